From an optimization exercise on the open Yosys and OpenROAD flow, aimed at small area; shortcuts taken in it are not production practice.
Only simulation tests tie the RTL to the original design; equivalence was not proved.
Runs are listed by start time; runs that overlapped did not see each other's results, and the first one shown may already differ from the original design.
Some runs may be left out. An edit can pass the tests and still lose a function that they never use.
In runs 10 and 11 the design's own scripts or RTL, not TritonCTS, make the clock network.
The flow treats the clock pin as an ideal source. Dropping or thinning the clock tree relies on that and would not hold on a real chip.

===== flow/config.mk =====
export PLATFORM = sky130hd
export DESIGN_NAME = temp_display
export DESIGN_NICKNAME = temp_display
export VERILOG_FILES = /design/flow/design.v
export SDC_FILE = /design/flow/constraint.sdc
export NUM_CORES = 4
export LEC_CHECK = 0
export CAP_MARGIN = 20
export CORE_MARGIN = 2
export CORE_UTILIZATION = 40
export SLEW_MARGIN = 20

===== flow/design.v =====
`timescale 1ns / 1ps
module i2cMaster(go, done, ready, rw, N_Byte, dev_add, dwr, R_Pointer,
drd,ack_e, reset,clk ,scl,sda,scl_int,sda_int);
input go,rw;
input clk;
input [5:0] N_Byte;
input [6:0] dev_add;
input [7:0] dwr;
input [7:0] R_Pointer;
input reset;
output reg [7:0] drd;
output reg ack_e;
output ready;
output reg done;
input scl;   
input sda;   
reg [3:0] state;
reg [7:0] RTX;
reg [7:0] RRX;
reg [7:0] R;
reg [5:0] NB;
reg [9:0] count;
reg stretch;
reg Q3;
reg [3:0] bc;
reg R_W;
output reg scl_int, sda_int;  
wire rbit;
wire ne;
wire pe;
wire wbit;
wire idle;
assign ne = (count ==0);
assign wbit = (count ==10'b0100000000);
assign pe = (count ==  10'b1000000000);
assign rbit = (count ==10'b1100000000);
assign ready = ((state==5 & !R_W) | (state==10 & NB>0) | (state==13) ) & wbit; 
assign idle=(scl & sda);  
always @ (posedge clk)
begin
		if (reset == 1'b1)
			begin
			count <= 0;
			end
		else
		begin
			if (state == 0)
				count <= 0;
			else
				begin
				if (stretch == 1'b0)
					count <= count + 1;
				end
		end
end
always @ (posedge clk)
begin
	if (reset)
	begin
		stretch <= 0;
		Q3 <= 0;
	end
	else if (pe)
		Q3 <= 1'b1;
		else if (rbit)
			Q3 <= 1'b0;
			else if (Q3)
				begin
				if (scl == 1'b0)  
					stretch <= 1'b1;
				else
					stretch <= 1'b0;
				end
end
always @(posedge clk)
begin
if( reset)begin
	scl_int<=1'b1; sda_int<=1'b1; drd<=0; done<=1'b1; ack_e<=1'b0; state<=0;  
end
else 
		case(state)
		0:begin 
					if(go&&idle)begin 
						RTX<=R_Pointer; NB<=N_Byte; R_W<=rw; ack_e<=1'b0; done<=1'b0; R<={dev_add,1'b0}; state<=1; end  
					else begin  scl_int<=1'b1; sda_int<=1'b1; state<=0; end  
				end  
		1:begin  if(rbit)begin sda_int<=1'b0; state<=1;end  
				else begin 
					if(ne && !sda_int)begin scl_int<=1'b0; bc<=8; state<=2; end
				end  
			end  
		2:begin if(wbit)begin
						if(bc>0)begin
							sda_int<=R[bc-1]; bc<=bc-1; state<=2;
							end
						else state<=2;	
				   end  
					else begin if(pe)begin scl_int<=1'b1; state<=2;end
							else begin if(ne)begin
											if(bc==0)begin
												scl_int<=1'b0; sda_int<=1'b1; state<=3; 
											end 
											else begin scl_int<=1'b0; state<=2;
											end
											end 
										  else state<=2;
										end
					end 
			end  
		3:begin  if(pe)begin
						scl_int<=1'b1; state<=3;
					end 
				  else begin
						if (rbit) begin
							if(sda!=1'b0)begin 
								ack_e<=1'b1; state<=3;
							end
							else begin
								ack_e<=1'b0; state<=3;
							end
						end
						else begin
							if(ne)begin
								scl_int<=1'b0; sda_int<=1'b1;bc<=8;state<=4;
							end
							else begin
								state<=3;
							end
						end
				  end  
		end  
		4:begin if(wbit)begin
						if(bc>0)begin
							sda_int<=RTX[bc-1]; bc<=bc-1; state<=4;
						end
						else state<=4;
					end  
				  else begin
						if(pe)begin
							scl_int<=1'b1; state<=4;
						end 
						else begin 
							if(ne)begin
								if(bc==0)begin
									scl_int<=1'b0; sda_int<=1'b1; state<=5;
								end 
								else begin
									scl_int<=1'b0; state<=4;
								end 
							end 
							else state<=4;
						end
						end
		end  
		5:begin if(pe)begin
						scl_int<=1; state<=5;
					end
				  else begin
						if(rbit)begin
							if(sda!=1'b0) begin ack_e<=1'b1; state<=5; end
							else begin ack_e<=1'b0; state<=5; end
						end
						else begin
							if (ne) begin 
								if(R_W) begin
									scl_int<=1'b0; sda_int<=1'b1; bc<=8; state<=6;
								end
								else begin 
									scl_int<=1'b0; sda_int<=1'b1; bc<=8; RTX<=dwr; state<=9;
								end
							end  
							else state<=5;
						end
				  end  
		end  
		6: begin if (wbit)begin
					scl_int<=1'b1; state<=6;
				end 
				else begin
					if (rbit)begin
						sda_int<=1'b0; state<=6;
					end  
					else begin
						if(ne&&sda==1'b0) begin
							scl_int<=1'b0; bc<=8; R<={dev_add,1'b1}; state<=7;
						end  
						else state<=6;
					end  
				end  
		end  
		7:begin if(wbit) begin
					if(bc>0) begin
					sda_int<=R[bc-1];bc<=bc-1;state<=7;
					end
					else state<=7;
					end
					else begin
						if(pe) begin
						scl_int<=1'b1; state<=7;
						end
						else begin
						if(ne)begin
							if(bc==0) begin
							scl_int<=1'b0;sda_int<=1'b1;state<=8;
							end
							else begin
									scl_int<=1'b0; state<=7;
								end
							end  
						else state<=7;
						end
					end
		end  
		8: begin if (pe) begin
						scl_int<=1'b1; state<=8;
					end 
					else begin
						if(rbit) begin
							if(sda!=1'b0)begin
								ack_e<=1'b1; state<=8;
							end
							else begin ack_e<=1'b0; state<=8;end
						end 
						else begin
							if(ne)begin
								scl_int<=1'b0; sda_int<=1'b1; bc<=8; state<=12;  
							end
							else state<=8;
						end  
					end 
		end  
		9:begin if (wbit)begin
						if(bc>0)begin
							sda_int<=RTX[bc-1]; bc<=bc-1; state<=9;
						end 
						else state<=9;
					end  
					else begin
						if(pe) begin
							scl_int<=1'b1; state<=9;
						end  
						else begin
							if(ne)begin
								if(bc==0)begin
									scl_int<=1'b0; sda_int<=1'b1; NB<=NB-1; state<=10;  
								end  
								else begin
									scl_int<=1'b0; state<=9;
								end
							end  
							else begin
								state<=9;
							end  
						end 
					end
		end  
		10:begin if(pe)begin 
					scl_int<=1'b1; state<=10;
				end  
				else begin
					if (rbit)begin
						if(sda!=1'b0)begin
							ack_e<=1'b1; state<=10;
						end  
						else begin
							ack_e<=1'b0; state<=10;
						end  
					end  
					else begin
						if (ne)begin
							if(NB>0)begin
								scl_int<=1'b0; sda_int<=1'b1; bc<=8; RTX<=dwr; state<=9;  
							end  
							else begin
								scl_int<=1'b0; sda_int<=1'b0; state<=11;  
							end  
						end  
						else state<=10;  
					end 
				end  
		 end  
		 11:begin if (pe)begin
		 			scl_int<=1'b1; state<=11;  
		 		end  
		 		else begin
		 			if (rbit)begin
		 				sda_int<=1'b1; state<=11;  
		 			end  
		 			else begin
		 				if(ne)begin
		 					scl_int<=1'b1; sda_int<=1'b1; drd<=0; ack_e<=1'b0; done<=1; state<=0;  
		 				end
		 				else state<=11;  
		 			end  
		 		end 
		 	end  
		 12:begin if (pe)begin
		 			scl_int<=1'b1; state<=12;
		 		end  
		 		else begin
		 			if(rbit)begin
		 				if(bc>0)begin
		 					RRX[bc-1]<=sda; bc<=bc-1; state<=12;  
		 				end 
		 				else state<=12;  
		 			end  
		 			else begin
		 				if(ne)begin
		 					if(bc==0)begin
		 						scl_int<=1'b0; drd<=RRX; NB<=NB-1; RRX<=1'b0; state<=13;  
		 					end  
		 					else begin	
		 						scl_int<=1'b0; state<=12;  
		 					end  
		 				end  
		 				else state<=12;  
		 			end  
		 		end  
		 end  
		 13:begin if (wbit)begin
		 			if(NB>0)begin
		 				sda_int<=1'b0; state<=13;  
		 			end  
		 			else begin
		 				sda_int<=1'b1; state<=13;  
		 			end  
		 		end  
		 		else begin
		 			if (pe) begin
		 				scl_int<=1'b1; state<=13;  
		 			end  
		 			else begin
		 				if(ne)begin
		 					if(NB>0)begin
		 						scl_int<=1'b0; bc<=8; sda_int<=1'b1; state<=12;  
		 					end  
		 					else begin
		 						scl_int<=1'b0; bc<=8; sda_int<=1'b0; state<=11;  
		 					end  
		 				end  
		 				else state<=13;
		 			end  
		 		end  
		 end  
		endcase
end  
endmodule
`timescale 1ns / 1ps
module controller(clk,reset,done,ready,drd,ack_e,go, rw, N_Byte, dev_add, dwr, R_Pointer,W,WADD,DIN);
input ready, done,ack_e;
input clk;
input reset;
input [7:0] drd;
output go;
output reg W;
output reg [4:0] WADD;
output reg [7:0]DIN;
output reg rw;
output reg [5:0] N_Byte;
output reg [6:0] dev_add;
output reg [7:0] dwr;
output reg [7:0] R_Pointer;
localparam [7:0] conifg_second_byte=0,conifg_first_byte=0, Temp_R_add=8'h05;  
reg [7:0] T;
localparam [7:0] Conf_R_add=8'b00000001;
reg [3:0] D1t,D2t;
reg [15:0]data;
reg [4:0] state;
	reg [3:0] hundreds;
   reg [3:0] tens;
   reg [3:0] ones;
   reg [19:0] shift;
   integer i; 
wire go;
assign go = (state == 1 || state==7 );  
always @(posedge clk)
if( reset)begin
state<=0; W<=0;
end 
else
	case(state)
	0: begin 
				if(done)begin
				rw<=0; N_Byte<=2; R_Pointer<=Conf_R_add; dev_add<=7'b0011_000; state<=1;  
			end
			else state<=0;
	end  
	1: begin  state<=2; end  
	2: begin if(ready)begin
				dwr<=conifg_first_byte; state<=3;  
			end
			else state<=2;
	end  
	3: begin  state<=4; end   
	4: begin  if(ready)begin
				dwr<=conifg_second_byte; state<=6;  
			end
			else state<=4;  
	end  
	5: begin 
			if(done)begin
				state<=6;  
			end
			else state<=5;  
	end  
	6: begin  
			if(done)begin
				rw<=1; N_Byte<=2; R_Pointer<=Temp_R_add; dev_add<=7'b0011_000; state<=7;  
			end
			else state<=6;  
	end  
	7: begin  state<=8; end   
	8: begin  
			if(ready)begin
				data[15:8]<=drd; state<=9;  
			end
			else state<=8;  
	end  
	9: begin 
			if(ready)begin
				data[7:0]<=drd; state<=10;  
			end
			else state<=9;  
	end  
	10: begin  
			if(data[12])begin
				T<=256-data[11:4]; state<=11;  
			end
			else begin
				T<=data[11:4]; state<=11;  
			end  
	end  
	11: begin  
			if(done)begin
				state<=12;
			end  
			else begin
				state<=11;
			end  
	end  
	12:begin
		D1t<=0; D2t<=0; state<=13;
	end  
	13: begin
		if(T>99)begin D2t<=D2t+1; T<=T-100; state<=13; end
		else state<=14;
	end  
	14: begin
		if(T>9)begin D1t<=D1t+1; T<=T-10; state<=14; end
		else state<=15;
	end  
	15: begin W<=1; DIN<=8'b01001001; WADD<=5'b10000; state<=16; end
	16: begin W<=1; DIN<={4'b0011,D2t}; WADD<=5'b000000; state<=17; end
	17: begin W<=1; DIN<={4'b0011,D1t}; WADD<=5'b000001; state<=18; end
	18: begin W<=1; DIN<={4'b0011,T[3:0]}; WADD<=5'b000010; state<=19;end
	19: begin W<=0; state<=5;end
	endcase
endmodule
`timescale 1ns / 1ps
module LCDI(clk, reset, DIN,W,WADD, dataout, control);
         input clk;
         input reset;
         input [7:0] DIN;
         output [3:0] dataout;
         output [2:0] control;
	 input [4:0] WADD;
	 input W;
	 reg [2:0] sel;
	 reg [25:0] delay;  
	 reg [5:0] state;
	 reg [3:0] dataout;
	 reg [2:0] control;  
	 reg [7:0] DR;
	 reg [4:0] add;
	 reg [7:0] datain;
	 reg R;
	 reg [7:0]LCDRAM[0:31];
	integer i;
	always@(posedge clk)
		if(reset)
			for (i = 0; i < 32; i = i+1)
				LCDRAM[i]<= 8'hFE;
		else if(W)LCDRAM[WADD]<= DIN;
	always@(*)
		if(R)datain=LCDRAM[add];
		else datain=0;
	 always @ (posedge clk)
	 if(reset)begin state<=0; control<=0; dataout<=0; end
	 else
	 begin
	 case(state)
	 0:begin delay <= 750_000; state<= 1;control[2:1] <= 0; control[0] <= 0;   end  
	 1:begin 
	   if(delay==0)begin state <= 2; delay<=12; dataout<= 4'h3; control<=3'h4; end
		else delay <= delay -1; 
		end
	 2:begin if(delay==0)begin delay <= 205_000; state<= 3;control <= 0; end
	   else delay <= delay -1 ; 
		end
	 3:begin 
	   if(delay==0)begin state <= 4; delay<=12; dataout<= 4'h3; control<=3'h4; end
		else delay <= delay -1; 
		end
	 4:begin if(delay==0)begin delay <= 5_000; state<= 5;control <= 0; end
	   else delay <= delay -1 ; 
		end
	 5:begin 
	   if(delay==0)begin state <= 6; delay<=12; dataout<= 4'h3; control<=3'h4; end
		else delay <= delay -1; 
		end
	 6:begin if(delay==0)begin delay <= 2_000; state<= 7;control <= 0; end
	   else delay <= delay -1 ; 
		end
	 7:begin 
	   if(delay==0)begin state <= 8; delay<=12; dataout<= 4'h2; control<=3'h4; end
		else delay <= delay -1; 
		end
	 8:begin if(delay==0)begin delay <= 2_000; state<= 9;control <= 0; end   
	   else delay <= delay -1 ; 
		end
	 9:begin 
	   if(delay==0)begin state <= 10;sel <= 4; end
		else delay <= delay -1; 
		end
	10:begin  
	   case(sel)
			 0: begin state <= 20; delay <= 82_000; end
			 1: begin state <= 11; DR <= 8'h01; end
			 2: begin state <= 11; DR <= 8'h0C; end
			 3: begin state <= 11; DR <= 8'h06; end
			 4: begin state <= 11; DR <= 8'h28; end 		 
	 default: state <= 0 ;
		endcase end
	11:begin state <= 12; control <= 0; dataout <= DR[7:4]; delay <= 2; sel <= sel -1; end
	12:begin if(delay==0)begin delay <= 12; state<= 13; control<=3'h4; end
	         else delay <= delay -1 ;end
	13:begin if(delay==0)begin delay <= 2; state<= 14; control<=0; end
	         else delay <= delay -1 ; end
	14:begin if(delay==0)begin delay <= 50 ; state<= 15; end
	         else delay <= delay -1 ; end
	15:begin if(delay==0)begin state <= 16; control <= 0; dataout <=DR[3:0]; delay <= 2;end
	         else delay <= delay -1 ; end
	16:begin if(delay==0)begin delay <= 12; state<= 17; control<=3'h4; end
	         else delay <= delay -1 ; end
	17:begin if(delay==0)begin delay <= 2; state<= 18; control<=0; end
	         else delay <= delay -1 ; end
	18:begin if(delay==0)begin delay <= 2_000 ; state<= 19; end
	         else delay <= delay -1 ; end
	19:begin if(delay==0)begin state<= 10; end
	         else delay <= delay -1 ; end
	20:begin if(delay==0)begin state<= 21; end
	   else delay <= delay -1 ; 
		end
	21:begin state <= 22;add <= 0;R <=1; end
	22:begin state <= 23; if(add==0)DR <=8'h80;else DR<=8'hC0;  end 
	23:begin state <= 24; control <= 0; dataout <= DR[7:4]; delay <= 2;end
	24:begin if(delay==0)begin delay <= 12; state<= 25; control<=3'h4; end
	         else delay <= delay -1 ;end
	25:begin if(delay==0)begin delay <= 2; state<= 26; control<=0; end
	         else delay <= delay -1 ; end
	26:begin if(delay==0)begin delay <= 50 ; state<= 27; end
	         else delay <= delay -1 ; end
	27:begin if(delay==0)begin state <= 28; control <= 0; dataout <=DR[3:0]; delay <= 2;end
	         else delay <= delay -1 ; end
	28:begin if(delay==0)begin delay <= 12; state<= 29; control<=3'h4; end
	         else delay <= delay -1 ; end
	29:begin if(delay==0)begin delay <= 2; state<= 30; control<=0; end
	         else delay <= delay -1 ; end
	30:begin if(delay==0)begin delay <= 2_000 ; state<= 31; end
	         else delay <= delay -1 ; end
	31:begin if(delay==0)begin state<= 32; end
	         else delay <= delay -1 ; end
	32:begin state <= 33; DR <= datain; if(add==31)add<=0;else add<= add+1;  end
	33:begin state <= 34; control <= 3'b010; dataout <= DR[7:4]; delay <= 2; end
	34:begin if(delay==0)begin delay <= 12; state<= 35; control<=3'b110; end
	         else delay <= delay -1 ;end
	35:begin if(delay==0)begin delay <= 2; state<= 36; control<=3'b010; end
	         else delay <= delay -1 ; end
	36:begin if(delay==0)begin delay <= 50 ; state<= 37;control<=0; end
	         else delay <= delay -1 ; end
	37:begin if(delay==0)begin state <= 38; control <= 3'b010; dataout <=DR[3:0]; delay <= 2;end
	         else delay <= delay -1 ; end
	38:begin if(delay==0)begin delay <= 12; state<= 39; control<=3'b110; end
	         else delay <= delay -1 ; end
	39:begin if(delay==0)begin delay <= 2; state<= 40; control<=3'b010; end
	         else delay <= delay -1 ; end
	40:begin if(delay==0)begin delay <= 2_000 ; state<= 41;control<=0; end
	         else delay <= delay -1 ; end
	41:begin if(delay==0)begin if(add==0 | add==16)state<= 42;else state<= 32;  end
	         else delay <= delay -1 ; end
	42:begin if(add==0)begin state <= 43; delay <= 1_000_000;end else state<=22; end
        43:begin if(delay==0)begin state<= 22; end
	         else delay <= delay -1 ; end	
	default: state <= 0;
	endcase
	 end
endmodule
`timescale 1ns / 1ps
module temp_display(clk, reset, dataout, control, scl_in, sda_in, scl_out, sda_out);
input clk,reset;
input scl_in, sda_in;    
output scl_out, sda_out;  
output [3:0] dataout;
output [2:0] control;
wire go,done, ready, rw, ack_e, W;
wire [5:0] N_Byte;
wire [6:0] dev_add;
wire [7:0] dwr,R_Pointer,drd,DIN;
wire [4:0] WADD;
i2cMaster I2c(go, done, ready, rw, N_Byte, dev_add, dwr, R_Pointer,drd,ack_e, reset,clk ,scl_in,sda_in,scl_out,sda_out );
controller Control(clk,reset,done,ready,drd,ack_e,go, rw, N_Byte, dev_add, dwr, R_Pointer,W,WADD,DIN ); 
LCDI display (clk, reset, DIN,W,WADD, dataout, control);
endmodule

===== flow/constraint.sdc =====
create_clock -name core_clock -period 10.0 [get_ports {clk}]
set_input_delay 2.0000 -clock core_clock [delete_from_list [all_inputs] [get_ports {clk}]]
set_output_delay 2.0000 -clock core_clock [all_outputs]
set_load 0.01 [all_outputs]

===== flow/run.sh =====
#!/bin/bash
# synth_recipe.tcl (not shown) runs the flow's synth.tcl, then flattens the netlist and writes it again
# the make line also repeats each setting of config.mk as NAME=value (left out here)
make -C /OpenROAD-flow-scripts/flow DESIGN_CONFIG=/design/flow/config.mk WORK_HOME=/design/flow/orfs CLKGATE_MAP_FILE= SYNTH_SCRIPT=/design/flow/synth_recipe.tcl finish

==> qor.csv, run 1 <==
stage;metric;value;unit
outcome;status;no timing/DRC/antenna violations;
critical_path;cp_slowest_cell;or4bb_1;
clock_tree;cts-root-buf;clkbuf_16;
timing;rsz0062_at_grt;no;
floorplan;io_pins;13;
placed_design;hpwl;21.6;mm
timing;max_clock_freq;244;MHz
clock_tree;cts_sinks;204;
logic_synthesis;yosys.area.top_type_share;0.363;
clock_tree;clock_latency;0.52;ns
logic_synthesis;syn_area;12700;um2
clock_tree;post_cts_resized;0;
clock_tree;ctsHoldBuffers;0;
final_layout;final_cell_mix;154 x edfxtp_1, 151 x nor2_1, 93 x nand2_1;
logic_synthesis;yosysWarnings;3;
logic_synthesis;ys.flop_type;edfxtp_1;
final_layout;finalNetCount;1348;
final_layout;antenna_cells;0;
floorplan;initial_core_util;0.405;
global_route;grt_max_degree;48;
logic_synthesis;yosys.cell_types.count;87;
critical_path;crit_buf_inv;2;
critical_path;max_stage_delay;0.50;ns
timing;slew_violations;0;
detailed_routing;ant_nets;0;
final_layout;fillers;3013;
detailed_routing;routedWlPerCell;18.0;um
logic_synthesis;synth_edf_count;154;
logic_synthesis;synth-seq-cells;204;
critical_path;start_kind;flip-flop;
timing;setup_viol;0;
clock_tree;post_cts_buffers;0;
timing;slew_headroom;0.276;
logic_synthesis;synth_area_per_cell;9.47;um2
logic_synthesis;synth_top_area_cell;edfxtp_1;
logic_synthesis;synthTopCellsByArea;edfxtp_1 36%, dfxtp_1 7.9%, nor2_1 4.4%, ha_1 2.9%, a21oi_1 2.9%;
critical_path;worstSetupEndpointType;flip-flop;
detailed_routing;vias;10168;
global_route;grtUsageTotal;0.187;
floorplan;core_region_area;31500;um2
timing;finalWorstSetupSlack;5.91;ns
placed_design;post-place-ws;5.54;ns
global_route;antenna_found_initial;0;
floorplan;die_width;182;um
detailed_routing;via_per_inst;5.86;
logic_synthesis;async_reset_ff_frac;0;
final_layout;final_common_cell;edfxtp_1;
final_layout;areaGrowthSynthToFinish;9.02;%
floorplan;die_y;182;um
floorplan;fp-row-count;65;
timing;finalCritPeriodShare;0.409;
detailed_routing;drc;0;
placed_design;place_congestion;0.906;
critical_path;crit_type;reg -> reg;
timing;fin_crit;4.09;ns
detailed_routing;wl;31.2;mm
global_route;grt-ovfl-total;0;
timing;tightest_slew;1.08;ns
critical_path;path_cells;inv_1 > ha_1 > or3b_1 > clkinv_2 > ha_1 > or4bb_1 > nor3_1 > o211ai_1 > nor4_1 > mux2i_1 > nor2_1;
global_route;grt_pass1_wl;51.2;mm
logic_synthesis;synthCells;1345;
clock_tree;htree_levels;1;
timing;clock_skew;0.0106;ns
clock_tree;clock_path_buffers;3;
critical_path;crit_path_frequent_cell;ha_1;
critical_path;required;10.26;ns
critical_path;crit_arrival;4.35;ns
timing;tns;0;ns
clock_tree;numCtsBuffers;24;
detailed_routing;drt-pass1-iter-count;5;
critical_path;path_max_fanout;11;
global_route;grt_pass1_vias;9695;
worst_hold_path;hold_path_class;reg -> reg;
logic_synthesis;synth-seq-area-share;0.442;
detailed_routing;drt_iter0_markers;1004;
timing;hold_violations;0;
floorplan;die_area;33300;um2
critical_path;crit_family;simple AND/OR/NAND/NOR gates;
clock_tree;tritoncts;built;
clock_tree;clkTransAtPathRegs;0.06;ns
final_layout;drive_above_1_share;0.0871;
job;cap_violations;0;
placed_design;port_buffers;11;
==> flip-flops by register name, summed over array words and instances, names as in the netlist, 8 cells and up, named ones only <==
| register | cells |
|---|---|
| Control.T | 8 |
| Control.data | 9 |
| I2c.RRX | 8 |
| I2c.count | 10 |
| I2c.drd | 8 |
| display.DR | 8 |
| display.LCDRAM | 56 |
| display.delay | 26 |
==> kinds of logic (layout without fill, tap and decap cells) <==
family,after synthesis,in the layout,synth area share
xor+xnor,61,61,0.0419
compound gates,305,305,0.162
other cells,2,5,0.000590
simple gates,568,568,0.235
buf+inv,135,119,0.0441
flops,204,204,0.442
mux,40,40,0.0456
fa+ha+maj,30,30,0.0295
==> path summary, 6_finish.rpt <==
kind,slack [ns],end,start,depth (start not counted)
worst max-delay path,5.91,I2c.RRX[6],I2c.bc[0],11
worst min-delay path,0.43,Control.data[9],I2c.drd[1],0
worst max register to register,5.91,I2c.RRX[6],I2c.bc[0],11
worst min register to register,0.43,Control.data[9],I2c.drd[1],0
==> layout make-up <==
cell class              instances  area, um2  area share
multi-input cells            1009       6580       0.474
flip-flops and latches        204       5630       0.405
repair buffers                 28        233      0.0168
inverters                      47        178      0.0128
clock buffers                  34        658      0.0474
clock inverters                10        113     0.00811
well taps                     402        503      0.0362
==> cells in the mapped netlist (7+ instances only) <==
cell         n
nor2_1     151
edfxtp_1   154
nor2b_1     36
clkbuf_1    57
and3_1      15
a21oi_1     73
a211oi_1     9
o21ai_1     13
o31ai_1     14
o211ai_1    13
a31oi_1     11
a211o_1      7
nand2_1     93
buf_2       19
nand2b_1    27
o21ai_0     45
xor2_1      32
nand3_1     42
nor4_1      27
or2_2       32
buf_4        8
mux4_2      14
nor3b_1      7
a22oi_1     15
nand4_1     16
dfxtp_1     50
inv_1       45
nor3_1      38
or4_1       12
and2_1      10
xnor2_1     29
nand3b_1    10
or3_1       21
o22ai_1     16
mux2i_1     22
ha_1        30
a2111oi_0   12
==> through the flow <==
| stage | std cells | area [um2] | utilization | hold slack (ns) |
|---|---|---|---|---|
| 2_1_floorplan | 1348 | 12700 | - | 0.409 |
| 3_3_place_gp | 1690 | 13100 | 0.417 | 0.423 |
| 3_5_place_dp | 1690 | 13100 | 0.417 | 0.421 |
| 4_1_cts | 1734 | 13900 | 0.441 | 0.435 |
| 5_1_grt | 1734 | 13900 | 0.441 | 0.447 |
| 6_report | 1734 | 13900 | 0.441 | 0.434 |
==> layer usage <==
| metal | share of wire | up-vias | GRT usage |
|---|---|---|---|
| met5 | 0 | - | 0 |
| met4 | 0.030 | 0 | 0.0616 |
| met3 | 0.056 | 85 | 0.0257 |
| met2 | 0.45 | 313 | 0.299 |
| met1 | 0.47 | 4830 | 0.263 |
| li1 | - | 4940 | - |
Power of run 1 is not shown: the default activity estimate is doubtful for this run.
==> run 2: changes to the inputs <==
==> flow/design.v (replaced) <==
`timescale 1ns / 1ps
module i2cMaster(clk, reset, go, rd, scl, sda, scl_int, sda_int, done, ready, shift_en);
input clk, reset;
input go;        
input rd;        
input scl, sda;  
output reg scl_int, sda_int;  
output done;      
output ready;     
output shift_en;  
localparam CW = 10;  
reg [CW-1:0] count;
reg stretch;
reg [3:0] state;
reg [3:0] bc;
reg nb;  
wire z8   = (count[CW-3:0] == 0);
wire ne   = z8 & (count[CW-1:CW-2] == 2'd0);
wire wbit = z8 & (count[CW-1:CW-2] == 2'd1);
wire pe   = z8 & (count[CW-1:CW-2] == 2'd2);
wire rbit = z8 & (count[CW-1:CW-2] == 2'd3);
wire win  = count[CW-1] & ~count[CW-2] & ~z8;  
wire idle = scl & sda;
wire bcz  = (bc == 4'd0);
assign done  = (state == 4'd0);
assign ready = wbit & (((state == 4'd5) & ~rd) | ((state == 4'd10) & nb) | (state == 4'd13));
wire bc_hi = bc[3] | (bc[2] & (bc[1] | bc[0]));              
wire bc_lo = ~bcz & ~bc[3] & ~(bc[2] & bc[1]);              
assign shift_en = (state == 4'd12) & rbit & (nb ? bc_hi : bc_lo);
wire bytest = (state == 4'd2) | (state == 4'd4) | (state == 4'd7) | (state == 4'd9) | (state == 4'd12);
reg txbit;
always @(*)
	case (state)
	4'd2: txbit = (bc == 4'd6) | (bc == 4'd5);
	4'd7: txbit = (bc == 4'd6) | (bc == 4'd5) | (bc == 4'd1);
	4'd4: txbit = (bc == 4'd1) | ((bc == 4'd3) & rd);
	default: txbit = 1'b0;
	endcase
always @(posedge clk)
	if (reset)
		count <= 0;
	else if (state == 4'd0)
		count <= 0;
	else if (!stretch)
		count <= count + 1'b1;
always @(posedge clk)
	if (reset)
		stretch <= 1'b0;
	else if (win)
		stretch <= ~scl;
always @(posedge clk)
	if (ne & (bcz | ~bytest))
		bc <= 4'd8;
	else if (~bcz & (((state == 4'd12) & rbit) | ((state != 4'd12) & bytest & wbit)))
		bc <= bc - 1'b1;
always @(posedge clk)
if (reset) begin
	scl_int <= 1'b1; sda_int <= 1'b1; state <= 4'd0;
end else
	case (state)
	4'd0: if (go & idle) begin nb <= 1'b0; state <= 4'd1; end
	4'd1: if (rbit) sda_int <= 1'b0;
	      else if (ne & ~sda_int) begin scl_int <= 1'b0; state <= 4'd2; end
	4'd2, 4'd4, 4'd7, 4'd9: begin
		if (wbit) begin
			if (~bcz) sda_int <= txbit;
		end else if (pe) scl_int <= 1'b1;
		else if (ne) begin
			scl_int <= 1'b0;
			if (bcz) begin
				sda_int <= 1'b1;
				case (state)
				4'd2: state <= 4'd3;
				4'd4: state <= 4'd5;
				4'd7: state <= 4'd8;
				default: begin state <= 4'd10; nb <= ~nb; end
				endcase
			end
		end
	end
	4'd3, 4'd5, 4'd8:
		if (pe) scl_int <= 1'b1;
		else if (ne) begin
			scl_int <= 1'b0; sda_int <= 1'b1;
			case (state)
			4'd3: state <= 4'd4;
			4'd5: state <= rd ? 4'd6 : 4'd9;
			default: state <= 4'd12;
			endcase
		end
	4'd6: if (wbit) scl_int <= 1'b1;
	      else if (rbit) sda_int <= 1'b0;
	      else if (ne & ~sda) begin scl_int <= 1'b0; state <= 4'd7; end
	4'd10: if (pe) scl_int <= 1'b1;
	       else if (ne) begin
	       	scl_int <= 1'b0;
	       	if (nb) begin sda_int <= 1'b1; state <= 4'd9; end
	       	else begin sda_int <= 1'b0; state <= 4'd11; end
	       end
	4'd11: if (pe) scl_int <= 1'b1;
	       else if (rbit) sda_int <= 1'b1;
	       else if (ne) begin scl_int <= 1'b1; sda_int <= 1'b1; state <= 4'd0; end
	4'd12: if (pe) scl_int <= 1'b1;
	       else if (ne) begin
	       	scl_int <= 1'b0;
	       	if (bcz) begin nb <= ~nb; state <= 4'd13; end
	       end
	4'd13: if (wbit) sda_int <= ~nb;
	       else if (pe) scl_int <= 1'b1;
	       else if (ne) begin
	       	scl_int <= 1'b0;
	       	if (nb) begin sda_int <= 1'b1; state <= 4'd12; end
	       	else begin sda_int <= 1'b0; state <= 4'd11; end
	       end
	default: ;
	endcase
endmodule
`timescale 1ns / 1ps
module controller(clk, reset, done, ready, shift_en, sda, go, rd, dh, dt, dn, v16);
input clk, reset;
input done, ready;
input shift_en, sda;    
output go;
output rd;
output reg [1:0] dh;    
output reg [3:0] dt;    
output reg [3:0] dn;    
output reg v16;         
reg [4:0] state;
reg [8:0] S;     
reg [1:0] D2t;
reg [3:0] D1t;
assign go = (state == 5'd1) | (state == 5'd7);
assign rd = state[3];
always @(posedge clk)
if (reset) begin
	state <= 5'd0; dh <= 2'd3; dt <= 4'd14; dn <= 4'd14; v16 <= 1'b0;
end else begin
	if (shift_en) S <= {S[7:0], sda};
	case (state)
	5'd0: if (done) state <= 5'd1;
	5'd1: state <= 5'd2;
	5'd2: if (ready) state <= 5'd4;
	5'd4: if (ready) state <= 5'd6;
	5'd5: if (done) state <= 5'd6;
	5'd6: if (done) state <= 5'd7;
	5'd7: state <= 5'd8;
	5'd8: if (ready) state <= 5'd9;
	5'd9: if (ready) state <= 5'd10;
	5'd10: begin
		S[7:0] <= S[8] ? 8'd0 - S[7:0] : S[7:0];
		D1t <= 4'd0; D2t <= 2'd0; state <= 5'd11;
	end
	5'd11: if (done) state <= 5'd12;
	5'd12: state <= 5'd13;
	5'd13: if (S[7:0] > 8'd99) begin D2t <= D2t + 1'b1; S[7:0] <= S[7:0] - 8'd100; end
	       else state <= 5'd14;
	5'd14: if (S[6:0] > 7'd9) begin D1t <= D1t + 1'b1; S[6:0] <= S[6:0] - 7'd10; end
	       else state <= 5'd15;
	5'd15: state <= 5'd16;
	5'd16: begin v16 <= 1'b1; state <= 5'd17; end
	5'd17: begin dh <= D2t; state <= 5'd18; end
	5'd18: begin dt <= D1t; state <= 5'd19; end
	5'd19: begin dn <= S[3:0]; state <= 5'd5; end
	default: ;
	endcase
end
endmodule
`timescale 1ns / 1ps
module LCDI(clk, reset, dh, dt, dn, v16, dataout, control);
input clk, reset;
input [1:0] dh;   
input [3:0] dt;   
input [3:0] dn;   
input v16;        
output reg [3:0] dataout;
output [2:0] control;  
localparam M_INIT = 2'd0, M_CFG = 2'd1, M_LINE = 2'd2, M_CHAR = 2'd3;
reg [1:0] mode;
reg [3:0] ph;
reg [19:0] delay;
reg [4:0] idx;     
reg [3:0] DR;      
wire dz  = (delay == 20'd0);
wire m0  = (mode == M_INIT);
wire adv = dz | (m0 & (ph == 4'd0));
reg [3:0] clo;
always @(*)
	case (idx)
	5'd0:  clo = (dh == 2'd3) ? 4'hE : {2'b00, dh};
	5'd1:  clo = dt;
	5'd2:  clo = dn;
	5'd16: clo = v16 ? 4'h9 : 4'hE;
	default: clo = 4'hE;
	endcase
reg [3:0] cmdlo;
always @(*)
	case (idx[1:0])
	2'd0: cmdlo = 4'h8;
	2'd1: cmdlo = 4'h6;
	2'd2: cmdlo = 4'hC;
	default: cmdlo = 4'h1;
	endcase
reg [3:0] hi, lo;
always @(*) begin
	case (mode)
	M_CFG:  hi = {2'b00, idx[1:0] == 2'd0, 1'b0};
	M_LINE: hi = {1'b1, idx[4], 2'b00};
	default: hi = (DR == 4'hE) ? 4'hF : {1'b0, idx[4], ~idx[4], ~idx[4]};
	endcase
	case (mode)
	M_CFG:  lo = cmdlo;
	M_LINE: lo = 4'h0;
	default: lo = DR;
	endcase
end
reg [1:0] nmode;
reg [3:0] nph;
always @(*) begin
	nmode = mode; nph = ph + 1'b1;
	if (m0)
		case (ph)
		4'd9:  begin nmode = M_CFG; nph = 4'd0; end
		4'd11, 4'd13: begin nmode = M_LINE; nph = 4'd0; end
		4'd12: if (idx != 5'd0) begin nmode = M_LINE; nph = 4'd0; end
		default: ;
		endcase
	else if (ph == 4'd0) begin
		if (mode == M_CFG && idx == 5'd0) begin nmode = M_INIT; nph = 4'd10; end
	end else if (ph == 4'd9) begin
		nph = 4'd0;
		if (mode == M_LINE) nmode = M_CHAR;
		else if (mode == M_CHAR && (idx[3:0] == 4'd15)) begin nmode = M_INIT; nph = 4'd12; end
	end
end
reg [19:0] nd;
always @(*)
	if (nmode == M_INIT)
		case (nph)
		4'd1: nd = 20'd750_000;
		4'd3: nd = 20'd205_000;
		4'd5: nd = 20'd5_000;
		4'd7, 4'd9: nd = 20'd2_000;
		4'd10: nd = 20'd82_000;
		4'd13: nd = 20'd1_000_000;
		4'd2, 4'd4, 4'd6, 4'd8: nd = 20'd12;
		default: nd = 20'd0;
		endcase
	else
		case (nph)
		4'd2, 4'd4, 4'd6, 4'd8: nd = 20'd2;
		4'd3, 4'd7: nd = 20'd12;
		4'd5: nd = 20'd50;
		4'd9: nd = 20'd2_000;
		default: nd = 20'd0;
		endcase
assign control[2] = m0 ? (ph == 4'd2 | ph == 4'd4 | ph == 4'd6 | ph == 4'd8)
                       : (ph == 4'd3 | ph == 4'd7);
assign control[1] = (mode == M_CHAR) & (ph == 4'd2 | ph == 4'd3 | ph == 4'd4 |
                                        ph == 4'd6 | ph == 4'd7 | ph == 4'd8);
assign control[0] = 1'b0;
always @(posedge clk)
	delay <= adv ? nd : delay - 1'b1;
always @(posedge clk)
	if (adv & ~m0 & (ph == 4'd0)) DR <= clo;
always @(posedge clk)
	if (adv) begin
		if (m0 & (ph == 4'd9)) idx <= 5'd28;
		else if (~m0 & (ph == 4'd9) & (mode != M_LINE)) idx <= idx + 1'b1;
	end
always @(posedge clk)
if (reset) begin
	mode <= M_INIT; ph <= 4'd0; dataout <= 4'd0;
end else if (adv) begin
	mode <= nmode; ph <= nph;
	if (m0) begin
		if (ph == 4'd1 | ph == 4'd3 | ph == 4'd5) dataout <= 4'h3;
		else if (ph == 4'd7) dataout <= 4'h2;
	end else begin
		if (ph == 4'd1) dataout <= hi;
		else if (ph == 4'd5) dataout <= lo;
	end
end
endmodule
`timescale 1ns / 1ps
module temp_display(clk, reset, dataout, control, scl_in, sda_in, scl_out, sda_out);
input clk, reset;
input scl_in, sda_in;     
output scl_out, sda_out;  
output [3:0] dataout;
output [2:0] control;
wire go, rd, done, ready, shift_en;
wire [1:0] dh;
wire [3:0] dt, dn;
wire v16;
i2cMaster I2c(.clk(clk), .reset(reset), .go(go), .rd(rd), .scl(scl_in), .sda(sda_in),
              .scl_int(scl_out), .sda_int(sda_out), .done(done), .ready(ready), .shift_en(shift_en));
controller Control(.clk(clk), .reset(reset), .done(done), .ready(ready), .shift_en(shift_en),
                   .sda(sda_in), .go(go), .rd(rd), .dh(dh), .dt(dt), .dn(dn), .v16(v16));
LCDI display(.clk(clk), .reset(reset), .dh(dh), .dt(dt), .dn(dn), .v16(v16),
             .dataout(dataout), .control(control));
endmodule
==> qor.csv, run 2 <==
stage;metric;value;unit;change
clock_tree;clock_path_buffers;2;;-1
clock_tree;cts-root-buf;clkbuf_16;;
detailed_routing;drt-pass1-iter-count;5;;unchanged
global_route;grtUsageTotal;0.183;;-0.00410
placed_design;place_area;7030;um2;-46%
placed_design;place_congestion;0.897;;-1.0%
floorplan;initial_core_util;0.411;;+0.00657
final_layout;top_register;display.delay;;
detailed_routing;drt_iter0_markers;470;;-53%
floorplan;core_region_area;16700;um2;-47%
logic_synthesis;yosysWarnings;3;;unchanged
critical_path;r2r_cells;9;;-2
timing;setup_viol;0;;unchanged
final_layout;reg_top3;display.delay x20, I2c.count x10, Control.S x9;;
logic_synthesis;synth_commonest_cells;94 x nor2_1, 75 x nand2_1, 67 x dfxtp_1, 48 x o21ai_0, 46 x a21oi_1;;
clock_tree;post_cts_resized;0;;unchanged
timing;fin_crit;4.33;ns;+0.240 ns
timing;slew_violations;0;;unchanged
outcome;status;no timing/DRC/antenna violations;;
logic_synthesis;yosys.area.top_type_share;0.195;;-0.168
clock_tree;clkTransAtPathRegs;0.07;ns;about the same
critical_path;required;8.00;ns;-2.26 ns
critical_path;r2r-start;display.mode[0];;
final_layout;drive_above_1_share;0.0605;;-0.0266
critical_path;worstSetupEndpointType;primary output;;
final_layout;fillers;1706;;-43%
logic_synthesis;synth_area_per_cell;8.06;um2;-15%
worst_hold_path;whs_endpoint;display.dataout[3];;
logic_synthesis;synth_edf_count;25;;-84%
final_layout;final_cell_mix;94 x nor2_1, 75 x nand2_1, 67 x dfxtp_1;;
logic_synthesis;yosys.cell_types.count;89;;+2.3%
logic_synthesis;synth-seq-cells;92;;-55%
placed_design;port_buffers;11;;unchanged
global_route;grt-ovfl-total;0;;unchanged
critical_path;crit_type;reg -> out;;
worst_hold_path;hold_start;display.dataout[3];;
critical_path;path_max_fanout;16;;+5
critical_path;start_kind;flip-flop;;
logic_synthesis;ys.flop_type;dfxtp_1;;
detailed_routing;vias;5940;;-42%
logic_synthesis;synthCells;852;;-37%
final_layout;fin_area;7310;um2;-47%
logic_synthesis;async_reset_ff_frac;0;;unchanged
clock_tree;htree_levels;3;;+2
timing;finalWorstSetupSlack;5.67;ns;-0.240 ns
detailed_routing;routedWlPerCell;15.6;um;-13%
final_layout;areaGrowthSynthToFinish;6.48;%;
clock_tree;tritoncts;built;;
critical_path;r2r_slack;6.62;ns;+0.71 ns
timing;clock_skew;0.0100;ns;-0.000535 ns
logic_synthesis;syn_area;6870;um2;-46%
final_layout;antenna_cells;0;;unchanged
logic_synthesis;synth_top_area_cell;dfxtp_1;;
critical_path;r2r-end;display.delay[3];;
worst_hold_path;hold_path_class;reg -> reg;;
clock_tree;numCtsBuffers;9;;-63%
floorplan;io_pins;13;;unchanged
logic_synthesis;yosysMostFrequentCell;nor2_1;;
timing;tightest_slew;0.942;ns;-0.141 ns
job;cap_violations;0;;unchanged
clock_tree;post_cts_buffers;0;;unchanged
logic_synthesis;synth-seq-area-share;0.305;;-0.137
logic_synthesis;synthTopCellsByArea;dfxtp_1 20%, edfxtp_1 11%, ha_1 6.7%, nor2_1 5.1%, nand2_1 4.1%;;
final_layout;largest_reg_flops;20;;-64%
clock_tree;ctsHoldBuffers;0;;unchanged
final_layout;final_common_cell;nor2_1;;
floorplan;fp-row-count;47;;-28%
final_layout;utilization;0.438;;-0.00326
timing;rsz0062_at_grt;no;;
timing;finalCritPeriodShare;0.433;;+0.0240
floorplan;die_area;18200;um2;-45%
detailed_routing;via_per_inst;5.67;;-3.2%
clock_tree;cts_sinks;92;;-55%
detailed_routing;wl;16.3;mm;-48%
final_layout;finalNetCount;863;;-36%
timing;tns;0;ns;unchanged
timing;slew_headroom;0.372;;+0.0954
critical_path;crit_arrival;2.33;ns;-2.02 ns
global_route;grt_pass1_vias;5441;;-44%
floorplan;die_y;135;um;-26%
global_route;antenna_found_initial;0;;unchanged
worst_hold_path;worstHoldPathCells;2;;+2
timing;hold_violations;0;;unchanged
floorplan;die_width;135;um;-26%
placed_design;hpwl;11.5;mm;-47%
placed_design;post-place-ws;6.06;ns;+0.519 ns
global_route;grt_pass1_wl;27.2;mm;-47%
clock_tree;clock_latency;0.36;ns;-0.16 ns
detailed_routing;ant_nets;0;;unchanged
global_route;grt_max_degree;35;;-27%
detailed_routing;drc;0;;unchanged
timing;max_clock_freq;231;MHz;-5.5%
==> run 2: changes by cell type after synthesis, moves of 20 or more <==
cell,previous run,this run
nor2_1,151,94
nor4_1,27,7
a21oi_1,73,46
nor2b_1,36,13
or2_2,32,7
edfxtp_1,154,25
==> run 2: worst max path at each step <==
| stage | from | to | depth (start not counted) |
|---|---|---|---|
| after floorplan | display.ph[0] | control[1] | 6 |
| after global placement | display.mode[0] | control[2] | 6 |
| after detailed placement | display.mode[0] | control[2] | 6 |
| after CTS | display.mode[0] | control[2] | 6 |
| after global routing | display.mode[0] | control[2] | 6 |
| final | display.mode[0] | control[2] | 6 |
==> run 2: routing by layer <==
metal,share of wire,vias to the layer above,GRT usage
met3,0.032,9,0.0364
met4,0.0099,0,0.0446
li1,-,3038,-
met5,0,-,0
met2,0.47,99,0.299
met1,0.49,2794,0.250
==> run 2: cells by family (layout without fill, tap and decap cells) <==
family                   Yosys count  in the layout  share of synthesized area
adder cells (fa/ha/maj)           37             37                     0.0674
XOR/XNOR                          39             39                     0.0497
AO/OA/AOI/OAI                    226            226                      0.220
flip-flops                        92             92                      0.305
AND/OR/NAND/NOR                  335            335                      0.257
multiplexers                      29             29                     0.0428
buffers and inverters             93             68                     0.0579
other                              1              1                   0.000546
==> run 2: cell type report <==
class / count / area, um2 / share of cell area
Multi-Input combinational cell: 667 / 4380 / 0.599
Clock buffer: 10 / 239 / 0.0327
Sequential cell: 92 / 2090 / 0.286
Clock inverter: 6 / 46.3 / 0.00633
Inverter: 36 / 135 / 0.0185
Timing Repair Buffer: 16 / 148 / 0.0202
Tap cell: 220 / 275 / 0.0376
==> run 2: per-stage QoR <==
stage	hold slack, ns	std cells
3_5_place_dp	0.450	1031
2_1_floorplan	0.425	852
4_1_cts	0.457	1047
3_3_place_gp	0.444	1031
6_report	0.454	1047
5_1_grt	0.483	1047
==> run 2: critical path: stages (launching register included) <==
cell,delay [ns]
dfxtp_1,0.35
inv_1,0.14
ha_1,0.57
inv_1,0.23
nand2_1,0.11
o21ai_0,0.07
clkdlybuf4s50_1,0.50
Power of run 2 is not shown: the default activity estimate is doubtful for this run.
==> run 3: changes to the inputs <==
--- a/flow/design.v
+++ b/flow/design.v
@@ -1,4 +1,4 @@
 `timescale 1ns / 1ps
-module i2cMaster(clk, reset, go, rd, scl, sda, scl_int, sda_int, done, ready, shift_en);
+module i2cMaster(clk, reset, go, rd, scl, sda, scl_int, sda_int, done, ready, shift_en, sbit);
 input clk, reset;
 input go;        
@@ -9,4 +9,5 @@
 output ready;     
 output shift_en;  
+output sbit;      
 localparam CW = 10;  
 reg [CW-1:0] count;
@@ -27,4 +28,5 @@
 wire bc_hi = bc[3] | (bc[2] & (bc[1] | bc[0]));              
 wire bc_lo = ~bcz & ~bc[3] & ~(bc[2] & bc[1]);              
+assign sbit = ~nb & (bc == 4'd5);
 assign shift_en = (state == 4'd12) & rbit & (nb ? bc_hi : bc_lo);
 wire bytest = (state == 4'd2) | (state == 4'd4) | (state == 4'd7) | (state == 4'd9) | (state == 4'd12);
@@ -117,8 +119,8 @@
 endmodule
 `timescale 1ns / 1ps
-module controller(clk, reset, done, ready, shift_en, sda, go, rd, dh, dt, dn, v16);
+module controller(clk, reset, done, ready, shift_en, sbit, sda, go, rd, dh, dt, dn, v16);
 input clk, reset;
 input done, ready;
-input shift_en, sda;    
+input shift_en, sbit, sda;  
 output go;
 output rd;
@@ -127,40 +129,62 @@
 output reg [3:0] dn;    
 output reg v16;         
+localparam [4:0]
+	S_INIT = 5'd0,  S_GOW = 5'd1, S_RDY1 = 5'd2, S_RDY2 = 5'd3, S_WAIT = 5'd4,
+	S_GOR = 5'd5, S_RDY3 = 5'd6, S_RDY4 = 5'd7, S_NEG = 5'd8, S_DONE = 5'd9,
+	S_C12 = 5'd11, S_H0 = 5'd12, S_T0 = 5'd16, S_W15 = 5'd26, S_W16 = 5'd27,
+	S_W17 = 5'd28, S_W18 = 5'd29, S_W19 = 5'd30, S_W5 = 5'd31;
 reg [4:0] state;
-reg [8:0] S;     
-reg [1:0] D2t;
-reg [3:0] D1t;
-assign go = (state == 5'd1) | (state == 5'd7);
-assign rd = state[3];
+reg sign;
+reg [1:0] wh;
+reg [3:0] wt, wo;
+assign go = (state == S_GOW) | (state == S_GOR);
+assign rd = (state == S_RDY3);
+wire b = sda ^ sign;
+wire [3:0] oa = (wo > 4'd4) ? wo + 4'd3 : wo;
+wire [3:0] ta = (wt > 4'd4) ? wt + 4'd3 : wt;
 always @(posedge clk)
 if (reset) begin
-	state <= 5'd0; dh <= 2'd3; dt <= 4'd14; dn <= 4'd14; v16 <= 1'b0;
+	state <= S_INIT; dh <= 2'd3; dt <= 4'd14; dn <= 4'd14; v16 <= 1'b0;
 end else begin
-	if (shift_en) S <= {S[7:0], sda};
+	if (shift_en) begin
+		if (sbit) begin
+			sign <= sda; wh <= 2'd0; wt <= 4'd0; wo <= 4'd0;
+		end else begin
+			wh <= {wh[0], ta[3]}; wt <= {ta[2:0], oa[3]}; wo <= {oa[2:0], b};
+		end
+	end
 	case (state)
-	5'd0: if (done) state <= 5'd1;
-	5'd1: state <= 5'd2;
-	5'd2: if (ready) state <= 5'd4;
-	5'd4: if (ready) state <= 5'd6;
-	5'd5: if (done) state <= 5'd6;
-	5'd6: if (done) state <= 5'd7;
-	5'd7: state <= 5'd8;
-	5'd8: if (ready) state <= 5'd9;
-	5'd9: if (ready) state <= 5'd10;
-	5'd10: begin
-		S[7:0] <= S[8] ? 8'd0 - S[7:0] : S[7:0];
-		D1t <= 4'd0; D2t <= 2'd0; state <= 5'd11;
+	S_INIT: if (done) state <= S_GOW;
+	S_GOW: state <= S_RDY1;
+	S_RDY1: if (ready) state <= S_RDY2;
+	S_RDY2: if (ready) state <= S_WAIT;
+	S_WAIT: if (done) state <= S_GOR;
+	S_GOR: state <= S_RDY3;
+	S_RDY3: if (ready) state <= S_RDY4;
+	S_RDY4: if (ready) state <= S_NEG;
+	S_NEG: begin
+		if (sign) begin
+			if (wh == 2'd2 && wt == 4'd5 && wo == 4'd5) begin
+				wh <= 2'd0; wt <= 4'd0; wo <= 4'd0;
+			end else if (wo != 4'd9) wo <= wo + 1'b1;
+			else begin
+				wo <= 4'd0;
+				if (wt != 4'd9) wt <= wt + 1'b1;
+				else begin wt <= 4'd0; wh <= wh + 1'b1; end
+			end
+		end
+		state <= S_DONE;
 	end
-	5'd11: if (done) state <= 5'd12;
-	5'd12: state <= 5'd13;
-	5'd13: if (S[7:0] > 8'd99) begin D2t <= D2t + 1'b1; S[7:0] <= S[7:0] - 8'd100; end
-	       else state <= 5'd14;
-	5'd14: if (S[6:0] > 7'd9) begin D1t <= D1t + 1'b1; S[6:0] <= S[6:0] - 7'd10; end
-	       else state <= 5'd15;
-	5'd15: state <= 5'd16;
-	5'd16: begin v16 <= 1'b1; state <= 5'd17; end
-	5'd17: begin dh <= D2t; state <= 5'd18; end
-	5'd18: begin dt <= D1t; state <= 5'd19; end
-	5'd19: begin dn <= S[3:0]; state <= 5'd5; end
+	S_DONE: if (done) state <= S_C12;
+	S_C12: state <= S_H0;
+	5'd12, 5'd13, 5'd14: state <= (state[1:0] == wh) ? S_T0 : state + 1'b1;
+	5'd16, 5'd17, 5'd18, 5'd19, 5'd20, 5'd21, 5'd22, 5'd23, 5'd24, 5'd25:
+		state <= (state[3:0] == wt) ? S_W15 : state + 1'b1;
+	S_W15: state <= S_W16;
+	S_W16: begin v16 <= 1'b1; state <= S_W17; end
+	S_W17: begin dh <= wh; state <= S_W18; end
+	S_W18: begin dt <= wt; state <= S_W19; end
+	S_W19: begin dn <= wo; state <= S_W5; end
+	S_W5: state <= S_WAIT;
 	default: ;
 	endcase
@@ -182,5 +206,5 @@
 reg [4:0] idx;     
 reg [3:0] DR;      
-wire dz  = (delay == 20'd0);
+wire dz  = (delay == 20'hFFFFF);
 wire m0  = (mode == M_INIT);
 wire adv = dz | (m0 & (ph == 4'd0));
@@ -238,20 +262,20 @@
 	if (nmode == M_INIT)
 		case (nph)
-		4'd1: nd = 20'd750_000;
-		4'd3: nd = 20'd205_000;
-		4'd5: nd = 20'd5_000;
-		4'd7, 4'd9: nd = 20'd2_000;
-		4'd10: nd = 20'd82_000;
-		4'd13: nd = 20'd1_000_000;
-		4'd2, 4'd4, 4'd6, 4'd8: nd = 20'd12;
-		default: nd = 20'd0;
+		4'd1: nd = 20'hBCDDB;
+		4'd3: nd = 20'hF1D74;
+		4'd5: nd = 20'hD09DF;
+		4'd7, 4'd9: nd = 20'h11274;
+		4'd10: nd = 20'h806C3;
+		4'd13: nd = 20'hD4CD1;
+		4'd2, 4'd4, 4'd6, 4'd8: nd = 20'hE38FF;
+		default: nd = 20'hFFFFF;
 		endcase
 	else
 		case (nph)
-		4'd2, 4'd4, 4'd6, 4'd8: nd = 20'd2;
-		4'd3, 4'd7: nd = 20'd12;
-		4'd5: nd = 20'd50;
-		4'd9: nd = 20'd2_000;
-		default: nd = 20'd0;
+		4'd2, 4'd4, 4'd6, 4'd8: nd = 20'h3FFFF;
+		4'd3, 4'd7: nd = 20'hE38FF;
+		4'd5: nd = 20'hC52C4;
+		4'd9: nd = 20'h11274;
+		default: nd = 20'hFFFFF;
 		endcase
 assign control[2] = m0 ? (ph == 4'd2 | ph == 4'd4 | ph == 4'd6 | ph == 4'd8)
@@ -261,5 +285,5 @@
 assign control[0] = 1'b0;
 always @(posedge clk)
-	delay <= adv ? nd : delay - 1'b1;
+	delay <= adv ? nd : {delay[18:0], delay[19] ^ delay[16]};
 always @(posedge clk)
 	if (adv & ~m0 & (ph == 4'd0)) DR <= clo;
@@ -290,11 +314,11 @@
 output [3:0] dataout;
 output [2:0] control;
-wire go, rd, done, ready, shift_en;
+wire go, rd, done, ready, shift_en, sbit;
 wire [1:0] dh;
 wire [3:0] dt, dn;
 wire v16;
 i2cMaster I2c(.clk(clk), .reset(reset), .go(go), .rd(rd), .scl(scl_in), .sda(sda_in),
-              .scl_int(scl_out), .sda_int(sda_out), .done(done), .ready(ready), .shift_en(shift_en));
-controller Control(.clk(clk), .reset(reset), .done(done), .ready(ready), .shift_en(shift_en),
+              .scl_int(scl_out), .sda_int(sda_out), .done(done), .ready(ready), .shift_en(shift_en), .sbit(sbit));
+controller Control(.clk(clk), .reset(reset), .done(done), .ready(ready), .shift_en(shift_en), .sbit(sbit),
                    .sda(sda_in), .go(go), .rd(rd), .dh(dh), .dt(dt), .dn(dn), .v16(v16));
 LCDI display(.clk(clk), .reset(reset), .dh(dh), .dt(dt), .dn(dn), .v16(v16),
==> flow/flow/run.sh (new file) <==
#!/bin/bash
# Layout flow: the standard synthesis, then the combinational logic between
# the registers is re-mapped for area with ABC (registers, their names and cell
# types are kept), the re-mapped netlist is proven equivalent to the standard
# one, and the standard ORFS flow lays it out. Each tool's output goes to a log
# file of its own in the work folder.
set -euo pipefail
W=$(pwd)
R=$W/orfs/results/${FLOW_PLATFORM}/temp_display/base
LIB=${FLOW_HOME}/platforms/${FLOW_PLATFORM}/lib/sky130_fd_sc_hd__tt_025C_1v80.lib
YOSYS=yosys
command -v yosys >/dev/null 2>&1 || YOSYS=${FLOW_HOME}/../tools/install/yosys/bin/yosys

bash standard.sh synth > $W/synth.log 2>&1
cp $R/1_2_yosys.v $W/synth_standard.v

# cells the synthesis must not use, as the standard synthesis was told
DU=$(grep -o -- "-dont_use [^ ]*" $(ls $W/orfs/logs/${FLOW_PLATFORM}/temp_display/base/1_2_yosys.log) | sort -u | tr '\n' ' ')
# register and tie cells stay as they are
SEQ=$(grep -o "sky130_fd_sc_hd__[a-z0-9_]*" $W/synth_standard.v | sort -u | grep -E "__(df|edf|sdf|dl|conb)" | tr '\n' ' ')

remap() {  # remap SCRIPT OUT LOG
	cat > $W/remap_$1.ys <<EOY
read_liberty -ignore_miss_func $LIB
setattr -mod -set blackbox 1 $SEQ
read_verilog $W/synth_standard.v
hierarchy -top ${FLOW_TOP}
flatten
opt_clean
abc -liberty $LIB $DU -script $W/flow/$1.abc
opt_clean -purge
hilomap -singleton -hicell sky130_fd_sc_hd__conb_1 HI -locell sky130_fd_sc_hd__conb_1 LO
insbuf -buf sky130_fd_sc_hd__buf_4 A X
splitnets
opt_clean -purge
tee -q -o $W/remap_$1_stat.txt stat -liberty $LIB
write_verilog -noexpr -noattr -nohex -nodec $2
EOY
	$YOSYS -s $W/remap_$1.ys > $3 2>&1
}

prove() {  # prove NETLIST LOG: the netlist does what the standard one does
	cat > $W/prove.ys <<EOY
read_liberty -ignore_miss_func $LIB
setattr -mod -set blackbox 1 $SEQ
read_verilog $W/synth_standard.v
rename ${FLOW_TOP} gold
read_verilog $1
rename ${FLOW_TOP} gate
hierarchy -check
flatten gold gate
opt_clean
equiv_make gold gate equiv
hierarchy -top equiv
equiv_simple
equiv_status -assert
EOY
	$YOSYS -s $W/prove.ys > $2 2>&1
}

area() { grep "Chip area" $1 | awk '{print $NF}'; }

best=$W/synth_standard.v
$YOSYS -p "read_liberty -lib $LIB; read_verilog $W/synth_standard.v; hierarchy -top ${FLOW_TOP}; tee -q -o $W/standard_stat.txt stat -liberty $LIB" > $W/standard_stat.log 2>&1
best_area=$(area $W/standard_stat.txt)
echo "standard synthesis: $best_area" > $W/remap_summary.txt
for s in deep map; do
	if remap $s $W/remap_$s.v $W/remap_$s.log && prove $W/remap_$s.v $W/prove_$s.log; then
		a=$(area $W/remap_${s}_stat.txt)
		echo "$s: $a (proven)" >> $W/remap_summary.txt
		if awk "BEGIN{exit !($a < $best_area)}"; then best=$W/remap_$s.v; best_area=$a; fi
	else
		echo "$s: failed" >> $W/remap_summary.txt
	fi
done
echo "using $best" >> $W/remap_summary.txt
cp $best $R/1_2_yosys.v
rm -f $R/1_synth.odb $R/1_synth.sdc
bash standard.sh > $W/layout.log 2>&1
==> flow/flow/deep.abc (new file) <==
strash; &get -n; &deepsyn -T 60; &put; dch -f; map -a; topo
==> flow/flow/map.abc (new file) <==
strash; dch; map -a; topo
==> flow/standard.sh (new file) <==
#!/bin/bash
# synth_recipe.tcl (not shown) runs the flow's synth.tcl, then flattens the netlist and writes it again
# the make line also repeats each setting of config.mk as NAME=value (left out here)
make -C /OpenROAD-flow-scripts/flow DESIGN_CONFIG=/design/flow/config.mk WORK_HOME=/design/flow/orfs CLKGATE_MAP_FILE= SYNTH_SCRIPT=/design/flow/synth_recipe.tcl "${@:-finish}"
removed: flow/run.sh
==> qor.csv, run 3 <==
stage;metric;value;unit;change
outcome;status;no timing/DRC/antenna violations;;
clock_tree;post_cts_buffers;0;;unchanged
timing;rsz0062_at_grt;no;;
timing;setup_viol;0;;unchanged
global_route;antenna_found_initial;0;;unchanged
critical_path;r2r_slack;6.18;ns;-0.44 ns
timing;slew_violations;0;;unchanged
timing;slew_headroom;0.296;;-0.0763
timing;fin_crit;4.50;ns;+0.170 ns
clock_tree;numCtsBuffers;9;;unchanged
critical_path;path_max_fanout;9;;-7
floorplan;die_width;113;um;-16%
final_layout;fillers;1177;;-31%
final_layout;reg_top3;display.delay x20, I2c.count x10;;
floorplan;io_pins;13;;unchanged
final_layout;final_cell_mix;120 x clkinv_1, 118 x nor2_1, 67 x dfxtp_1;;
timing;hold_violations;0;;unchanged
critical_path;worstSetupEndpointType;primary output;;
clock_tree;htree_levels;3;;unchanged
floorplan;fp-row-count;39;;-17%
floorplan;die_area;12700;um2;-30%
placed_design;place_congestion;0.952;;+6.1%
worst_hold_path;hold_start;display.delay[11];;
global_route;met2_usage;0.352;;+0.0529
global_route;grt_pass1_vias;4450;;-18%
clock_tree;cts-root-buf;clkbuf_16;;
global_route;grtUsageTotal;0.206;;+0.0229
final_layout;final_common_cell;clkinv_1;;
critical_path;crit_type;reg -> out;;
detailed_routing;routedWlPerCell;15.3;um;-2.0%
clock_tree;tritoncts;built;;
placed_design;port_buffers;11;;unchanged
worst_hold_path;hold_path_class;reg -> reg;;
detailed_routing;wl;12.7;mm;-22%
critical_path;r2r_cells;14;;+5
clock_tree;clkTransAtPathRegs;0.07;ns;about the same
logic_synthesis;synth_area_per_cell;7.12;um2;-12%
worst_hold_path;whs_endpoint;display.delay[12];;
detailed_routing;drt-pass1-iter-count;6;;+1
global_route;gr-usage-met1;0.252;;+0.00242
placed_design;hpwl;9.57;mm;-17%
detailed_routing;drt_iter0_markers;400;;-15%
logic_synthesis;synthCells;665;;-22%
final_layout;largest_reg_flops;20;;unchanged
timing;clock_skew;0.0111;ns;+0.00102 ns
global_route;grt_use_met3;0.0311;;-0.00535
global_route;busiest_layer;met2;;
global_route;grt_max_degree;20;;-43%
clock_tree;clock_path_buffers;2;;unchanged
timing;max_clock_freq;222;MHz;-3.8%
global_route;grt-ovfl-total;0;;unchanged
clock_tree;cts_sinks;88;;-4.3%
timing;tightest_slew;1.05;ns;+0.105 ns
final_layout;drive_above_1_share;0.0406;;-0.0199
detailed_routing;vias;4653;;-22%
clock_tree;post_cts_resized;0;;unchanged
logic_synthesis;yosysWarnings;3;;unchanged
detailed_routing;ant_nets;0;;unchanged
final_layout;antenna_cells;0;;unchanged
critical_path;required;8.00;ns;about the same
global_route;grt_pass1_wl;21.4;mm;-21%
clock_tree;ctsHoldBuffers;0;;unchanged
detailed_routing;via_per_inst;5.59;;-1.5%
final_layout;top_register;display.delay;;
floorplan;core_region_area;11500;um2;-31%
critical_path;start_kind;flip-flop;;
clock_tree;clock_latency;0.36;ns;about the same
floorplan;initial_core_util;0.413;;+0.00147
timing;tns;0;ns;unchanged
critical_path;crit_arrival;2.50;ns;+0.17 ns
critical_path;r2r-end;Control.wt[1];;
critical_path;r2r-start;I2c.state[3];;
detailed_routing;drc;0;;unchanged
logic_synthesis;syn_area;4730;um2;-31%
final_layout;finalNetCount;689;;-20%
worst_hold_path;worstHoldPathCells;2;;unchanged
floorplan;die_y;113;um;-16%
final_layout;areaGrowthSynthToFinish;12.0;%;
job;cap_violations;0;;unchanged
timing;finalCritPeriodShare;0.450;;+0.0170
-- run 3: cell count changes in the layout (fill, tap and decap cells not counted), sizes merged, moves of 11 or more --
| cell | previous run | this run |
|---|---|---|
| and2 | 11 | 0 |
| clkinv | 3 | 123 |
| ha | 37 | 0 |
| inv | 39 | 3 |
| mux2i | 26 | 0 |
| nor2 | 95 | 118 |
| nor2b | 13 | 0 |
| nor3 | 29 | 42 |
| or3 | 12 | 0 |
| xnor2 | 25 | 0 |
-- run 3: cell type report --
cell class,count,area (um2),area share
clock inverter,6,45.0,0.00849
tap,143,179,0.0337
timing repair buffer,14,133,0.0250
clock buffer,10,250,0.0472
multi-input combinational,452,2270,0.429
sequential,88,1970,0.372
inverter,120,450,0.0849
-- run 3: per-layer routing --
metal,share of wire,vias to the layer above
met5,0,-
met4,0.030,0
met3,0.043,32
met2,0.49,147
met1,0.43,2145
li1,-,2329
-- run 3: critical path, stage by stage (launching register included) --
cell and delay [ns]:
dfxtp_1 0.42, clkinv_1 0.25, nand2_1 0.20, nor3_1 0.08, a21oi_1 0.25, clkinv_1 0.21
a21oi_1 0.19, clkdlybuf4s50_1 0.55
-- run 3: worst max-delay path by stage --
stage                        startpoint         end  depth (start not counted)
after global routing      display.ph[0]  control[2]                          7
after global placement    display.ph[0]  control[2]                          7
final                     display.ph[0]  control[2]                          7
after floorplan           display.ph[0]  control[2]                          6
after detailed placement  display.ph[0]  control[2]                          7
after CTS                 display.ph[0]  control[2]                          7
-- run 3: through the flow --
step / hold slack (ns) / utilization / std cells / setup WS [ns] / instance area, um2
2_1_floorplan: 0.403 / - / 665 / 6.61 / 4730
3_3_place_gp: 0.415 / 0.437 / 817 / 5.96 / 5010
3_5_place_dp: 0.421 / 0.437 / 817 / 5.93 / 5010
4_1_cts: 0.431 / 0.462 / 833 / 5.54 / 5300
5_1_grt: 0.462 / 0.462 / 833 / 5.27 / 5300
6_report: 0.425 / 0.462 / 833 / 5.50 / 5300
Power of run 3 is not shown: the default activity estimate is doubtful for this run.
==> run 4: changes to the inputs <==
--- a/flow/flow/run.sh
+++ b/flow/flow/run.sh
@@ -77,3 +77,4 @@
 cp $best $R/1_2_yosys.v
 rm -f $R/1_synth.odb $R/1_synth.sdc
-bash standard.sh > $W/layout.log 2>&1
+# port buffers: the smallest buffer cell
+bash standard.sh "BUFFER_PORTS_ARGS=-buffer_cell sky130_fd_sc_hd__buf_1" finish > $W/layout.log 2>&1
--- a/flow/config.mk
+++ b/flow/config.mk
@@ -9,3 +9,4 @@
 export CORE_MARGIN = 2
 export CORE_UTILIZATION = 40
+export CTS_BUF_LIST = sky130_fd_sc_hd__clkbuf_8
 export SLEW_MARGIN = 20
==> qor.csv, run 4 <==
stage;metric;value;unit;change
critical_path;r2r-end;Control.wt[1];;
worst_hold_path;hold_start;display.delay[11];;
critical_path;max_stage_delay;0.44;ns;-0.11 ns
final_layout;final_cell_mix;121 x clkinv_1, 118 x nor2_1, 67 x dfxtp_1;;
clock_tree;clkTransAtPathRegs;0.08;ns;about the same
floorplan;initial_core_util;0.413;;unchanged
critical_path;start_kind;flip-flop;;
detailed_routing;vias;4695;;+0.90%
clock_tree;htree_levels;3;;unchanged
global_route;antenna_found_initial;0;;unchanged
final_layout;multi_input_area;2270;um2;unchanged
global_route;gr-usage-met1;0.249;;-0.00328
placed_design;place_congestion;0.957;;+0.56%
final_layout;areaGrowthSynthToFinish;8.78;%;
job;cap_violations;0;;unchanged
detailed_routing;via_per_inst;5.64;;+0.90%
floorplan;die_width;113;um;unchanged
floorplan;io_pins;13;;unchanged
final_layout;fillers;1146;;-2.6%
timing;fin_crit;4.08;ns;-0.423 ns
critical_path;r2r-start;I2c.state[3];;
critical_path;crit_type;reg -> out;;
placed_design;hpwl;9.55;mm;-0.21%
floorplan;die_area;12700;um2;unchanged
worst_hold_path;whs_endpoint;display.delay[12];;
timing;rsz0062_at_grt;no;;
global_route;grt_pass1_vias;4468;;+0.40%
global_route;grtUsageTotal;0.207;;+0.00140
floorplan;core_region_area;11500;um2;unchanged
final_layout;finalNetCount;689;;unchanged
critical_path;worstSetupEndpointType;primary output;;
worst_hold_path;worstHoldPathCells;2;;unchanged
final_layout;regArea;1970;um2;unchanged
clock_tree;cts-root-buf;clkbuf_8;;
logic_synthesis;synth_area_per_cell;7.12;um2;unchanged
critical_path;path_cells;clkinv_1 > nand2_1 > nor3_1 > a21oi_1 > clkinv_1 > a21oi_1 > buf_1;;
critical_path;r2r_slack;6.35;ns;+0.17 ns
logic_synthesis;synthCells;665;;unchanged
clock_tree;clock_latency;0.38;ns;+0.02 ns
clock_tree;ctsHoldBuffers;0;;unchanged
timing;slew_violations;0;;unchanged
clock_tree;numCtsBuffers;9;;unchanged
clock_tree;clock_path_buffers;2;;unchanged
global_route;grt_pass1_wl;21.4;mm;about the same
global_route;grt_max_degree;20;;unchanged
final_layout;drive_above_1_share;0.0377;;-0.00290
timing;holdWs;0.433;ns;+0.00811 ns
final_layout;top_register;display.delay;;
clock_tree;post_cts_resized;0;;unchanged
critical_path;crit_arrival;2.08;ns;-0.42 ns
final_layout;largest_reg_flops;20;;unchanged
final_layout;antenna_cells;0;;unchanged
logic_synthesis;yosysWarnings;3;;unchanged
global_route;grt-ovfl-total;0;;unchanged
timing;finalCritPeriodShare;0.408;;-0.0423
timing;max_clock_freq;245;MHz;+10%
clock_tree;cts_sinks;88;;unchanged
final_layout;reg_top3;display.delay x20, I2c.count x10;;
detailed_routing;routedWlPerCell;15.3;um;about the same
critical_path;required;8.00;ns;about the same
placed_design;port_buffers;11;;unchanged
detailed_routing;drt-pass1-iter-count;6;;unchanged
critical_path;r2r_cells;14;;unchanged
timing;setup_viol;0;;unchanged
timing;clock_skew;0.0132;ns;+0.00217 ns
detailed_routing;ant_nets;0;;unchanged
clock_tree;tritoncts;built;;
floorplan;die_y;113;um;unchanged
global_route;busiest_layer;met2;;
global_route;met2_usage;0.351;;-0.000798
logic_synthesis;syn_area;4730;um2;unchanged
timing;tightest_slew;0.919;ns;-0.128 ns
detailed_routing;drt_iter0_markers;352;;-12%
floorplan;fp-row-count;39;;unchanged
detailed_routing;drc;0;;unchanged
worst_hold_path;hold_path_class;reg -> reg;;
critical_path;cp_slowest_cell;dfxtp_1;;
clock_tree;post_cts_buffers;0;;unchanged
final_layout;final_common_cell;clkinv_1;;
global_route;grt_use_met3;0.0332;;+0.00214
timing;tns;0;ns;unchanged
outcome;status;no timing/DRC/antenna violations;;
critical_path;path_max_fanout;9;;unchanged
timing;slew_headroom;0.381;;+0.0858
timing;hold_violations;0;;unchanged
detailed_routing;wl;12.7;mm;about the same
==> run 4: cell types whose count changed in the layout (fill, tap and decap cells not counted), sizes merged <==
| cell | previous run | this run |
|---|---|---|
| clkinvlp | 0 | 1 |
| inv | 3 | 2 |
| clkinv | 123 | 122 |
| buf | 3 | 14 |
| clkbuf | 10 | 9 |
| bufinv | 0 | 2 |
| clkdlybuf4s50 | 11 | 0 |
==> run 4: area by class of cell <==
type,instances,share of cell area
clock buffer,9,0.0241
clock inverter,7,0.0168
inverter,120,0.0875
multi-input combinational,452,0.442
sequential,88,0.383
tap,143,0.0348
timing repair buffer,14,0.0124
==> run 4: routing by layer <==
metal	part of all wire	up-vias	routed length (um)
li1	-	2345	-
met1	0.43	2128	5480
met2	0.48	177	6130
met3	0.047	45	600
met4	0.041	0	524
met5	0	-	0
==> run 4: critical path, delay by kind of cell (launching register included) <==
family / cells / cell delay [ns]
AND/OR/NAND/NOR: 2 / 0.26
flip-flops: 1 / 0.44
buffers and inverters: 3 / 0.60
AO/OA/AOI/OAI: 2 / 0.41
==> run 4: how the worst max path moves through the flow <==
stage	startpoint	end	slack, ns	cells after the start
2_1_floorplan	display.ph[0]	control[2]	6.61	6
3_3_place_gp	display.ph[0]	control[2]	6.38	7
3_5_place_dp	display.ph[0]	control[2]	6.34	7
4_1_cts	display.ph[0]	control[2]	5.93	7
5_1_grt	display.ph[0]	control[2]	5.72	7
6_report	display.ph[0]	control[2]	5.92	7
==> run 4: metrics by stage <==
stage           util  cells  instance area (um2)  worst slack (ns)
5_1_grt        0.449    833                 5150              5.72
3_5_place_dp   0.431    817                 4940              6.34
4_1_cts        0.449    833                 5150              5.93
6_report       0.449    833                 5150              5.92
2_1_floorplan      -    665                 4730              6.61
3_3_place_gp   0.431    817                 4940              6.38
Power of run 4 is not shown: the default activity estimate is doubtful for this run.
==> run 5: changes to the inputs <==
--- a/flow/design.v
+++ b/flow/design.v
@@ -1,4 +1,4 @@
 `timescale 1ns / 1ps
-module i2cMaster(clk, reset, go, rd, scl, sda, scl_int, sda_int, done, ready, shift_en, sbit);
+module i2cMaster(clk, reset, go, rd, scl, sda, scl_int, sda_int, done, shift_en, sbit);
 input clk, reset;
 input go;        
@@ -7,5 +7,4 @@
 output reg scl_int, sda_int;  
 output done;      
-output ready;     
 output shift_en;  
 output sbit;      
@@ -25,5 +24,4 @@
 wire bcz  = (bc == 4'd0);
 assign done  = (state == 4'd0);
-assign ready = wbit & (((state == 4'd5) & ~rd) | ((state == 4'd10) & nb) | (state == 4'd13));
 wire bc_hi = bc[3] | (bc[2] & (bc[1] | bc[0]));              
 wire bc_lo = ~bcz & ~bc[3] & ~(bc[2] & bc[1]);              
@@ -119,10 +117,10 @@
 endmodule
 `timescale 1ns / 1ps
-module controller(clk, reset, done, ready, shift_en, sbit, sda, go, rd, dh, dt, dn, v16);
+module controller(clk, reset, done, shift_en, sbit, sda, go, rd, dh, dt, dn, v16);
 input clk, reset;
-input done, ready;
+input done;             
 input shift_en, sbit, sda;  
 output go;
-output rd;
+output rd;              
 output reg [1:0] dh;    
 output reg [3:0] dt;    
@@ -130,6 +128,6 @@
 output reg v16;         
 localparam [4:0]
-	S_INIT = 5'd0,  S_GOW = 5'd1, S_RDY1 = 5'd2, S_RDY2 = 5'd3, S_WAIT = 5'd4,
-	S_GOR = 5'd5, S_RDY3 = 5'd6, S_RDY4 = 5'd7, S_NEG = 5'd8, S_DONE = 5'd9,
+	S_INIT = 5'd0, S_GOW = 5'd1, S_ACCW = 5'd2, S_WAIT = 5'd3,
+	S_GOR = 5'd5, S_ACCR = 5'd6, S_DONE = 5'd7,
 	S_C12 = 5'd11, S_H0 = 5'd12, S_T0 = 5'd16, S_W15 = 5'd26, S_W16 = 5'd27,
 	S_W17 = 5'd28, S_W18 = 5'd29, S_W19 = 5'd30, S_W5 = 5'd31;
@@ -139,12 +137,16 @@
 reg [3:0] wt, wo;
 assign go = (state == S_GOW) | (state == S_GOR);
-assign rd = (state == S_RDY3);
+assign rd = (state == S_DONE);
 wire b = sda ^ sign;
+wire o9 = (wo == 4'd9);
+wire t9 = (wt == 4'd9);
+wire w255 = wh[1] & (wt == 4'd5) & (wo == 4'd5);
+wire inc = sign & ~w255;
+wire [1:0] hT = w255 & sign ? 2'd0 : wh + (inc & o9 & t9);
+wire [3:0] tT = w255 & sign ? 4'd0 : (inc & o9) ? (t9 ? 4'd0 : wt + 1'b1) : wt;
+wire [3:0] oT = w255 & sign ? 4'd0 : inc ? (o9 ? 4'd0 : wo + 1'b1) : wo;
 wire [3:0] oa = (wo > 4'd4) ? wo + 4'd3 : wo;
 wire [3:0] ta = (wt > 4'd4) ? wt + 4'd3 : wt;
 always @(posedge clk)
-if (reset) begin
-	state <= S_INIT; dh <= 2'd3; dt <= 4'd14; dn <= 4'd14; v16 <= 1'b0;
-end else begin
 	if (shift_en) begin
 		if (sbit) begin
@@ -154,40 +156,28 @@
 		end
 	end
+always @(posedge clk)
+if (reset) begin
+	state <= S_INIT; dh <= 2'd3; dt <= 4'd14; dn <= 4'd14; v16 <= 1'b0;
+end else
 	case (state)
 	S_INIT: if (done) state <= S_GOW;
-	S_GOW: state <= S_RDY1;
-	S_RDY1: if (ready) state <= S_RDY2;
-	S_RDY2: if (ready) state <= S_WAIT;
+	S_GOW: state <= S_ACCW;
+	S_ACCW: if (~done) state <= S_WAIT;
 	S_WAIT: if (done) state <= S_GOR;
-	S_GOR: state <= S_RDY3;
-	S_RDY3: if (ready) state <= S_RDY4;
-	S_RDY4: if (ready) state <= S_NEG;
-	S_NEG: begin
-		if (sign) begin
-			if (wh == 2'd2 && wt == 4'd5 && wo == 4'd5) begin
-				wh <= 2'd0; wt <= 4'd0; wo <= 4'd0;
-			end else if (wo != 4'd9) wo <= wo + 1'b1;
-			else begin
-				wo <= 4'd0;
-				if (wt != 4'd9) wt <= wt + 1'b1;
-				else begin wt <= 4'd0; wh <= wh + 1'b1; end
-			end
-		end
-		state <= S_DONE;
-	end
+	S_GOR: state <= S_ACCR;
+	S_ACCR: if (~done) state <= S_DONE;
 	S_DONE: if (done) state <= S_C12;
 	S_C12: state <= S_H0;
-	5'd12, 5'd13, 5'd14: state <= (state[1:0] == wh) ? S_T0 : state + 1'b1;
+	5'd12, 5'd13, 5'd14: state <= (state[1:0] == hT) ? S_T0 : state + 1'b1;
 	5'd16, 5'd17, 5'd18, 5'd19, 5'd20, 5'd21, 5'd22, 5'd23, 5'd24, 5'd25:
-		state <= (state[3:0] == wt) ? S_W15 : state + 1'b1;
+		state <= (state[3:0] == tT) ? S_W15 : state + 1'b1;
 	S_W15: state <= S_W16;
 	S_W16: begin v16 <= 1'b1; state <= S_W17; end
-	S_W17: begin dh <= wh; state <= S_W18; end
-	S_W18: begin dt <= wt; state <= S_W19; end
-	S_W19: begin dn <= wo; state <= S_W5; end
+	S_W17: begin dh <= hT; state <= S_W18; end
+	S_W18: begin dt <= tT; state <= S_W19; end
+	S_W19: begin dn <= oT; state <= S_W5; end
 	S_W5: state <= S_WAIT;
 	default: ;
 	endcase
-end
 endmodule
 `timescale 1ns / 1ps
@@ -314,11 +304,11 @@
 output [3:0] dataout;
 output [2:0] control;
-wire go, rd, done, ready, shift_en, sbit;
+wire go, rd, done, shift_en, sbit;
 wire [1:0] dh;
 wire [3:0] dt, dn;
 wire v16;
 i2cMaster I2c(.clk(clk), .reset(reset), .go(go), .rd(rd), .scl(scl_in), .sda(sda_in),
-              .scl_int(scl_out), .sda_int(sda_out), .done(done), .ready(ready), .shift_en(shift_en), .sbit(sbit));
-controller Control(.clk(clk), .reset(reset), .done(done), .ready(ready), .shift_en(shift_en), .sbit(sbit),
+              .scl_int(scl_out), .sda_int(sda_out), .done(done), .shift_en(shift_en), .sbit(sbit));
+controller Control(.clk(clk), .reset(reset), .done(done), .shift_en(shift_en), .sbit(sbit),
                    .sda(sda_in), .go(go), .rd(rd), .dh(dh), .dt(dt), .dn(dn), .v16(v16));
 LCDI display(.clk(clk), .reset(reset), .dh(dh), .dt(dt), .dn(dn), .v16(v16),
--- a/flow/flow/run.sh
+++ b/flow/flow/run.sh
@@ -65,5 +65,5 @@
 best_area=$(area $W/standard_stat.txt)
 echo "standard synthesis: $best_area" > $W/remap_summary.txt
-for s in deep map; do
+for s in amap nf deep; do
 	if remap $s $W/remap_$s.v $W/remap_$s.log && prove $W/remap_$s.v $W/prove_$s.log; then
 		a=$(area $W/remap_${s}_stat.txt)
==> flow/flow/amap.abc (new file) <==
strash; &get -n; &deepsyn -T 30 -S 1; &put; dch -f; amap; topo
==> flow/flow/deep.abc (replaced) <==
strash; &get -n; &deepsyn -T 30 -S 1; &put; dch -f; map -a; topo
==> flow/flow/nf.abc (new file) <==
strash; &get -n; &deepsyn -T 30 -S 1; &dch -f; &nf -R 1000; &put; topo
removed: flow/flow/map.abc
==> qor.csv, run 5 <==
stage;metric;value;unit;change
logic_synthesis;syn_area;4540;um2;-4.1%
clock_tree;htree_levels;3;;unchanged
global_route;met2_usage;0.284;;-0.0675
floorplan;core_region_area;10900;um2;-4.6%
detailed_routing;wl;10.8;mm;-15%
critical_path;r2r_slack;6.53;ns;+0.18 ns
critical_path;crit_buf_inv;2;;-1
final_layout;fin_area;4940;um2;-4.0%
timing;slew_violations;0;;unchanged
logic_synthesis;synthCells;569;;-14%
critical_path;critPathLaunch;display.ph[3];;
clock_tree;clock_latency;0.37;ns;about the same
final_layout;final_common_cell;nand2_1;;
critical_path;path_cells;clkinv_1 > nor4_1 > a21oi_1 > o22ai_1 > buf_1;;
timing;tightest_slew;0.932;ns;+0.0126 ns
timing;hold_violations;0;;unchanged
clock_tree;post_cts_resized;0;;unchanged
global_route;grt_max_degree;28;;+40%
global_route;grt-ovfl-total;0;;unchanged
timing;clock_skew;0.0106;ns;-0.00260 ns
placed_design;port_buffers;11;;unchanged
critical_path;required;8.00;ns;about the same
clock_tree;clock_path_buffers;2;;unchanged
global_route;gr-usage-met1;0.247;;-0.00192
worst_hold_path;hold_path_class;reg -> reg;;
clock_tree;numCtsBuffers;9;;unchanged
clock_tree;post_cts_buffers;0;;unchanged
final_layout;finalNetCount;591;;-14%
critical_path;r2r_cells;9;;-5
timing;slew_headroom;0.379;;-0.00276
outcome;status;no timing/DRC/antenna violations;;
detailed_routing;routedWlPerCell;14.8;um;-3.3%
global_route;grt_pass1_vias;3944;;-12%
final_layout;drive_above_1_share;0.0304;;-0.00728
critical_path;max_stage_delay;0.69;ns;+0.25 ns
global_route;grt_pass1_wl;18.7;mm;-12%
clock_tree;clkTransAtPathRegs;0.10;ns;+0.02 ns
floorplan;die_area;12200;um2;-3.9%
timing;tns;0;ns;unchanged
global_route;busiest_layer;met2;;
timing;max_clock_freq;226;MHz;-7.9%
global_route;grtUsageTotal;0.180;;-0.0274
clock_tree;cts_sinks;88;;unchanged
clock_tree;ctsHoldBuffers;0;;unchanged
critical_path;start_kind;flip-flop;;
critical_path;worstSetupEndpointType;primary output;;
critical_path;crit_arrival;2.43;ns;+0.35 ns
detailed_routing;vias;4269;;-9.1%
job;cap_violations;0;;unchanged
critical_path;r2r-start;display.idx[0];;
final_layout;largest_reg_flops;20;;unchanged
detailed_routing;ant_nets;0;;unchanged
timing;fin_crit;4.43;ns;+0.350 ns
detailed_routing;drc;0;;unchanged
critical_path;r2r-end;display.delay[3];;
timing;holdWs;0.438;ns;+0.00483 ns
floorplan;io_pins;13;;unchanged
final_layout;final_cell_mix;80 x nand2_1, 68 x nor2_1, 67 x dfxtp_1;;
global_route;grt_use_met3;0.0417;;+0.00850
worst_hold_path;worstHoldPathCells;2;;unchanged
logic_synthesis;yosysWarnings;3;;unchanged
clock_tree;cts-root-buf;clkbuf_8;;
critical_path;crit_type;reg -> out;;
final_layout;top_register;display.delay;;
clock_tree;tritoncts;built;;
worst_hold_path;whs_endpoint;display.delay[13];;
critical_path;path_max_fanout;9;;unchanged
detailed_routing;via_per_inst;5.83;;+3.5%
worst_hold_path;hold_start;display.delay[12];;
timing;rsz0062_at_grt;no;;
timing;finalCritPeriodShare;0.443;;+0.0350
placed_design;dp_cells;716;;-12%
logic_synthesis;synth_area_per_cell;7.98;um2;+12%
floorplan;die_width;111;um;-2.0%
final_layout;stdcell_count;732;;-12%
placed_design;place_area;4730;um2;-4.3%
placed_design;hpwl;7.96;mm;-17%
final_layout;areaGrowthSynthToFinish;8.87;%;about the same
floorplan;fp-row-count;38;;-2.6%
final_layout;antenna_cells;0;;unchanged
global_route;antenna_found_initial;0;;unchanged
final_layout;reg_top3;display.delay x20, I2c.count x10;;
floorplan;initial_core_util;0.415;;+0.00245
detailed_routing;drt-pass1-iter-count;8;;+2
floorplan;die_y;111;um;-2.0%
critical_path;crit_family;simple AND/OR/NAND/NOR gates;;
timing;setup_viol;0;;unchanged
detailed_routing;drt_iter0_markers;232;;-34%
placed_design;place_congestion;0.906;;-5.3%
critical_path;cp_slowest_cell;nor4_1;;
[run 5: metal layers]
metal / up-vias / part of all wire
li1: 2154 / -
met1: 1981 / 0.47
met2: 118 / 0.46
met3: 16 / 0.048
met4: 0 / 0.016
met5: - / 0
[run 5: cell type report]
type | instances | area, um2
Tap cell | 140 | 175
Fill cell | 1144 | 5990
Sequential cell | 88 | 1970
Inverter | 15 | 56.3
Multi-Input combinational cell | 461 | 2480
Clock buffer | 9 | 124
Timing Repair Buffer | 12 | 48.8
Clock inverter | 7 | 87.6
[run 5: stage by stage]
| step | util | worst slack [ns] |
|---|---|---|
| 2_1_floorplan | - | 6.47 |
| 3_3_place_gp | 0.432 | 6.12 |
| 3_5_place_dp | 0.432 | 6.04 |
| 4_1_cts | 0.452 | 5.59 |
| 5_1_grt | 0.452 | 5.34 |
| 6_report | 0.452 | 5.57 |
[run 5: worst max-delay path by stage]
stage | endpoint | cells after the start | slack (ns)
2_1_floorplan | control[2] | 4 | 6.47
3_3_place_gp | control[2] | 5 | 6.12
3_5_place_dp | control[2] | 5 | 6.04
4_1_cts | control[2] | 5 | 5.59
5_1_grt | control[2] | 5 | 5.34
6_report | control[2] | 5 | 5.57
[run 5: worst register-to-register path, cell delays in order, from the launching register on]
cell and delay, ns:
edfxtp_1 0.59, or4_1 0.66, nor3_1 0.31, nand3_1 0.25, a21boi_0 0.23, mux2_1 0.40, a21o_1 0.25, a21oi_1 0.30
a211oi_1 0.13, a22o_1 0.25
Power of run 5 is not shown: the default activity estimate is doubtful for this run.
==> run 6: changes to the inputs <==
--- a/flow/design.v
+++ b/flow/design.v
@@ -193,10 +193,12 @@
 reg [1:0] mode;
 reg [3:0] ph;
-reg [19:0] delay;
+reg [10:0] delay;
 reg [4:0] idx;     
 reg [3:0] DR;      
-wire dz  = (delay == 20'hFFFFF);
+wire dz  = (delay == 11'h7FF);
 wire m0  = (mode == M_INIT);
-wire adv = dz | (m0 & (ph == 4'd0));
+wire lng = m0 & (ph == 4'd1 | ph == 4'd3 | ph == 4'd5 | ph == 4'd10 | ph == 4'd13);
+wire rep = dz & lng & ({DR, idx} != 9'd0);    
+wire adv = (dz & ~rep) | (m0 & (ph == 4'd0));
 reg [3:0] clo;
 always @(*)
@@ -248,25 +250,28 @@
 	end
 end
-reg [19:0] nd;
-always @(*)
+reg [10:0] nd;
+reg [8:0] nc;
+always @(*) begin
+	nc = 9'd137;
 	if (nmode == M_INIT)
 		case (nph)
-		4'd1: nd = 20'hBCDDB;
-		4'd3: nd = 20'hF1D74;
-		4'd5: nd = 20'hD09DF;
-		4'd7, 4'd9: nd = 20'h11274;
-		4'd10: nd = 20'h806C3;
-		4'd13: nd = 20'hD4CD1;
-		4'd2, 4'd4, 4'd6, 4'd8: nd = 20'hE38FF;
-		default: nd = 20'hFFFFF;
+		4'd1: nd = 11'h7FF;
+		4'd3: begin nd = 11'h281; nc = 9'd410; end
+		4'd5: begin nd = 11'h281; nc = 9'd510; end
+		4'd7, 4'd9: nd = 11'h7FB;
+		4'd10: begin nd = 11'h7FF; nc = 9'd471; end
+		4'd13: begin nd = 11'h7FF; nc = 9'd12; end
+		4'd2, 4'd4, 4'd6, 4'd8: nd = 11'h266;
+		default: nd = 11'h7FF;
 		endcase
 	else
 		case (nph)
-		4'd2, 4'd4, 4'd6, 4'd8: nd = 20'h3FFFF;
-		4'd3, 4'd7: nd = 20'hE38FF;
-		4'd5: nd = 20'hC52C4;
-		4'd9: nd = 20'h11274;
-		default: nd = 20'hFFFFF;
+		4'd2, 4'd4, 4'd6, 4'd8: nd = 11'h1FF;
+		4'd3, 4'd7: nd = 11'h266;
+		4'd5: nd = 11'h28B;
+		4'd9: nd = 11'h7FB;
+		default: nd = 11'h7FF;
 		endcase
+end
 assign control[2] = m0 ? (ph == 4'd2 | ph == 4'd4 | ph == 4'd6 | ph == 4'd8)
                        : (ph == 4'd3 | ph == 4'd7);
@@ -275,10 +280,12 @@
 assign control[0] = 1'b0;
 always @(posedge clk)
-	delay <= adv ? nd : {delay[18:0], delay[19] ^ delay[16]};
-always @(posedge clk)
-	if (adv & ~m0 & (ph == 4'd0)) DR <= clo;
+	delay <= adv ? nd : rep ? 11'h7F6 : {delay[9:0], delay[10] ^ delay[8]};
+wire nlng = (nmode == M_INIT) & (nph == 4'd1 | nph == 4'd3 | nph == 4'd5 | nph == 4'd10 | nph == 4'd13);
 always @(posedge clk)
-	if (adv) begin
+	if (rep) {DR, idx} <= {DR, idx} + 1'b1;
+	else if (adv) begin
 		if (m0 & (ph == 4'd9)) idx <= 5'd28;
+		else if (nlng) {DR, idx} <= nc;
+		else if (~m0 & (ph == 4'd0)) DR <= clo;
 		else if (~m0 & (ph == 4'd9) & (mode != M_LINE)) idx <= idx + 1'b1;
 	end
--- a/flow/flow/run.sh
+++ b/flow/flow/run.sh
@@ -40,6 +40,6 @@
 }
 
-prove() {  # prove NETLIST LOG: the netlist does what the standard one does
-	cat > $W/prove.ys <<EOY
+prove() {  # prove NETLIST LOG NAME: the netlist does what the standard one does
+	cat > $W/prove_$3.ys <<EOY
 read_liberty -ignore_miss_func $LIB
 setattr -mod -set blackbox 1 $SEQ
@@ -56,5 +56,5 @@
 equiv_status -assert
 EOY
-	$YOSYS -s $W/prove.ys > $2 2>&1
+	$YOSYS -s $W/prove_$3.ys > $2 2>&1
 }
 
@@ -65,6 +65,11 @@
 best_area=$(area $W/standard_stat.txt)
 echo "standard synthesis: $best_area" > $W/remap_summary.txt
-for s in amap nf deep; do
-	if remap $s $W/remap_$s.v $W/remap_$s.log && prove $W/remap_$s.v $W/prove_$s.log; then
+cands="nfa nfb ama amb"
+for s in $cands; do
+	remap $s $W/remap_$s.v $W/remap_$s.log &
+done
+wait || true
+for s in $cands; do
+	if [[ -s $W/remap_$s.v ]] && grep -q "Chip area" $W/remap_${s}_stat.txt 2>/dev/null && prove $W/remap_$s.v $W/prove_$s.log $s; then
 		a=$(area $W/remap_${s}_stat.txt)
 		echo "$s: $a (proven)" >> $W/remap_summary.txt
==> flow/flow/ama.abc (new file) <==
strash; &get -n; &deepsyn -T 240 -S 1; &put; dch -f; amap; topo
==> flow/flow/amb.abc (new file) <==
strash; &get -n; &deepsyn -T 240 -S 3; &put; dch -f; amap; topo
==> flow/flow/nfa.abc (new file) <==
strash; &get -n; &deepsyn -T 240 -S 1; &dch -f; &nf -R 1000; &put; topo
==> flow/flow/nfb.abc (new file) <==
strash; &get -n; &deepsyn -T 240 -S 2; &dch -f; &nf -R 1000; &put; topo
removed: flow/flow/amap.abc
removed: flow/flow/deep.abc
removed: flow/flow/nf.abc
==> qor.csv, run 6 <==
stage;metric;value;unit;change
timing;setup_viol;0;;unchanged
logic_synthesis;yosysWarnings;3;;unchanged
placed_design;port_buffers;11;;unchanged
final_layout;final_cell_mix;77 x nor2_1, 67 x nand2_1, 58 x dfxtp_1;;
critical_path;crit_path_frequent_cell;nor2_1;;
placed_design;hpwl;7.28;mm;-8.5%
critical_path;crit_type;reg -> out;;
job;cap_violations;0;;unchanged
global_route;grtUsageTotal;0.186;;+0.00602
final_layout;largest_reg_flops;11;;-45%
detailed_routing;drc;0;;unchanged
clock_tree;tritoncts;built;;
timing;hold_violations;0;;unchanged
global_route;grt_max_degree;22;;-21%
final_layout;stdcell_count;688;;-6.0%
floorplan;initial_core_util;0.410;;-0.00484
outcome;status;no timing/DRC/antenna violations;;
placed_design;dp_cells;673;;-6.0%
timing;max_clock_freq;257;MHz;+14%
critical_path;crit_buf_inv;1;;-1
global_route;grt-ovfl-total;0;;unchanged
critical_path;required;8.00;ns;about the same
floorplan;io_pins;13;;unchanged
logic_synthesis;syn_area;4240;um2;-6.7%
global_route;grt_pass1_vias;3659;;-7.2%
clock_tree;numCtsBuffers;9;;unchanged
placed_design;place_congestion;0.928;;+2.4%
detailed_routing;wl;10.1;mm;-7.1%
final_layout;areaGrowthSynthToFinish;8.51;%;
clock_tree;clock_latency;0.37;ns;about the same
timing;rsz0062_at_grt;no;;
critical_path;path_max_fanout;16;;+7
clock_tree;clkTransAtPathRegs;0.09;ns;about the same
global_route;antenna_found_initial;0;;unchanged
critical_path;max_stage_delay;0.65;ns;-0.04 ns
clock_tree;cts-root-buf;clkbuf_8;;
detailed_routing;drt-pass1-iter-count;5;;-3
timing;finalCritPeriodShare;0.388;;-0.0545
floorplan;die_width;107;um;-3.3%
detailed_routing;vias;3888;;-8.9%
timing;tns;0;ns;unchanged
critical_path;start_kind;flip-flop;;
logic_synthesis;synthCells;529;;-7.0%
critical_path;cp_slowest_cell;dfxtp_1;;
worst_hold_path;hold_path_class;reg -> reg;;
timing;clock_skew;0.0133;ns;+0.00264 ns
timing;tightest_slew;0.858;ns;-0.0737 ns
clock_tree;clock_path_buffers;2;;unchanged
floorplan;die_y;107;um;-3.3%
detailed_routing;drt_iter0_markers;236;;+1.7%
critical_path;worstSetupEndpointType;primary output;;
detailed_routing;ant_nets;0;;unchanged
floorplan;core_region_area;10300;um2;-5.6%
clock_tree;post_cts_resized;0;;unchanged
detailed_routing;routedWlPerCell;14.6;um;-1.1%
clock_tree;htree_levels;3;;unchanged
floorplan;fp-row-count;37;;-2.6%
clock_tree;ctsHoldBuffers;0;;unchanged
final_layout;antenna_cells;0;;unchanged
final_layout;reg_top3;display.delay x11, I2c.count x10;;
final_layout;finalNetCount;552;;-6.6%
timing;fin_crit;3.88;ns;-0.545 ns
logic_synthesis;synth_area_per_cell;8.01;um2;+0.36%
floorplan;die_area;11400;um2;-6.5%
critical_path;path_cells;nor2_1 > nor2_1 > a21oi_1 > o21ai_0 > buf_1;;
timing;slew_headroom;0.422;;+0.0439
final_layout;fillers;1019;;-11%
timing;slew_violations;0;;unchanged
detailed_routing;via_per_inst;5.65;;-3.1%
critical_path;crit_family;flip-flops;;
critical_path;crit_arrival;1.88;ns;-0.55 ns
final_layout;drive_above_1_share;0.0308;;+0.000392
final_layout;final_common_cell;nor2_1;;
clock_tree;post_cts_buffers;0;;unchanged
final_layout;top_register;display.delay;;
global_route;grt_pass1_wl;17.1;mm;-8.5%
clock_tree;cts_sinks;79;;-10%
## run 6: cell types whose count changed in the layout (fill, tap and decap cells not counted), sizes merged, moves of 9 or more
cell   before  now
dfxtp      67   58
nand2      80   67
nor2       68   77
o21ai      49   38
## run 6: routing by layer
layer  global-route usage  up-vias  share of wire
met2                0.283       95           0.45
met3               0.0462       25          0.047
met1                0.248     1800           0.48
li1                     -     1968              -
met5                    0        -              0
met4               0.0863        0          0.021
## run 6: final timing paths
kind	startpoint	slack, ns	end	cells past startpoint
worst max-delay path	display.ph[2]	6.12	control[2]	5
worst min-delay path	display.dataout[0]	0.45	display.dataout[0]	2
worst max register to register	display.idx[1]	6.14	display.ph[3]	11
worst min register to register	display.dataout[0]	0.45	display.dataout[0]	2
## run 6: worst min-delay path: stages, from the launching register on
cell	delay [ns]
dfxtp_1	0.32
nand2_1	0.05
nand2_1	0.04
## run 6: final cells by class
cell class              instances  area (um2)  area share
well taps                     136         170      0.0370
clock inverters                 5        33.8     0.00735
repair buffers                 13        56.3      0.0122
multi-input cells             431        2350       0.512
inverters                      14        52.6      0.0114
clock buffers                  10         138      0.0299
flip-flops and latches         79        1790       0.390
## run 6: stage by stage
step / utilization / hold WS [ns] / cell area, um2 / setup slack [ns]
after floorplan: - / 0.417 / 4240 / 6.84
after global placement: 0.429 / 0.432 / 4430 / 6.41
after detailed placement: 0.429 / 0.433 / 4430 / 6.25
after CTS: 0.445 / 0.444 / 4600 / 6.15
after global routing: 0.445 / 0.468 / 4600 / 5.77
final: 0.445 / 0.445 / 4600 / 6.12
Power of run 6 is not shown: the default activity estimate is doubtful for this run.
==> run 7: changes to the inputs <==
--- a/flow/design.v
+++ b/flow/design.v
@@ -12,7 +12,5 @@
 reg [CW-1:0] count;
 reg stretch;
-reg [3:0] state;
-reg [3:0] bc;
-reg nb;  
+reg [5:0] k;
 wire z8   = (count[CW-3:0] == 0);
 wire ne   = z8 & (count[CW-1:CW-2] == 2'd0);
@@ -22,23 +20,42 @@
 wire win  = count[CW-1] & ~count[CW-2] & ~z8;  
 wire idle = scl & sda;
-wire bcz  = (bc == 4'd0);
-assign done  = (state == 4'd0);
-wire bc_hi = bc[3] | (bc[2] & (bc[1] | bc[0]));              
-wire bc_lo = ~bcz & ~bc[3] & ~(bc[2] & bc[1]);              
-assign sbit = ~nb & (bc == 4'd5);
-assign shift_en = (state == 4'd12) & rbit & (nb ? bc_hi : bc_lo);
-wire bytest = (state == 4'd2) | (state == 4'd4) | (state == 4'd7) | (state == 4'd9) | (state == 4'd12);
-reg txbit;
-always @(*)
-	case (state)
-	4'd2: txbit = (bc == 4'd6) | (bc == 4'd5);
-	4'd7: txbit = (bc == 4'd6) | (bc == 4'd5) | (bc == 4'd1);
-	4'd4: txbit = (bc == 4'd1) | ((bc == 4'd3) & rd);
-	default: txbit = 1'b0;
-	endcase
+localparam P_IDLE = 3'd0, P_START = 3'd1, P_SEND = 3'd2, P_ACK = 3'd3,
+           P_SR = 3'd4, P_READ = 3'd5, P_MACK = 3'd6, P_STOP = 3'd7;
+reg [2:0] pk;    
+reg txbit;       
+reg last;        
+always @(*) begin
+	txbit = 1'b0; last = 1'b0;
+	if (k == 6'd0) pk = P_IDLE;
+	else if (k == 6'd1) pk = P_START;
+	else if (k <= 6'd9) begin            
+		pk = P_SEND; txbit = (k == 6'd4) | (k == 6'd5); last = (k == 6'd9);
+	end else if (k == 6'd10) begin pk = P_ACK; last = 1'b1; end
+	else if (k <= 6'd18) begin           
+		pk = P_SEND; txbit = (k == 6'd18) | ((k == 6'd16) & rd); last = (k == 6'd18);
+	end else if (k == 6'd19) begin pk = P_ACK; last = 1'b1; end
+	else if (~rd) begin                  
+		if (k == 6'd28) begin pk = P_ACK; last = 1'b1; end
+		else if (k == 6'd37) pk = P_ACK;
+		else if (k == 6'd38) pk = P_STOP;
+		else begin pk = P_SEND; last = (k == 6'd27) | (k == 6'd36); end
+	end else begin                       
+		if (k == 6'd20) pk = P_SR;
+		else if (k <= 6'd28) begin       
+			pk = P_SEND; txbit = (k == 6'd23) | (k == 6'd24) | (k == 6'd28); last = (k == 6'd28);
+		end else if (k == 6'd29) begin pk = P_ACK; last = 1'b1; end
+		else if (k == 6'd38) begin pk = P_MACK; last = 1'b1; end
+		else if (k == 6'd47) pk = P_MACK;
+		else if (k == 6'd48) pk = P_STOP;
+		else pk = P_READ;
+	end
+end
+assign done = (k == 6'd0);
+assign sbit = (k == 6'd33);
+assign shift_en = rd & rbit & (((k >= 6'd33) & (k <= 6'd37)) | ((k >= 6'd39) & (k <= 6'd42)));
 always @(posedge clk)
 	if (reset)
 		count <= 0;
-	else if (state == 4'd0)
+	else if (k == 6'd0)
 		count <= 0;
 	else if (!stretch)
@@ -50,68 +67,28 @@
 		stretch <= ~scl;
 always @(posedge clk)
-	if (ne & (bcz | ~bytest))
-		bc <= 4'd8;
-	else if (~bcz & (((state == 4'd12) & rbit) | ((state != 4'd12) & bytest & wbit)))
-		bc <= bc - 1'b1;
-always @(posedge clk)
 if (reset) begin
-	scl_int <= 1'b1; sda_int <= 1'b1; state <= 4'd0;
+	scl_int <= 1'b1; sda_int <= 1'b1; k <= 6'd0;
 end else
-	case (state)
-	4'd0: if (go & idle) begin nb <= 1'b0; state <= 4'd1; end
-	4'd1: if (rbit) sda_int <= 1'b0;
-	      else if (ne & ~sda_int) begin scl_int <= 1'b0; state <= 4'd2; end
-	4'd2, 4'd4, 4'd7, 4'd9: begin
+	case (pk)
+	P_IDLE: if (go & idle) k <= 6'd1;
+	P_START: if (rbit) sda_int <= 1'b0;
+	         else if (ne & ~sda_int) begin scl_int <= 1'b0; k <= k + 1'b1; end
+	P_SR: if (wbit) scl_int <= 1'b1;
+	      else if (rbit) sda_int <= 1'b0;
+	      else if (ne & ~sda) begin scl_int <= 1'b0; k <= k + 1'b1; end
+	P_STOP: if (pe) scl_int <= 1'b1;
+	        else if (rbit) sda_int <= 1'b1;
+	        else if (ne) begin scl_int <= 1'b1; sda_int <= 1'b1; k <= 6'd0; end
+	default: begin  
 		if (wbit) begin
-			if (~bcz) sda_int <= txbit;
+			if (pk == P_SEND) sda_int <= txbit;
+			else if (pk == P_MACK) sda_int <= ~last;    
 		end else if (pe) scl_int <= 1'b1;
 		else if (ne) begin
-			scl_int <= 1'b0;
-			if (bcz) begin
-				sda_int <= 1'b1;
-				case (state)
-				4'd2: state <= 4'd3;
-				4'd4: state <= 4'd5;
-				4'd7: state <= 4'd8;
-				default: begin state <= 4'd10; nb <= ~nb; end
-				endcase
-			end
+			scl_int <= 1'b0; k <= k + 1'b1;
+			if (last) sda_int <= 1'b1;
+			else if (pk == P_ACK | pk == P_MACK) sda_int <= 1'b0;   
 		end
 	end
-	4'd3, 4'd5, 4'd8:
-		if (pe) scl_int <= 1'b1;
-		else if (ne) begin
-			scl_int <= 1'b0; sda_int <= 1'b1;
-			case (state)
-			4'd3: state <= 4'd4;
-			4'd5: state <= rd ? 4'd6 : 4'd9;
-			default: state <= 4'd12;
-			endcase
-		end
-	4'd6: if (wbit) scl_int <= 1'b1;
-	      else if (rbit) sda_int <= 1'b0;
-	      else if (ne & ~sda) begin scl_int <= 1'b0; state <= 4'd7; end
-	4'd10: if (pe) scl_int <= 1'b1;
-	       else if (ne) begin
-	       	scl_int <= 1'b0;
-	       	if (nb) begin sda_int <= 1'b1; state <= 4'd9; end
-	       	else begin sda_int <= 1'b0; state <= 4'd11; end
-	       end
-	4'd11: if (pe) scl_int <= 1'b1;
-	       else if (rbit) sda_int <= 1'b1;
-	       else if (ne) begin scl_int <= 1'b1; sda_int <= 1'b1; state <= 4'd0; end
-	4'd12: if (pe) scl_int <= 1'b1;
-	       else if (ne) begin
-	       	scl_int <= 1'b0;
-	       	if (bcz) begin nb <= ~nb; state <= 4'd13; end
-	       end
-	4'd13: if (wbit) sda_int <= ~nb;
-	       else if (pe) scl_int <= 1'b1;
-	       else if (ne) begin
-	       	scl_int <= 1'b0;
-	       	if (nb) begin sda_int <= 1'b1; state <= 4'd12; end
-	       	else begin sda_int <= 1'b0; state <= 4'd11; end
-	       end
-	default: ;
 	endcase
 endmodule
==> qor.csv, run 7 <==
stage;metric;value;unit;change
outcome;status;no timing/DRC/antenna violations;;
floorplan;fp-row-count;37;;unchanged
timing;finalCritPeriodShare;0.416;;+0.0275
critical_path;crit_buf_inv;1;;unchanged
clock_tree;ctsHoldBuffers;0;;unchanged
clock_tree;clkTransAtPathRegs;0.08;ns;about the same
final_layout;stdcell_count;664;;-3.5%
timing;hold_violations;0;;unchanged
logic_synthesis;yosysWarnings;3;;unchanged
detailed_routing;via_per_inst;5.69;;+0.66%
final_layout;utilization;0.447;;+0.00172
logic_synthesis;syn_area;4110;um2;-2.9%
final_layout;final_common_cell;nor2_1;;
timing;tns;0;ns;unchanged
timing;slew_headroom;0.434;;+0.0119
timing;finalWorstSetupSlack;5.84;ns;-0.275 ns
job;cap_violations;0;;unchanged
final_layout;drive_above_1_share;0.0341;;+0.00329
critical_path;crit_type;reg -> out;;
timing;slew_violations;0;;unchanged
final_layout;reg_top3;display.delay x11, I2c.count x10, I2c.k x6;;
critical_path;cp_slowest_cell;dfxtp_1;;
clock_tree;cts_sinks;76;;-3.8%
critical_path;max_stage_delay;0.43;ns;-0.22 ns
critical_path;path_cells;or2_0 > nand2_1 > nor2_1 > nor4_1 > nor2_1 > a21oi_1 > buf_1;;
floorplan;die_width;105;um;-1.4%
worst_hold_path;hold_path_class;reg -> reg;;
timing;rsz0062_at_grt;no;;
floorplan;die_y;105;um;-1.4%
final_layout;finalNetCount;527;;-4.5%
floorplan;initial_core_util;0.406;;-0.00472
timing;setup_viol;0;;unchanged
global_route;grt_pass1_wl;16.2;mm;-5.1%
critical_path;start_kind;flip-flop;;
critical_path;crit_family;simple AND/OR/NAND/NOR gates;;
floorplan;io_pins;13;;unchanged
global_route;grt-ovfl-total;0;;unchanged
final_layout;final_cell_mix;70 x nor2_1, 56 x dfxtp_1, 56 x a21oi_1;;
clock_tree;htree_levels;3;;unchanged
placed_design;port_buffers;11;;unchanged
critical_path;path_max_fanout;15;;-1
global_route;grt_max_degree;28;;+27%
critical_path;worstSetupEndpointType;primary output;;
detailed_routing;drt_iter0_markers;224;;-5.1%
detailed_routing;wl;9.57;mm;-4.9%
critical_path;crit_path_frequent_cell;nor2_1;;
clock_tree;numCtsBuffers;9;;unchanged
clock_tree;cts-root-buf;clkbuf_8;;
placed_design;hpwl;6.81;mm;-6.5%
clock_tree;clock_latency;0.34;ns;-0.03 ns
logic_synthesis;synthCells;503;;-4.9%
detailed_routing;drt-pass1-iter-count;5;;unchanged
clock_tree;tritoncts;built;;
clock_tree;post_cts_buffers;0;;unchanged
logic_synthesis;synth_area_per_cell;8.18;um2;+2.1%
global_route;grtUsageTotal;0.177;;-0.00907
final_layout;areaGrowthSynthToFinish;10.2;%;
critical_path;required;8.00;ns;about the same
floorplan;die_area;11100;um2;-2.8%
timing;tightest_slew;0.842;ns;-0.0164 ns
detailed_routing;ant_nets;0;;unchanged
critical_path;crit_arrival;2.16;ns;+0.28 ns
detailed_routing;routedWlPerCell;14.4;um;-1.5%
timing;clock_skew;0.0153;ns;+0.00204 ns
final_layout;largest_reg_flops;11;;unchanged
final_layout;top_register;display.delay;;
timing;max_clock_freq;240;MHz;-6.6%
placed_design;post-place-ws;6.23;ns;-0.0179 ns
timing;fin_crit;4.16;ns;+0.275 ns
global_route;antenna_found_initial;0;;unchanged
global_route;grt_pass1_vias;3473;;-5.1%
clock_tree;post_cts_resized;0;;unchanged
detailed_routing;drc;0;;unchanged
floorplan;core_region_area;10100;um2;-1.8%
final_layout;antenna_cells;0;;unchanged
detailed_routing;vias;3777;;-2.9%
placed_design;place_congestion;0.856;;-7.8%
clock_tree;clock_path_buffers;2;;unchanged
placed_design;dp_cells;648;;-3.7%
==> run 7: layout make-up <==
class	instances	area (um2)
Clock buffer	10	138
Clock inverter	6	78.8
Fill cell	1016	5610
Inverter	5	18.8
Multi-Input combinational cell	417	2340
Sequential cell	76	1720
Tap cell	136	170
Timing Repair Buffer	14	63.8
==> run 7: routing by layer <==
metal | wire [um] | track usage | up-vias
met5 | 0 | 0 | -
met4 | 177 | 0.0676 | 0
met3 | 422 | 0.0359 | 15
met2 | 4390 | 0.279 | 93
met1 | 4580 | 0.239 | 1755
li1 | - | - | 1914
==> run 7: final timing paths <==
| check | startpoint | endpoint | slack [ns] | cells past startpoint |
|---|---|---|---|---|
| worst max-delay path | display.mode[1] | control[2] | 5.84 | 7 |
| worst min-delay path | Control.dt[0] | Control.dt[0] | 0.45 | 2 |
| worst max register to register | Control.sign | Control.state[3] | 6.41 | 12 |
| worst min register to register | Control.dt[0] | Control.dt[0] | 0.45 | 2 |
==> run 7: through the flow <==
step / hold slack (ns) / area (um2)
final: 0.452 / 4530
after global routing: 0.474 / 4530
after CTS: 0.453 / 4530
after detailed placement: 0.439 / 4320
after global placement: 0.437 / 4320
after floorplan: 0.423 / 4110
==> run 7: worst reg2reg max path, stage by stage, from the launching register on <==
cell and delay (ns):
edfxtp_1 0.40, and2_0 0.32, o21ai_0 0.14, a21o_1 0.20, nor3b_1 0.31, and2_0 0.33
a21oi_1 0.12, and3_1 0.22, a211oi_1 0.35, xor2_1 0.11, or4_1 0.56, a21o_1 0.20
a221oi_1 0.23
Power of run 7 is not shown: the default activity estimate is doubtful for this run.
==> run 8: changes to the inputs <==
--- a/flow/flow/run.sh
+++ b/flow/flow/run.sh
@@ -82,4 +82,7 @@
 cp $best $R/1_2_yosys.v
 rm -f $R/1_synth.odb $R/1_synth.sdc
-# port buffers: the smallest buffer cell
-bash standard.sh "BUFFER_PORTS_ARGS=-buffer_cell sky130_fd_sc_hd__buf_1" finish > $W/layout.log 2>&1
+# port buffers: the smallest buffer cell; clock tree of clkbuf_8 without
+# the dummy loads that only balance the tree
+bash standard.sh "BUFFER_PORTS_ARGS=-buffer_cell sky130_fd_sc_hd__buf_1" \
+	"CTS_ARGS=-sink_clustering_enable -repair_clock_nets -buf_list sky130_fd_sc_hd__clkbuf_8 -dont_use_dummy_load" \
+	finish > $W/layout.log 2>&1
--- a/flow/config.mk
+++ b/flow/config.mk
@@ -10,3 +10,4 @@
 export CORE_UTILIZATION = 40
 export CTS_BUF_LIST = sky130_fd_sc_hd__clkbuf_8
+export GPL_TIMING_DRIVEN = 0
 export SLEW_MARGIN = 20
==> qor.csv, run 8 <==
stage;metric;value;unit;change
global_route;grtUsageTotal;0.173;;-0.00400
detailed_routing;drt-pass1-iter-count;4;;-1
final_layout;stdcell_count;660;;-0.60%
timing;finalCritPeriodShare;0.417;;+0.000744
critical_path;start_kind;flip-flop;;
final_layout;areaGrowthSynthToFinish;8.46;%;
worst_hold_path;hold_path_class;reg -> reg;;
detailed_routing;vias;3739;;-1.0%
critical_path;worstSetupEndpointType;primary output;;
clock_tree;clkTransAtPathRegs;0.09;ns;about the same
global_route;grt-ovfl-total;0;;unchanged
clock_tree;cts_sinks;76;;unchanged
timing;clock_skew;0.0271;ns;+0.0118 ns
timing;slew_violations;0;;unchanged
final_layout;finalNetCount;530;;+0.57%
clock_tree;post_cts_buffers;0;;unchanged
detailed_routing;drt_iter0_markers;187;;-17%
final_layout;final_cell_mix;70 x nor2_1, 56 x dfxtp_1, 56 x a21oi_1;;
critical_path;crit_type;reg -> out;;
critical_path;required;8.00;ns;about the same
final_layout;top_register;display.delay;;
clock_tree;clock_latency;0.36;ns;+0.02 ns
clock_tree;clock_path_buffers;2;;unchanged
floorplan;initial_core_util;0.406;;unchanged
timing;hold_violations;0;;unchanged
critical_path;crit_arrival;2.17;ns;about the same
final_layout;antenna_cells;0;;unchanged
timing;setup_viol;0;;unchanged
global_route;antenna_found_initial;0;;unchanged
timing;tns;0;ns;unchanged
floorplan;io_pins;13;;unchanged
floorplan;fp-row-count;37;;unchanged
global_route;grt_pass1_wl;15.8;mm;-2.8%
critical_path;path_max_fanout;15;;unchanged
global_route;grt_pass1_vias;3426;;-1.4%
timing;max_clock_freq;240;MHz;-0.18%
global_route;grt_max_degree;28;;unchanged
timing;rsz0062_at_grt;no;;
timing;fin_crit;4.17;ns;+0.00744 ns
final_layout;drive_above_1_share;0.0324;;-0.00165
job;cap_violations;0;;unchanged
final_layout;largest_reg_flops;11;;unchanged
timing;tightest_slew;0.881;ns;+0.0394 ns
floorplan;die_width;105;um;unchanged
final_layout;final_common_cell;nor2_1;;
logic_synthesis;synth_area_per_cell;8.18;um2;unchanged
logic_synthesis;synthCells;503;;unchanged
clock_tree;htree_levels;3;;unchanged
clock_tree;cts-root-buf;clkbuf_8;;
logic_synthesis;yosysWarnings;3;;unchanged
placed_design;place_congestion;0.855;;-0.13%
final_layout;reg_top3;display.delay x11, I2c.count x10, I2c.k x6;;
detailed_routing;wl;9.54;mm;-0.24%
floorplan;die_y;105;um;unchanged
clock_tree;tritoncts;built;;
detailed_routing;ant_nets;0;;unchanged
outcome;status;no timing/DRC/antenna violations;;
placed_design;port_buffers;11;;unchanged
clock_tree;post_cts_resized;0;;unchanged
timing;slew_headroom;0.408;;-0.0265
detailed_routing;via_per_inst;5.67;;-0.41%
detailed_routing;routedWlPerCell;14.5;um;+0.36%
placed_design;hpwl;6.82;mm;+0.11%
logic_synthesis;syn_area;4110;um2;unchanged
floorplan;core_region_area;10100;um2;unchanged
detailed_routing;drc;0;;unchanged
placed_design;dp_cells;651;;+0.46%
floorplan;die_area;11100;um2;unchanged
clock_tree;ctsHoldBuffers;0;;unchanged
clock_tree;numCtsBuffers;9;;unchanged
## run 8: cell types whose count changed in the layout (fill, tap and decap cells not counted), sizes merged
cell,previous run,this run
buf,14,17
bufinv,2,0
clkbuf,10,9
clkinv,6,5
inv,3,0
## run 8: layout make-up
cell class,count,area [um2]
Fill cell,1020,5680
Tap cell,136,170
Clock buffer,9,124
Buffer,5,37.5
Multi-Input combinational cell,417,2340
Inverter,5,18.8
Sequential cell,76,1720
Timing Repair Buffer,12,47.5
## run 8: final timing paths
path                        start               end  slack [ns]  cells past startpoint
setup / recovery  display.mode[1]        control[2]        5.83                      7
hold reg to reg     Control.dt[0]     Control.dt[0]        0.45                      2
setup reg to reg     Control.sign  Control.state[3]        6.27                     12
hold / removal      Control.dt[0]     Control.dt[0]        0.45                      2
## run 8: layer usage
| layer | part of all wire | track usage | vias to the layer above |
|---|---|---|---|
| li1 | - | - | 1911 |
| met1 | 0.48 | 0.227 | 1741 |
| met2 | 0.46 | 0.277 | 74 |
| met3 | 0.037 | 0.0303 | 13 |
| met4 | 0.022 | 0.0790 | 0 |
| met5 | 0 | 0 | - |
## run 8: worst max-delay path: stages (launching register included)
cell and delay, ns:
dfxtp_1 0.43, or2_0 0.37, nand2_1 0.11, nor2_1 0.06
nor4_1 0.37, nor2_1 0.17, a21oi_1 0.14, buf_1 0.16
## run 8: per-stage QoR
| stage | cell area, um2 | setup WS, ns | util | hold slack [ns] |
|---|---|---|---|---|
| 6_report | 4460 | 5.83 | 0.440 | 0.451 |
| 2_1_floorplan | 4110 | 6.54 | - | 0.423 |
| 4_1_cts | 4460 | 5.83 | 0.440 | 0.454 |
| 5_1_grt | 4460 | 5.65 | 0.440 | 0.476 |
| 3_3_place_gp | 4320 | 5.84 | 0.427 | 0.438 |
| 3_5_place_dp | 4340 | 6.22 | 0.428 | 0.444 |
Power of run 8 is not shown: the default activity estimate is doubtful for this run.
==> run 9: changes to the inputs <==
--- a/flow/design.v
+++ b/flow/design.v
@@ -1,16 +1,21 @@
 `timescale 1ns / 1ps
-module i2cMaster(clk, reset, go, rd, scl, sda, scl_int, sda_int, done, shift_en, sbit);
+module i2cMaster(clk, reset, scl, sda, scl_int, sda_int, hT, tT, shift_en, sbit, wr16, wrh, wrt, wrn);
 input clk, reset;
-input go;        
-input rd;        
 input scl, sda;  
 output reg scl_int, sda_int;  
-output done;      
+input [1:0] hT;   
+input [3:0] tT;
 output shift_en;  
 output sbit;      
+output wr16, wrh, wrt, wrn;  
 localparam CW = 10;  
+localparam [5:0] K_DEAD = 6'd0, K_START = 6'd1, K_WSTOP = 6'd38, K_RSTOP = 6'd48,
+	K_SEEN = 6'd49, K_C12 = 6'd50, K_H = 6'd51, K_T = 6'd52, K_W15 = 6'd53,
+	K_W16 = 6'd54, K_W17 = 6'd55, K_W18 = 6'd56, K_W19 = 6'd57, K_W5 = 6'd58,
+	K_WAIT = 6'd59, K_GO = 6'd60;
 reg [CW-1:0] count;
 reg stretch;
 reg [5:0] k;
+reg rd;    
 wire z8   = (count[CW-3:0] == 0);
 wire ne   = z8 & (count[CW-1:CW-2] == 2'd0);
@@ -20,5 +25,5 @@
 wire win  = count[CW-1] & ~count[CW-2] & ~z8;  
 wire idle = scl & sda;
-localparam P_IDLE = 3'd0, P_START = 3'd1, P_SEND = 3'd2, P_ACK = 3'd3,
+localparam P_NONE = 3'd0, P_START = 3'd1, P_SEND = 3'd2, P_ACK = 3'd3,
            P_SR = 3'd4, P_READ = 3'd5, P_MACK = 3'd6, P_STOP = 3'd7;
 reg [2:0] pk;    
@@ -27,5 +32,5 @@
 always @(*) begin
 	txbit = 1'b0; last = 1'b0;
-	if (k == 6'd0) pk = P_IDLE;
+	if (k == 6'd0 || k > K_RSTOP) pk = P_NONE;
 	else if (k == 6'd1) pk = P_START;
 	else if (k <= 6'd9) begin            
@@ -39,5 +44,6 @@
 		else if (k == 6'd37) pk = P_ACK;
 		else if (k == 6'd38) pk = P_STOP;
-		else begin pk = P_SEND; last = (k == 6'd27) | (k == 6'd36); end
+		else if (k < 6'd38) begin pk = P_SEND; last = (k == 6'd27) | (k == 6'd36); end
+		else pk = P_NONE;
 	end else begin                       
 		if (k == 6'd20) pk = P_SR;
@@ -51,11 +57,15 @@
 	end
 end
-assign done = (k == 6'd0);
 assign sbit = (k == 6'd33);
 assign shift_en = rd & rbit & (((k >= 6'd33) & (k <= 6'd37)) | ((k >= 6'd39) & (k <= 6'd42)));
+assign wr16 = (k == K_W16);
+assign wrh = (k == K_W17);
+assign wrt = (k == K_W18);
+assign wrn = (k == K_W19);
+wire hdone = (k == K_H) & (count[1:0] == hT);
+wire tdone = (k == K_T) & (count[3:0] == tT);
+wire run = (pk != P_NONE) | ((k == K_H) & ~hdone) | (k == K_T);
 always @(posedge clk)
-	if (reset)
-		count <= 0;
-	else if (k == 6'd0)
+	if (reset | ~run)
 		count <= 0;
 	else if (!stretch)
@@ -68,8 +78,15 @@
 always @(posedge clk)
 if (reset) begin
-	scl_int <= 1'b1; sda_int <= 1'b1; k <= 6'd0;
+	scl_int <= 1'b1; sda_int <= 1'b1; k <= K_WAIT; rd <= 1'b0;
 end else
 	case (pk)
-	P_IDLE: if (go & idle) k <= 6'd1;
+	P_NONE:
+		case (k)
+		K_DEAD: ;
+		K_GO: k <= idle ? K_START : K_DEAD;
+		K_H: if (hdone) k <= K_T;
+		K_T: if (tdone) k <= K_W15;
+		default: k <= k + 1'b1;    
+		endcase
 	P_START: if (rbit) sda_int <= 1'b0;
 	         else if (ne & ~sda_int) begin scl_int <= 1'b0; k <= k + 1'b1; end
@@ -79,5 +96,9 @@
 	P_STOP: if (pe) scl_int <= 1'b1;
 	        else if (rbit) sda_int <= 1'b1;
-	        else if (ne) begin scl_int <= 1'b1; sda_int <= 1'b1; k <= 6'd0; end
+	        else if (ne) begin
+	        	scl_int <= 1'b1; sda_int <= 1'b1;
+	        	if (rd) k <= K_SEEN;
+	        	else begin k <= K_WAIT; rd <= 1'b1; end
+	        end
 	default: begin  
 		if (wbit) begin
@@ -94,25 +115,17 @@
 endmodule
 `timescale 1ns / 1ps
-module controller(clk, reset, done, shift_en, sbit, sda, go, rd, dh, dt, dn, v16);
+module controller(clk, reset, shift_en, sbit, sda, wr16, wrh, wrt, wrn, hT, tT, dh, dt, dn, v16);
 input clk, reset;
-input done;             
 input shift_en, sbit, sda;  
-output go;
-output rd;              
+input wr16, wrh, wrt, wrn;  
+output [1:0] hT;        
+output [3:0] tT;
 output reg [1:0] dh;    
 output reg [3:0] dt;    
 output reg [3:0] dn;    
 output reg v16;         
-localparam [4:0]
-	S_INIT = 5'd0, S_GOW = 5'd1, S_ACCW = 5'd2, S_WAIT = 5'd3,
-	S_GOR = 5'd5, S_ACCR = 5'd6, S_DONE = 5'd7,
-	S_C12 = 5'd11, S_H0 = 5'd12, S_T0 = 5'd16, S_W15 = 5'd26, S_W16 = 5'd27,
-	S_W17 = 5'd28, S_W18 = 5'd29, S_W19 = 5'd30, S_W5 = 5'd31;
-reg [4:0] state;
 reg sign;
 reg [1:0] wh;
 reg [3:0] wt, wo;
-assign go = (state == S_GOW) | (state == S_GOR);
-assign rd = (state == S_DONE);
 wire b = sda ^ sign;
 wire o9 = (wo == 4'd9);
@@ -120,6 +133,6 @@
 wire w255 = wh[1] & (wt == 4'd5) & (wo == 4'd5);
 wire inc = sign & ~w255;
-wire [1:0] hT = w255 & sign ? 2'd0 : wh + (inc & o9 & t9);
-wire [3:0] tT = w255 & sign ? 4'd0 : (inc & o9) ? (t9 ? 4'd0 : wt + 1'b1) : wt;
+assign hT = w255 & sign ? 2'd0 : wh + (inc & o9 & t9);
+assign tT = w255 & sign ? 4'd0 : (inc & o9) ? (t9 ? 4'd0 : wt + 1'b1) : wt;
 wire [3:0] oT = w255 & sign ? 4'd0 : inc ? (o9 ? 4'd0 : wo + 1'b1) : wo;
 wire [3:0] oa = (wo > 4'd4) ? wo + 4'd3 : wo;
@@ -135,26 +148,11 @@
 always @(posedge clk)
 if (reset) begin
-	state <= S_INIT; dh <= 2'd3; dt <= 4'd14; dn <= 4'd14; v16 <= 1'b0;
-end else
-	case (state)
-	S_INIT: if (done) state <= S_GOW;
-	S_GOW: state <= S_ACCW;
-	S_ACCW: if (~done) state <= S_WAIT;
-	S_WAIT: if (done) state <= S_GOR;
-	S_GOR: state <= S_ACCR;
-	S_ACCR: if (~done) state <= S_DONE;
-	S_DONE: if (done) state <= S_C12;
-	S_C12: state <= S_H0;
-	5'd12, 5'd13, 5'd14: state <= (state[1:0] == hT) ? S_T0 : state + 1'b1;
-	5'd16, 5'd17, 5'd18, 5'd19, 5'd20, 5'd21, 5'd22, 5'd23, 5'd24, 5'd25:
-		state <= (state[3:0] == tT) ? S_W15 : state + 1'b1;
-	S_W15: state <= S_W16;
-	S_W16: begin v16 <= 1'b1; state <= S_W17; end
-	S_W17: begin dh <= hT; state <= S_W18; end
-	S_W18: begin dt <= tT; state <= S_W19; end
-	S_W19: begin dn <= oT; state <= S_W5; end
-	S_W5: state <= S_WAIT;
-	default: ;
-	endcase
+	dh <= 2'd3; dt <= 4'd14; dn <= 4'd14; v16 <= 1'b0;
+end else begin
+	if (wr16) v16 <= 1'b1;
+	if (wrh) dh <= hT;
+	if (wrt) dt <= tT;
+	if (wrn) dn <= oT;
+end
 endmodule
 `timescale 1ns / 1ps
@@ -288,12 +286,14 @@
 output [3:0] dataout;
 output [2:0] control;
-wire go, rd, done, shift_en, sbit;
-wire [1:0] dh;
-wire [3:0] dt, dn;
+wire shift_en, sbit, wr16, wrh, wrt, wrn;
+wire [1:0] hT, dh;
+wire [3:0] tT, dt, dn;
 wire v16;
-i2cMaster I2c(.clk(clk), .reset(reset), .go(go), .rd(rd), .scl(scl_in), .sda(sda_in),
-              .scl_int(scl_out), .sda_int(sda_out), .done(done), .shift_en(shift_en), .sbit(sbit));
-controller Control(.clk(clk), .reset(reset), .done(done), .shift_en(shift_en), .sbit(sbit),
-                   .sda(sda_in), .go(go), .rd(rd), .dh(dh), .dt(dt), .dn(dn), .v16(v16));
+i2cMaster I2c(.clk(clk), .reset(reset), .scl(scl_in), .sda(sda_in),
+              .scl_int(scl_out), .sda_int(sda_out), .hT(hT), .tT(tT), .shift_en(shift_en), .sbit(sbit),
+              .wr16(wr16), .wrh(wrh), .wrt(wrt), .wrn(wrn));
+controller Control(.clk(clk), .reset(reset), .shift_en(shift_en), .sbit(sbit), .sda(sda_in),
+                   .wr16(wr16), .wrh(wrh), .wrt(wrt), .wrn(wrn), .hT(hT), .tT(tT),
+                   .dh(dh), .dt(dt), .dn(dn), .v16(v16));
 LCDI display(.clk(clk), .reset(reset), .dh(dh), .dt(dt), .dn(dn), .v16(v16),
              .dataout(dataout), .control(control));
==> qor.csv, run 9 <==
stage;metric;value;unit;change
clock_tree;ctsHoldBuffers;0;;unchanged
critical_path;critPathCapture;display.dataout[0];;
logic_synthesis;yosysWarnings;3;;unchanged
floorplan;fp-row-count;36;;-2.7%
placed_design;place_congestion;0.883;;+3.3%
critical_path;crit_type;reg -> reg;;
critical_path;worstSetupEndpointType;flip-flop;;
timing;setup_viol;0;;unchanged
final_layout;top_register;display.delay;;
final_layout;final_common_cell;nor2_1;;
clock_tree;post_cts_buffers;0;;unchanged
critical_path;crit_arrival;4.39;ns;+2.22 ns
logic_synthesis;synth_area_per_cell;8.04;um2;-1.6%
timing;finalWorstSetupSlack;5.80;ns;-0.0315 ns
outcome;status;no timing/DRC/antenna violations;;
final_layout;areaGrowthSynthToFinish;8.68;%;
global_route;grt_pass1_wl;15.8;mm;+0.13%
global_route;antenna_found_initial;0;;unchanged
floorplan;core_region_area;9640;um2;-4.9%
logic_synthesis;syn_area;3930;um2;-4.4%
critical_path;r2r-start;display.mode[0];;
detailed_routing;drt_iter0_markers;244;;+30%
critical_path;crit_family;simple AND/OR/NAND/NOR gates;;
floorplan;die_y;103;um;-2.1%
critical_path;max_stage_delay;0.82;ns;+0.39 ns
final_layout;antenna_cells;0;;unchanged
critical_path;r2r-end;display.dataout[0];;
clock_tree;cts_sinks;72;;-5.3%
timing;max_clock_freq;238;MHz;-0.75%
floorplan;initial_core_util;0.408;;+0.00245
critical_path;critPathLaunch;display.mode[0];;
global_route;grt_pass1_vias;3207;;-6.4%
detailed_routing;vias;3638;;-2.7%
global_route;grtUsageTotal;0.186;;+0.0133
detailed_routing;drc;0;;unchanged
detailed_routing;wl;9.52;mm;-0.25%
critical_path;r2r_cells;11;;-1
clock_tree;clock_latency;0.35;ns;about the same
critical_path;cp.depth;11;;+4
global_route;grt_max_degree;30;;+7.1%
critical_path;required;10.19;ns;+2.19 ns
placed_design;place_area;4140;um2;-4.5%
clock_tree;cts-root-buf;clkbuf_8;;
final_layout;largest_reg_flops;11;;unchanged
detailed_routing;ant_nets;0;;unchanged
final_layout;finalNetCount;515;;-2.8%
clock_tree;numCtsBuffers;9;;unchanged
timing;hold_violations;0;;unchanged
final_layout;reg_top3;display.delay x11, I2c.count x10, I2c.k x6;;
worst_hold_path;hold_path_class;reg -> reg;;
global_route;grt-ovfl-total;0;;unchanged
clock_tree;htree_levels;3;;unchanged
final_layout;drive_above_1_share;0.0334;;+0.000956
critical_path;cp_slowest_cell;a211oi_1;;
timing;finalCritPeriodShare;0.420;;+0.00315
timing;tightest_slew;0.928;ns;+0.0467 ns
placed_design;post-place-ws;5.87;ns;-0.354 ns
final_layout;fin_area;4280;um2;-4.2%
clock_tree;post_cts_resized;0;;unchanged
timing;tns;0;ns;unchanged
detailed_routing;drt-pass1-iter-count;5;;+1
floorplan;die_area;10600;um2;-4.2%
critical_path;crit_buf_inv;0;;-1
clock_tree;tritoncts;built;;
clock_tree;clock_path_buffers;2;;unchanged
timing;fin_crit;4.20;ns;+0.0315 ns
critical_path;path_cells;or2_0 > nor2_1 > and2_0 > a22oi_1 > a21oi_1 > nor2_1 > nand2_1 > a211oi_1 > nand2_1 > a2111oi_0 > nor3_1;;
timing;clock_skew;0.0222;ns;-0.00496 ns
timing;slew_violations;0;;unchanged
detailed_routing;routedWlPerCell;14.8;um;+2.5%
critical_path;start_kind;flip-flop;;
critical_path;r2r_slack;5.80;ns;-0.47 ns
final_layout;final_cell_mix;73 x nor2_1, 55 x nand2_1, 52 x dfxtp_1;;
detailed_routing;via_per_inst;5.67;;about the same
clock_tree;clkTransAtPathRegs;0.07;ns;-0.02 ns
placed_design;hpwl;6.78;mm;-0.52%
floorplan;io_pins;13;;unchanged
floorplan;die_width;103;um;-2.1%
placed_design;port_buffers;11;;unchanged
logic_synthesis;synthCells;489;;-2.8%
critical_path;path_max_fanout;11;;-4
job;cap_violations;0;;unchanged
timing;rsz0062_at_grt;no;;
timing;slew_headroom;0.378;;-0.0303
[run 9: stage by stage]
step	utilization	hold slack, ns	instances
2_1_floorplan	-	0.425	489
3_3_place_gp	0.430	0.456	633
3_5_place_dp	0.430	0.457	633
4_1_cts	0.443	0.462	642
5_1_grt	0.444	0.489	642
6_report	0.444	0.462	642
[run 9: area by class of cell]
cell class,instances,area [um2]
fill,966,5360
sequential,72,1640
tap,133,166
timing repair buffer,11,42.5
clock buffer,9,124
buffer,5,37.5
multi-input combinational,399,2210
inverter,13,48.8
[run 9: routing by layer]
layer | routed length [um] | vias up | global-route usage
met1 | 4870 | 1704 | 0.288
met4 | 80 | 0 | 0.0567
met5 | 0 | - | 0
li1 | - | 1827 | -
met3 | 494 | 10 | 0.0363
met2 | 4080 | 97 | 0.260
[run 9: worst min path at each step]
stage / cells after the start / from / end / slack (ns)
6_report: 1 / display.delay[6] / display.delay[7] / 0.46
5_1_grt: 1 / display.delay[6] / display.delay[7] / 0.49
4_1_cts: 1 / display.delay[6] / display.delay[7] / 0.46
3_5_place_dp: 1 / display.delay[6] / display.delay[7] / 0.46
3_3_place_gp: 1 / display.delay[7] / display.delay[8] / 0.46
2_1_floorplan: 2 / display.delay[0] / display.delay[1] / 0.42
[run 9: worst reg2reg max path: stages, from the launching register on]
cell and delay [ns]:
dfxtp_1 0.54, or2_0 0.51, nor2_1 0.18, and2_0 0.23, a22oi_1 0.21, a21oi_1 0.10, nor2_1 0.56, nand2_1 0.23
a211oi_1 0.82, nand2_1 0.13, a2111oi_0 0.45, nor3_1 0.09
Power of run 9 is not shown: the default activity estimate is doubtful for this run.
==> run 10: changes to the inputs <==
--- a/flow/flow/run.sh
+++ b/flow/flow/run.sh
@@ -82,7 +82,17 @@
 cp $best $R/1_2_yosys.v
 rm -f $R/1_synth.odb $R/1_synth.sdc
-# port buffers: the smallest buffer cell; clock tree of clkbuf_8 without
-# the dummy loads that only balance the tree
-bash standard.sh "BUFFER_PORTS_ARGS=-buffer_cell sky130_fd_sc_hd__buf_1" \
-	"CTS_ARGS=-sink_clustering_enable -repair_clock_nets -buf_list sky130_fd_sc_hd__clkbuf_8 -dont_use_dummy_load" \
-	finish > $W/layout.log 2>&1
+# port buffers: the smallest buffer cell; the clock tree that CTS builds is
+# replaced by three clkbuf_16, each driving a third of the flip-flops
+BP="BUFFER_PORTS_ARGS=-buffer_cell sky130_fd_sc_hd__buf_1"
+CTS="CTS_ARGS=-sink_clustering_enable -repair_clock_nets -buf_list sky130_fd_sc_hd__clkbuf_8 -dont_use_dummy_load"
+bash standard.sh "$BP" "$CTS" cts > $W/layout_cts.log 2>&1
+if IN_ODB=$R/4_1_cts.odb OUT_ODB=$W/clock_rebuilt.odb LIB=$LIB SDC=$R/4_cts.sdc \
+	PLATFORM_DIR=${FLOW_HOME}/platforms/${FLOW_PLATFORM} NB=3 BUF=sky130_fd_sc_hd__clkbuf_16 \
+	openroad -no_init -exit $W/flow/rebuild_clock.tcl > $W/clock_rebuild.log 2>&1 && [[ -s $W/clock_rebuilt.odb ]]; then
+	cp $W/clock_rebuilt.odb $R/4_1_cts.odb
+	cp $W/clock_rebuilt.odb $R/4_cts.odb
+	echo "clock tree rebuilt" >> $W/remap_summary.txt
+else
+	echo "clock tree kept" >> $W/remap_summary.txt
+fi
+bash standard.sh "$BP" "$CTS" finish > $W/layout.log 2>&1
==> flow/flow/rebuild_clock.tcl (new file) <==
# Replace the clock tree that CTS built by NB buffers of type BUF, each driven
# straight from the clock port and driving the flip-flops of one region (the
# flip-flops sorted by x and cut into NB groups of equal size).
read_liberty $::env(LIB)
read_db $::env(IN_ODB)
read_sdc $::env(SDC)
set NB $::env(NB)
set BUF $::env(BUF)
set block [ord::get_db_block]
set db [ord::get_db]
set clkport [$block findBTerm clk]
set clk [$clkport getNet]

# the CTS buffers: instances whose output net is a clock net below clk
set ctsbufs {}
set sinks {}
proc walk {net} {
  global ctsbufs sinks
  foreach it [$net getITerms] {
    if {[$it isInputSignal] || [$it isClocked]} {
      set inst [$it getInst]
      set m [[$inst getMaster] getName]
      if {[regexp {clkbuf|clkinv} $m] && [regexp {^clk} [$inst getName]]} {
        lappend ctsbufs $inst
        foreach o [$inst getITerms] { if {[$o isOutputSignal] && [$o getNet] != "NULL"} { walk [$o getNet] } }
      } else {
        lappend sinks $it
      }
    }
  }
}
walk $clk
puts "CTS buffers: [llength $ctsbufs], sinks: [llength $sinks]"
foreach it $sinks {
  set m [[[$it getInst] getMaster] getName]
  if {![regexp {df} $m]} { puts "unexpected sink [$it getInst] $m"; exit 1 }
}
# remove the old tree
set oldnets {}
foreach inst $ctsbufs {
  foreach it [$inst getITerms] {
    set n [$it getNet]
    if {$n != "NULL" && [$n getName] != "clk" && [lsearch $oldnets $n] < 0} { lappend oldnets $n }
    $it disconnect
  }
  odb::dbInst_destroy $inst
}
foreach it $sinks { $it disconnect }
foreach n $oldnets { odb::dbNet_destroy $n }
# group the sinks by location: split on x into NB groups of equal size
set pts {}
foreach it $sinks {
  set inst [$it getInst]
  set loc [$inst getLocation]
  lappend pts [list [lindex $loc 0] [lindex $loc 1] $it]
}
set pts [lsort -integer -index 0 $pts]
set n [llength $pts]
set master [$db findMaster $BUF]
for {set g 0} {$g < $NB} {incr g} {
  set lo [expr {$g * $n / $NB}]
  set hi [expr {($g + 1) * $n / $NB - 1}]
  set grp [lrange $pts $lo $hi]
  # within the group, sort by y (keeps groups compact for 1-D splits)
  set sx 0; set sy 0
  foreach p $grp { incr sx [lindex $p 0]; incr sy [lindex $p 1] }
  set cx [expr {$sx / [llength $grp]}]
  set cy [expr {$sy / [llength $grp]}]
  set inst [odb::dbInst_create $block $master "clkbuf_leaf_$g"]
  $inst setLocation $cx $cy
  $inst setPlacementStatus PLACED
  set net [odb::dbNet_create $block "clknet_leaf_$g"]
  $net setSigType CLOCK
  foreach it [$inst getITerms] {
    set mt [[$it getMTerm] getName]
    if {$mt == "A"} { $it connect $clk }
    if {$mt == "X"} { $it connect $net }
  }
  foreach p $grp { [lindex $p 2] connect $net }
  puts "group $g: [llength $grp] sinks, buffer at $cx $cy"
}
detailed_placement
check_placement -verbose
source $::env(PLATFORM_DIR)/setRC.tcl
set_propagated_clock [all_clocks]
estimate_parasitics -placement
set mx 0
foreach pin [get_pins -hierarchical */CLK] { set s [get_property $pin slew_max]; if {$s > $mx} {set mx $s} }
puts "MAXCLKSLEW $mx"
report_worst_slack -max
report_worst_slack -min
report_clock_skew
if {$mx > 0.115e-9 && $mx > 0.115} { puts "clock slew too high, tree not replaced"; exit 1 }
write_db $::env(OUT_ODB)
==> qor.csv, run 10 <==
stage;metric;value;unit;change
timing;slew_violations;0;;unchanged
critical_path;crit_type;reg -> reg;;
final_layout;largest_reg_flops;11;;unchanged
worst_hold_path;hold_path_class;reg -> reg;;
clock_tree;cts_sinks;72;;unchanged
critical_path;required;10.06;ns;-0.13 ns
floorplan;core_region_area;9640;um2;unchanged
timing;tns;0;ns;unchanged
global_route;grt_pass1_vias;3359;;+4.7%
worst_hold_path;hold_start;display.delay[4];;
detailed_routing;routedWlPerCell;14.0;um;-5.7%
detailed_routing;drc;0;;unchanged
timing;fin_crit;3.91;ns;-0.287 ns
global_route;grt_pass1_wl;15.5;mm;-1.7%
global_route;grtUsageTotal;0.180;;-0.00672
detailed_routing;ant_nets;0;;unchanged
floorplan;die_y;103;um;-0.34%
detailed_routing;vias;3526;;-3.1%
final_layout;final_cell_mix;71 x nor2_1, 56 x nand2_1, 54 x a21oi_1;;
floorplan;fp-row-count;36;;unchanged
final_layout;areaGrowthSynthToFinish;7.72;%;
critical_path;crit_path_frequent_cell;nand2_1;;
clock_tree;post_cts_buffers;0;;unchanged
critical_path;start_kind;flip-flop;;
timing;max_clock_freq;256;MHz;+7.3%
critical_path;crit_arrival;3.97;ns;-0.42 ns
final_layout;antenna_cells;0;;unchanged
clock_tree;clkTransAtPathRegs;0.09;ns;+0.02 ns
job;cap_violations;0;;unchanged
critical_path;worstSetupEndpointType;flip-flop;;
logic_synthesis;yosysWarnings;3;;unchanged
detailed_routing;drt_iter0_markers;175;;-28%
critical_path;path_max_fanout;6;;-5
logic_synthesis;synth_area_per_cell;8.00;um2;-0.50%
timing;clock_skew;0.0106;ns;-0.0115 ns
timing;tightest_slew;1.00;ns;+0.0743 ns
detailed_routing;via_per_inst;5.54;;-2.2%
global_route;grt_max_degree;25;;-17%
critical_path;r2r_slack;6.09;ns;+0.29 ns
final_layout;reg_top3;display.delay x11, I2c.count x10, I2c.k x6;;
floorplan;io_pins;13;;unchanged
final_layout;final_common_cell;nor2_1;;
timing;hold_violations;0;;unchanged
floorplan;die_width;103;um;-0.34%
placed_design;port_buffers;11;;unchanged
critical_path;r2r-start;Control.wo[2];;
global_route;grt-ovfl-total;0;;unchanged
floorplan;die_area;10600;um2;-0.68%
timing;rsz0062_at_grt;no;;
final_layout;drive_above_1_share;0.0239;;-0.00954
final_layout;top_register;display.delay;;
final_layout;finalNetCount;509;;-1.2%
logic_synthesis;syn_area;3910;um2;-0.70%
worst_hold_path;whs_endpoint;display.delay[5];;
outcome;status;no timing/DRC/antenna violations;;
final_layout;fillers;1012;;+4.8%
critical_path;r2r_cells;14;;+3
timing;finalCritPeriodShare;0.391;;-0.0287
critical_path;cp_slowest_cell;a21boi_0;;
critical_path;r2r-end;I2c.k[4];;
final_layout;regArea;1640;um2;unchanged
timing;slew_headroom;0.327;;-0.0509
detailed_routing;drt-pass1-iter-count;5;;unchanged
placed_design;hpwl;6.76;mm;-0.27%
final_layout;multi_input_area;2180;um2;-1.5%
timing;setup_viol;0;;unchanged
critical_path;path_cells;nor2b_1 > and3_1 > nand2_1 > nand2_1 > nand2_1 > nor4_1 > a21oi_1 > a21oi_1 > xnor2_1 > o21ai_0 > a21boi_0 > a21boi_0 > nand3b_1 > o31a_1;;
clock_tree;ctsHoldBuffers;0;;unchanged
logic_synthesis;synthCells;488;;-0.20%
clock_tree;post_cts_resized;0;;unchanged
placed_design;place_congestion;0.901;;+2.1%
floorplan;initial_core_util;0.405;;-0.00286
worst_hold_path;worstHoldPathCells;2;;+1
clock_tree;clock_latency;0.16;ns;-0.19 ns
global_route;antenna_found_initial;0;;unchanged
detailed_routing;wl;8.89;mm;-6.6%
critical_path;max_stage_delay;0.53;ns;-0.29 ns
-- run 10: cell type report --
type	count	area share
plain buffers	8	0.0268
inverters	15	0.0134
multi-input cells	396	0.518
flip-flops and latches	72	0.390
well taps	133	0.0395
repair buffers	12	0.0119
-- run 10: per-stage QoR --
step / instances / setup slack [ns] / cell area [um2] / util / hold WS [ns]
6_report: 636 / 6.09 / 4210 / 0.437 / 0.441
5_1_grt: 636 / 5.65 / 4210 / 0.437 / 0.474
4_1_cts: 642 / 6.04 / 4250 / 0.441 / 0.439
3_5_place_dp: 633 / 5.97 / 4130 / 0.428 / 0.430
3_3_place_gp: 632 / 5.98 / 4110 / 0.427 / 0.426
2_1_floorplan: 488 / 6.73 / 3910 / - / 0.420
-- run 10: worst max path at each step --
stage | end | cells past startpoint | slack (ns) | startpoint
2_1_floorplan | I2c.k[4] | 8 | 6.73 | sda_in
3_3_place_gp | Control.dn[3] | 6 | 5.98 | reset
3_5_place_dp | Control.dn[3] | 6 | 5.97 | reset
4_1_cts | control[2] | 6 | 6.04 | display.ph[2]
5_1_grt | I2c.k[4] | 14 | 5.65 | Control.wo[2]
6_report | I2c.k[4] | 14 | 6.09 | Control.wo[2]
-- run 10: worst max-delay path: cells and delay by family (launching register included) --
family	cells	cell delay [ns]
compound gates	6	1.75
xor+xnor	1	0.09
flops	1	0.47
simple gates	7	1.50
-- run 10: layer usage --
layer / vias to the layer above / part of all wire / GRT usage
met5: - / 0 / 0
met4: 0 / 0.014 / 0.0516
met1: 1641 / 0.49 / 0.244
met3: 10 / 0.029 / 0.0237
met2: 67 / 0.47 / 0.301
li1: 1808 / - / -
Power of run 10 is not shown: the default activity estimate is doubtful for this run.
==> run 11: changes to the inputs <==
--- a/flow/flow/run.sh
+++ b/flow/flow/run.sh
@@ -1,8 +1,10 @@
 #!/bin/bash
 # Layout flow: the standard synthesis, then the combinational logic between
-# the registers is re-mapped for area with ABC (registers, their names and cell
-# types are kept), the re-mapped netlist is proven equivalent to the standard
-# one, and the standard ORFS flow lays it out. Each tool's output goes to a log
-# file of its own in the work folder.
+# the registers is re-mapped for area with ABC (&deepsyn from four seeds, in
+# parallel; registers, their names and cell types are kept), each re-mapped
+# netlist is proven equivalent to the standard one with Yosys and the smallest
+# is kept, and the standard ORFS flow lays it out, with the smallest buffer on
+# the ports and a clock tree of three clkbuf_16 in place of the one CTS builds.
+# Each tool's output goes to a log file of its own in the work folder.
 set -euo pipefail
 W=$(pwd)
@@ -65,5 +67,5 @@
 best_area=$(area $W/standard_stat.txt)
 echo "standard synthesis: $best_area" > $W/remap_summary.txt
-cands="nfa nfb ama amb"
+cands="nf1 nf2 nf3 nf4"
 for s in $cands; do
 	remap $s $W/remap_$s.v $W/remap_$s.log &
==> flow/flow/nf1.abc (new file) <==
strash; &get -n; &deepsyn -T 540 -S 1; &dch -f; &nf -R 1000; &put; topo
==> flow/flow/nf2.abc (new file) <==
strash; &get -n; &deepsyn -T 540 -S 2; &dch -f; &nf -R 1000; &put; topo
==> flow/flow/nf3.abc (new file) <==
strash; &get -n; &deepsyn -T 540 -S 3; &dch -f; &nf -R 1000; &put; topo
==> flow/flow/nf4.abc (new file) <==
strash; &get -n; &deepsyn -T 540 -S 4; &dch -f; &nf -R 1000; &put; topo
removed: flow/flow/ama.abc
removed: flow/flow/amb.abc
removed: flow/flow/nfa.abc
removed: flow/flow/nfb.abc
==> qor.csv, run 11 <==
stage;metric;value;unit;change
final_layout;reg_top3;display.delay x11, I2c.count x10, I2c.k x6;;
outcome;status;no timing/DRC/antenna violations;;
final_layout;finalNetCount;506;;-0.59%
timing;clock_skew;0.0106;ns;-0.0000577 ns
critical_path;max_stage_delay;0.68;ns;+0.15 ns
final_layout;largest_reg_flops;11;;unchanged
critical_path;cp_slowest_cell;dfxtp_1;;
global_route;grt-ovfl-total;0;;unchanged
detailed_routing;drt-pass1-iter-count;5;;unchanged
global_route;grt_pass1_wl;16.8;mm;+8.1%
critical_path;path_cells;clkinv_1 > nand3_1 > nand3_1 > a21oi_1 > buf_1;;
detailed_routing;routedWlPerCell;15.2;um;+9.0%
timing;setup_viol;0;;unchanged
timing;rsz0062_at_grt;no;;
detailed_routing;via_per_inst;5.81;;+4.8%
floorplan;die_width;103;um;-0.21%
timing;tns;0;ns;unchanged
worst_hold_path;hold_path_class;reg -> reg;;
detailed_routing;drc;0;;unchanged
global_route;grt_max_degree;25;;unchanged
final_layout;areaGrowthSynthToFinish;7.85;%;
detailed_routing;drt_iter0_markers;312;;+78%
floorplan;initial_core_util;0.417;;+0.0117
clock_tree;clock_latency;0.16;ns;about the same
timing;tightest_slew;1.09;ns;+0.0838 ns
timing;hold_violations;0;;unchanged
timing;slew_violations;0;;unchanged
floorplan;core_region_area;9330;um2;-3.2%
clock_tree;ctsHoldBuffers;0;;unchanged
final_layout;multi_input_area;2160;um2;-0.86%
detailed_routing;wl;9.58;mm;+7.8%
global_route;grtUsageTotal;0.194;;+0.0143
floorplan;die_area;10500;um2;-0.43%
critical_path;path_max_fanout;16;;+10
job;cap_violations;0;;unchanged
critical_path;start_kind;flip-flop;;
clock_tree;post_cts_resized;0;;unchanged
critical_path;worstSetupEndpointType;primary output;;
final_layout;regArea;1640;um2;unchanged
logic_synthesis;yosysWarnings;3;;unchanged
timing;fin_crit;4.08;ns;+0.165 ns
floorplan;fp-row-count;35;;-2.8%
placed_design;port_buffers;11;;unchanged
timing;slew_headroom;0.276;;-0.0507
logic_synthesis;synth_area_per_cell;8.03;um2;+0.37%
detailed_routing;vias;3654;;+3.6%
timing;max_clock_freq;245;MHz;-4.1%
final_layout;final_common_cell;nor2_1;;
final_layout;drive_above_1_share;0.0240;;+0.000143
critical_path;crit_path_frequent_cell;nand3_1;;
timing;finalCritPeriodShare;0.408;;+0.0165
floorplan;die_y;103;um;-0.21%
critical_path;crit_arrival;2.08;ns;-1.89 ns
clock_tree;clkTransAtPathRegs;0.10;ns;about the same
final_layout;final_cell_mix;76 x nor2_1, 52 x dfxtp_1, 48 x a21oi_1;;
placed_design;place_congestion;0.938;;+4.1%
critical_path;required;8.00;ns;-2.06 ns
placed_design;hpwl;7.16;mm;+5.9%
logic_synthesis;syn_area;3890;um2;-0.45%
clock_tree;cts_sinks;72;;unchanged
final_layout;utilization;0.450;;+0.0131
clock_tree;post_cts_buffers;0;;unchanged
floorplan;io_pins;13;;unchanged
global_route;grt_pass1_vias;3474;;+3.4%
final_layout;antenna_cells;0;;unchanged
detailed_routing;ant_nets;0;;unchanged
global_route;antenna_found_initial;0;;unchanged
final_layout;top_register;display.delay;;
logic_synthesis;synthCells;484;;-0.82%
critical_path;crit_type;reg -> out;;
final_layout;fillers;949;;-6.2%
[run 11: critical path: cells and delay by family (launching register included)]
family	cells	cell delay (ns)
AO/OA/AOI/OAI	1	0.24
flip-flops	1	0.68
AND/OR/NAND/NOR	2	0.51
buffers and inverters	2	0.48
[run 11: routing by layer]
| metal | vias up | wire length [um] | global-route usage | share of wire |
|---|---|---|---|---|
| li1 | 1798 | - | - | - |
| met1 | 1725 | 4710 | 0.285 | 0.49 |
| met2 | 126 | 4300 | 0.311 | 0.45 |
| met3 | 5 | 549 | 0.0278 | 0.057 |
| met4 | 0 | 24 | 0.0267 | 0.0025 |
| met5 | - | 0 | 0 | 0 |
[run 11: through the flow]
stage / hold slack, ns / cell area (um2) / setup slack [ns] / std cells
final: 0.466 / 4190 / 5.92 / 629
after global routing: 0.494 / 4190 / 5.72 / 629
after CTS: 0.463 / 4240 / 5.80 / 635
after detailed placement: 0.447 / 4120 / 5.71 / 626
after global placement: 0.438 / 4090 / 5.79 / 624
after floorplan: 0.426 / 3890 / 6.70 / 484
[run 11: final timing paths]
path / startpoint / end / slack (ns) / cells after the start
max: display.ph[2] / control[2] / 5.92 / 5
max reg2reg: display.idx[0] / display.DR[2] / 6.21 / 8
min: display.dataout[1] / display.dataout[1] / 0.47 / 1
min reg2reg: display.dataout[1] / display.dataout[1] / 0.47 / 1
[run 11: final cells by class]
type,instances,area share
plain buffers,8,0.0268
inverters,16,0.0143
multi-input cells,391,0.516
flip-flops and latches,72,0.391
well taps,129,0.0385
repair buffers,13,0.0134
Power of run 11 is not shown: the default activity estimate is doubtful for this run.

-- static timing again, ports no longer ideal --
How much do the figures lean on ideal ports? The routed layouts below were timed once more, with nothing changed but the port constraints. Step 1: set_driving_cell puts a clkbuf_16 on clk and a buf_2 on each other input, an assumption about the parent block. Step 2, shift: input delay + t, output delay - t, t = (earliest + latest rising clock arrival at the registers) / 2. This alone moves slack from input paths to output paths. Three values: ideal ports, drivers, drivers and shift; two values: the first two.
| run | t (ns) | slack for setup (ns) | clock arrival spread, ns | cell pins on the clock port's net |
|---|---|---|---|---|
| run 1 | 0.568 | 5.907 / 5.907 / 5.533 | 0.011 / 0.011 | 1 |
| run 2 | 0.399 | 5.667 / 5.624 / 6.022 | 0.011 / 0.011 | 1 |
| run 3 | 0.388 | 5.497 / 5.460 / 5.847 | 0.011 / 0.011 | 1 |
| run 4 | 0.408 | 5.921 / 5.889 / 6.297 | 0.013 / 0.013 | 1 |
| run 5 | 0.396 | 5.571 / 5.539 / 5.935 | 0.011 / 0.011 | 1 |
| run 6 | 0.394 | 6.116 / 6.085 / 6.145 | 0.013 / 0.013 | 1 |
| run 7 | 0.370 | 5.841 / 5.807 / 6.177 | 0.015 / 0.015 | 1 |
| run 8 | 0.378 | 5.834 / 5.800 / 6.177 | 0.028 / 0.029 | 1 |
| run 9 | 0.368 | 5.802 / 5.799 / 5.802 | 0.022 / 0.023 | 1 |
| run 10 | 0.216 | 6.089 / 6.089 / 6.089 | 0.011 / 0.011 | 3 |
| run 11 | 0.216 | 5.923 / 5.866 / 5.808 | 0.011 / 0.011 | 3 |
After both steps every run listed still meets setup and hold. For run 1, which loses most, drivers alone change the setup slack by 0.000 ns; drivers and shift together by -0.374 ns.
